Context: an optimization exercise on an open-source flow, tuned for small area. The choices shown serve that exercise and are no tape-out recipe.
In this exercise RTL edits were held to simulation tests only and were not proved equivalent to the original.
Order is by start time. A run may have started before the one above it ended, and the first run may already hold edits.
Not every run is shown, and edits may drop behaviour that the tests do not exercise.
No driver is modelled on the clock port, so clocking that relies on it looks cheaper here than on a real chip.
Power and IR drop assume default switching activity.

<file path="design/flow/config.mk">
export PLATFORM = sky130hd
export DESIGN_NAME = ALU_P2
export DESIGN_NICKNAME = ALU_P2
export VERILOG_FILES = /design/flow/design.v
export SDC_FILE = /design/flow/constraint.sdc
export NUM_CORES = 4
export LEC_CHECK = 0
export CAP_MARGIN = 20
export CORE_MARGIN = 2
export CORE_UTILIZATION = 40
export SLEW_MARGIN = 20
</file>
<file path="design/flow/constraint.sdc">
create_clock -name core_clock -period 10.0 [get_ports {clock}]
set_input_delay 2.0000 -clock core_clock [delete_from_list [all_inputs] [get_ports {clock}]]
set_output_delay 2.0000 -clock core_clock [all_outputs]
set_load 0.01 [all_outputs]
</file>
<file path="design/flow/design.v">
module ALU_P2(RS1,RS2,OPC,ALU_OUT,ALU,Jump,clock);
input [31:0]RS1;
input [31:0]RS2;
input [5:0]OPC;
input clock;
output [31:0]ALU_OUT;
output [31:0]ALU;
output Jump;
reg [31:0]ALU_OUT;
reg [31:0]ALU;
reg Jump;
parameter NOP = 6'b0;
parameter ADD = 6'b1;
parameter SUB = 6'b10;
parameter STORE = 6'b11;
parameter LOAD= 6'b100;
parameter MOVE = 6'b101;
parameter SGE = 6'b110;
parameter SLE = 6'b111;
parameter SGT = 6'b1000;
parameter SLT = 6'b1001;
parameter SEQ = 6'b1010;
parameter SNE = 6'b1011;
parameter AND = 6'b1100;
parameter OR = 6'b1101;
parameter XOR= 6'b1110;
parameter NOT = 6'b1111;
parameter MOVEI = 6'b10000;
parameter SLI = 6'b10001;
parameter SRI = 6'b10010;
parameter ADDI = 6'b10011;
parameter SUBI = 6'b10100;
parameter JUMP = 6'b10101;
parameter BRA = 6'b10110;
parameter ADDF = 6'b10111;
parameter MULF = 6'b 11000; 
always @(*)
begin
case(OPC)
NOP : ALU_OUT = ALU;  
ADD : ALU_OUT = RS1 + RS2;
SUB : ALU_OUT =  RS1 - RS2;
STORE : ALU_OUT = RS1 + RS2;  
LOAD : ALU_OUT = RS1 + RS2;  
MOVE : ALU_OUT = RS1;
SGE : ALU_OUT = RS1>=RS2;
SLE : ALU_OUT = RS1<=RS2;
SGT : ALU_OUT = RS1>RS2;
SLT : ALU_OUT = RS1<RS2;
SEQ : ALU_OUT = RS1==RS2;
SNE : ALU_OUT = RS1!=RS2;
AND : ALU_OUT = RS1 & RS2;
OR : ALU_OUT =RS1||RS2;
XOR : ALU_OUT = RS1 ^ RS2;
NOT : ALU_OUT = ~RS1;
MOVEI : ALU_OUT = RS1;
SLI : ALU_OUT = RS1 <<RS2; 
SRI : ALU_OUT = RS1>>RS2; 
ADDI: ALU_OUT = RS1+RS2; 
SUBI : ALU_OUT = RS1-RS2;  
default : ALU_OUT = ALU;  
endcase
Jump = (OPC==JUMP);
end
always @(posedge clock)
begin
ALU<=ALU_OUT;
end
endmodule
</file>
<file path="design/flow/run.sh">
#!/bin/bash
# synth_recipe.tcl (not shown) runs the flow's synth.tcl, then flattens the netlist and writes it again
# the make line also repeats each setting of config.mk as NAME=value (left out here)
make -C /OpenROAD-flow-scripts/flow DESIGN_CONFIG=/design/flow/config.mk WORK_HOME=/design/flow/orfs CLKGATE_MAP_FILE= SYNTH_SCRIPT=/design/flow/synth_recipe.tcl finish
</file>
==> key figures, run 1 <==
Final layout
  – Reg with most FFs: ALU
  – Max reg flops: 32
  – Most common cell after layout, fill and taps aside: nor2_1
  – Final Non-Filler Cells: 1767
  – Final nets: 1617
  – P&R area growth vs syn: 17.3%
  – Commonest non-fill, non-tap cells in the layout: nor2_1, a21oi_1, clkdlybuf4s50_1
  – Layout cell share with drive strength beyond 1: 6.89%
  – Filler cell count: 2429
  – Biggest registers after layout: ALU (32)

Routing
  – Vias/cell: 6.78
  – Routed length per placed instance: 27.3 µm
  – Post-Route WL: 48200 µm
  – DR vias: 12000
  – Drt first pass iters: 6
  – Post-route DRC: 0
  – Final ANT Viol Nets: 0
  – DR iter-0 viols: 1617

Synth
  – Ys Warns: 1
  – Fraction of registers with async set/reset: 0%
  – Synth Net Count: 1562
  – Synthesized netlist cell count: 1425
  – Share of the synthesized area in the top cell type: 8.87%
  – Post-synthesis mux area share: 13.8%
  – Mapped cell area: 9310 µm²
  – Post-synth EDFFs: 0
  – Distinct cell type count after synthesis: 85
  – Main combinational cell family by area after synthesis: compound AO/OA/AOI/OAI gates
  – Compound-Gate Fraction of Synth Area: 36.2%
  – Number of synthesized register bits: 32
  – Synth area leaders: a21oi_1, ha_1, mux2i_1
  – Register area share after synthesis: 6.88%
  – Primary FF master, synth: dfxtp_1
  – Syn_area_per_cell: 6.53 µm²
  – Xor-xnor portion of the synthesized cell area: 1.22%
  – Synthesized-area fraction occupied by adder cells: 9.04%
  – Simple-Gate Fraction of Synth Area: 24.9%
  – Cell taking the most area after synthesis: a21oi_1

Floorplanning
  – Die area: 24500 µm²
  – DIE WIDTH: 157 µm
  – Initial core utilization: 41.0%
  – IO Pins: 136
  – Row cnt: 55
  – Die H: 157 µm
  – Core area: 22700 µm²

Timing
  – Slew margin rel.: 31.1%
  – Final slew viol count: 0
  – Worst Tran Pin Value: 1030 ps
  – Final min period: 8430 ps
  – Post-Route Skew: 0 ps
  – Fin. Hold Viols: 0
  – Max Clk Rate: 119 MHz
  – RSZ-0062 raised after global routing: no
  – Final Cycle Share: 84.3%
  – # setup viols final: 0
  – Total Neg Setup Slack: 0 ps

Placement
  – GP Congestion: 1.03
  – IO buf count: 135
  – Dpl cells: 1758
  – DP Wirelength: 37200 µm

Run
  – Max Cap Viol: 0

Clocking
  – Clk Latency, worst-skew pair: 310 ps
  – Hold-fix buffers at CTS: 0
  – Setup bufs post-CTS: 0
  – H-tree levels: 2
  – CTS max path bufs: 2
  – Post_cts resized: 0
  – Sink Count: 32
  – CTS Root Cell: clkbuf_16
  – Reg clk slew, reported paths: 60 ps
  – TritonCTS clock tree: yes
  – Total CTS buffers: 5

GRT
  – Total congestion overflow: 0
  – First-pass GRT wire length: 71500 µm
  – Initial antenna violation count: 2
  – Grt met3 use: 8.36%
  – Largest net degree at the start of global routing: 79
  – Global-route usage over all layers: 38.6%
  – Met2 GRT Util: 60.8%
  – Vias in the first global route: 11100
  – Met1 Use GR: 53.2%
  – GR peak layer: met2

Setup path
  – CP endpoint kind: output pin
  – Worst Path Arrival: 6430 ps
  – Max Fanout on Critical Path: 24
  – Worst endpoint required time: 8000 ps
  – CP startpoint kind: input port
  – Crit path kind: input port to output pin

Run status
  – Outcome: no timing/DRC/antenna violations

Hold path
  – Hold Crit Class: register to register

Power
  – Maximum VDD drop: 0.0552 mV
  – Lkg Pwr: 4.20 nW
  – Total power per unit cell area: 89.1 nW/µm²
power by group:
| group | leakage (nW) | internal, mW | total, mW | switching (mW) |
|---|---|---|---|---|
| Sequential | 0.270 | 0.151 | 0.163 | 0.0127 |
| Combinational | 3.85 | 0.254 | 0.617 | 0.363 |
| Clock | 0.0808 | 0.118 | 0.192 | 0.0739 |
| Total | 4.20 | 0.522 | 0.972 | 0.450 |
metrics by stage:
stage	power (mW)	cell area, µm²	util [%]	setup WS (ps)	hold WS [ps]
6_report	0.972	10900	48.1	1570	498
5_1_grt	1.02	10900	48.1	1380	536
4_1_cts	0.960	10900	48.1	1690	500
3_5_place_dp	0.767	10800	47.3	1700	492
3_3_place_gp	0.770	10800	47.3	1770	487
2_1_floorplan	0.513	9310	-	2600	559
final timing paths:
check                           depth (start not counted)  slack (ps)         endpoint             from
worst min register to register                          2         500  ALU[15]$_DFF_P_  ALU[15]$_DFF_P_
worst max-delay path                                   14        1570      ALU_OUT[29]           RS2[4]
worst max register to register                          3        9050  ALU[31]$_DFF_P_  ALU[31]$_DFF_P_
worst min-delay path                                    2         500  ALU[15]$_DFF_P_  ALU[15]$_DFF_P_
routing by layer:
layer / share of wire (%) / vias up
met1: 41 / 5666
met5: 0 / -
met4: 2.9 / 0
met3: 12 / 103
met2: 44 / 770
li1: - / 5437
synth_stat cells (all sizes together), types with 6 or more instances:
cell type,n
o21a,8
or3,9
nor2b,10
a221oi,16
mux2i,79
nand2b,23
a31oi,22
mux4,6
a211oi,37
nor3,48
o211ai,24
xnor2,11
o31a,7
nand3,35
dfxtp,32
mux2,32
a21o,11
o22a,11
buf,42
nor2,166
and3,13
nand4,14
o21bai,6
a2111oi,13
nand2,128
o221ai,15
a21oi,165
and2,7
o2111ai,6
nor4,24
o21ai,97
o2bb2ai,7
o31ai,14
ha,64
o22ai,19
clkbuf,75
inv,64
critical path, stage by stage:
cell and delay, ps:
clkdlybuf4s50_1 450, buf_4 290, inv_1 300, ha_1 490
nor3b_1 310, o21a_1 170, a21oi_1 70, a211oi_2 500
o21ai_0 290, a2111oi_1 540, o21a_1 170, nor3_1 40
o22ai_1 190, clkdlybuf4s50_1 570
cells by family (layout without fill, tap and decap cells):
family,after synthesis,count (layout)
AOI/OAI and AO/OA,518,518
xor gates and xnor gates,13,13
adders and majority gates,66,66
buffers and inverters,183,239
DFF,32,32
muxes,117,117
other,0,1
and+or+nand+nor,496,496
final cells by class:
class / count / area, µm² / share of cell area (%)
Inverter: 66 / 248 / 2.27
Sequential cell: 32 / 641 / 5.87
Multi-Input combinational cell: 1210 / 7950 / 72.8
Timing Repair Buffer: 165 / 1560 / 14.3
Antenna cell: 1 / 2.50 / 0.0229
Tap cell: 285 / 357 / 3.27
Clock inverter: 2 / 35.0 / 0.321
Clock buffer: 6 / 129 / 1.18
==> inputs of run 2 (changes only) <==
==> design/flow/design.v (replaced) <==
module ALU_P2(RS1,RS2,OPC,ALU_OUT,ALU,Jump,clock);
input [31:0]RS1;
input [31:0]RS2;
input [5:0]OPC;
input clock;
output [31:0]ALU_OUT;
output [31:0]ALU;
output Jump;
reg [31:0]ALU;
wire op_add  = (OPC==6'd1) | (OPC==6'd3) | (OPC==6'd4) | (OPC==6'd19);
wire op_sub  = (OPC==6'd2) | (OPC==6'd20);
wire op_cmp  = (OPC>=6'd6) & (OPC<=6'd11);
wire op_mov  = (OPC==6'd5) | (OPC==6'd16);
wire op_and  = (OPC==6'd12);
wire op_or   = (OPC==6'd13);
wire op_xor  = (OPC==6'd14);
wire op_not  = (OPC==6'd15);
wire op_shl  = (OPC==6'd17);
wire op_shr  = (OPC==6'd18);
wire op_hold = (OPC==6'd0) | (OPC>=6'd21);
wire sub = op_sub | op_cmp;
wire [31:0] b = RS2 ^ {32{sub}};
wire [31:0] p = RS1 ^ b;
wire [31:0] g = RS1 & b;
genvar i;
wire [32:0] c;
assign c[0] = sub;
generate for (i = 0; i < 8; i = i + 1) begin : grp
  wire [3:0] gp = p[4*i+3:4*i];
  wire [3:0] gg = g[4*i+3:4*i];
  wire G = gg[3] | (gp[3] & gg[2]) | (gp[3] & gp[2] & gg[1]) | (gp[3] & gp[2] & gp[1] & gg[0]);
  wire P = &gp;
  assign c[4*i+1] = gg[0] | (gp[0] & c[4*i]);
  assign c[4*i+2] = gg[1] | (gp[1] & c[4*i+1]);
  assign c[4*i+3] = gg[2] | (gp[2] & c[4*i+2]);
  assign c[4*i+4] = G | (P & c[4*i]);
end endgenerate
wire [31:0] sum = p ^ c[31:0];
wire geu = c[32];
wire eq  = &p;
reg cmp;
always @(*) begin
  case (OPC[2:0])
    3'd6: cmp = geu;           
    3'd7: cmp = ~geu | eq;     
    3'd0: cmp = geu & ~eq;     
    3'd1: cmp = ~geu;          
    3'd2: cmp = eq;            
    default: cmp = ~eq;        
  endcase
end
wire lor = (|RS1) | (|RS2);
wire big = |RS2[31:5];
wire [31:0] rrev;
generate for (i = 0; i < 32; i = i + 1) begin : rv
  assign rrev[i] = RS1[31-i];
end endgenerate
wire [31:0] s0 = op_shr ? rrev : RS1;
wire [31:0] s1 = RS2[0] ? {s0[30:0], 1'b0} : s0;
wire [31:0] s2 = RS2[1] ? {s1[29:0], 2'b0} : s1;
wire [31:0] s3 = RS2[2] ? {s2[27:0], 4'b0} : s2;
wire [31:0] s4 = RS2[3] ? {s3[23:0], 8'b0} : s3;
wire [31:0] s5 = RS2[4] ? {s4[15:0], 16'b0} : s4;
wire [31:0] shl = s5;
wire [31:0] shr;
generate for (i = 0; i < 32; i = i + 1) begin : ro
  assign shr[i] = s5[31-i];
end endgenerate
wire sel_l = op_shl & ~big;
wire sel_r = op_shr & ~big;
assign ALU_OUT = ({32{op_add | op_sub}} & sum)
               | ({32{op_and}} & g)
               | ({32{op_xor}} & p)
               | ({32{op_mov}} & RS1)
               | ({32{op_not}} & ~RS1)
               | ({32{sel_l}} & shl)
               | ({32{sel_r}} & shr)
               | ({32{op_hold}} & ALU)
               | {31'b0, (op_cmp & cmp) | (op_or & lor)};
assign Jump = (OPC==6'd21);
always @(posedge clock)
  ALU <= ALU_OUT;
endmodule
==> key figures, run 2 <==
GRT
  – First-pass GRT wire length: 43200 µm
  – Vias in the first global route: 6831
  – Largest net degree at the start of global routing: 41
  – Global-route usage over all layers: 35.1%
  – Initial antenna violation count: 0
  – Total congestion overflow: 0

Placement
  – IO buf count: 135
  – DP Wirelength: 22600 µm
  – Dpl cells: 1025
  – GP Congestion: 1.03
  – Pre-CTS WS: 283 ps

Synth
  – Number of synthesized register bits: 32
  – Mapped cell area: 6190 µm²
  – Register area share after synthesis: 10.3%
  – Distinct cell type count after synthesis: 61
  – Post-synth EDFFs: 0
  – Fraction of registers with async set/reset: 0%
  – Syn_area_per_cell: 8.48 µm²
  – Cell taking the most area after synthesis: mux4_2
  – Most numerous cell in the Yosys netlist: mux2i_1
  – Synth area leaders: mux4_2, mux2i_1, dfxtp_1
  – Synth Net Count: 856
  – Primary FF master, synth: dfxtp_1
  – Synthesized netlist cell count: 730
  – Post-synth top cells: mux2i_1, nand2_1, nor2_1
  – Ys Warns: 1
  – Share of the synthesized area in the top cell type: 12.0%

Final layout
  – P&R area growth vs syn: 27.9%
  – Layout cell share with drive strength beyond 1: 10.3%
  – Final cell utilization of the core: 52.3%
  – Biggest registers after layout: ALU (32)
  – Max reg flops: 32
  – Final nets: 970
  – Reg with most FFs: ALU
  – Most common cell after layout, fill and taps aside: clkdlybuf4s50_1
  – Commonest non-fill, non-tap cells in the layout: clkdlybuf4s50_1, mux2i_1, nand2_1
  – Final Non-Filler Cells: 1033

Routing
  – Vias/cell: 6.95
  – Drt first pass iters: 6
  – Post-Route WL: 29100 µm
  – Final ANT Viol Nets: 0
  – Post-route DRC: 0
  – DR iter-0 viols: 863
  – Routed length per placed instance: 28.2 µm
  – DR vias: 7176

Floorplanning
  – DIE WIDTH: 128 µm
  – Die area: 16500 µm²
  – Die H: 128 µm
  – IO Pins: 136
  – Core area: 15100 µm²
  – Initial core utilization: 40.9%
  – Row cnt: 45

Clocking
  – H-tree levels: 2
  – Total CTS buffers: 5
  – Sink Count: 32
  – Clk Latency, worst-skew pair: 300 ps
  – Setup bufs post-CTS: 0
  – CTS max path bufs: 2
  – CTS Root Cell: clkbuf_16
  – TritonCTS clock tree: yes
  – Reg clk slew, reported paths: 50 ps

Timing
  – Final min period: 9660 ps
  – # setup viols final: 0
  – Post-Route Skew: 0 ps
  – Final worst setup slack: 344 ps
  – Total Neg Setup Slack: 0 ps
  – Worst Tran Pin Value: 994 ps
  – Slew margin rel.: 33.5%
  – Fin. Hold Viols: 0
  – Max Clk Rate: 104 MHz
  – Final Cycle Share: 96.6%
  – Final slew viol count: 0
  – RSZ-0062 raised after global routing: no

Run status
  – Outcome: no timing/DRC/antenna violations

Setup path
  – Slowest cell on crit path: clkdlybuf4s50_1
  – CP max stage delay: 550 ps
  – Worst Path Buf+Inv: 5
  – Crit path kind: input port to output pin
  – Critical path's most frequent cell: fa_1
  – CP endpoint kind: output pin
  – Max Fanout on Critical Path: 10
  – CP top delay family: buffers and inverters
  – CP startpoint kind: input port
  – Worst endpoint required time: 8000 ps
  – Worst path cell trace: clkdlybuf4s50_1 -> buf_4 -> nor2_1 -> a21oi_4 -> buf_4 -> xnor2_1 -> ha_1 -> a21oi_1 -> o21ai_0 -> a21o_1 -> o21ai_0 -> nand3_1 -> a21oi_1 -> o21bai_1 -> a21o_1 -> fa_1 -> fa_1 -> inv_1 -> fa_1 -> nor2_1 -> or3_1 -> clkdlybuf4s50_1
  – Worst Path Arrival: 7660 ps

Power
  – Lkg Pwr: 3.07 nW
  – Maximum VDD drop: 0.0842 mV
  – Total power per unit cell area: 117 nW/µm²
  – Total power: 0.927 mW

Run
  – Max Cap Viol: 0

Hold path
  – Hold Crit Class: register to register
-- run 2: worst reg2reg max path, cell delays in order, from the launching register on --
cell      delay, ps
dfxtp_1         340
a222oi_1        380
o211ai_1        150
a221oi_1        320
o21a_1          180
o21ai_1          90
-- run 2: final timing paths --
check             slack [ps]             from  cells past startpoint         endpoint
hold reg to reg          550   ALU[5]$_DFF_P_                      2   ALU[5]$_DFF_P_
hold / removal           550   ALU[5]$_DFF_P_                      2   ALU[5]$_DFF_P_
setup reg to reg        8410  ALU[13]$_DFF_P_                      5  ALU[13]$_DFF_P_
setup / recovery         340           OPC[5]                     22      ALU_OUT[30]
-- run 2: logic make-up (layout without fill, tap and decap cells) --
family          count (synthesis)  after routing  share of synthesized area [%]
compound gates                221            221                           25.7
xor+xnor                       39             39                           5.52
fa+ha+maj                      55             55                           13.9
buf+inv                        82            196                           5.19
flops                          32             32                           10.3
mux                           103            103                           23.4
other cells                     0              1                              0
simple gates                  198            198                           16.0
-- run 2: per-stage QoR --
step	cell area, µm²	hold WS [ps]
3_5_place_dp	7770	546
2_1_floorplan	6190	622
5_1_grt	7920	596
6_report	7920	551
4_1_cts	7910	561
3_3_place_gp	7770	540
-- run 2: what timing repair did --
| action | 4_1_cts | 5_1_grt |
|---|---|---|
| resized for setup | 0 | 2 |
| hold buffers | 0 | 0 |
| endpoints found under the setup margin | 0 | 5 |
-- run 2: cell type report --
cell class,instances,area (µm²)
Antenna cell,1,2.50
Clock buffer,6,129
Clock inverter,1,5.00
Fill cell,1452,7230
Inverter,29,109
Multi-Input combinational cell,616,5270
Sequential cell,32,641
Tap cell,188,235
Timing Repair Buffer,160,1530
-- run 2: routing by layer --
metal / global-route usage (%) / vias to the layer above / part of all wire [%]
met5: 0 / - / 0
met4: 15.1 / 0 / 4.5
met3: 8.48 / 86 / 11
met2: 53.9 / 498 / 45
met1: 47.2 / 3492 / 40
li1: - / 3100 / -
-- run 2: power breakdown --
group | internal (mW) | switching [mW] | total (mW)
Combinational | 0.278 | 0.310 | 0.588
Clock | 0.0907 | 0.0667 | 0.157
Sequential | 0.158 | 0.0236 | 0.181
==> inputs of run 3 (changes only) <==
==> design/flow/design.v (replaced) <==
module ALU_P2(RS1,RS2,OPC,ALU_OUT,ALU,Jump,clock);
input [31:0]RS1;
input [31:0]RS2;
input [5:0]OPC;
input clock;
output [31:0]ALU_OUT;
output [31:0]ALU;
output Jump;
reg [31:0]ALU;
wire op_add  = (OPC==6'd1) | (OPC==6'd3) | (OPC==6'd4) | (OPC==6'd19);
wire op_sub  = (OPC==6'd2) | (OPC==6'd20);
wire op_cmp  = (OPC>=6'd6) & (OPC<=6'd11);
wire op_mov  = (OPC==6'd5) | (OPC==6'd16);
wire op_and  = (OPC==6'd12);
wire op_or   = (OPC==6'd13);
wire op_xor  = (OPC==6'd14);
wire op_not  = (OPC==6'd15);
wire op_shl  = (OPC==6'd17);
wire op_shr  = (OPC==6'd18);
wire op_hold = (OPC==6'd0) | (OPC>=6'd21);
wire sub = op_sub | op_cmp;
wire U = ~(sub | op_mov);
wire V = sub | op_not;
wire s_sum = op_add | op_sub;               
wire s_p   = op_xor | op_mov | op_not;      
wire s_g   = op_and;                        
wire s_h   = op_hold;                       
wire ns_p = ~s_p;
wire ns_g = ~s_g;
wire big = |RS2[31:5];
wire en  = (op_shl | op_shr) & ~big;
wire [31:0] bt;       
wire [31:0] pp;       
wire [31:0] gg;       
wire [32:0] c;        
wire [31:0] sum;
assign c[0] = sub;
genvar i;
m_mux2  ub0 (.x(bt[0]), .a0(V), .a1(U), .s(RS2[0]));
m_ha    uh0 (.s(pp[0]), .co(gg[0]), .a(RS1[0]), .b(bt[0]));
m_xor2  us0 (.y(sum[0]), .a(pp[0]), .b(c[0]));
m_mux2  ub1 (.x(bt[1]), .a0(V), .a1(U), .s(RS2[1]));
m_xnor2 up1 (.y(pp[1]), .a(RS1[1]), .b(bt[1]));
m_nand2 ug1 (.y(gg[1]), .a(RS1[1]), .b(bt[1]));
m_xor2  us1 (.y(sum[1]), .a(pp[1]), .b(c[1]));
m_mux2  ub2 (.x(bt[2]), .a0(V), .a1(U), .s(RS2[2]));
m_ha    uh2 (.s(pp[2]), .co(gg[2]), .a(RS1[2]), .b(bt[2]));
m_xor2  us2 (.y(sum[2]), .a(pp[2]), .b(c[2]));
m_mux2  ub3 (.x(bt[3]), .a0(V), .a1(U), .s(RS2[3]));
m_xnor2 up3 (.y(pp[3]), .a(RS1[3]), .b(bt[3]));
m_nand2 ug3 (.y(gg[3]), .a(RS1[3]), .b(bt[3]));
m_xor2  us3 (.y(sum[3]), .a(pp[3]), .b(c[3]));
m_mux2  ub4 (.x(bt[4]), .a0(V), .a1(U), .s(RS2[4]));
m_xnor2 up4 (.y(pp[4]), .a(RS1[4]), .b(bt[4]));
m_nand2 ug4 (.y(gg[4]), .a(RS1[4]), .b(bt[4]));
m_xor2  us4 (.y(sum[4]), .a(pp[4]), .b(c[4]));
m_mux2  ub5 (.x(bt[5]), .a0(V), .a1(U), .s(RS2[5]));
m_ha    uh5 (.s(pp[5]), .co(gg[5]), .a(RS1[5]), .b(bt[5]));
m_xor2  us5 (.y(sum[5]), .a(pp[5]), .b(c[5]));
m_mux2  ub6 (.x(bt[6]), .a0(V), .a1(U), .s(RS2[6]));
m_xnor2 up6 (.y(pp[6]), .a(RS1[6]), .b(bt[6]));
m_nand2 ug6 (.y(gg[6]), .a(RS1[6]), .b(bt[6]));
m_xor2  us6 (.y(sum[6]), .a(pp[6]), .b(c[6]));
m_mux2  ub7 (.x(bt[7]), .a0(V), .a1(U), .s(RS2[7]));
m_ha    uh7 (.s(pp[7]), .co(gg[7]), .a(RS1[7]), .b(bt[7]));
m_xor2  us7 (.y(sum[7]), .a(pp[7]), .b(c[7]));
m_mux2  ub8 (.x(bt[8]), .a0(V), .a1(U), .s(RS2[8]));
m_ha    uh8 (.s(pp[8]), .co(gg[8]), .a(RS1[8]), .b(bt[8]));
m_xor2  us8 (.y(sum[8]), .a(pp[8]), .b(c[8]));
m_mux2  ub9 (.x(bt[9]), .a0(V), .a1(U), .s(RS2[9]));
m_xnor2 up9 (.y(pp[9]), .a(RS1[9]), .b(bt[9]));
m_nand2 ug9 (.y(gg[9]), .a(RS1[9]), .b(bt[9]));
m_xor2  us9 (.y(sum[9]), .a(pp[9]), .b(c[9]));
m_mux2  ub10 (.x(bt[10]), .a0(V), .a1(U), .s(RS2[10]));
m_ha    uh10 (.s(pp[10]), .co(gg[10]), .a(RS1[10]), .b(bt[10]));
m_xor2  us10 (.y(sum[10]), .a(pp[10]), .b(c[10]));
m_mux2  ub11 (.x(bt[11]), .a0(V), .a1(U), .s(RS2[11]));
m_xnor2 up11 (.y(pp[11]), .a(RS1[11]), .b(bt[11]));
m_nand2 ug11 (.y(gg[11]), .a(RS1[11]), .b(bt[11]));
m_xor2  us11 (.y(sum[11]), .a(pp[11]), .b(c[11]));
m_mux2  ub12 (.x(bt[12]), .a0(V), .a1(U), .s(RS2[12]));
m_xnor2 up12 (.y(pp[12]), .a(RS1[12]), .b(bt[12]));
m_nand2 ug12 (.y(gg[12]), .a(RS1[12]), .b(bt[12]));
m_xor2  us12 (.y(sum[12]), .a(pp[12]), .b(c[12]));
m_mux2  ub13 (.x(bt[13]), .a0(V), .a1(U), .s(RS2[13]));
m_ha    uh13 (.s(pp[13]), .co(gg[13]), .a(RS1[13]), .b(bt[13]));
m_xor2  us13 (.y(sum[13]), .a(pp[13]), .b(c[13]));
m_mux2  ub14 (.x(bt[14]), .a0(V), .a1(U), .s(RS2[14]));
m_xnor2 up14 (.y(pp[14]), .a(RS1[14]), .b(bt[14]));
m_nand2 ug14 (.y(gg[14]), .a(RS1[14]), .b(bt[14]));
m_xor2  us14 (.y(sum[14]), .a(pp[14]), .b(c[14]));
m_mux2  ub15 (.x(bt[15]), .a0(V), .a1(U), .s(RS2[15]));
m_ha    uh15 (.s(pp[15]), .co(gg[15]), .a(RS1[15]), .b(bt[15]));
m_xor2  us15 (.y(sum[15]), .a(pp[15]), .b(c[15]));
m_mux2  ub16 (.x(bt[16]), .a0(V), .a1(U), .s(RS2[16]));
m_ha    uh16 (.s(pp[16]), .co(gg[16]), .a(RS1[16]), .b(bt[16]));
m_xor2  us16 (.y(sum[16]), .a(pp[16]), .b(c[16]));
m_mux2  ub17 (.x(bt[17]), .a0(V), .a1(U), .s(RS2[17]));
m_xnor2 up17 (.y(pp[17]), .a(RS1[17]), .b(bt[17]));
m_nand2 ug17 (.y(gg[17]), .a(RS1[17]), .b(bt[17]));
m_xor2  us17 (.y(sum[17]), .a(pp[17]), .b(c[17]));
m_mux2  ub18 (.x(bt[18]), .a0(V), .a1(U), .s(RS2[18]));
m_ha    uh18 (.s(pp[18]), .co(gg[18]), .a(RS1[18]), .b(bt[18]));
m_xor2  us18 (.y(sum[18]), .a(pp[18]), .b(c[18]));
m_mux2  ub19 (.x(bt[19]), .a0(V), .a1(U), .s(RS2[19]));
m_xnor2 up19 (.y(pp[19]), .a(RS1[19]), .b(bt[19]));
m_nand2 ug19 (.y(gg[19]), .a(RS1[19]), .b(bt[19]));
m_xor2  us19 (.y(sum[19]), .a(pp[19]), .b(c[19]));
m_mux2  ub20 (.x(bt[20]), .a0(V), .a1(U), .s(RS2[20]));
m_xnor2 up20 (.y(pp[20]), .a(RS1[20]), .b(bt[20]));
m_nand2 ug20 (.y(gg[20]), .a(RS1[20]), .b(bt[20]));
m_xor2  us20 (.y(sum[20]), .a(pp[20]), .b(c[20]));
m_mux2  ub21 (.x(bt[21]), .a0(V), .a1(U), .s(RS2[21]));
m_ha    uh21 (.s(pp[21]), .co(gg[21]), .a(RS1[21]), .b(bt[21]));
m_xor2  us21 (.y(sum[21]), .a(pp[21]), .b(c[21]));
m_mux2  ub22 (.x(bt[22]), .a0(V), .a1(U), .s(RS2[22]));
m_xnor2 up22 (.y(pp[22]), .a(RS1[22]), .b(bt[22]));
m_nand2 ug22 (.y(gg[22]), .a(RS1[22]), .b(bt[22]));
m_xor2  us22 (.y(sum[22]), .a(pp[22]), .b(c[22]));
m_mux2  ub23 (.x(bt[23]), .a0(V), .a1(U), .s(RS2[23]));
m_ha    uh23 (.s(pp[23]), .co(gg[23]), .a(RS1[23]), .b(bt[23]));
m_xor2  us23 (.y(sum[23]), .a(pp[23]), .b(c[23]));
m_mux2  ub24 (.x(bt[24]), .a0(V), .a1(U), .s(RS2[24]));
m_ha    uh24 (.s(pp[24]), .co(gg[24]), .a(RS1[24]), .b(bt[24]));
m_xor2  us24 (.y(sum[24]), .a(pp[24]), .b(c[24]));
m_mux2  ub25 (.x(bt[25]), .a0(V), .a1(U), .s(RS2[25]));
m_xnor2 up25 (.y(pp[25]), .a(RS1[25]), .b(bt[25]));
m_nand2 ug25 (.y(gg[25]), .a(RS1[25]), .b(bt[25]));
m_xor2  us25 (.y(sum[25]), .a(pp[25]), .b(c[25]));
m_mux2  ub26 (.x(bt[26]), .a0(V), .a1(U), .s(RS2[26]));
m_ha    uh26 (.s(pp[26]), .co(gg[26]), .a(RS1[26]), .b(bt[26]));
m_xor2  us26 (.y(sum[26]), .a(pp[26]), .b(c[26]));
m_mux2  ub27 (.x(bt[27]), .a0(V), .a1(U), .s(RS2[27]));
m_xnor2 up27 (.y(pp[27]), .a(RS1[27]), .b(bt[27]));
m_nand2 ug27 (.y(gg[27]), .a(RS1[27]), .b(bt[27]));
m_xor2  us27 (.y(sum[27]), .a(pp[27]), .b(c[27]));
m_mux2  ub28 (.x(bt[28]), .a0(V), .a1(U), .s(RS2[28]));
m_xnor2 up28 (.y(pp[28]), .a(RS1[28]), .b(bt[28]));
m_nand2 ug28 (.y(gg[28]), .a(RS1[28]), .b(bt[28]));
m_xor2  us28 (.y(sum[28]), .a(pp[28]), .b(c[28]));
m_mux2  ub29 (.x(bt[29]), .a0(V), .a1(U), .s(RS2[29]));
m_ha    uh29 (.s(pp[29]), .co(gg[29]), .a(RS1[29]), .b(bt[29]));
m_xor2  us29 (.y(sum[29]), .a(pp[29]), .b(c[29]));
m_mux2  ub30 (.x(bt[30]), .a0(V), .a1(U), .s(RS2[30]));
m_xnor2 up30 (.y(pp[30]), .a(RS1[30]), .b(bt[30]));
m_nand2 ug30 (.y(gg[30]), .a(RS1[30]), .b(bt[30]));
m_xor2  us30 (.y(sum[30]), .a(pp[30]), .b(c[30]));
m_mux2  ub31 (.x(bt[31]), .a0(V), .a1(U), .s(RS2[31]));
m_ha    uh31 (.s(pp[31]), .co(gg[31]), .a(RS1[31]), .b(bt[31]));
m_xor2  us31 (.y(sum[31]), .a(pp[31]), .b(c[31]));
m_a21oi uc0 (.y(c[1]), .a1(pp[0]), .a2(c[0]), .b1(gg[0]));
m_o21ai uc1 (.y(c[2]), .a1(pp[1]), .a2(c[1]), .b1(gg[1]));
m_a21oi uc2 (.y(c[3]), .a1(pp[2]), .a2(c[2]), .b1(gg[2]));
wire bg0, bp0;
m_bgp #(.K(4), .INV(4'b1010)) ul0 (.G(bg0), .P(bp0), .p(pp[3:0]), .g(gg[3:0]));
m_a21oi ucb0 (.y(c[4]), .a1(bp0), .a2(c[0]), .b1(bg0));
m_o21ai uc4 (.y(c[5]), .a1(pp[4]), .a2(c[4]), .b1(gg[4]));
m_a21oi uc5 (.y(c[6]), .a1(pp[5]), .a2(c[5]), .b1(gg[5]));
m_o21ai uc6 (.y(c[7]), .a1(pp[6]), .a2(c[6]), .b1(gg[6]));
wire bgn1, bpn1;
m_bgpn #(.K(4), .INV(4'b0101)) ul1 (.GN(bgn1), .PN(bpn1), .p(pp[7:4]), .g(gg[7:4]));
m_o21ai ucb1 (.y(c[8]), .a1(bpn1), .a2(c[4]), .b1(bgn1));
m_a21oi uc8 (.y(c[9]), .a1(pp[8]), .a2(c[8]), .b1(gg[8]));
m_o21ai uc9 (.y(c[10]), .a1(pp[9]), .a2(c[9]), .b1(gg[9]));
m_a21oi uc10 (.y(c[11]), .a1(pp[10]), .a2(c[10]), .b1(gg[10]));
wire bg2, bp2;
m_bgp #(.K(4), .INV(4'b1010)) ul2 (.G(bg2), .P(bp2), .p(pp[11:8]), .g(gg[11:8]));
m_a21oi ucb2 (.y(c[12]), .a1(bp2), .a2(c[8]), .b1(bg2));
m_o21ai uc12 (.y(c[13]), .a1(pp[12]), .a2(c[12]), .b1(gg[12]));
m_a21oi uc13 (.y(c[14]), .a1(pp[13]), .a2(c[13]), .b1(gg[13]));
m_o21ai uc14 (.y(c[15]), .a1(pp[14]), .a2(c[14]), .b1(gg[14]));
wire bgn3, bpn3;
m_bgpn #(.K(4), .INV(4'b0101)) ul3 (.GN(bgn3), .PN(bpn3), .p(pp[15:12]), .g(gg[15:12]));
m_o21ai ucb3 (.y(c[16]), .a1(bpn3), .a2(c[12]), .b1(bgn3));
m_a21oi uc16 (.y(c[17]), .a1(pp[16]), .a2(c[16]), .b1(gg[16]));
m_o21ai uc17 (.y(c[18]), .a1(pp[17]), .a2(c[17]), .b1(gg[17]));
m_a21oi uc18 (.y(c[19]), .a1(pp[18]), .a2(c[18]), .b1(gg[18]));
wire bg4, bp4;
m_bgp #(.K(4), .INV(4'b1010)) ul4 (.G(bg4), .P(bp4), .p(pp[19:16]), .g(gg[19:16]));
m_a21oi ucb4 (.y(c[20]), .a1(bp4), .a2(c[16]), .b1(bg4));
m_o21ai uc20 (.y(c[21]), .a1(pp[20]), .a2(c[20]), .b1(gg[20]));
m_a21oi uc21 (.y(c[22]), .a1(pp[21]), .a2(c[21]), .b1(gg[21]));
m_o21ai uc22 (.y(c[23]), .a1(pp[22]), .a2(c[22]), .b1(gg[22]));
wire bgn5, bpn5;
m_bgpn #(.K(4), .INV(4'b0101)) ul5 (.GN(bgn5), .PN(bpn5), .p(pp[23:20]), .g(gg[23:20]));
m_o21ai ucb5 (.y(c[24]), .a1(bpn5), .a2(c[20]), .b1(bgn5));
m_a21oi uc24 (.y(c[25]), .a1(pp[24]), .a2(c[24]), .b1(gg[24]));
m_o21ai uc25 (.y(c[26]), .a1(pp[25]), .a2(c[25]), .b1(gg[25]));
m_a21oi uc26 (.y(c[27]), .a1(pp[26]), .a2(c[26]), .b1(gg[26]));
wire bg6, bp6;
m_bgp #(.K(4), .INV(4'b1010)) ul6 (.G(bg6), .P(bp6), .p(pp[27:24]), .g(gg[27:24]));
m_a21oi ucb6 (.y(c[28]), .a1(bp6), .a2(c[24]), .b1(bg6));
m_o21ai uc28 (.y(c[29]), .a1(pp[28]), .a2(c[28]), .b1(gg[28]));
m_a21oi uc29 (.y(c[30]), .a1(pp[29]), .a2(c[29]), .b1(gg[29]));
m_o21ai uc30 (.y(c[31]), .a1(pp[30]), .a2(c[30]), .b1(gg[30]));
wire bgn7, bpn7;
m_bgpn #(.K(4), .INV(4'b0101)) ul7 (.GN(bgn7), .PN(bpn7), .p(pp[31:28]), .g(gg[31:28]));
m_o21ai ucb7 (.y(c[32]), .a1(bpn7), .a2(c[28]), .b1(bgn7));
wire geu = c[32];      
wire eq = (&{pp[0],pp[2],pp[5],pp[7],pp[8],pp[10],pp[13],pp[15],pp[16],pp[18],pp[21],pp[23],pp[24],pp[26],pp[29],pp[31]}) & ~(|{pp[1],pp[3],pp[4],pp[6],pp[9],pp[11],pp[12],pp[14],pp[17],pp[19],pp[20],pp[22],pp[25],pp[27],pp[28],pp[30]});
wire lor = (|RS1) | (|RS2);
reg cmp;
always @(*) begin
  case (OPC[2:0])
    3'd6: cmp = geu;           
    3'd7: cmp = ~geu | eq;     
    3'd0: cmp = geu & ~eq;     
    3'd1: cmp = ~geu;          
    3'd2: cmp = eq;            
    default: cmp = ~eq;        
  endcase
end
wire x0 = (op_cmp & cmp) | (op_or & lor);
wire [31:0] sd0 = RS1;
wire sN0 = en & ~RS2[4];
wire sL0 = en & RS2[4] & ~op_shr;
wire sR0 = en & RS2[4] & op_shr;
wire [31:0] sd1;
m_a22oi uk0_0 (.y(sd1[0]), .a1(sN0), .a2(sd0[0]), .b1(sR0), .b2(sd0[16]));
m_a22oi uk0_1 (.y(sd1[1]), .a1(sN0), .a2(sd0[1]), .b1(sR0), .b2(sd0[17]));
m_a22oi uk0_2 (.y(sd1[2]), .a1(sN0), .a2(sd0[2]), .b1(sR0), .b2(sd0[18]));
m_a22oi uk0_3 (.y(sd1[3]), .a1(sN0), .a2(sd0[3]), .b1(sR0), .b2(sd0[19]));
m_a22oi uk0_4 (.y(sd1[4]), .a1(sN0), .a2(sd0[4]), .b1(sR0), .b2(sd0[20]));
m_a22oi uk0_5 (.y(sd1[5]), .a1(sN0), .a2(sd0[5]), .b1(sR0), .b2(sd0[21]));
m_a22oi uk0_6 (.y(sd1[6]), .a1(sN0), .a2(sd0[6]), .b1(sR0), .b2(sd0[22]));
m_a22oi uk0_7 (.y(sd1[7]), .a1(sN0), .a2(sd0[7]), .b1(sR0), .b2(sd0[23]));
m_a22oi uk0_8 (.y(sd1[8]), .a1(sN0), .a2(sd0[8]), .b1(sR0), .b2(sd0[24]));
m_a22oi uk0_9 (.y(sd1[9]), .a1(sN0), .a2(sd0[9]), .b1(sR0), .b2(sd0[25]));
m_a22oi uk0_10 (.y(sd1[10]), .a1(sN0), .a2(sd0[10]), .b1(sR0), .b2(sd0[26]));
m_a22oi uk0_11 (.y(sd1[11]), .a1(sN0), .a2(sd0[11]), .b1(sR0), .b2(sd0[27]));
m_a22oi uk0_12 (.y(sd1[12]), .a1(sN0), .a2(sd0[12]), .b1(sR0), .b2(sd0[28]));
m_a22oi uk0_13 (.y(sd1[13]), .a1(sN0), .a2(sd0[13]), .b1(sR0), .b2(sd0[29]));
m_a22oi uk0_14 (.y(sd1[14]), .a1(sN0), .a2(sd0[14]), .b1(sR0), .b2(sd0[30]));
m_a22oi uk0_15 (.y(sd1[15]), .a1(sN0), .a2(sd0[15]), .b1(sR0), .b2(sd0[31]));
m_a22oi uk0_16 (.y(sd1[16]), .a1(sN0), .a2(sd0[16]), .b1(sL0), .b2(sd0[0]));
m_a22oi uk0_17 (.y(sd1[17]), .a1(sN0), .a2(sd0[17]), .b1(sL0), .b2(sd0[1]));
m_a22oi uk0_18 (.y(sd1[18]), .a1(sN0), .a2(sd0[18]), .b1(sL0), .b2(sd0[2]));
m_a22oi uk0_19 (.y(sd1[19]), .a1(sN0), .a2(sd0[19]), .b1(sL0), .b2(sd0[3]));
m_a22oi uk0_20 (.y(sd1[20]), .a1(sN0), .a2(sd0[20]), .b1(sL0), .b2(sd0[4]));
m_a22oi uk0_21 (.y(sd1[21]), .a1(sN0), .a2(sd0[21]), .b1(sL0), .b2(sd0[5]));
m_a22oi uk0_22 (.y(sd1[22]), .a1(sN0), .a2(sd0[22]), .b1(sL0), .b2(sd0[6]));
m_a22oi uk0_23 (.y(sd1[23]), .a1(sN0), .a2(sd0[23]), .b1(sL0), .b2(sd0[7]));
m_a22oi uk0_24 (.y(sd1[24]), .a1(sN0), .a2(sd0[24]), .b1(sL0), .b2(sd0[8]));
m_a22oi uk0_25 (.y(sd1[25]), .a1(sN0), .a2(sd0[25]), .b1(sL0), .b2(sd0[9]));
m_a22oi uk0_26 (.y(sd1[26]), .a1(sN0), .a2(sd0[26]), .b1(sL0), .b2(sd0[10]));
m_a22oi uk0_27 (.y(sd1[27]), .a1(sN0), .a2(sd0[27]), .b1(sL0), .b2(sd0[11]));
m_a22oi uk0_28 (.y(sd1[28]), .a1(sN0), .a2(sd0[28]), .b1(sL0), .b2(sd0[12]));
m_a22oi uk0_29 (.y(sd1[29]), .a1(sN0), .a2(sd0[29]), .b1(sL0), .b2(sd0[13]));
m_a22oi uk0_30 (.y(sd1[30]), .a1(sN0), .a2(sd0[30]), .b1(sL0), .b2(sd0[14]));
m_a22oi uk0_31 (.y(sd1[31]), .a1(sN0), .a2(sd0[31]), .b1(sL0), .b2(sd0[15]));
wire sN1 = ~RS2[0];
wire sL1 = RS2[0] & ~op_shr;
wire sR1 = RS2[0] & op_shr;
wire [31:0] sd2;
m_a221oi uk1_0 (.y(sd2[0]), .a1(sN1), .a2(sd1[0]), .b1(sR1), .b2(sd1[1]), .c1(sL1));
m_a222oi uk1_1 (.y(sd2[1]), .a1(sN1), .a2(sd1[1]), .b1(sL1), .b2(sd1[0]), .c1(sR1), .c2(sd1[2]));
m_a222oi uk1_2 (.y(sd2[2]), .a1(sN1), .a2(sd1[2]), .b1(sL1), .b2(sd1[1]), .c1(sR1), .c2(sd1[3]));
m_a222oi uk1_3 (.y(sd2[3]), .a1(sN1), .a2(sd1[3]), .b1(sL1), .b2(sd1[2]), .c1(sR1), .c2(sd1[4]));
m_a222oi uk1_4 (.y(sd2[4]), .a1(sN1), .a2(sd1[4]), .b1(sL1), .b2(sd1[3]), .c1(sR1), .c2(sd1[5]));
m_a222oi uk1_5 (.y(sd2[5]), .a1(sN1), .a2(sd1[5]), .b1(sL1), .b2(sd1[4]), .c1(sR1), .c2(sd1[6]));
m_a222oi uk1_6 (.y(sd2[6]), .a1(sN1), .a2(sd1[6]), .b1(sL1), .b2(sd1[5]), .c1(sR1), .c2(sd1[7]));
m_a222oi uk1_7 (.y(sd2[7]), .a1(sN1), .a2(sd1[7]), .b1(sL1), .b2(sd1[6]), .c1(sR1), .c2(sd1[8]));
m_a222oi uk1_8 (.y(sd2[8]), .a1(sN1), .a2(sd1[8]), .b1(sL1), .b2(sd1[7]), .c1(sR1), .c2(sd1[9]));
m_a222oi uk1_9 (.y(sd2[9]), .a1(sN1), .a2(sd1[9]), .b1(sL1), .b2(sd1[8]), .c1(sR1), .c2(sd1[10]));
m_a222oi uk1_10 (.y(sd2[10]), .a1(sN1), .a2(sd1[10]), .b1(sL1), .b2(sd1[9]), .c1(sR1), .c2(sd1[11]));
m_a222oi uk1_11 (.y(sd2[11]), .a1(sN1), .a2(sd1[11]), .b1(sL1), .b2(sd1[10]), .c1(sR1), .c2(sd1[12]));
m_a222oi uk1_12 (.y(sd2[12]), .a1(sN1), .a2(sd1[12]), .b1(sL1), .b2(sd1[11]), .c1(sR1), .c2(sd1[13]));
m_a222oi uk1_13 (.y(sd2[13]), .a1(sN1), .a2(sd1[13]), .b1(sL1), .b2(sd1[12]), .c1(sR1), .c2(sd1[14]));
m_a222oi uk1_14 (.y(sd2[14]), .a1(sN1), .a2(sd1[14]), .b1(sL1), .b2(sd1[13]), .c1(sR1), .c2(sd1[15]));
m_a222oi uk1_15 (.y(sd2[15]), .a1(sN1), .a2(sd1[15]), .b1(sL1), .b2(sd1[14]), .c1(sR1), .c2(sd1[16]));
m_a222oi uk1_16 (.y(sd2[16]), .a1(sN1), .a2(sd1[16]), .b1(sL1), .b2(sd1[15]), .c1(sR1), .c2(sd1[17]));
m_a222oi uk1_17 (.y(sd2[17]), .a1(sN1), .a2(sd1[17]), .b1(sL1), .b2(sd1[16]), .c1(sR1), .c2(sd1[18]));
m_a222oi uk1_18 (.y(sd2[18]), .a1(sN1), .a2(sd1[18]), .b1(sL1), .b2(sd1[17]), .c1(sR1), .c2(sd1[19]));
m_a222oi uk1_19 (.y(sd2[19]), .a1(sN1), .a2(sd1[19]), .b1(sL1), .b2(sd1[18]), .c1(sR1), .c2(sd1[20]));
m_a222oi uk1_20 (.y(sd2[20]), .a1(sN1), .a2(sd1[20]), .b1(sL1), .b2(sd1[19]), .c1(sR1), .c2(sd1[21]));
m_a222oi uk1_21 (.y(sd2[21]), .a1(sN1), .a2(sd1[21]), .b1(sL1), .b2(sd1[20]), .c1(sR1), .c2(sd1[22]));
m_a222oi uk1_22 (.y(sd2[22]), .a1(sN1), .a2(sd1[22]), .b1(sL1), .b2(sd1[21]), .c1(sR1), .c2(sd1[23]));
m_a222oi uk1_23 (.y(sd2[23]), .a1(sN1), .a2(sd1[23]), .b1(sL1), .b2(sd1[22]), .c1(sR1), .c2(sd1[24]));
m_a222oi uk1_24 (.y(sd2[24]), .a1(sN1), .a2(sd1[24]), .b1(sL1), .b2(sd1[23]), .c1(sR1), .c2(sd1[25]));
m_a222oi uk1_25 (.y(sd2[25]), .a1(sN1), .a2(sd1[25]), .b1(sL1), .b2(sd1[24]), .c1(sR1), .c2(sd1[26]));
m_a222oi uk1_26 (.y(sd2[26]), .a1(sN1), .a2(sd1[26]), .b1(sL1), .b2(sd1[25]), .c1(sR1), .c2(sd1[27]));
m_a222oi uk1_27 (.y(sd2[27]), .a1(sN1), .a2(sd1[27]), .b1(sL1), .b2(sd1[26]), .c1(sR1), .c2(sd1[28]));
m_a222oi uk1_28 (.y(sd2[28]), .a1(sN1), .a2(sd1[28]), .b1(sL1), .b2(sd1[27]), .c1(sR1), .c2(sd1[29]));
m_a222oi uk1_29 (.y(sd2[29]), .a1(sN1), .a2(sd1[29]), .b1(sL1), .b2(sd1[28]), .c1(sR1), .c2(sd1[30]));
m_a222oi uk1_30 (.y(sd2[30]), .a1(sN1), .a2(sd1[30]), .b1(sL1), .b2(sd1[29]), .c1(sR1), .c2(sd1[31]));
m_a221oi uk1_31 (.y(sd2[31]), .a1(sN1), .a2(sd1[31]), .b1(sL1), .b2(sd1[30]), .c1(sR1));
wire sN2 = ~RS2[3];
wire sL2 = RS2[3] & ~op_shr;
wire sR2 = RS2[3] & op_shr;
wire [31:0] sd3;
m_a22oi uk2_0 (.y(sd3[0]), .a1(sN2), .a2(sd2[0]), .b1(sR2), .b2(sd2[8]));
m_a22oi uk2_1 (.y(sd3[1]), .a1(sN2), .a2(sd2[1]), .b1(sR2), .b2(sd2[9]));
m_a22oi uk2_2 (.y(sd3[2]), .a1(sN2), .a2(sd2[2]), .b1(sR2), .b2(sd2[10]));
m_a22oi uk2_3 (.y(sd3[3]), .a1(sN2), .a2(sd2[3]), .b1(sR2), .b2(sd2[11]));
m_a22oi uk2_4 (.y(sd3[4]), .a1(sN2), .a2(sd2[4]), .b1(sR2), .b2(sd2[12]));
m_a22oi uk2_5 (.y(sd3[5]), .a1(sN2), .a2(sd2[5]), .b1(sR2), .b2(sd2[13]));
m_a22oi uk2_6 (.y(sd3[6]), .a1(sN2), .a2(sd2[6]), .b1(sR2), .b2(sd2[14]));
m_a22oi uk2_7 (.y(sd3[7]), .a1(sN2), .a2(sd2[7]), .b1(sR2), .b2(sd2[15]));
m_a222oi uk2_8 (.y(sd3[8]), .a1(sN2), .a2(sd2[8]), .b1(sL2), .b2(sd2[0]), .c1(sR2), .c2(sd2[16]));
m_a222oi uk2_9 (.y(sd3[9]), .a1(sN2), .a2(sd2[9]), .b1(sL2), .b2(sd2[1]), .c1(sR2), .c2(sd2[17]));
m_a222oi uk2_10 (.y(sd3[10]), .a1(sN2), .a2(sd2[10]), .b1(sL2), .b2(sd2[2]), .c1(sR2), .c2(sd2[18]));
m_a222oi uk2_11 (.y(sd3[11]), .a1(sN2), .a2(sd2[11]), .b1(sL2), .b2(sd2[3]), .c1(sR2), .c2(sd2[19]));
m_a222oi uk2_12 (.y(sd3[12]), .a1(sN2), .a2(sd2[12]), .b1(sL2), .b2(sd2[4]), .c1(sR2), .c2(sd2[20]));
m_a222oi uk2_13 (.y(sd3[13]), .a1(sN2), .a2(sd2[13]), .b1(sL2), .b2(sd2[5]), .c1(sR2), .c2(sd2[21]));
m_a222oi uk2_14 (.y(sd3[14]), .a1(sN2), .a2(sd2[14]), .b1(sL2), .b2(sd2[6]), .c1(sR2), .c2(sd2[22]));
m_a222oi uk2_15 (.y(sd3[15]), .a1(sN2), .a2(sd2[15]), .b1(sL2), .b2(sd2[7]), .c1(sR2), .c2(sd2[23]));
m_a222oi uk2_16 (.y(sd3[16]), .a1(sN2), .a2(sd2[16]), .b1(sL2), .b2(sd2[8]), .c1(sR2), .c2(sd2[24]));
m_a222oi uk2_17 (.y(sd3[17]), .a1(sN2), .a2(sd2[17]), .b1(sL2), .b2(sd2[9]), .c1(sR2), .c2(sd2[25]));
m_a222oi uk2_18 (.y(sd3[18]), .a1(sN2), .a2(sd2[18]), .b1(sL2), .b2(sd2[10]), .c1(sR2), .c2(sd2[26]));
m_a222oi uk2_19 (.y(sd3[19]), .a1(sN2), .a2(sd2[19]), .b1(sL2), .b2(sd2[11]), .c1(sR2), .c2(sd2[27]));
m_a222oi uk2_20 (.y(sd3[20]), .a1(sN2), .a2(sd2[20]), .b1(sL2), .b2(sd2[12]), .c1(sR2), .c2(sd2[28]));
m_a222oi uk2_21 (.y(sd3[21]), .a1(sN2), .a2(sd2[21]), .b1(sL2), .b2(sd2[13]), .c1(sR2), .c2(sd2[29]));
m_a222oi uk2_22 (.y(sd3[22]), .a1(sN2), .a2(sd2[22]), .b1(sL2), .b2(sd2[14]), .c1(sR2), .c2(sd2[30]));
m_a222oi uk2_23 (.y(sd3[23]), .a1(sN2), .a2(sd2[23]), .b1(sL2), .b2(sd2[15]), .c1(sR2), .c2(sd2[31]));
m_a22oi uk2_24 (.y(sd3[24]), .a1(sN2), .a2(sd2[24]), .b1(sL2), .b2(sd2[16]));
m_a22oi uk2_25 (.y(sd3[25]), .a1(sN2), .a2(sd2[25]), .b1(sL2), .b2(sd2[17]));
m_a22oi uk2_26 (.y(sd3[26]), .a1(sN2), .a2(sd2[26]), .b1(sL2), .b2(sd2[18]));
m_a22oi uk2_27 (.y(sd3[27]), .a1(sN2), .a2(sd2[27]), .b1(sL2), .b2(sd2[19]));
m_a22oi uk2_28 (.y(sd3[28]), .a1(sN2), .a2(sd2[28]), .b1(sL2), .b2(sd2[20]));
m_a22oi uk2_29 (.y(sd3[29]), .a1(sN2), .a2(sd2[29]), .b1(sL2), .b2(sd2[21]));
m_a22oi uk2_30 (.y(sd3[30]), .a1(sN2), .a2(sd2[30]), .b1(sL2), .b2(sd2[22]));
m_a22oi uk2_31 (.y(sd3[31]), .a1(sN2), .a2(sd2[31]), .b1(sL2), .b2(sd2[23]));
wire sN3 = ~RS2[1];
wire sL3 = RS2[1] & ~op_shr;
wire sR3 = RS2[1] & op_shr;
wire [31:0] sd4;
m_a221oi uk3_0 (.y(sd4[0]), .a1(sN3), .a2(sd3[0]), .b1(sR3), .b2(sd3[2]), .c1(sL3));
m_a221oi uk3_1 (.y(sd4[1]), .a1(sN3), .a2(sd3[1]), .b1(sR3), .b2(sd3[3]), .c1(sL3));
m_a222oi uk3_2 (.y(sd4[2]), .a1(sN3), .a2(sd3[2]), .b1(sL3), .b2(sd3[0]), .c1(sR3), .c2(sd3[4]));
m_a222oi uk3_3 (.y(sd4[3]), .a1(sN3), .a2(sd3[3]), .b1(sL3), .b2(sd3[1]), .c1(sR3), .c2(sd3[5]));
m_a222oi uk3_4 (.y(sd4[4]), .a1(sN3), .a2(sd3[4]), .b1(sL3), .b2(sd3[2]), .c1(sR3), .c2(sd3[6]));
m_a222oi uk3_5 (.y(sd4[5]), .a1(sN3), .a2(sd3[5]), .b1(sL3), .b2(sd3[3]), .c1(sR3), .c2(sd3[7]));
m_a222oi uk3_6 (.y(sd4[6]), .a1(sN3), .a2(sd3[6]), .b1(sL3), .b2(sd3[4]), .c1(sR3), .c2(sd3[8]));
m_a222oi uk3_7 (.y(sd4[7]), .a1(sN3), .a2(sd3[7]), .b1(sL3), .b2(sd3[5]), .c1(sR3), .c2(sd3[9]));
m_a222oi uk3_8 (.y(sd4[8]), .a1(sN3), .a2(sd3[8]), .b1(sL3), .b2(sd3[6]), .c1(sR3), .c2(sd3[10]));
m_a222oi uk3_9 (.y(sd4[9]), .a1(sN3), .a2(sd3[9]), .b1(sL3), .b2(sd3[7]), .c1(sR3), .c2(sd3[11]));
m_a222oi uk3_10 (.y(sd4[10]), .a1(sN3), .a2(sd3[10]), .b1(sL3), .b2(sd3[8]), .c1(sR3), .c2(sd3[12]));
m_a222oi uk3_11 (.y(sd4[11]), .a1(sN3), .a2(sd3[11]), .b1(sL3), .b2(sd3[9]), .c1(sR3), .c2(sd3[13]));
m_a222oi uk3_12 (.y(sd4[12]), .a1(sN3), .a2(sd3[12]), .b1(sL3), .b2(sd3[10]), .c1(sR3), .c2(sd3[14]));
m_a222oi uk3_13 (.y(sd4[13]), .a1(sN3), .a2(sd3[13]), .b1(sL3), .b2(sd3[11]), .c1(sR3), .c2(sd3[15]));
m_a222oi uk3_14 (.y(sd4[14]), .a1(sN3), .a2(sd3[14]), .b1(sL3), .b2(sd3[12]), .c1(sR3), .c2(sd3[16]));
m_a222oi uk3_15 (.y(sd4[15]), .a1(sN3), .a2(sd3[15]), .b1(sL3), .b2(sd3[13]), .c1(sR3), .c2(sd3[17]));
m_a222oi uk3_16 (.y(sd4[16]), .a1(sN3), .a2(sd3[16]), .b1(sL3), .b2(sd3[14]), .c1(sR3), .c2(sd3[18]));
m_a222oi uk3_17 (.y(sd4[17]), .a1(sN3), .a2(sd3[17]), .b1(sL3), .b2(sd3[15]), .c1(sR3), .c2(sd3[19]));
m_a222oi uk3_18 (.y(sd4[18]), .a1(sN3), .a2(sd3[18]), .b1(sL3), .b2(sd3[16]), .c1(sR3), .c2(sd3[20]));
m_a222oi uk3_19 (.y(sd4[19]), .a1(sN3), .a2(sd3[19]), .b1(sL3), .b2(sd3[17]), .c1(sR3), .c2(sd3[21]));
m_a222oi uk3_20 (.y(sd4[20]), .a1(sN3), .a2(sd3[20]), .b1(sL3), .b2(sd3[18]), .c1(sR3), .c2(sd3[22]));
m_a222oi uk3_21 (.y(sd4[21]), .a1(sN3), .a2(sd3[21]), .b1(sL3), .b2(sd3[19]), .c1(sR3), .c2(sd3[23]));
m_a222oi uk3_22 (.y(sd4[22]), .a1(sN3), .a2(sd3[22]), .b1(sL3), .b2(sd3[20]), .c1(sR3), .c2(sd3[24]));
m_a222oi uk3_23 (.y(sd4[23]), .a1(sN3), .a2(sd3[23]), .b1(sL3), .b2(sd3[21]), .c1(sR3), .c2(sd3[25]));
m_a222oi uk3_24 (.y(sd4[24]), .a1(sN3), .a2(sd3[24]), .b1(sL3), .b2(sd3[22]), .c1(sR3), .c2(sd3[26]));
m_a222oi uk3_25 (.y(sd4[25]), .a1(sN3), .a2(sd3[25]), .b1(sL3), .b2(sd3[23]), .c1(sR3), .c2(sd3[27]));
m_a222oi uk3_26 (.y(sd4[26]), .a1(sN3), .a2(sd3[26]), .b1(sL3), .b2(sd3[24]), .c1(sR3), .c2(sd3[28]));
m_a222oi uk3_27 (.y(sd4[27]), .a1(sN3), .a2(sd3[27]), .b1(sL3), .b2(sd3[25]), .c1(sR3), .c2(sd3[29]));
m_a222oi uk3_28 (.y(sd4[28]), .a1(sN3), .a2(sd3[28]), .b1(sL3), .b2(sd3[26]), .c1(sR3), .c2(sd3[30]));
m_a222oi uk3_29 (.y(sd4[29]), .a1(sN3), .a2(sd3[29]), .b1(sL3), .b2(sd3[27]), .c1(sR3), .c2(sd3[31]));
m_a221oi uk3_30 (.y(sd4[30]), .a1(sN3), .a2(sd3[30]), .b1(sL3), .b2(sd3[28]), .c1(sR3));
m_a221oi uk3_31 (.y(sd4[31]), .a1(sN3), .a2(sd3[31]), .b1(sL3), .b2(sd3[29]), .c1(sR3));
wire sN4 = ~RS2[2];
wire sL4 = RS2[2] & ~op_shr;
wire sR4 = RS2[2] & op_shr;
wire [31:0] sd5;
m_a22oi uk4_0 (.y(sd5[0]), .a1(sN4), .a2(sd4[0]), .b1(sR4), .b2(sd4[4]));
m_a22oi uk4_1 (.y(sd5[1]), .a1(sN4), .a2(sd4[1]), .b1(sR4), .b2(sd4[5]));
m_a22oi uk4_2 (.y(sd5[2]), .a1(sN4), .a2(sd4[2]), .b1(sR4), .b2(sd4[6]));
m_a22oi uk4_3 (.y(sd5[3]), .a1(sN4), .a2(sd4[3]), .b1(sR4), .b2(sd4[7]));
m_a222oi uk4_4 (.y(sd5[4]), .a1(sN4), .a2(sd4[4]), .b1(sL4), .b2(sd4[0]), .c1(sR4), .c2(sd4[8]));
m_a222oi uk4_5 (.y(sd5[5]), .a1(sN4), .a2(sd4[5]), .b1(sL4), .b2(sd4[1]), .c1(sR4), .c2(sd4[9]));
m_a222oi uk4_6 (.y(sd5[6]), .a1(sN4), .a2(sd4[6]), .b1(sL4), .b2(sd4[2]), .c1(sR4), .c2(sd4[10]));
m_a222oi uk4_7 (.y(sd5[7]), .a1(sN4), .a2(sd4[7]), .b1(sL4), .b2(sd4[3]), .c1(sR4), .c2(sd4[11]));
m_a222oi uk4_8 (.y(sd5[8]), .a1(sN4), .a2(sd4[8]), .b1(sL4), .b2(sd4[4]), .c1(sR4), .c2(sd4[12]));
m_a222oi uk4_9 (.y(sd5[9]), .a1(sN4), .a2(sd4[9]), .b1(sL4), .b2(sd4[5]), .c1(sR4), .c2(sd4[13]));
m_a222oi uk4_10 (.y(sd5[10]), .a1(sN4), .a2(sd4[10]), .b1(sL4), .b2(sd4[6]), .c1(sR4), .c2(sd4[14]));
m_a222oi uk4_11 (.y(sd5[11]), .a1(sN4), .a2(sd4[11]), .b1(sL4), .b2(sd4[7]), .c1(sR4), .c2(sd4[15]));
m_a222oi uk4_12 (.y(sd5[12]), .a1(sN4), .a2(sd4[12]), .b1(sL4), .b2(sd4[8]), .c1(sR4), .c2(sd4[16]));
m_a222oi uk4_13 (.y(sd5[13]), .a1(sN4), .a2(sd4[13]), .b1(sL4), .b2(sd4[9]), .c1(sR4), .c2(sd4[17]));
m_a222oi uk4_14 (.y(sd5[14]), .a1(sN4), .a2(sd4[14]), .b1(sL4), .b2(sd4[10]), .c1(sR4), .c2(sd4[18]));
m_a222oi uk4_15 (.y(sd5[15]), .a1(sN4), .a2(sd4[15]), .b1(sL4), .b2(sd4[11]), .c1(sR4), .c2(sd4[19]));
m_a222oi uk4_16 (.y(sd5[16]), .a1(sN4), .a2(sd4[16]), .b1(sL4), .b2(sd4[12]), .c1(sR4), .c2(sd4[20]));
m_a222oi uk4_17 (.y(sd5[17]), .a1(sN4), .a2(sd4[17]), .b1(sL4), .b2(sd4[13]), .c1(sR4), .c2(sd4[21]));
m_a222oi uk4_18 (.y(sd5[18]), .a1(sN4), .a2(sd4[18]), .b1(sL4), .b2(sd4[14]), .c1(sR4), .c2(sd4[22]));
m_a222oi uk4_19 (.y(sd5[19]), .a1(sN4), .a2(sd4[19]), .b1(sL4), .b2(sd4[15]), .c1(sR4), .c2(sd4[23]));
m_a222oi uk4_20 (.y(sd5[20]), .a1(sN4), .a2(sd4[20]), .b1(sL4), .b2(sd4[16]), .c1(sR4), .c2(sd4[24]));
m_a222oi uk4_21 (.y(sd5[21]), .a1(sN4), .a2(sd4[21]), .b1(sL4), .b2(sd4[17]), .c1(sR4), .c2(sd4[25]));
m_a222oi uk4_22 (.y(sd5[22]), .a1(sN4), .a2(sd4[22]), .b1(sL4), .b2(sd4[18]), .c1(sR4), .c2(sd4[26]));
m_a222oi uk4_23 (.y(sd5[23]), .a1(sN4), .a2(sd4[23]), .b1(sL4), .b2(sd4[19]), .c1(sR4), .c2(sd4[27]));
m_a222oi uk4_24 (.y(sd5[24]), .a1(sN4), .a2(sd4[24]), .b1(sL4), .b2(sd4[20]), .c1(sR4), .c2(sd4[28]));
m_a222oi uk4_25 (.y(sd5[25]), .a1(sN4), .a2(sd4[25]), .b1(sL4), .b2(sd4[21]), .c1(sR4), .c2(sd4[29]));
m_a222oi uk4_26 (.y(sd5[26]), .a1(sN4), .a2(sd4[26]), .b1(sL4), .b2(sd4[22]), .c1(sR4), .c2(sd4[30]));
m_a222oi uk4_27 (.y(sd5[27]), .a1(sN4), .a2(sd4[27]), .b1(sL4), .b2(sd4[23]), .c1(sR4), .c2(sd4[31]));
m_a22oi uk4_28 (.y(sd5[28]), .a1(sN4), .a2(sd4[28]), .b1(sL4), .b2(sd4[24]));
m_a22oi uk4_29 (.y(sd5[29]), .a1(sN4), .a2(sd4[29]), .b1(sL4), .b2(sd4[25]));
m_a22oi uk4_30 (.y(sd5[30]), .a1(sN4), .a2(sd4[30]), .b1(sL4), .b2(sd4[26]));
m_a22oi uk4_31 (.y(sd5[31]), .a1(sN4), .a2(sd4[31]), .b1(sL4), .b2(sd4[27]));
wire [31:0] shn = sd5;    
wire [31:0] res;
wire shx0 = shn[0] & ~x0;
wire t1_0, t2_0;
m_a222oi uo0 (.y(t1_0), .a1(s_sum), .a2(sum[0]), .b1(s_p), .b2(pp[0]), .c1(s_g), .c2(gg[0]));
m_nand2  uq0 (.y(t2_0), .a(s_h), .b(ALU[0]));
m_nand3  ur0 (.y(res[0]), .a(t1_0), .b(t2_0), .c(shx0));
wire t1_1, t2_1;
m_o22ai  uo1 (.y(t1_1), .a1(ns_p), .a2(pp[1]), .b1(ns_g), .b2(gg[1]));
m_a221oi uq1 (.y(t2_1), .a1(s_sum), .a2(sum[1]), .b1(s_h), .b2(ALU[1]), .c1(t1_1));
m_nand2  ur1 (.y(res[1]), .a(t2_1), .b(shn[1]));
wire t1_2, t2_2;
m_a222oi uo2 (.y(t1_2), .a1(s_sum), .a2(sum[2]), .b1(s_p), .b2(pp[2]), .c1(s_g), .c2(gg[2]));
m_nand2  uq2 (.y(t2_2), .a(s_h), .b(ALU[2]));
m_nand3  ur2 (.y(res[2]), .a(t1_2), .b(t2_2), .c(shn[2]));
wire t1_3, t2_3;
m_o22ai  uo3 (.y(t1_3), .a1(ns_p), .a2(pp[3]), .b1(ns_g), .b2(gg[3]));
m_a221oi uq3 (.y(t2_3), .a1(s_sum), .a2(sum[3]), .b1(s_h), .b2(ALU[3]), .c1(t1_3));
m_nand2  ur3 (.y(res[3]), .a(t2_3), .b(shn[3]));
wire t1_4, t2_4;
m_o22ai  uo4 (.y(t1_4), .a1(ns_p), .a2(pp[4]), .b1(ns_g), .b2(gg[4]));
m_a221oi uq4 (.y(t2_4), .a1(s_sum), .a2(sum[4]), .b1(s_h), .b2(ALU[4]), .c1(t1_4));
m_nand2  ur4 (.y(res[4]), .a(t2_4), .b(shn[4]));
wire t1_5, t2_5;
m_a222oi uo5 (.y(t1_5), .a1(s_sum), .a2(sum[5]), .b1(s_p), .b2(pp[5]), .c1(s_g), .c2(gg[5]));
m_nand2  uq5 (.y(t2_5), .a(s_h), .b(ALU[5]));
m_nand3  ur5 (.y(res[5]), .a(t1_5), .b(t2_5), .c(shn[5]));
wire t1_6, t2_6;
m_o22ai  uo6 (.y(t1_6), .a1(ns_p), .a2(pp[6]), .b1(ns_g), .b2(gg[6]));
m_a221oi uq6 (.y(t2_6), .a1(s_sum), .a2(sum[6]), .b1(s_h), .b2(ALU[6]), .c1(t1_6));
m_nand2  ur6 (.y(res[6]), .a(t2_6), .b(shn[6]));
wire t1_7, t2_7;
m_a222oi uo7 (.y(t1_7), .a1(s_sum), .a2(sum[7]), .b1(s_p), .b2(pp[7]), .c1(s_g), .c2(gg[7]));
m_nand2  uq7 (.y(t2_7), .a(s_h), .b(ALU[7]));
m_nand3  ur7 (.y(res[7]), .a(t1_7), .b(t2_7), .c(shn[7]));
wire t1_8, t2_8;
m_a222oi uo8 (.y(t1_8), .a1(s_sum), .a2(sum[8]), .b1(s_p), .b2(pp[8]), .c1(s_g), .c2(gg[8]));
m_nand2  uq8 (.y(t2_8), .a(s_h), .b(ALU[8]));
m_nand3  ur8 (.y(res[8]), .a(t1_8), .b(t2_8), .c(shn[8]));
wire t1_9, t2_9;
m_o22ai  uo9 (.y(t1_9), .a1(ns_p), .a2(pp[9]), .b1(ns_g), .b2(gg[9]));
m_a221oi uq9 (.y(t2_9), .a1(s_sum), .a2(sum[9]), .b1(s_h), .b2(ALU[9]), .c1(t1_9));
m_nand2  ur9 (.y(res[9]), .a(t2_9), .b(shn[9]));
wire t1_10, t2_10;
m_a222oi uo10 (.y(t1_10), .a1(s_sum), .a2(sum[10]), .b1(s_p), .b2(pp[10]), .c1(s_g), .c2(gg[10]));
m_nand2  uq10 (.y(t2_10), .a(s_h), .b(ALU[10]));
m_nand3  ur10 (.y(res[10]), .a(t1_10), .b(t2_10), .c(shn[10]));
wire t1_11, t2_11;
m_o22ai  uo11 (.y(t1_11), .a1(ns_p), .a2(pp[11]), .b1(ns_g), .b2(gg[11]));
m_a221oi uq11 (.y(t2_11), .a1(s_sum), .a2(sum[11]), .b1(s_h), .b2(ALU[11]), .c1(t1_11));
m_nand2  ur11 (.y(res[11]), .a(t2_11), .b(shn[11]));
wire t1_12, t2_12;
m_o22ai  uo12 (.y(t1_12), .a1(ns_p), .a2(pp[12]), .b1(ns_g), .b2(gg[12]));
m_a221oi uq12 (.y(t2_12), .a1(s_sum), .a2(sum[12]), .b1(s_h), .b2(ALU[12]), .c1(t1_12));
m_nand2  ur12 (.y(res[12]), .a(t2_12), .b(shn[12]));
wire t1_13, t2_13;
m_a222oi uo13 (.y(t1_13), .a1(s_sum), .a2(sum[13]), .b1(s_p), .b2(pp[13]), .c1(s_g), .c2(gg[13]));
m_nand2  uq13 (.y(t2_13), .a(s_h), .b(ALU[13]));
m_nand3  ur13 (.y(res[13]), .a(t1_13), .b(t2_13), .c(shn[13]));
wire t1_14, t2_14;
m_o22ai  uo14 (.y(t1_14), .a1(ns_p), .a2(pp[14]), .b1(ns_g), .b2(gg[14]));
m_a221oi uq14 (.y(t2_14), .a1(s_sum), .a2(sum[14]), .b1(s_h), .b2(ALU[14]), .c1(t1_14));
m_nand2  ur14 (.y(res[14]), .a(t2_14), .b(shn[14]));
wire t1_15, t2_15;
m_a222oi uo15 (.y(t1_15), .a1(s_sum), .a2(sum[15]), .b1(s_p), .b2(pp[15]), .c1(s_g), .c2(gg[15]));
m_nand2  uq15 (.y(t2_15), .a(s_h), .b(ALU[15]));
m_nand3  ur15 (.y(res[15]), .a(t1_15), .b(t2_15), .c(shn[15]));
wire t1_16, t2_16;
m_a222oi uo16 (.y(t1_16), .a1(s_sum), .a2(sum[16]), .b1(s_p), .b2(pp[16]), .c1(s_g), .c2(gg[16]));
m_nand2  uq16 (.y(t2_16), .a(s_h), .b(ALU[16]));
m_nand3  ur16 (.y(res[16]), .a(t1_16), .b(t2_16), .c(shn[16]));
wire t1_17, t2_17;
m_o22ai  uo17 (.y(t1_17), .a1(ns_p), .a2(pp[17]), .b1(ns_g), .b2(gg[17]));
m_a221oi uq17 (.y(t2_17), .a1(s_sum), .a2(sum[17]), .b1(s_h), .b2(ALU[17]), .c1(t1_17));
m_nand2  ur17 (.y(res[17]), .a(t2_17), .b(shn[17]));
wire t1_18, t2_18;
m_a222oi uo18 (.y(t1_18), .a1(s_sum), .a2(sum[18]), .b1(s_p), .b2(pp[18]), .c1(s_g), .c2(gg[18]));
m_nand2  uq18 (.y(t2_18), .a(s_h), .b(ALU[18]));
m_nand3  ur18 (.y(res[18]), .a(t1_18), .b(t2_18), .c(shn[18]));
wire t1_19, t2_19;
m_o22ai  uo19 (.y(t1_19), .a1(ns_p), .a2(pp[19]), .b1(ns_g), .b2(gg[19]));
m_a221oi uq19 (.y(t2_19), .a1(s_sum), .a2(sum[19]), .b1(s_h), .b2(ALU[19]), .c1(t1_19));
m_nand2  ur19 (.y(res[19]), .a(t2_19), .b(shn[19]));
wire t1_20, t2_20;
m_o22ai  uo20 (.y(t1_20), .a1(ns_p), .a2(pp[20]), .b1(ns_g), .b2(gg[20]));
m_a221oi uq20 (.y(t2_20), .a1(s_sum), .a2(sum[20]), .b1(s_h), .b2(ALU[20]), .c1(t1_20));
m_nand2  ur20 (.y(res[20]), .a(t2_20), .b(shn[20]));
wire t1_21, t2_21;
m_a222oi uo21 (.y(t1_21), .a1(s_sum), .a2(sum[21]), .b1(s_p), .b2(pp[21]), .c1(s_g), .c2(gg[21]));
m_nand2  uq21 (.y(t2_21), .a(s_h), .b(ALU[21]));
m_nand3  ur21 (.y(res[21]), .a(t1_21), .b(t2_21), .c(shn[21]));
wire t1_22, t2_22;
m_o22ai  uo22 (.y(t1_22), .a1(ns_p), .a2(pp[22]), .b1(ns_g), .b2(gg[22]));
m_a221oi uq22 (.y(t2_22), .a1(s_sum), .a2(sum[22]), .b1(s_h), .b2(ALU[22]), .c1(t1_22));
m_nand2  ur22 (.y(res[22]), .a(t2_22), .b(shn[22]));
wire t1_23, t2_23;
m_a222oi uo23 (.y(t1_23), .a1(s_sum), .a2(sum[23]), .b1(s_p), .b2(pp[23]), .c1(s_g), .c2(gg[23]));
m_nand2  uq23 (.y(t2_23), .a(s_h), .b(ALU[23]));
m_nand3  ur23 (.y(res[23]), .a(t1_23), .b(t2_23), .c(shn[23]));
wire t1_24, t2_24;
m_a222oi uo24 (.y(t1_24), .a1(s_sum), .a2(sum[24]), .b1(s_p), .b2(pp[24]), .c1(s_g), .c2(gg[24]));
m_nand2  uq24 (.y(t2_24), .a(s_h), .b(ALU[24]));
m_nand3  ur24 (.y(res[24]), .a(t1_24), .b(t2_24), .c(shn[24]));
wire t1_25, t2_25;
m_o22ai  uo25 (.y(t1_25), .a1(ns_p), .a2(pp[25]), .b1(ns_g), .b2(gg[25]));
m_a221oi uq25 (.y(t2_25), .a1(s_sum), .a2(sum[25]), .b1(s_h), .b2(ALU[25]), .c1(t1_25));
m_nand2  ur25 (.y(res[25]), .a(t2_25), .b(shn[25]));
wire t1_26, t2_26;
m_a222oi uo26 (.y(t1_26), .a1(s_sum), .a2(sum[26]), .b1(s_p), .b2(pp[26]), .c1(s_g), .c2(gg[26]));
m_nand2  uq26 (.y(t2_26), .a(s_h), .b(ALU[26]));
m_nand3  ur26 (.y(res[26]), .a(t1_26), .b(t2_26), .c(shn[26]));
wire t1_27, t2_27;
m_o22ai  uo27 (.y(t1_27), .a1(ns_p), .a2(pp[27]), .b1(ns_g), .b2(gg[27]));
m_a221oi uq27 (.y(t2_27), .a1(s_sum), .a2(sum[27]), .b1(s_h), .b2(ALU[27]), .c1(t1_27));
m_nand2  ur27 (.y(res[27]), .a(t2_27), .b(shn[27]));
wire t1_28, t2_28;
m_o22ai  uo28 (.y(t1_28), .a1(ns_p), .a2(pp[28]), .b1(ns_g), .b2(gg[28]));
m_a221oi uq28 (.y(t2_28), .a1(s_sum), .a2(sum[28]), .b1(s_h), .b2(ALU[28]), .c1(t1_28));
m_nand2  ur28 (.y(res[28]), .a(t2_28), .b(shn[28]));
wire t1_29, t2_29;
m_a222oi uo29 (.y(t1_29), .a1(s_sum), .a2(sum[29]), .b1(s_p), .b2(pp[29]), .c1(s_g), .c2(gg[29]));
m_nand2  uq29 (.y(t2_29), .a(s_h), .b(ALU[29]));
m_nand3  ur29 (.y(res[29]), .a(t1_29), .b(t2_29), .c(shn[29]));
wire t1_30, t2_30;
m_o22ai  uo30 (.y(t1_30), .a1(ns_p), .a2(pp[30]), .b1(ns_g), .b2(gg[30]));
m_a221oi uq30 (.y(t2_30), .a1(s_sum), .a2(sum[30]), .b1(s_h), .b2(ALU[30]), .c1(t1_30));
m_nand2  ur30 (.y(res[30]), .a(t2_30), .b(shn[30]));
wire t1_31, t2_31;
m_a222oi uo31 (.y(t1_31), .a1(s_sum), .a2(sum[31]), .b1(s_p), .b2(pp[31]), .c1(s_g), .c2(gg[31]));
m_nand2  uq31 (.y(t2_31), .a(s_h), .b(ALU[31]));
m_nand3  ur31 (.y(res[31]), .a(t1_31), .b(t2_31), .c(shn[31]));
assign ALU_OUT = res;
assign Jump = (OPC==6'd21);
always @(posedge clock)
  ALU <= ALU_OUT;
endmodule
module m_mux2 (output x, input a0, input a1, input s); assign x = s ? a1 : a0; endmodule
module m_ha (output s, output co, input a, input b); assign s = a ^ b; assign co = a & b; endmodule
module m_xor2 (output y, input a, input b); assign y = a ^ b; endmodule
module m_xnor2 (output y, input a, input b); assign y = ~(a ^ b); endmodule
module m_nand2 (output y, input a, input b); assign y = ~(a & b); endmodule
module m_nand3 (output y, input a, input b, input c); assign y = ~(a & b & c); endmodule
module m_a21oi (output y, input a1, input a2, input b1); assign y = ~((a1 & a2) | b1); endmodule
module m_o21ai (output y, input a1, input a2, input b1); assign y = ~((a1 | a2) & b1); endmodule
module m_a22oi (output y, input a1, input a2, input b1, input b2); assign y = ~((a1 & a2) | (b1 & b2)); endmodule
module m_o22ai (output y, input a1, input a2, input b1, input b2); assign y = ~((a1 | a2) & (b1 | b2)); endmodule
module m_a221oi (output y, input a1, input a2, input b1, input b2, input c1); assign y = ~((a1 & a2) | (b1 & b2) | c1); endmodule
module m_a21o (output x, input a1, input a2, input b1); assign x = (a1 & a2) | b1; endmodule
module m_bgp #(parameter K = 4, parameter [K-1:0] INV = 0) (output G, output P, input [K-1:0] p, input [K-1:0] g);
  wire [K-1:0] tp = p ^ INV, tg = g ^ INV;
  integer j; reg t;
  always @(*) begin t = tg[0]; for (j = 1; j < K; j = j + 1) t = tg[j] | (tp[j] & t); end
  assign G = t; assign P = &tp;
endmodule
module m_bgpn #(parameter K = 4, parameter [K-1:0] INV = 0) (output GN, output PN, input [K-1:0] p, input [K-1:0] g);
  wire [K-1:0] tp = p ^ INV, tg = g ^ INV;
  integer j; reg t;
  always @(*) begin t = tg[0]; for (j = 1; j < K; j = j + 1) t = tg[j] | (tp[j] & t); end
  assign GN = ~t; assign PN = ~&tp;
endmodule
module m_a222oi (output y, input a1, input a2, input b1, input b2, input c1, input c2); assign y = ~((a1 & a2) | (b1 & b2) | (c1 & c2)); endmodule
==> design/flow/flow/run.sh (new file) <==
#!/bin/bash
# Own layout flow: the standard flow (standard.sh) with two changes:
#  - the port buffers are buf_1, the smallest buffer, rather than the resizer's default choice;
#  - before floorplanning, every cell gets its smallest-area variant (area recovery); the
#    standard repair steps then resize wherever timing, slew or load need it.
# make's full output goes to standard_flow.log; ORFS's per-step logs stay under orfs/logs/.
set -euo pipefail
cd "$(dirname "$0")/.."
here=$(pwd)
bash standard.sh \
  "PRE_FLOORPLAN_TCL=$here/flow/downsize.tcl" \
  "BUFFER_PORTS_ARGS=-buffer_cell sky130_fd_sc_hd__buf_1" \
  finish > "$here/standard_flow.log" 2>&1
==> design/flow/flow/downsize.tcl (new file) <==
# Area recovery before floorplanning: give every cell with a smaller-area variant of the same
set_dont_use $::env(DONT_USE_CELLS)
# function that variant. Later repair steps (floorplan repair_timing, placement repair_design,
# post-CTS/post-route timing repair) upsize again wherever timing, slew or load needs it.
set n 0
foreach inst [get_cells *] {
  set lc [get_lib_cells -of_objects $inst]
  set name [get_name $lc]
  if {![regexp {^(sky130_fd_sc_hd__[a-z0-9]+)_[0-9]+$} $name -> base]} { continue }
  if {[regexp {df|dl|conb|tap|fill|decap|clk} $base]} { continue }
  set best $name
  set best_area [get_property $lc area]
  foreach cand [get_lib_cells ${base}_*] {
    set cn [get_name $cand]
    if {![regexp "^${base}_\[0-9\]+\$" $cn]} { continue }
    if {[get_property $cand dont_use]} { continue }
    set a [get_property $cand area]
    if {$a < $best_area - 1e-6} { set best $cn; set best_area $a }
  }
  if {$best ne $name} {
    replace_cell $inst $best
    incr n
  }
}
puts "downsize: replaced $n cells with smaller variants"
==> design/flow/standard.sh (new file) <==
#!/bin/bash
# synth_recipe.tcl (not shown) runs the flow's synth.tcl, then flattens the netlist and writes it again
# the make line also repeats each setting of config.mk as NAME=value (left out here)
make -C /OpenROAD-flow-scripts/flow DESIGN_CONFIG=/design/flow/config.mk WORK_HOME=/design/flow/orfs CLKGATE_MAP_FILE= SYNTH_SCRIPT=/design/flow/synth_recipe.tcl "${@:-finish}"
--- a/design/flow/config.mk
+++ b/design/flow/config.mk
@@ -10,2 +10,3 @@
 export CORE_UTILIZATION = 40
 export SLEW_MARGIN = 20
+export SYNTH_HIERARCHICAL = 1
removed: design/flow/run.sh
==> key figures, run 3 <==
Final layout
  – Multi-input gate area: 4100 µm²
  – Commonest non-fill, non-tap cells in the layout: buf_1, a222oi_1, a22oi_1
  – Most common cell after layout, fill and taps aside: buf_1
  – Max reg flops: 32
  – Final cell utilization of the core: 48.6%
  – Filler cell count: 1233
  – Reg with most FFs: ALU
  – Sequential Area: 641 µm²
  – Layout cell share with drive strength beyond 1: 4.23%
  – Diodes inserted: 0
  – Final nets: 842
  – Biggest registers after layout: ALU (32)

Floorplanning
  – Die area: 13000 µm²
  – DIE WIDTH: 114 µm
  – Row cnt: 40
  – IO Pins: 136
  – Die H: 114 µm
  – Initial core utilization: 40.8%
  – Core area: 11900 µm²

Setup path
  – CP endpoint kind: output pin
  – CP top delay family: compound AO/OA/AOI/OAI gates
  – Slowest cell on crit path: xnor2_1
  – Max Fanout on Critical Path: 11
  – Critical path's most frequent cell: o21ai_1
  – Crit path kind: input port to output pin
  – CP startpoint kind: input port
  – Worst Path Buf+Inv: 3
  – CP max stage delay: 420 ps
  – Worst Path Arrival: 7470 ps
  – Reg2Reg Setup Slack: 9110 ps
  – Worst endpoint required time: 8000 ps

Routing
  – Drt first pass iters: 13
  – DR vias: 6663
  – Final ANT Viol Nets: 0
  – Vias/cell: 7.38
  – Post-Route WL: 22900 µm
  – Post-route DRC: 0
  – DR iter-0 viols: 1347
  – Routed length per placed instance: 25.3 µm

Synth
  – Synthesized netlist cell count: 606
  – Ys Warns: 9
  – Synth Net Count: 693

Power
  – Total power per unit cell area: 124 nW/µm²
  – Switch share: 46.7%
  – Net Sw Power: 0.335 mW
  – Flop pwr share: 23.7%
  – Combinational Power Share: 53.8%
  – Maximum VDD drop: 0.0577 mV
  – Int Power: 0.382 mW
  – Lkg Pwr: 2.00 nW
  – Clock Power Share: 22.5%

Clocking
  – Setup bufs post-CTS: 0
  – Hold-fix buffers at CTS: 0
  – Sink Count: 32
  – Total CTS buffers: 5
  – Clk Latency, worst-skew pair: 300 ps
  – Reg clk slew, reported paths: 60 ps
  – H-tree levels: 2
  – CTS max path bufs: 2
  – TritonCTS clock tree: yes
  – CTS Root Cell: clkbuf_16

GRT
  – Global-route usage over all layers: 33.2%
  – Largest net degree at the start of global routing: 35
  – Vias in the first global route: 5841
  – Total congestion overflow: 0
  – Initial antenna violation count: 0
  – First-pass GRT wire length: 33300 µm

Timing
  – Final slew viol count: 0
  – Total Neg Setup Slack: 0 ps
  – RSZ-0062 raised after global routing: no
  – Final worst setup slack: 527 ps
  – Worst Tran Pin Value: 1090 ps
  – Fin. Hold Viols: 0
  – # setup viols final: 0
  – Final Cycle Share: 94.7%
  – Max Clk Rate: 106 MHz
  – Post-Route Skew: 0 ps
  – Final min period: 9470 ps
  – Slew margin rel.: 27.1%

Run
  – Max Cap Viol: 0

Hold path
  – Hold Crit Class: register to register

Placement
  – GP Congestion: 1.02
  – Pre-CTS WS: 298 ps
  – DP Wirelength: 17600 µm
  – IO buf count: 135

Run status
  – Outcome: no timing/DRC/antenna violations
-- run 3: area by class of cell --
class	count	share of cell area, %
clock buffers	5	2.16
clock inverters	3	0.324
inverters	32	2.07
multi-input cells	536	70.7
flip-flops and latches	32	11.1
well taps	147	3.18
repair buffers	148	10.5
-- run 3: final timing paths --
path	startpoint	endpoint	depth (start not counted)
worst max-delay path	OPC[1]	ALU_OUT[0]	25
worst min-delay path	ALU[31]$_DFF_P_	ALU[31]$_DFF_P_	2
worst max register to register	ALU[20]$_DFF_P_	ALU[20]$_DFF_P_	2
worst min register to register	ALU[31]$_DFF_P_	ALU[31]$_DFF_P_	2
-- run 3: worst register-to-register path, stage by stage, from the launching register on --
cell and delay [ps]:
dfxtp_1 320, a221oi_1 320, nand2_1 120
-- run 3: timing repair --
action                                  in CTS  in global routing
gates resized for setup                      0                  3
endpoints found under the setup margin       0                  4
endpoints found under the hold margin        0                  0
-- run 3: stage by stage --
step	std cells	hold WS, ps	total power, mW	instance area [µm²]
finish	903	484	0.717	5790
global route	903	493	0.756	5790
CTS	903	486	0.709	5780
global placement	895	458	0.543	5640
floorplan	606	583	0.414	4860
detailed placement	895	466	0.546	5640
-- run 3: power groups by stage --
stage	logic (mW)	clock network [mW]	registers [mW]
floorplan	0.231	0	0.183
detailed placement	0.374	0	0.172
global placement	0.373	0	0.171
CTS	0.376	0.164	0.170
global route	0.416	0.168	0.172
finish	0.385	0.161	0.170
-- run 3: metal layers --
metal / part of all wire (%) / GRT usage (%) / vias up
li1: - / - / 3025
met1: 43 / 47.0 / 3168
met2: 44 / 50.4 / 423
met3: 11 / 6.93 / 47
met4: 2.4 / 10.4 / 0
met5: 0 / 0 / -
==> inputs of run 4 (changes only) <==
==> design/flow/design.v (replaced) <==
module ALU_P2(RS1,RS2,OPC,ALU_OUT,ALU,Jump,clock);
input [31:0]RS1;
input [31:0]RS2;
input [5:0]OPC;
input clock;
output [31:0]ALU_OUT;
output [31:0]ALU;
output Jump;
reg [31:0]ALU;
wire op_add  = (OPC==6'd1) | (OPC==6'd3) | (OPC==6'd4) | (OPC==6'd19);
wire op_sub  = (OPC==6'd2) | (OPC==6'd20);
wire op_cmp  = (OPC>=6'd6) & (OPC<=6'd11);
wire op_mov  = (OPC==6'd5) | (OPC==6'd16);
wire op_and  = (OPC==6'd12);
wire op_or   = (OPC==6'd13);
wire op_xor  = (OPC==6'd14);
wire op_not  = (OPC==6'd15);
wire op_shl  = (OPC==6'd17);
wire op_shr  = (OPC==6'd18);
wire op_hold = (OPC==6'd0) | (OPC>=6'd21);
wire sub = op_sub | op_cmp;
wire U, V, nU, nV;
wire s_sum = op_add | op_sub;               
wire s_p   = op_xor | op_mov | op_not;      
wire s_g   = op_and;                        
wire s_h   = op_hold;                       
wire ns_p = ~s_p;
wire ns_g = ~s_g;
wire big = |RS2[31:5];
wire en  = (op_shl | op_shr) & ~big;
m_decu udu (.U(U), .NU(nU), .o(OPC[4:0]));
m_decv udv (.V(V), .NV(nV), .o(OPC[4:0]));
wire [31:0] bt;       
wire [31:0] pp;       
wire [31:0] gg;       
wire [32:0] c;        
wire [31:0] sum;
assign c[0] = V;
genvar i;
m_mux2i ub0 (.y(bt[0]), .a0(nV), .a1(nU), .s(RS2[0]));
m_ha    uh0 (.s(pp[0]), .co(gg[0]), .a(RS1[0]), .b(bt[0]));
m_xor2  us0 (.y(sum[0]), .a(pp[0]), .b(c[0]));
m_mux2i ub1 (.y(bt[1]), .a0(nV), .a1(nU), .s(RS2[1]));
m_xnor2 up1 (.y(pp[1]), .a(RS1[1]), .b(bt[1]));
m_nand2 ug1 (.y(gg[1]), .a(RS1[1]), .b(bt[1]));
m_xor2  us1 (.y(sum[1]), .a(pp[1]), .b(c[1]));
m_mux2i ub2 (.y(bt[2]), .a0(nV), .a1(nU), .s(RS2[2]));
m_ha    uh2 (.s(pp[2]), .co(gg[2]), .a(RS1[2]), .b(bt[2]));
m_xor2  us2 (.y(sum[2]), .a(pp[2]), .b(c[2]));
m_mux2i ub3 (.y(bt[3]), .a0(nV), .a1(nU), .s(RS2[3]));
m_xnor2 up3 (.y(pp[3]), .a(RS1[3]), .b(bt[3]));
m_nand2 ug3 (.y(gg[3]), .a(RS1[3]), .b(bt[3]));
m_xor2  us3 (.y(sum[3]), .a(pp[3]), .b(c[3]));
m_mux2i ub4 (.y(bt[4]), .a0(nV), .a1(nU), .s(RS2[4]));
m_ha    uh4 (.s(pp[4]), .co(gg[4]), .a(RS1[4]), .b(bt[4]));
m_xor2  us4 (.y(sum[4]), .a(pp[4]), .b(c[4]));
m_mux2i ub5 (.y(bt[5]), .a0(nV), .a1(nU), .s(RS2[5]));
m_xnor2 up5 (.y(pp[5]), .a(RS1[5]), .b(bt[5]));
m_nand2 ug5 (.y(gg[5]), .a(RS1[5]), .b(bt[5]));
m_xor2  us5 (.y(sum[5]), .a(pp[5]), .b(c[5]));
m_mux2i ub6 (.y(bt[6]), .a0(nV), .a1(nU), .s(RS2[6]));
m_ha    uh6 (.s(pp[6]), .co(gg[6]), .a(RS1[6]), .b(bt[6]));
m_xor2  us6 (.y(sum[6]), .a(pp[6]), .b(c[6]));
m_mux2i ub7 (.y(bt[7]), .a0(nV), .a1(nU), .s(RS2[7]));
m_xnor2 up7 (.y(pp[7]), .a(RS1[7]), .b(bt[7]));
m_nand2 ug7 (.y(gg[7]), .a(RS1[7]), .b(bt[7]));
m_xor2  us7 (.y(sum[7]), .a(pp[7]), .b(c[7]));
m_mux2i ub8 (.y(bt[8]), .a0(nV), .a1(nU), .s(RS2[8]));
m_xnor2 up8 (.y(pp[8]), .a(RS1[8]), .b(bt[8]));
m_nand2 ug8 (.y(gg[8]), .a(RS1[8]), .b(bt[8]));
m_xor2  us8 (.y(sum[8]), .a(pp[8]), .b(c[8]));
m_mux2i ub9 (.y(bt[9]), .a0(nV), .a1(nU), .s(RS2[9]));
m_ha    uh9 (.s(pp[9]), .co(gg[9]), .a(RS1[9]), .b(bt[9]));
m_xor2  us9 (.y(sum[9]), .a(pp[9]), .b(c[9]));
m_mux2i ub10 (.y(bt[10]), .a0(nV), .a1(nU), .s(RS2[10]));
m_xnor2 up10 (.y(pp[10]), .a(RS1[10]), .b(bt[10]));
m_nand2 ug10 (.y(gg[10]), .a(RS1[10]), .b(bt[10]));
m_xor2  us10 (.y(sum[10]), .a(pp[10]), .b(c[10]));
m_mux2i ub11 (.y(bt[11]), .a0(nV), .a1(nU), .s(RS2[11]));
m_ha    uh11 (.s(pp[11]), .co(gg[11]), .a(RS1[11]), .b(bt[11]));
m_xor2  us11 (.y(sum[11]), .a(pp[11]), .b(c[11]));
m_mux2i ub12 (.y(bt[12]), .a0(nV), .a1(nU), .s(RS2[12]));
m_ha    uh12 (.s(pp[12]), .co(gg[12]), .a(RS1[12]), .b(bt[12]));
m_xor2  us12 (.y(sum[12]), .a(pp[12]), .b(c[12]));
m_mux2i ub13 (.y(bt[13]), .a0(nV), .a1(nU), .s(RS2[13]));
m_xnor2 up13 (.y(pp[13]), .a(RS1[13]), .b(bt[13]));
m_nand2 ug13 (.y(gg[13]), .a(RS1[13]), .b(bt[13]));
m_xor2  us13 (.y(sum[13]), .a(pp[13]), .b(c[13]));
m_mux2i ub14 (.y(bt[14]), .a0(nV), .a1(nU), .s(RS2[14]));
m_ha    uh14 (.s(pp[14]), .co(gg[14]), .a(RS1[14]), .b(bt[14]));
m_xor2  us14 (.y(sum[14]), .a(pp[14]), .b(c[14]));
m_mux2i ub15 (.y(bt[15]), .a0(nV), .a1(nU), .s(RS2[15]));
m_xnor2 up15 (.y(pp[15]), .a(RS1[15]), .b(bt[15]));
m_nand2 ug15 (.y(gg[15]), .a(RS1[15]), .b(bt[15]));
m_xor2  us15 (.y(sum[15]), .a(pp[15]), .b(c[15]));
m_mux2i ub16 (.y(bt[16]), .a0(nV), .a1(nU), .s(RS2[16]));
m_xnor2 up16 (.y(pp[16]), .a(RS1[16]), .b(bt[16]));
m_nand2 ug16 (.y(gg[16]), .a(RS1[16]), .b(bt[16]));
m_xor2  us16 (.y(sum[16]), .a(pp[16]), .b(c[16]));
m_mux2i ub17 (.y(bt[17]), .a0(nV), .a1(nU), .s(RS2[17]));
m_ha    uh17 (.s(pp[17]), .co(gg[17]), .a(RS1[17]), .b(bt[17]));
m_xor2  us17 (.y(sum[17]), .a(pp[17]), .b(c[17]));
m_mux2i ub18 (.y(bt[18]), .a0(nV), .a1(nU), .s(RS2[18]));
m_xnor2 up18 (.y(pp[18]), .a(RS1[18]), .b(bt[18]));
m_nand2 ug18 (.y(gg[18]), .a(RS1[18]), .b(bt[18]));
m_xor2  us18 (.y(sum[18]), .a(pp[18]), .b(c[18]));
m_mux2i ub19 (.y(bt[19]), .a0(nV), .a1(nU), .s(RS2[19]));
m_ha    uh19 (.s(pp[19]), .co(gg[19]), .a(RS1[19]), .b(bt[19]));
m_xor2  us19 (.y(sum[19]), .a(pp[19]), .b(c[19]));
m_mux2i ub20 (.y(bt[20]), .a0(nV), .a1(nU), .s(RS2[20]));
m_ha    uh20 (.s(pp[20]), .co(gg[20]), .a(RS1[20]), .b(bt[20]));
m_xor2  us20 (.y(sum[20]), .a(pp[20]), .b(c[20]));
m_mux2i ub21 (.y(bt[21]), .a0(nV), .a1(nU), .s(RS2[21]));
m_xnor2 up21 (.y(pp[21]), .a(RS1[21]), .b(bt[21]));
m_nand2 ug21 (.y(gg[21]), .a(RS1[21]), .b(bt[21]));
m_xor2  us21 (.y(sum[21]), .a(pp[21]), .b(c[21]));
m_mux2i ub22 (.y(bt[22]), .a0(nV), .a1(nU), .s(RS2[22]));
m_ha    uh22 (.s(pp[22]), .co(gg[22]), .a(RS1[22]), .b(bt[22]));
m_xor2  us22 (.y(sum[22]), .a(pp[22]), .b(c[22]));
m_mux2i ub23 (.y(bt[23]), .a0(nV), .a1(nU), .s(RS2[23]));
m_xnor2 up23 (.y(pp[23]), .a(RS1[23]), .b(bt[23]));
m_nand2 ug23 (.y(gg[23]), .a(RS1[23]), .b(bt[23]));
m_xor2  us23 (.y(sum[23]), .a(pp[23]), .b(c[23]));
m_mux2i ub24 (.y(bt[24]), .a0(nV), .a1(nU), .s(RS2[24]));
m_xnor2 up24 (.y(pp[24]), .a(RS1[24]), .b(bt[24]));
m_nand2 ug24 (.y(gg[24]), .a(RS1[24]), .b(bt[24]));
m_xor2  us24 (.y(sum[24]), .a(pp[24]), .b(c[24]));
m_mux2i ub25 (.y(bt[25]), .a0(nV), .a1(nU), .s(RS2[25]));
m_ha    uh25 (.s(pp[25]), .co(gg[25]), .a(RS1[25]), .b(bt[25]));
m_xor2  us25 (.y(sum[25]), .a(pp[25]), .b(c[25]));
m_mux2i ub26 (.y(bt[26]), .a0(nV), .a1(nU), .s(RS2[26]));
m_xnor2 up26 (.y(pp[26]), .a(RS1[26]), .b(bt[26]));
m_nand2 ug26 (.y(gg[26]), .a(RS1[26]), .b(bt[26]));
m_xor2  us26 (.y(sum[26]), .a(pp[26]), .b(c[26]));
m_mux2i ub27 (.y(bt[27]), .a0(nV), .a1(nU), .s(RS2[27]));
m_ha    uh27 (.s(pp[27]), .co(gg[27]), .a(RS1[27]), .b(bt[27]));
m_xor2  us27 (.y(sum[27]), .a(pp[27]), .b(c[27]));
m_mux2i ub28 (.y(bt[28]), .a0(nV), .a1(nU), .s(RS2[28]));
m_ha    uh28 (.s(pp[28]), .co(gg[28]), .a(RS1[28]), .b(bt[28]));
m_xor2  us28 (.y(sum[28]), .a(pp[28]), .b(c[28]));
m_mux2i ub29 (.y(bt[29]), .a0(nV), .a1(nU), .s(RS2[29]));
m_xnor2 up29 (.y(pp[29]), .a(RS1[29]), .b(bt[29]));
m_nand2 ug29 (.y(gg[29]), .a(RS1[29]), .b(bt[29]));
m_xor2  us29 (.y(sum[29]), .a(pp[29]), .b(c[29]));
m_mux2i ub30 (.y(bt[30]), .a0(nV), .a1(nU), .s(RS2[30]));
m_ha    uh30 (.s(pp[30]), .co(gg[30]), .a(RS1[30]), .b(bt[30]));
m_xor2  us30 (.y(sum[30]), .a(pp[30]), .b(c[30]));
m_mux2i ub31 (.y(bt[31]), .a0(nV), .a1(nU), .s(RS2[31]));
m_xnor2 up31 (.y(pp[31]), .a(RS1[31]), .b(bt[31]));
m_nand2 ug31 (.y(gg[31]), .a(RS1[31]), .b(bt[31]));
m_xor2  us31 (.y(sum[31]), .a(pp[31]), .b(c[31]));
m_a21oi uc0 (.y(c[1]), .a1(pp[0]), .a2(c[0]), .b1(gg[0]));
m_o21ai uc1 (.y(c[2]), .a1(pp[1]), .a2(c[1]), .b1(gg[1]));
m_a21oi uc2 (.y(c[3]), .a1(pp[2]), .a2(c[2]), .b1(gg[2]));
m_o21ai uc3 (.y(c[4]), .a1(pp[3]), .a2(c[3]), .b1(gg[3]));
m_a21oi uc4 (.y(c[5]), .a1(pp[4]), .a2(c[4]), .b1(gg[4]));
m_o21ai uc5 (.y(c[6]), .a1(pp[5]), .a2(c[5]), .b1(gg[5]));
m_a21oi uc6 (.y(c[7]), .a1(pp[6]), .a2(c[6]), .b1(gg[6]));
wire bg1_0, bg1_1, bg1_2, bg1, bp1;
m_inv   ulg1_0 (.y(bg1_0), .a(gg[4]));
m_o21ai ulg1_1 (.y(bg1_1), .a1(pp[5]), .a2(bg1_0), .b1(gg[5]));
m_a21oi ulg1_2 (.y(bg1_2), .a1(pp[6]), .a2(bg1_1), .b1(gg[6]));
m_o21ai ulg1_3 (.y(bg1), .a1(pp[7]), .a2(bg1_2), .b1(gg[7]));
m_and4bb ulp1 (.x(bp1), .a_n(pp[5]), .b_n(pp[7]), .c(pp[4]), .d(pp[6]));
m_a21oi ucb1 (.y(c[8]), .a1(bp1), .a2(c[4]), .b1(bg1));
m_o21ai uc8 (.y(c[9]), .a1(pp[8]), .a2(c[8]), .b1(gg[8]));
m_a21oi uc9 (.y(c[10]), .a1(pp[9]), .a2(c[9]), .b1(gg[9]));
m_o21ai uc10 (.y(c[11]), .a1(pp[10]), .a2(c[10]), .b1(gg[10]));
wire bg2_0, bg2_1, bg2_2, bgn2, bpn2;
m_inv   ulg2_0 (.y(bg2_0), .a(gg[8]));
m_a21oi ulg2_1 (.y(bg2_1), .a1(pp[9]), .a2(bg2_0), .b1(gg[9]));
m_o21ai ulg2_2 (.y(bg2_2), .a1(pp[10]), .a2(bg2_1), .b1(gg[10]));
m_a21oi ulg2_3 (.y(bgn2), .a1(pp[11]), .a2(bg2_2), .b1(gg[11]));
m_nand4bb ulp2 (.y(bpn2), .a_n(pp[8]), .b_n(pp[10]), .c(pp[9]), .d(pp[11]));
m_o21ai ucb2 (.y(c[12]), .a1(bpn2), .a2(c[8]), .b1(bgn2));
m_a21oi uc12 (.y(c[13]), .a1(pp[12]), .a2(c[12]), .b1(gg[12]));
m_o21ai uc13 (.y(c[14]), .a1(pp[13]), .a2(c[13]), .b1(gg[13]));
m_a21oi uc14 (.y(c[15]), .a1(pp[14]), .a2(c[14]), .b1(gg[14]));
wire bg3_0, bg3_1, bg3_2, bg3, bp3;
m_inv   ulg3_0 (.y(bg3_0), .a(gg[12]));
m_o21ai ulg3_1 (.y(bg3_1), .a1(pp[13]), .a2(bg3_0), .b1(gg[13]));
m_a21oi ulg3_2 (.y(bg3_2), .a1(pp[14]), .a2(bg3_1), .b1(gg[14]));
m_o21ai ulg3_3 (.y(bg3), .a1(pp[15]), .a2(bg3_2), .b1(gg[15]));
m_and4bb ulp3 (.x(bp3), .a_n(pp[13]), .b_n(pp[15]), .c(pp[12]), .d(pp[14]));
m_a21oi ucb3 (.y(c[16]), .a1(bp3), .a2(c[12]), .b1(bg3));
m_o21ai uc16 (.y(c[17]), .a1(pp[16]), .a2(c[16]), .b1(gg[16]));
m_a21oi uc17 (.y(c[18]), .a1(pp[17]), .a2(c[17]), .b1(gg[17]));
m_o21ai uc18 (.y(c[19]), .a1(pp[18]), .a2(c[18]), .b1(gg[18]));
wire bg4_0, bg4_1, bg4_2, bgn4, bpn4;
m_inv   ulg4_0 (.y(bg4_0), .a(gg[16]));
m_a21oi ulg4_1 (.y(bg4_1), .a1(pp[17]), .a2(bg4_0), .b1(gg[17]));
m_o21ai ulg4_2 (.y(bg4_2), .a1(pp[18]), .a2(bg4_1), .b1(gg[18]));
m_a21oi ulg4_3 (.y(bgn4), .a1(pp[19]), .a2(bg4_2), .b1(gg[19]));
m_nand4bb ulp4 (.y(bpn4), .a_n(pp[16]), .b_n(pp[18]), .c(pp[17]), .d(pp[19]));
m_o21ai ucb4 (.y(c[20]), .a1(bpn4), .a2(c[16]), .b1(bgn4));
m_a21oi uc20 (.y(c[21]), .a1(pp[20]), .a2(c[20]), .b1(gg[20]));
m_o21ai uc21 (.y(c[22]), .a1(pp[21]), .a2(c[21]), .b1(gg[21]));
m_a21oi uc22 (.y(c[23]), .a1(pp[22]), .a2(c[22]), .b1(gg[22]));
wire bg5_0, bg5_1, bg5_2, bg5, bp5;
m_inv   ulg5_0 (.y(bg5_0), .a(gg[20]));
m_o21ai ulg5_1 (.y(bg5_1), .a1(pp[21]), .a2(bg5_0), .b1(gg[21]));
m_a21oi ulg5_2 (.y(bg5_2), .a1(pp[22]), .a2(bg5_1), .b1(gg[22]));
m_o21ai ulg5_3 (.y(bg5), .a1(pp[23]), .a2(bg5_2), .b1(gg[23]));
m_and4bb ulp5 (.x(bp5), .a_n(pp[21]), .b_n(pp[23]), .c(pp[20]), .d(pp[22]));
m_a21oi ucb5 (.y(c[24]), .a1(bp5), .a2(c[20]), .b1(bg5));
m_o21ai uc24 (.y(c[25]), .a1(pp[24]), .a2(c[24]), .b1(gg[24]));
m_a21oi uc25 (.y(c[26]), .a1(pp[25]), .a2(c[25]), .b1(gg[25]));
m_o21ai uc26 (.y(c[27]), .a1(pp[26]), .a2(c[26]), .b1(gg[26]));
wire bg6_0, bg6_1, bg6_2, bgn6, bpn6;
m_inv   ulg6_0 (.y(bg6_0), .a(gg[24]));
m_a21oi ulg6_1 (.y(bg6_1), .a1(pp[25]), .a2(bg6_0), .b1(gg[25]));
m_o21ai ulg6_2 (.y(bg6_2), .a1(pp[26]), .a2(bg6_1), .b1(gg[26]));
m_a21oi ulg6_3 (.y(bgn6), .a1(pp[27]), .a2(bg6_2), .b1(gg[27]));
m_nand4bb ulp6 (.y(bpn6), .a_n(pp[24]), .b_n(pp[26]), .c(pp[25]), .d(pp[27]));
m_o21ai ucb6 (.y(c[28]), .a1(bpn6), .a2(c[24]), .b1(bgn6));
m_a21oi uc28 (.y(c[29]), .a1(pp[28]), .a2(c[28]), .b1(gg[28]));
m_o21ai uc29 (.y(c[30]), .a1(pp[29]), .a2(c[29]), .b1(gg[29]));
m_a21oi uc30 (.y(c[31]), .a1(pp[30]), .a2(c[30]), .b1(gg[30]));
wire bg7_0, bg7_1, bg7_2, bg7, bp7;
m_inv   ulg7_0 (.y(bg7_0), .a(gg[28]));
m_o21ai ulg7_1 (.y(bg7_1), .a1(pp[29]), .a2(bg7_0), .b1(gg[29]));
m_a21oi ulg7_2 (.y(bg7_2), .a1(pp[30]), .a2(bg7_1), .b1(gg[30]));
m_o21ai ulg7_3 (.y(bg7), .a1(pp[31]), .a2(bg7_2), .b1(gg[31]));
m_and4bb ulp7 (.x(bp7), .a_n(pp[29]), .b_n(pp[31]), .c(pp[28]), .d(pp[30]));
m_a21oi ucb7 (.y(c[32]), .a1(bp7), .a2(c[28]), .b1(bg7));
wire geu = ~c[32];      
wire eq = (&{pp[0],pp[2],pp[4],pp[6],pp[9],pp[11],pp[12],pp[14],pp[17],pp[19],pp[20],pp[22],pp[25],pp[27],pp[28],pp[30]}) & ~(|{pp[1],pp[3],pp[5],pp[7],pp[8],pp[10],pp[13],pp[15],pp[16],pp[18],pp[21],pp[23],pp[24],pp[26],pp[29],pp[31]});
wire lor = (|RS1) | (|RS2[4:0]) | big;
reg cmp;
always @(*) begin
  case (OPC[2:0])
    3'd6: cmp = geu;           
    3'd7: cmp = ~geu | eq;     
    3'd0: cmp = geu & ~eq;     
    3'd1: cmp = ~geu;          
    3'd2: cmp = eq;            
    default: cmp = ~eq;        
  endcase
end
wire x0 = (op_cmp & cmp) | (op_or & lor);
wire [31:0] sd0 = RS1;
wire sN0 = en & ~RS2[4];
wire sL0 = en & RS2[4] & ~op_shr;
wire sR0 = en & RS2[4] & op_shr;
wire sH0 = s_h;
wire [31:0] sd1;
m_a222oi uk0_0 (.y(sd1[0]), .a1(sN0), .a2(sd0[0]), .b1(sH0), .b2(ALU[0]), .c1(sR0), .c2(sd0[16]));
m_a222oi uk0_1 (.y(sd1[1]), .a1(sN0), .a2(sd0[1]), .b1(sH0), .b2(ALU[1]), .c1(sR0), .c2(sd0[17]));
m_a222oi uk0_2 (.y(sd1[2]), .a1(sN0), .a2(sd0[2]), .b1(sH0), .b2(ALU[2]), .c1(sR0), .c2(sd0[18]));
m_a222oi uk0_3 (.y(sd1[3]), .a1(sN0), .a2(sd0[3]), .b1(sH0), .b2(ALU[3]), .c1(sR0), .c2(sd0[19]));
m_a222oi uk0_4 (.y(sd1[4]), .a1(sN0), .a2(sd0[4]), .b1(sH0), .b2(ALU[4]), .c1(sR0), .c2(sd0[20]));
m_a222oi uk0_5 (.y(sd1[5]), .a1(sN0), .a2(sd0[5]), .b1(sH0), .b2(ALU[5]), .c1(sR0), .c2(sd0[21]));
m_a222oi uk0_6 (.y(sd1[6]), .a1(sN0), .a2(sd0[6]), .b1(sH0), .b2(ALU[6]), .c1(sR0), .c2(sd0[22]));
m_a222oi uk0_7 (.y(sd1[7]), .a1(sN0), .a2(sd0[7]), .b1(sH0), .b2(ALU[7]), .c1(sR0), .c2(sd0[23]));
m_a222oi uk0_8 (.y(sd1[8]), .a1(sN0), .a2(sd0[8]), .b1(sH0), .b2(ALU[8]), .c1(sR0), .c2(sd0[24]));
m_a222oi uk0_9 (.y(sd1[9]), .a1(sN0), .a2(sd0[9]), .b1(sH0), .b2(ALU[9]), .c1(sR0), .c2(sd0[25]));
m_a222oi uk0_10 (.y(sd1[10]), .a1(sN0), .a2(sd0[10]), .b1(sH0), .b2(ALU[10]), .c1(sR0), .c2(sd0[26]));
m_a222oi uk0_11 (.y(sd1[11]), .a1(sN0), .a2(sd0[11]), .b1(sH0), .b2(ALU[11]), .c1(sR0), .c2(sd0[27]));
m_a222oi uk0_12 (.y(sd1[12]), .a1(sN0), .a2(sd0[12]), .b1(sH0), .b2(ALU[12]), .c1(sR0), .c2(sd0[28]));
m_a222oi uk0_13 (.y(sd1[13]), .a1(sN0), .a2(sd0[13]), .b1(sH0), .b2(ALU[13]), .c1(sR0), .c2(sd0[29]));
m_a222oi uk0_14 (.y(sd1[14]), .a1(sN0), .a2(sd0[14]), .b1(sH0), .b2(ALU[14]), .c1(sR0), .c2(sd0[30]));
m_a222oi uk0_15 (.y(sd1[15]), .a1(sN0), .a2(sd0[15]), .b1(sH0), .b2(ALU[15]), .c1(sR0), .c2(sd0[31]));
m_a222oi uk0_16 (.y(sd1[16]), .a1(sN0), .a2(sd0[16]), .b1(sH0), .b2(ALU[16]), .c1(sL0), .c2(sd0[0]));
m_a222oi uk0_17 (.y(sd1[17]), .a1(sN0), .a2(sd0[17]), .b1(sH0), .b2(ALU[17]), .c1(sL0), .c2(sd0[1]));
m_a222oi uk0_18 (.y(sd1[18]), .a1(sN0), .a2(sd0[18]), .b1(sH0), .b2(ALU[18]), .c1(sL0), .c2(sd0[2]));
m_a222oi uk0_19 (.y(sd1[19]), .a1(sN0), .a2(sd0[19]), .b1(sH0), .b2(ALU[19]), .c1(sL0), .c2(sd0[3]));
m_a222oi uk0_20 (.y(sd1[20]), .a1(sN0), .a2(sd0[20]), .b1(sH0), .b2(ALU[20]), .c1(sL0), .c2(sd0[4]));
m_a222oi uk0_21 (.y(sd1[21]), .a1(sN0), .a2(sd0[21]), .b1(sH0), .b2(ALU[21]), .c1(sL0), .c2(sd0[5]));
m_a222oi uk0_22 (.y(sd1[22]), .a1(sN0), .a2(sd0[22]), .b1(sH0), .b2(ALU[22]), .c1(sL0), .c2(sd0[6]));
m_a222oi uk0_23 (.y(sd1[23]), .a1(sN0), .a2(sd0[23]), .b1(sH0), .b2(ALU[23]), .c1(sL0), .c2(sd0[7]));
m_a222oi uk0_24 (.y(sd1[24]), .a1(sN0), .a2(sd0[24]), .b1(sH0), .b2(ALU[24]), .c1(sL0), .c2(sd0[8]));
m_a222oi uk0_25 (.y(sd1[25]), .a1(sN0), .a2(sd0[25]), .b1(sH0), .b2(ALU[25]), .c1(sL0), .c2(sd0[9]));
m_a222oi uk0_26 (.y(sd1[26]), .a1(sN0), .a2(sd0[26]), .b1(sH0), .b2(ALU[26]), .c1(sL0), .c2(sd0[10]));
m_a222oi uk0_27 (.y(sd1[27]), .a1(sN0), .a2(sd0[27]), .b1(sH0), .b2(ALU[27]), .c1(sL0), .c2(sd0[11]));
m_a222oi uk0_28 (.y(sd1[28]), .a1(sN0), .a2(sd0[28]), .b1(sH0), .b2(ALU[28]), .c1(sL0), .c2(sd0[12]));
m_a222oi uk0_29 (.y(sd1[29]), .a1(sN0), .a2(sd0[29]), .b1(sH0), .b2(ALU[29]), .c1(sL0), .c2(sd0[13]));
m_a222oi uk0_30 (.y(sd1[30]), .a1(sN0), .a2(sd0[30]), .b1(sH0), .b2(ALU[30]), .c1(sL0), .c2(sd0[14]));
m_a222oi uk0_31 (.y(sd1[31]), .a1(sN0), .a2(sd0[31]), .b1(sH0), .b2(ALU[31]), .c1(sL0), .c2(sd0[15]));
wire sN1 = ~RS2[0] | s_h;
wire sL1 = RS2[0] & ~op_shr & ~s_h;
wire sR1 = RS2[0] & op_shr & ~s_h;
wire [31:0] sd2;
m_a221oi uk1_0 (.y(sd2[0]), .a1(sN1), .a2(sd1[0]), .b1(sR1), .b2(sd1[1]), .c1(sL1));
m_a222oi uk1_1 (.y(sd2[1]), .a1(sN1), .a2(sd1[1]), .b1(sL1), .b2(sd1[0]), .c1(sR1), .c2(sd1[2]));
m_a222oi uk1_2 (.y(sd2[2]), .a1(sN1), .a2(sd1[2]), .b1(sL1), .b2(sd1[1]), .c1(sR1), .c2(sd1[3]));
m_a222oi uk1_3 (.y(sd2[3]), .a1(sN1), .a2(sd1[3]), .b1(sL1), .b2(sd1[2]), .c1(sR1), .c2(sd1[4]));
m_a222oi uk1_4 (.y(sd2[4]), .a1(sN1), .a2(sd1[4]), .b1(sL1), .b2(sd1[3]), .c1(sR1), .c2(sd1[5]));
m_a222oi uk1_5 (.y(sd2[5]), .a1(sN1), .a2(sd1[5]), .b1(sL1), .b2(sd1[4]), .c1(sR1), .c2(sd1[6]));
m_a222oi uk1_6 (.y(sd2[6]), .a1(sN1), .a2(sd1[6]), .b1(sL1), .b2(sd1[5]), .c1(sR1), .c2(sd1[7]));
m_a222oi uk1_7 (.y(sd2[7]), .a1(sN1), .a2(sd1[7]), .b1(sL1), .b2(sd1[6]), .c1(sR1), .c2(sd1[8]));
m_a222oi uk1_8 (.y(sd2[8]), .a1(sN1), .a2(sd1[8]), .b1(sL1), .b2(sd1[7]), .c1(sR1), .c2(sd1[9]));
m_a222oi uk1_9 (.y(sd2[9]), .a1(sN1), .a2(sd1[9]), .b1(sL1), .b2(sd1[8]), .c1(sR1), .c2(sd1[10]));
m_a222oi uk1_10 (.y(sd2[10]), .a1(sN1), .a2(sd1[10]), .b1(sL1), .b2(sd1[9]), .c1(sR1), .c2(sd1[11]));
m_a222oi uk1_11 (.y(sd2[11]), .a1(sN1), .a2(sd1[11]), .b1(sL1), .b2(sd1[10]), .c1(sR1), .c2(sd1[12]));
m_a222oi uk1_12 (.y(sd2[12]), .a1(sN1), .a2(sd1[12]), .b1(sL1), .b2(sd1[11]), .c1(sR1), .c2(sd1[13]));
m_a222oi uk1_13 (.y(sd2[13]), .a1(sN1), .a2(sd1[13]), .b1(sL1), .b2(sd1[12]), .c1(sR1), .c2(sd1[14]));
m_a222oi uk1_14 (.y(sd2[14]), .a1(sN1), .a2(sd1[14]), .b1(sL1), .b2(sd1[13]), .c1(sR1), .c2(sd1[15]));
m_a222oi uk1_15 (.y(sd2[15]), .a1(sN1), .a2(sd1[15]), .b1(sL1), .b2(sd1[14]), .c1(sR1), .c2(sd1[16]));
m_a222oi uk1_16 (.y(sd2[16]), .a1(sN1), .a2(sd1[16]), .b1(sL1), .b2(sd1[15]), .c1(sR1), .c2(sd1[17]));
m_a222oi uk1_17 (.y(sd2[17]), .a1(sN1), .a2(sd1[17]), .b1(sL1), .b2(sd1[16]), .c1(sR1), .c2(sd1[18]));
m_a222oi uk1_18 (.y(sd2[18]), .a1(sN1), .a2(sd1[18]), .b1(sL1), .b2(sd1[17]), .c1(sR1), .c2(sd1[19]));
m_a222oi uk1_19 (.y(sd2[19]), .a1(sN1), .a2(sd1[19]), .b1(sL1), .b2(sd1[18]), .c1(sR1), .c2(sd1[20]));
m_a222oi uk1_20 (.y(sd2[20]), .a1(sN1), .a2(sd1[20]), .b1(sL1), .b2(sd1[19]), .c1(sR1), .c2(sd1[21]));
m_a222oi uk1_21 (.y(sd2[21]), .a1(sN1), .a2(sd1[21]), .b1(sL1), .b2(sd1[20]), .c1(sR1), .c2(sd1[22]));
m_a222oi uk1_22 (.y(sd2[22]), .a1(sN1), .a2(sd1[22]), .b1(sL1), .b2(sd1[21]), .c1(sR1), .c2(sd1[23]));
m_a222oi uk1_23 (.y(sd2[23]), .a1(sN1), .a2(sd1[23]), .b1(sL1), .b2(sd1[22]), .c1(sR1), .c2(sd1[24]));
m_a222oi uk1_24 (.y(sd2[24]), .a1(sN1), .a2(sd1[24]), .b1(sL1), .b2(sd1[23]), .c1(sR1), .c2(sd1[25]));
m_a222oi uk1_25 (.y(sd2[25]), .a1(sN1), .a2(sd1[25]), .b1(sL1), .b2(sd1[24]), .c1(sR1), .c2(sd1[26]));
m_a222oi uk1_26 (.y(sd2[26]), .a1(sN1), .a2(sd1[26]), .b1(sL1), .b2(sd1[25]), .c1(sR1), .c2(sd1[27]));
m_a222oi uk1_27 (.y(sd2[27]), .a1(sN1), .a2(sd1[27]), .b1(sL1), .b2(sd1[26]), .c1(sR1), .c2(sd1[28]));
m_a222oi uk1_28 (.y(sd2[28]), .a1(sN1), .a2(sd1[28]), .b1(sL1), .b2(sd1[27]), .c1(sR1), .c2(sd1[29]));
m_a222oi uk1_29 (.y(sd2[29]), .a1(sN1), .a2(sd1[29]), .b1(sL1), .b2(sd1[28]), .c1(sR1), .c2(sd1[30]));
m_a222oi uk1_30 (.y(sd2[30]), .a1(sN1), .a2(sd1[30]), .b1(sL1), .b2(sd1[29]), .c1(sR1), .c2(sd1[31]));
m_a221oi uk1_31 (.y(sd2[31]), .a1(sN1), .a2(sd1[31]), .b1(sL1), .b2(sd1[30]), .c1(sR1));
wire sN2 = ~RS2[3] | s_h;
wire sL2 = RS2[3] & ~op_shr & ~s_h;
wire sR2 = RS2[3] & op_shr & ~s_h;
wire [31:0] sd3;
m_a22oi uk2_0 (.y(sd3[0]), .a1(sN2), .a2(sd2[0]), .b1(sR2), .b2(sd2[8]));
m_a22oi uk2_1 (.y(sd3[1]), .a1(sN2), .a2(sd2[1]), .b1(sR2), .b2(sd2[9]));
m_a22oi uk2_2 (.y(sd3[2]), .a1(sN2), .a2(sd2[2]), .b1(sR2), .b2(sd2[10]));
m_a22oi uk2_3 (.y(sd3[3]), .a1(sN2), .a2(sd2[3]), .b1(sR2), .b2(sd2[11]));
m_a22oi uk2_4 (.y(sd3[4]), .a1(sN2), .a2(sd2[4]), .b1(sR2), .b2(sd2[12]));
m_a22oi uk2_5 (.y(sd3[5]), .a1(sN2), .a2(sd2[5]), .b1(sR2), .b2(sd2[13]));
m_a22oi uk2_6 (.y(sd3[6]), .a1(sN2), .a2(sd2[6]), .b1(sR2), .b2(sd2[14]));
m_a22oi uk2_7 (.y(sd3[7]), .a1(sN2), .a2(sd2[7]), .b1(sR2), .b2(sd2[15]));
m_a222oi uk2_8 (.y(sd3[8]), .a1(sN2), .a2(sd2[8]), .b1(sL2), .b2(sd2[0]), .c1(sR2), .c2(sd2[16]));
m_a222oi uk2_9 (.y(sd3[9]), .a1(sN2), .a2(sd2[9]), .b1(sL2), .b2(sd2[1]), .c1(sR2), .c2(sd2[17]));
m_a222oi uk2_10 (.y(sd3[10]), .a1(sN2), .a2(sd2[10]), .b1(sL2), .b2(sd2[2]), .c1(sR2), .c2(sd2[18]));
m_a222oi uk2_11 (.y(sd3[11]), .a1(sN2), .a2(sd2[11]), .b1(sL2), .b2(sd2[3]), .c1(sR2), .c2(sd2[19]));
m_a222oi uk2_12 (.y(sd3[12]), .a1(sN2), .a2(sd2[12]), .b1(sL2), .b2(sd2[4]), .c1(sR2), .c2(sd2[20]));
m_a222oi uk2_13 (.y(sd3[13]), .a1(sN2), .a2(sd2[13]), .b1(sL2), .b2(sd2[5]), .c1(sR2), .c2(sd2[21]));
m_a222oi uk2_14 (.y(sd3[14]), .a1(sN2), .a2(sd2[14]), .b1(sL2), .b2(sd2[6]), .c1(sR2), .c2(sd2[22]));
m_a222oi uk2_15 (.y(sd3[15]), .a1(sN2), .a2(sd2[15]), .b1(sL2), .b2(sd2[7]), .c1(sR2), .c2(sd2[23]));
m_a222oi uk2_16 (.y(sd3[16]), .a1(sN2), .a2(sd2[16]), .b1(sL2), .b2(sd2[8]), .c1(sR2), .c2(sd2[24]));
m_a222oi uk2_17 (.y(sd3[17]), .a1(sN2), .a2(sd2[17]), .b1(sL2), .b2(sd2[9]), .c1(sR2), .c2(sd2[25]));
m_a222oi uk2_18 (.y(sd3[18]), .a1(sN2), .a2(sd2[18]), .b1(sL2), .b2(sd2[10]), .c1(sR2), .c2(sd2[26]));
m_a222oi uk2_19 (.y(sd3[19]), .a1(sN2), .a2(sd2[19]), .b1(sL2), .b2(sd2[11]), .c1(sR2), .c2(sd2[27]));
m_a222oi uk2_20 (.y(sd3[20]), .a1(sN2), .a2(sd2[20]), .b1(sL2), .b2(sd2[12]), .c1(sR2), .c2(sd2[28]));
m_a222oi uk2_21 (.y(sd3[21]), .a1(sN2), .a2(sd2[21]), .b1(sL2), .b2(sd2[13]), .c1(sR2), .c2(sd2[29]));
m_a222oi uk2_22 (.y(sd3[22]), .a1(sN2), .a2(sd2[22]), .b1(sL2), .b2(sd2[14]), .c1(sR2), .c2(sd2[30]));
m_a222oi uk2_23 (.y(sd3[23]), .a1(sN2), .a2(sd2[23]), .b1(sL2), .b2(sd2[15]), .c1(sR2), .c2(sd2[31]));
m_a22oi uk2_24 (.y(sd3[24]), .a1(sN2), .a2(sd2[24]), .b1(sL2), .b2(sd2[16]));
m_a22oi uk2_25 (.y(sd3[25]), .a1(sN2), .a2(sd2[25]), .b1(sL2), .b2(sd2[17]));
m_a22oi uk2_26 (.y(sd3[26]), .a1(sN2), .a2(sd2[26]), .b1(sL2), .b2(sd2[18]));
m_a22oi uk2_27 (.y(sd3[27]), .a1(sN2), .a2(sd2[27]), .b1(sL2), .b2(sd2[19]));
m_a22oi uk2_28 (.y(sd3[28]), .a1(sN2), .a2(sd2[28]), .b1(sL2), .b2(sd2[20]));
m_a22oi uk2_29 (.y(sd3[29]), .a1(sN2), .a2(sd2[29]), .b1(sL2), .b2(sd2[21]));
m_a22oi uk2_30 (.y(sd3[30]), .a1(sN2), .a2(sd2[30]), .b1(sL2), .b2(sd2[22]));
m_a22oi uk2_31 (.y(sd3[31]), .a1(sN2), .a2(sd2[31]), .b1(sL2), .b2(sd2[23]));
wire sN3 = ~RS2[1] | s_h;
wire sL3 = RS2[1] & ~op_shr & ~s_h;
wire sR3 = RS2[1] & op_shr & ~s_h;
wire [31:0] sd4;
m_a221oi uk3_0 (.y(sd4[0]), .a1(sN3), .a2(sd3[0]), .b1(sR3), .b2(sd3[2]), .c1(sL3));
m_a221oi uk3_1 (.y(sd4[1]), .a1(sN3), .a2(sd3[1]), .b1(sR3), .b2(sd3[3]), .c1(sL3));
m_a222oi uk3_2 (.y(sd4[2]), .a1(sN3), .a2(sd3[2]), .b1(sL3), .b2(sd3[0]), .c1(sR3), .c2(sd3[4]));
m_a222oi uk3_3 (.y(sd4[3]), .a1(sN3), .a2(sd3[3]), .b1(sL3), .b2(sd3[1]), .c1(sR3), .c2(sd3[5]));
m_a222oi uk3_4 (.y(sd4[4]), .a1(sN3), .a2(sd3[4]), .b1(sL3), .b2(sd3[2]), .c1(sR3), .c2(sd3[6]));
m_a222oi uk3_5 (.y(sd4[5]), .a1(sN3), .a2(sd3[5]), .b1(sL3), .b2(sd3[3]), .c1(sR3), .c2(sd3[7]));
m_a222oi uk3_6 (.y(sd4[6]), .a1(sN3), .a2(sd3[6]), .b1(sL3), .b2(sd3[4]), .c1(sR3), .c2(sd3[8]));
m_a222oi uk3_7 (.y(sd4[7]), .a1(sN3), .a2(sd3[7]), .b1(sL3), .b2(sd3[5]), .c1(sR3), .c2(sd3[9]));
m_a222oi uk3_8 (.y(sd4[8]), .a1(sN3), .a2(sd3[8]), .b1(sL3), .b2(sd3[6]), .c1(sR3), .c2(sd3[10]));
m_a222oi uk3_9 (.y(sd4[9]), .a1(sN3), .a2(sd3[9]), .b1(sL3), .b2(sd3[7]), .c1(sR3), .c2(sd3[11]));
m_a222oi uk3_10 (.y(sd4[10]), .a1(sN3), .a2(sd3[10]), .b1(sL3), .b2(sd3[8]), .c1(sR3), .c2(sd3[12]));
m_a222oi uk3_11 (.y(sd4[11]), .a1(sN3), .a2(sd3[11]), .b1(sL3), .b2(sd3[9]), .c1(sR3), .c2(sd3[13]));
m_a222oi uk3_12 (.y(sd4[12]), .a1(sN3), .a2(sd3[12]), .b1(sL3), .b2(sd3[10]), .c1(sR3), .c2(sd3[14]));
m_a222oi uk3_13 (.y(sd4[13]), .a1(sN3), .a2(sd3[13]), .b1(sL3), .b2(sd3[11]), .c1(sR3), .c2(sd3[15]));
m_a222oi uk3_14 (.y(sd4[14]), .a1(sN3), .a2(sd3[14]), .b1(sL3), .b2(sd3[12]), .c1(sR3), .c2(sd3[16]));
m_a222oi uk3_15 (.y(sd4[15]), .a1(sN3), .a2(sd3[15]), .b1(sL3), .b2(sd3[13]), .c1(sR3), .c2(sd3[17]));
m_a222oi uk3_16 (.y(sd4[16]), .a1(sN3), .a2(sd3[16]), .b1(sL3), .b2(sd3[14]), .c1(sR3), .c2(sd3[18]));
m_a222oi uk3_17 (.y(sd4[17]), .a1(sN3), .a2(sd3[17]), .b1(sL3), .b2(sd3[15]), .c1(sR3), .c2(sd3[19]));
m_a222oi uk3_18 (.y(sd4[18]), .a1(sN3), .a2(sd3[18]), .b1(sL3), .b2(sd3[16]), .c1(sR3), .c2(sd3[20]));
m_a222oi uk3_19 (.y(sd4[19]), .a1(sN3), .a2(sd3[19]), .b1(sL3), .b2(sd3[17]), .c1(sR3), .c2(sd3[21]));
m_a222oi uk3_20 (.y(sd4[20]), .a1(sN3), .a2(sd3[20]), .b1(sL3), .b2(sd3[18]), .c1(sR3), .c2(sd3[22]));
m_a222oi uk3_21 (.y(sd4[21]), .a1(sN3), .a2(sd3[21]), .b1(sL3), .b2(sd3[19]), .c1(sR3), .c2(sd3[23]));
m_a222oi uk3_22 (.y(sd4[22]), .a1(sN3), .a2(sd3[22]), .b1(sL3), .b2(sd3[20]), .c1(sR3), .c2(sd3[24]));
m_a222oi uk3_23 (.y(sd4[23]), .a1(sN3), .a2(sd3[23]), .b1(sL3), .b2(sd3[21]), .c1(sR3), .c2(sd3[25]));
m_a222oi uk3_24 (.y(sd4[24]), .a1(sN3), .a2(sd3[24]), .b1(sL3), .b2(sd3[22]), .c1(sR3), .c2(sd3[26]));
m_a222oi uk3_25 (.y(sd4[25]), .a1(sN3), .a2(sd3[25]), .b1(sL3), .b2(sd3[23]), .c1(sR3), .c2(sd3[27]));
m_a222oi uk3_26 (.y(sd4[26]), .a1(sN3), .a2(sd3[26]), .b1(sL3), .b2(sd3[24]), .c1(sR3), .c2(sd3[28]));
m_a222oi uk3_27 (.y(sd4[27]), .a1(sN3), .a2(sd3[27]), .b1(sL3), .b2(sd3[25]), .c1(sR3), .c2(sd3[29]));
m_a222oi uk3_28 (.y(sd4[28]), .a1(sN3), .a2(sd3[28]), .b1(sL3), .b2(sd3[26]), .c1(sR3), .c2(sd3[30]));
m_a222oi uk3_29 (.y(sd4[29]), .a1(sN3), .a2(sd3[29]), .b1(sL3), .b2(sd3[27]), .c1(sR3), .c2(sd3[31]));
m_a221oi uk3_30 (.y(sd4[30]), .a1(sN3), .a2(sd3[30]), .b1(sL3), .b2(sd3[28]), .c1(sR3));
m_a221oi uk3_31 (.y(sd4[31]), .a1(sN3), .a2(sd3[31]), .b1(sL3), .b2(sd3[29]), .c1(sR3));
wire sN4 = ~RS2[2] | s_h;
wire sL4 = RS2[2] & ~op_shr & ~s_h;
wire sR4 = RS2[2] & op_shr & ~s_h;
wire [31:0] sd5;
m_a22oi uk4_0 (.y(sd5[0]), .a1(sN4), .a2(sd4[0]), .b1(sR4), .b2(sd4[4]));
m_a22oi uk4_1 (.y(sd5[1]), .a1(sN4), .a2(sd4[1]), .b1(sR4), .b2(sd4[5]));
m_a22oi uk4_2 (.y(sd5[2]), .a1(sN4), .a2(sd4[2]), .b1(sR4), .b2(sd4[6]));
m_a22oi uk4_3 (.y(sd5[3]), .a1(sN4), .a2(sd4[3]), .b1(sR4), .b2(sd4[7]));
m_a222oi uk4_4 (.y(sd5[4]), .a1(sN4), .a2(sd4[4]), .b1(sL4), .b2(sd4[0]), .c1(sR4), .c2(sd4[8]));
m_a222oi uk4_5 (.y(sd5[5]), .a1(sN4), .a2(sd4[5]), .b1(sL4), .b2(sd4[1]), .c1(sR4), .c2(sd4[9]));
m_a222oi uk4_6 (.y(sd5[6]), .a1(sN4), .a2(sd4[6]), .b1(sL4), .b2(sd4[2]), .c1(sR4), .c2(sd4[10]));
m_a222oi uk4_7 (.y(sd5[7]), .a1(sN4), .a2(sd4[7]), .b1(sL4), .b2(sd4[3]), .c1(sR4), .c2(sd4[11]));
m_a222oi uk4_8 (.y(sd5[8]), .a1(sN4), .a2(sd4[8]), .b1(sL4), .b2(sd4[4]), .c1(sR4), .c2(sd4[12]));
m_a222oi uk4_9 (.y(sd5[9]), .a1(sN4), .a2(sd4[9]), .b1(sL4), .b2(sd4[5]), .c1(sR4), .c2(sd4[13]));
m_a222oi uk4_10 (.y(sd5[10]), .a1(sN4), .a2(sd4[10]), .b1(sL4), .b2(sd4[6]), .c1(sR4), .c2(sd4[14]));
m_a222oi uk4_11 (.y(sd5[11]), .a1(sN4), .a2(sd4[11]), .b1(sL4), .b2(sd4[7]), .c1(sR4), .c2(sd4[15]));
m_a222oi uk4_12 (.y(sd5[12]), .a1(sN4), .a2(sd4[12]), .b1(sL4), .b2(sd4[8]), .c1(sR4), .c2(sd4[16]));
m_a222oi uk4_13 (.y(sd5[13]), .a1(sN4), .a2(sd4[13]), .b1(sL4), .b2(sd4[9]), .c1(sR4), .c2(sd4[17]));
m_a222oi uk4_14 (.y(sd5[14]), .a1(sN4), .a2(sd4[14]), .b1(sL4), .b2(sd4[10]), .c1(sR4), .c2(sd4[18]));
m_a222oi uk4_15 (.y(sd5[15]), .a1(sN4), .a2(sd4[15]), .b1(sL4), .b2(sd4[11]), .c1(sR4), .c2(sd4[19]));
m_a222oi uk4_16 (.y(sd5[16]), .a1(sN4), .a2(sd4[16]), .b1(sL4), .b2(sd4[12]), .c1(sR4), .c2(sd4[20]));
m_a222oi uk4_17 (.y(sd5[17]), .a1(sN4), .a2(sd4[17]), .b1(sL4), .b2(sd4[13]), .c1(sR4), .c2(sd4[21]));
m_a222oi uk4_18 (.y(sd5[18]), .a1(sN4), .a2(sd4[18]), .b1(sL4), .b2(sd4[14]), .c1(sR4), .c2(sd4[22]));
m_a222oi uk4_19 (.y(sd5[19]), .a1(sN4), .a2(sd4[19]), .b1(sL4), .b2(sd4[15]), .c1(sR4), .c2(sd4[23]));
m_a222oi uk4_20 (.y(sd5[20]), .a1(sN4), .a2(sd4[20]), .b1(sL4), .b2(sd4[16]), .c1(sR4), .c2(sd4[24]));
m_a222oi uk4_21 (.y(sd5[21]), .a1(sN4), .a2(sd4[21]), .b1(sL4), .b2(sd4[17]), .c1(sR4), .c2(sd4[25]));
m_a222oi uk4_22 (.y(sd5[22]), .a1(sN4), .a2(sd4[22]), .b1(sL4), .b2(sd4[18]), .c1(sR4), .c2(sd4[26]));
m_a222oi uk4_23 (.y(sd5[23]), .a1(sN4), .a2(sd4[23]), .b1(sL4), .b2(sd4[19]), .c1(sR4), .c2(sd4[27]));
m_a222oi uk4_24 (.y(sd5[24]), .a1(sN4), .a2(sd4[24]), .b1(sL4), .b2(sd4[20]), .c1(sR4), .c2(sd4[28]));
m_a222oi uk4_25 (.y(sd5[25]), .a1(sN4), .a2(sd4[25]), .b1(sL4), .b2(sd4[21]), .c1(sR4), .c2(sd4[29]));
m_a222oi uk4_26 (.y(sd5[26]), .a1(sN4), .a2(sd4[26]), .b1(sL4), .b2(sd4[22]), .c1(sR4), .c2(sd4[30]));
m_a222oi uk4_27 (.y(sd5[27]), .a1(sN4), .a2(sd4[27]), .b1(sL4), .b2(sd4[23]), .c1(sR4), .c2(sd4[31]));
m_a22oi uk4_28 (.y(sd5[28]), .a1(sN4), .a2(sd4[28]), .b1(sL4), .b2(sd4[24]));
m_a22oi uk4_29 (.y(sd5[29]), .a1(sN4), .a2(sd4[29]), .b1(sL4), .b2(sd4[25]));
m_a22oi uk4_30 (.y(sd5[30]), .a1(sN4), .a2(sd4[30]), .b1(sL4), .b2(sd4[26]));
m_a22oi uk4_31 (.y(sd5[31]), .a1(sN4), .a2(sd4[31]), .b1(sL4), .b2(sd4[27]));
wire [31:0] shn = sd5;    
wire [31:0] res;
wire shx0 = shn[0] & ~x0;
wire t1_0, t2_0;
m_a222oi uo0 (.y(t1_0), .a1(s_sum), .a2(sum[0]), .b1(s_p), .b2(pp[0]), .c1(s_g), .c2(gg[0]));
m_nand2  ur0 (.y(res[0]), .a(t1_0), .b(shx0));
wire t1_1, t2_1;
m_o22ai  uo1 (.y(t1_1), .a1(ns_p), .a2(pp[1]), .b1(ns_g), .b2(gg[1]));
m_a21oi  uq1 (.y(t2_1), .a1(s_sum), .a2(sum[1]), .b1(t1_1));
m_nand2  ur1 (.y(res[1]), .a(t2_1), .b(shn[1]));
wire t1_2, t2_2;
m_a222oi uo2 (.y(t1_2), .a1(s_sum), .a2(sum[2]), .b1(s_p), .b2(pp[2]), .c1(s_g), .c2(gg[2]));
m_nand2  ur2 (.y(res[2]), .a(t1_2), .b(shn[2]));
wire t1_3, t2_3;
m_o22ai  uo3 (.y(t1_3), .a1(ns_p), .a2(pp[3]), .b1(ns_g), .b2(gg[3]));
m_a21oi  uq3 (.y(t2_3), .a1(s_sum), .a2(sum[3]), .b1(t1_3));
m_nand2  ur3 (.y(res[3]), .a(t2_3), .b(shn[3]));
wire t1_4, t2_4;
m_a222oi uo4 (.y(t1_4), .a1(s_sum), .a2(sum[4]), .b1(s_p), .b2(pp[4]), .c1(s_g), .c2(gg[4]));
m_nand2  ur4 (.y(res[4]), .a(t1_4), .b(shn[4]));
wire t1_5, t2_5;
m_o22ai  uo5 (.y(t1_5), .a1(ns_p), .a2(pp[5]), .b1(ns_g), .b2(gg[5]));
m_a21oi  uq5 (.y(t2_5), .a1(s_sum), .a2(sum[5]), .b1(t1_5));
m_nand2  ur5 (.y(res[5]), .a(t2_5), .b(shn[5]));
wire t1_6, t2_6;
m_a222oi uo6 (.y(t1_6), .a1(s_sum), .a2(sum[6]), .b1(s_p), .b2(pp[6]), .c1(s_g), .c2(gg[6]));
m_nand2  ur6 (.y(res[6]), .a(t1_6), .b(shn[6]));
wire t1_7, t2_7;
m_o22ai  uo7 (.y(t1_7), .a1(ns_p), .a2(pp[7]), .b1(ns_g), .b2(gg[7]));
m_a21oi  uq7 (.y(t2_7), .a1(s_sum), .a2(sum[7]), .b1(t1_7));
m_nand2  ur7 (.y(res[7]), .a(t2_7), .b(shn[7]));
wire t1_8, t2_8;
m_o22ai  uo8 (.y(t1_8), .a1(ns_p), .a2(pp[8]), .b1(ns_g), .b2(gg[8]));
m_a21oi  uq8 (.y(t2_8), .a1(s_sum), .a2(sum[8]), .b1(t1_8));
m_nand2  ur8 (.y(res[8]), .a(t2_8), .b(shn[8]));
wire t1_9, t2_9;
m_a222oi uo9 (.y(t1_9), .a1(s_sum), .a2(sum[9]), .b1(s_p), .b2(pp[9]), .c1(s_g), .c2(gg[9]));
m_nand2  ur9 (.y(res[9]), .a(t1_9), .b(shn[9]));
wire t1_10, t2_10;
m_o22ai  uo10 (.y(t1_10), .a1(ns_p), .a2(pp[10]), .b1(ns_g), .b2(gg[10]));
m_a21oi  uq10 (.y(t2_10), .a1(s_sum), .a2(sum[10]), .b1(t1_10));
m_nand2  ur10 (.y(res[10]), .a(t2_10), .b(shn[10]));
wire t1_11, t2_11;
m_a222oi uo11 (.y(t1_11), .a1(s_sum), .a2(sum[11]), .b1(s_p), .b2(pp[11]), .c1(s_g), .c2(gg[11]));
m_nand2  ur11 (.y(res[11]), .a(t1_11), .b(shn[11]));
wire t1_12, t2_12;
m_a222oi uo12 (.y(t1_12), .a1(s_sum), .a2(sum[12]), .b1(s_p), .b2(pp[12]), .c1(s_g), .c2(gg[12]));
m_nand2  ur12 (.y(res[12]), .a(t1_12), .b(shn[12]));
wire t1_13, t2_13;
m_o22ai  uo13 (.y(t1_13), .a1(ns_p), .a2(pp[13]), .b1(ns_g), .b2(gg[13]));
m_a21oi  uq13 (.y(t2_13), .a1(s_sum), .a2(sum[13]), .b1(t1_13));
m_nand2  ur13 (.y(res[13]), .a(t2_13), .b(shn[13]));
wire t1_14, t2_14;
m_a222oi uo14 (.y(t1_14), .a1(s_sum), .a2(sum[14]), .b1(s_p), .b2(pp[14]), .c1(s_g), .c2(gg[14]));
m_nand2  ur14 (.y(res[14]), .a(t1_14), .b(shn[14]));
wire t1_15, t2_15;
m_o22ai  uo15 (.y(t1_15), .a1(ns_p), .a2(pp[15]), .b1(ns_g), .b2(gg[15]));
m_a21oi  uq15 (.y(t2_15), .a1(s_sum), .a2(sum[15]), .b1(t1_15));
m_nand2  ur15 (.y(res[15]), .a(t2_15), .b(shn[15]));
wire t1_16, t2_16;
m_o22ai  uo16 (.y(t1_16), .a1(ns_p), .a2(pp[16]), .b1(ns_g), .b2(gg[16]));
m_a21oi  uq16 (.y(t2_16), .a1(s_sum), .a2(sum[16]), .b1(t1_16));
m_nand2  ur16 (.y(res[16]), .a(t2_16), .b(shn[16]));
wire t1_17, t2_17;
m_a222oi uo17 (.y(t1_17), .a1(s_sum), .a2(sum[17]), .b1(s_p), .b2(pp[17]), .c1(s_g), .c2(gg[17]));
m_nand2  ur17 (.y(res[17]), .a(t1_17), .b(shn[17]));
wire t1_18, t2_18;
m_o22ai  uo18 (.y(t1_18), .a1(ns_p), .a2(pp[18]), .b1(ns_g), .b2(gg[18]));
m_a21oi  uq18 (.y(t2_18), .a1(s_sum), .a2(sum[18]), .b1(t1_18));
m_nand2  ur18 (.y(res[18]), .a(t2_18), .b(shn[18]));
wire t1_19, t2_19;
m_a222oi uo19 (.y(t1_19), .a1(s_sum), .a2(sum[19]), .b1(s_p), .b2(pp[19]), .c1(s_g), .c2(gg[19]));
m_nand2  ur19 (.y(res[19]), .a(t1_19), .b(shn[19]));
wire t1_20, t2_20;
m_a222oi uo20 (.y(t1_20), .a1(s_sum), .a2(sum[20]), .b1(s_p), .b2(pp[20]), .c1(s_g), .c2(gg[20]));
m_nand2  ur20 (.y(res[20]), .a(t1_20), .b(shn[20]));
wire t1_21, t2_21;
m_o22ai  uo21 (.y(t1_21), .a1(ns_p), .a2(pp[21]), .b1(ns_g), .b2(gg[21]));
m_a21oi  uq21 (.y(t2_21), .a1(s_sum), .a2(sum[21]), .b1(t1_21));
m_nand2  ur21 (.y(res[21]), .a(t2_21), .b(shn[21]));
wire t1_22, t2_22;
m_a222oi uo22 (.y(t1_22), .a1(s_sum), .a2(sum[22]), .b1(s_p), .b2(pp[22]), .c1(s_g), .c2(gg[22]));
m_nand2  ur22 (.y(res[22]), .a(t1_22), .b(shn[22]));
wire t1_23, t2_23;
m_o22ai  uo23 (.y(t1_23), .a1(ns_p), .a2(pp[23]), .b1(ns_g), .b2(gg[23]));
m_a21oi  uq23 (.y(t2_23), .a1(s_sum), .a2(sum[23]), .b1(t1_23));
m_nand2  ur23 (.y(res[23]), .a(t2_23), .b(shn[23]));
wire t1_24, t2_24;
m_o22ai  uo24 (.y(t1_24), .a1(ns_p), .a2(pp[24]), .b1(ns_g), .b2(gg[24]));
m_a21oi  uq24 (.y(t2_24), .a1(s_sum), .a2(sum[24]), .b1(t1_24));
m_nand2  ur24 (.y(res[24]), .a(t2_24), .b(shn[24]));
wire t1_25, t2_25;
m_a222oi uo25 (.y(t1_25), .a1(s_sum), .a2(sum[25]), .b1(s_p), .b2(pp[25]), .c1(s_g), .c2(gg[25]));
m_nand2  ur25 (.y(res[25]), .a(t1_25), .b(shn[25]));
wire t1_26, t2_26;
m_o22ai  uo26 (.y(t1_26), .a1(ns_p), .a2(pp[26]), .b1(ns_g), .b2(gg[26]));
m_a21oi  uq26 (.y(t2_26), .a1(s_sum), .a2(sum[26]), .b1(t1_26));
m_nand2  ur26 (.y(res[26]), .a(t2_26), .b(shn[26]));
wire t1_27, t2_27;
m_a222oi uo27 (.y(t1_27), .a1(s_sum), .a2(sum[27]), .b1(s_p), .b2(pp[27]), .c1(s_g), .c2(gg[27]));
m_nand2  ur27 (.y(res[27]), .a(t1_27), .b(shn[27]));
wire t1_28, t2_28;
m_a222oi uo28 (.y(t1_28), .a1(s_sum), .a2(sum[28]), .b1(s_p), .b2(pp[28]), .c1(s_g), .c2(gg[28]));
m_nand2  ur28 (.y(res[28]), .a(t1_28), .b(shn[28]));
wire t1_29, t2_29;
m_o22ai  uo29 (.y(t1_29), .a1(ns_p), .a2(pp[29]), .b1(ns_g), .b2(gg[29]));
m_a21oi  uq29 (.y(t2_29), .a1(s_sum), .a2(sum[29]), .b1(t1_29));
m_nand2  ur29 (.y(res[29]), .a(t2_29), .b(shn[29]));
wire t1_30, t2_30;
m_a222oi uo30 (.y(t1_30), .a1(s_sum), .a2(sum[30]), .b1(s_p), .b2(pp[30]), .c1(s_g), .c2(gg[30]));
m_nand2  ur30 (.y(res[30]), .a(t1_30), .b(shn[30]));
wire t1_31, t2_31;
m_o22ai  uo31 (.y(t1_31), .a1(ns_p), .a2(pp[31]), .b1(ns_g), .b2(gg[31]));
m_a21oi  uq31 (.y(t2_31), .a1(s_sum), .a2(sum[31]), .b1(t1_31));
m_nand2  ur31 (.y(res[31]), .a(t2_31), .b(shn[31]));
assign ALU_OUT = res;
assign Jump = (OPC==6'd21);
always @(posedge clock)
  ALU <= ALU_OUT;
endmodule
module m_decu (output U, output NU, input [4:0] o);
  assign U = (~o[4] & ~o[3] & ~o[1] & ~o[0]) | (~o[3] & ~o[2] & o[0]) | (o[3] & o[2]);
  assign NU = ~U;
endmodule
module m_decv (output V, output NV, input [4:0] o);
  assign V = (~o[4] & ~o[2] & ~o[0]) | (o[4] & o[2]) | (~o[3] & o[2] & o[1]) | (o[3] & o[0]);
  assign NV = ~V;
endmodule
module m_inv (output y, input a); assign y = ~a; endmodule
module m_and4bb (output x, input a_n, input b_n, input c, input d); assign x = ~a_n & ~b_n & c & d; endmodule
module m_nand4bb (output y, input a_n, input b_n, input c, input d); assign y = ~(~a_n & ~b_n & c & d); endmodule
module m_mux2i (output y, input a0, input a1, input s); assign y = ~(s ? a1 : a0); endmodule
module m_mux2 (output x, input a0, input a1, input s); assign x = s ? a1 : a0; endmodule
module m_ha (output s, output co, input a, input b); assign s = a ^ b; assign co = a & b; endmodule
module m_xor2 (output y, input a, input b); assign y = a ^ b; endmodule
module m_xnor2 (output y, input a, input b); assign y = ~(a ^ b); endmodule
module m_nand2 (output y, input a, input b); assign y = ~(a & b); endmodule
module m_nand3 (output y, input a, input b, input c); assign y = ~(a & b & c); endmodule
module m_a21oi (output y, input a1, input a2, input b1); assign y = ~((a1 & a2) | b1); endmodule
module m_o21ai (output y, input a1, input a2, input b1); assign y = ~((a1 | a2) & b1); endmodule
module m_a22oi (output y, input a1, input a2, input b1, input b2); assign y = ~((a1 & a2) | (b1 & b2)); endmodule
module m_o22ai (output y, input a1, input a2, input b1, input b2); assign y = ~((a1 | a2) & (b1 | b2)); endmodule
module m_a221oi (output y, input a1, input a2, input b1, input b2, input c1); assign y = ~((a1 & a2) | (b1 & b2) | c1); endmodule
module m_a21o (output x, input a1, input a2, input b1); assign x = (a1 & a2) | b1; endmodule
module m_bgp #(parameter K = 4, parameter [K-1:0] INV = 0) (output G, output P, input [K-1:0] p, input [K-1:0] g);
  wire [K-1:0] tp = p ^ INV, tg = g ^ INV;
  integer j; reg t;
  always @(*) begin t = tg[0]; for (j = 1; j < K; j = j + 1) t = tg[j] | (tp[j] & t); end
  assign G = t; assign P = &tp;
endmodule
module m_bgpn #(parameter K = 4, parameter [K-1:0] INV = 0) (output GN, output PN, input [K-1:0] p, input [K-1:0] g);
  wire [K-1:0] tp = p ^ INV, tg = g ^ INV;
  integer j; reg t;
  always @(*) begin t = tg[0]; for (j = 1; j < K; j = j + 1) t = tg[j] | (tp[j] & t); end
  assign GN = ~t; assign PN = ~&tp;
endmodule
module m_a222oi (output y, input a1, input a2, input b1, input b2, input c1, input c2); assign y = ~((a1 & a2) | (b1 & b2) | (c1 & c2)); endmodule
--- a/design/flow/config.mk
+++ b/design/flow/config.mk
@@ -9,4 +9,6 @@
 export CORE_MARGIN = 2
 export CORE_UTILIZATION = 40
+export CTS_BUF_LIST = sky130_fd_sc_hd__clkbuf_4
+export PLACE_DENSITY = 0.45
 export SLEW_MARGIN = 20
 export SYNTH_HIERARCHICAL = 1
==> key figures, run 4 <==
Synth
  – Synthesized netlist cell count: 562
  – Ys Warns: 7
  – Synth Net Count: 649
  – Syn_area_per_cell: 8.25 µm²
  – Mapped cell area: 4640 µm²

Power
  – Lkg Pwr: 1.94 nW
  – Total power per unit cell area: 154 nW/µm²
  – Maximum VDD drop: 0.0973 mV

Final layout
  – Filler cell count: 1203
  – Max reg flops: 32
  – Reg with most FFs: ALU
  – Sequential Area: 641 µm²
  – Final cell utilization of the core: 49.0%
  – Diodes inserted: 0
  – P&R area growth vs syn: 20.2%
  – Commonest non-fill, non-tap cells in the layout: a222oi_1, buf_1, nand2_1
  – Multi-input gate area: 3980 µm²
  – Biggest registers after layout: ALU (32)
  – Final nets: 811
  – Final Non-Filler Cells: 867
  – Most common cell after layout, fill and taps aside: a222oi_1
  – Layout cell share with drive strength beyond 1: 5.39%

Placement
  – DP Wirelength: 18700 µm
  – Dpl cells: 860
  – GP Congestion: 1.04
  – IO buf count: 135

Setup path
  – Reg-to-Reg End: ALU[0]$_DFF_P_
  – Max Fanout on Critical Path: 13
  – CP top delay family: compound AO/OA/AOI/OAI gates
  – Crit path kind: input port to output pin
  – FF-to-FF path depth: 11
  – CP startpoint kind: input port
  – Worst endpoint required time: 8000 ps
  – CP max stage delay: 480 ps
  – RR Startpoint: ALU[15]$_DFF_P_
  – Worst Path Arrival: 7260 ps
  – CP startpoint: OPC[1]
  – Critical path's most frequent cell: a21oi_1
  – Worst Path Buf+Inv: 2
  – Worst path cell trace: buf_1 -> nor2b_1 -> o21ai_0 -> o311a_1 -> mux2i_1 -> ha_1 -> a21oi_1 -> o21ai_1 -> a21oi_1 -> o21ai_1 -> a21oi_1 -> o21ai_1 -> a21oi_1 -> o21ai_1 -> a21oi_1 -> o21ai_1 -> a21oi_1 -> a22o_1 -> nand2_1 -> a311oi_1 -> a32oi_1 -> nand2_1 -> buf_1
  – Reg2Reg Setup Slack: 6740 ps
  – CP endpoint kind: output pin
  – Slowest cell on crit path: o311a_1

Floorplanning
  – Row cnt: 39
  – Die area: 12500 µm²
  – Die H: 112 µm
  – Initial core utilization: 40.8%
  – IO Pins: 136
  – Core area: 11400 µm²
  – DIE WIDTH: 112 µm

Routing
  – Drt first pass iters: 13
  – Routed length per placed instance: 27.5 µm
  – DR vias: 6762
  – Post-Route WL: 23900 µm
  – DR iter-0 viols: 1745
  – Final ANT Viol Nets: 0
  – Post-route DRC: 0
  – Vias/cell: 7.80

Clocking
  – Total CTS buffers: 5
  – Clk Latency, worst-skew pair: 360 ps
  – Setup bufs post-CTS: 0
  – H-tree levels: 2
  – CTS Root Cell: clkbuf_4
  – Reg clk slew, reported paths: 110 ps
  – TritonCTS clock tree: yes
  – CTS max path bufs: 2
  – Sink Count: 32
  – Hold-fix buffers at CTS: 0
  – Post_cts resized: 0

GRT
  – Total congestion overflow: 0
  – First-pass GRT wire length: 35400 µm
  – Vias in the first global route: 5947
  – Global-route usage over all layers: 36.1%
  – Initial antenna violation count: 0
  – Largest net degree at the start of global routing: 35

Hold path
  – Worst Hold Path Cells: 6
  – Hold Crit Class: register to register
  – Hold Path Origin: ALU[1]$_DFF_P_
  – Hold endpoint: ALU[4]$_DFF_P_

Run status
  – Outcome: no timing/DRC/antenna violations

Timing
  – Fin. Hold Viols: 0
  – Worst Tran Pin Value: 818 ps
  – Final min period: 9260 ps
  – Slew margin rel.: 45.4%
  – Post-Route Skew: 16.4 ps
  – RSZ-0062 raised after global routing: no
  – Final slew viol count: 0
  – # setup viols final: 0
  – Max Clk Rate: 108 MHz
  – Total Neg Setup Slack: 0 ps
  – Hold slack: 1630 ps
  – Final Cycle Share: 92.6%

Run
  – Max Cap Viol: 0
==> run 4: metrics by stage <==
stage                     power, mW  cell area, µm²  setup slack [ps]
after floorplan               0.555            4640               801
after global placement        0.761            5530              1040
after detailed placement      0.763            5530               843
after CTS                     0.839            5580               808
after global routing          0.901            5580               254
final                         0.860            5580               744
==> run 4: routing by layer <==
layer | wire, µm | global-route usage, %
met2 | 11200 | 60.6
met3 | 2580 | 5.17
met5 | 0 | 0
met4 | 809 | 12.3
met1 | 9300 | 47.5
==> run 4: final cells by class <==
class | instances | share of cell area (%)
Inverter | 10 | 0.673
Multi-Input combinational cell | 515 | 71.4
Clock inverter | 2 | 0.135
Timing Repair Buffer | 160 | 12.5
Tap cell | 143 | 3.21
Sequential cell | 32 | 11.5
Clock buffer | 5 | 0.673
==> run 4: worst max-delay path by stage <==
stage	to	slack [ps]	cells past startpoint
5_1_grt	ALU_OUT[0]	250	23
2_1_floorplan	ALU_OUT[30]	800	19
3_5_place_dp	ALU_OUT[0]	840	22
3_3_place_gp	ALU_OUT[0]	1040	22
4_1_cts	ALU_OUT[0]	810	22
6_report	ALU_OUT[0]	740	23
==> run 4: worst register-to-register path: stages, from the launching register on <==
cell      delay [ps]
dfxtp_1          330
a222oi_1         640
a222oi_1         330
a22oi_1          340
a222oi_1         190
a22oi_1          410
nor4b_1          280
nand4_1          150
nor2_1           100
nand4_1          100
a32oi_1          200
nand2_1           80
==> run 4: where the power goes <==
group | total (mW) | internal (mW) | leakage, nW | switching, mW
registers | 0.191 | 0.164 | 0.270 | 0.0262
logic | 0.594 | 0.211 | 1.64 | 0.383
clock network | 0.0753 | 0.0245 | 0.0261 | 0.0508
total | 0.860 | 0.400 | 1.94 | 0.460
==> inputs of run 5 (changes only) <==
--- a/design/flow/design.v
+++ b/design/flow/design.v
@@ -217,26 +217,23 @@
 m_o21ai uc29 (.y(c[30]), .a1(pp[29]), .a2(c[29]), .b1(gg[29]));
 m_a21oi uc30 (.y(c[31]), .a1(pp[30]), .a2(c[30]), .b1(gg[30]));
-wire bg7_0, bg7_1, bg7_2, bg7, bp7;
-m_inv   ulg7_0 (.y(bg7_0), .a(gg[28]));
-m_o21ai ulg7_1 (.y(bg7_1), .a1(pp[29]), .a2(bg7_0), .b1(gg[29]));
-m_a21oi ulg7_2 (.y(bg7_2), .a1(pp[30]), .a2(bg7_1), .b1(gg[30]));
-m_o21ai ulg7_3 (.y(bg7), .a1(pp[31]), .a2(bg7_2), .b1(gg[31]));
-m_and4bb ulp7 (.x(bp7), .a_n(pp[29]), .b_n(pp[31]), .c(pp[28]), .d(pp[30]));
-m_a21oi ucb7 (.y(c[32]), .a1(bp7), .a2(c[28]), .b1(bg7));
-wire geu = ~c[32];      
+m_o21ai uc31 (.y(c[32]), .a1(pp[31]), .a2(c[31]), .b1(gg[31]));
+wire geu = c[32];      
 wire eq = (&{pp[0],pp[2],pp[4],pp[6],pp[9],pp[11],pp[12],pp[14],pp[17],pp[19],pp[20],pp[22],pp[25],pp[27],pp[28],pp[30]}) & ~(|{pp[1],pp[3],pp[5],pp[7],pp[8],pp[10],pp[13],pp[15],pp[16],pp[18],pp[21],pp[23],pp[24],pp[26],pp[29],pp[31]});
 wire lor = (|RS1) | (|RS2[4:0]) | big;
-reg cmp;
+reg cmpa, cmpb;
 always @(*) begin
   case (OPC[2:0])
-    3'd6: cmp = geu;           
-    3'd7: cmp = ~geu | eq;     
-    3'd0: cmp = geu & ~eq;     
-    3'd1: cmp = ~geu;          
-    3'd2: cmp = eq;            
-    default: cmp = ~eq;        
+    3'd6: begin cmpa = 1'b1; cmpb = 1'b0; end    
+    3'd7: begin cmpa = eq;   cmpb = 1'b1; end    
+    3'd0: begin cmpa = ~eq;  cmpb = 1'b0; end    
+    3'd1: begin cmpa = 1'b0; cmpb = 1'b1; end    
+    3'd2: begin cmpa = eq;   cmpb = eq;   end    
+    default: begin cmpa = ~eq; cmpb = ~eq; end   
   endcase
 end
-wire x0 = (op_cmp & cmp) | (op_or & lor);
+wire xa = (op_cmp & cmpa) | (op_or & lor);
+wire xb = (op_cmp & cmpb) | (op_or & lor);
+wire nx0;
+m_mux2i ux0 (.y(nx0), .a0(xb), .a1(xa), .s(c[32]));
 wire [31:0] sd0 = RS1;
 wire sN0 = en & ~RS2[4];
@@ -423,8 +420,7 @@
 wire [31:0] shn = sd5;    
 wire [31:0] res;
-wire shx0 = shn[0] & ~x0;
 wire t1_0, t2_0;
 m_a222oi uo0 (.y(t1_0), .a1(s_sum), .a2(sum[0]), .b1(s_p), .b2(pp[0]), .c1(s_g), .c2(gg[0]));
-m_nand2  ur0 (.y(res[0]), .a(t1_0), .b(shx0));
+m_nand3  ur0 (.y(res[0]), .a(t1_0), .b(shn[0]), .c(nx0));
 wire t1_1, t2_1;
 m_o22ai  uo1 (.y(t1_1), .a1(ns_p), .a2(pp[1]), .b1(ns_g), .b2(gg[1]));
==> design/flow/flow/run.sh (replaced) <==
#!/bin/bash
# Own layout flow: the standard flow (standard.sh) with these changes:
#  - the port buffers are buf_1, the smallest buffer, rather than the resizer's default choice;
#  - before floorplanning, every cell gets its smallest-area variant (area recovery); the
#    standard repair steps then resize wherever timing, slew or load need it;
#  - clock tree synthesis with clkbuf_4 buffers and without dummy loads.
# make's full output goes to standard_flow.log; ORFS's per-step logs stay under orfs/logs/.
set -euo pipefail
cd "$(dirname "$0")/.."
here=$(pwd)
bash standard.sh \
  "PRE_FLOORPLAN_TCL=$here/flow/downsize.tcl" \
  "BUFFER_PORTS_ARGS=-buffer_cell sky130_fd_sc_hd__buf_1" \
  "CTS_ARGS=-sink_clustering_enable -repair_clock_nets -buf_list sky130_fd_sc_hd__clkbuf_4 -dont_use_dummy_load" \
  finish > "$here/standard_flow.log" 2>&1
==> key figures, run 5 <==
Setup path
  – Worst Path Arrival: 7260 ps
  – CP startpoint kind: input port
  – Crit path kind: input port to output pin
  – Max Fanout on Critical Path: 32
  – Worst endpoint required time: 8000 ps
  – CP endpoint kind: output pin

GRT
  – Initial antenna violation count: 0
  – Largest net degree at the start of global routing: 35
  – Global-route usage over all layers: 37.7%
  – Vias in the first global route: 6031
  – First-pass GRT wire length: 36700 µm
  – Total congestion overflow: 0

Floorplanning
  – Die area: 12300 µm²
  – Row cnt: 39
  – DIE WIDTH: 111 µm
  – Initial core utilization: 40.6%
  – Die H: 111 µm
  – Core area: 11300 µm²
  – IO Pins: 136

Synth
  – Syn_area_per_cell: 8.26 µm²
  – Mapped cell area: 4590 µm²
  – Ys Warns: 7
  – Synthesized netlist cell count: 556
  – Synth Net Count: 643

Placement
  – DP Wirelength: 18500 µm
  – GP Congestion: 0.976
  – IO buf count: 135

Clocking
  – Hold-fix buffers at CTS: 0
  – Reg clk slew, reported paths: 100 ps
  – Sink Count: 32
  – Setup bufs post-CTS: 0
  – CTS Root Cell: clkbuf_4
  – Post_cts resized: 0
  – Clk Latency, worst-skew pair: 360 ps
  – Total CTS buffers: 5
  – CTS max path bufs: 2
  – TritonCTS clock tree: yes
  – H-tree levels: 2

Final layout
  – Diodes inserted: 0
  – P&R area growth vs syn: 18.9%
  – Final nets: 798
  – Biggest registers after layout: ALU (32)
  – Most common cell after layout, fill and taps aside: a222oi_1
  – Final cell utilization of the core: 48.2%
  – Max reg flops: 32
  – Layout cell share with drive strength beyond 1: 4.51%
  – Commonest non-fill, non-tap cells in the layout: a222oi_1, buf_1, nand2_1
  – Reg with most FFs: ALU

Routing
  – Drt first pass iters: 17
  – Final ANT Viol Nets: 0
  – Post-Route WL: 24500 µm
  – DR iter-0 viols: 2613
  – DR vias: 6808
  – Vias/cell: 7.99
  – Routed length per placed instance: 28.8 µm
  – Post-route DRC: 0

Timing
  – Fin. Hold Viols: 0
  – Total Neg Setup Slack: 0 ps
  – Final slew viol count: 0
  – Final min period: 9260 ps
  – Slew margin rel.: 22.5%
  – RSZ-0062 raised after global routing: no
  – Post-Route Skew: 28.0 ps
  – Final Cycle Share: 92.6%
  – # setup viols final: 0
  – Max Clk Rate: 108 MHz
  – Worst Tran Pin Value: 1160 ps

Hold path
  – Hold Crit Class: register to register

Run
  – Max Cap Viol: 0

Power
  – Total power per unit cell area: 155 nW/µm²
  – Lkg Pwr: 1.92 nW
  – Maximum VDD drop: 0.108 mV
  – Total power: 0.846 mW

Run status
  – Outcome: no timing/DRC/antenna violations
run 5: cell count changes in the layout (fill, tap and decap cells not counted), moves of 3 or more:
cell,change
nand3b_1,+3
nand3_1,+4
a211oi_1,+3
nor2_1,+6
buf_4,-8
nand2_2,+3
o21ai_0,-3
nand2_1,-4
run 5: stage by stage:
step	hold WS (ps)	area, µm²	worst slack (ps)	instances
floorplan	1390	4590	792	556
global placement	1520	5410	1090	847
global route	1730	5460	379	852
finish	1570	5460	741	852
CTS	1540	5450	960	852
detailed placement	1520	5410	989	847
run 5: path summary, 6_finish.rpt:
path / depth (start not counted) / end / from / slack, ps
worst max-delay path: 12 / ALU_OUT[18] / OPC[2] / 740
worst min-delay path: 6 / ALU[31]$_DFF_P_ / ALU[31]$_DFF_P_ / 1570
worst max register to register: 6 / ALU[18]$_DFF_P_ / ALU[21]$_DFF_P_ / 6800
worst min register to register: 6 / ALU[31]$_DFF_P_ / ALU[31]$_DFF_P_ / 1570
run 5: critical path, cell delays in order:
cell      delay [ps]
buf_1            310
o21a_1           240
o21a_1           170
a211oi_1         700
inv_1            720
a222oi_1         800
a222oi_1         330
a222oi_1         650
a222oi_1         260
a222oi_1         690
nand2_1          200
buf_1            180
run 5: area by class of cell:
type / count / area [µm²]
clock buffer: 5 / 37.5
sequential: 32 / 641
multi-input combinational: 510 / 3930
fill: 1215 / 5860
tap: 143 / 179
timing repair buffer: 152 / 634
inverter: 10 / 37.5
run 5: routing by layer:
layer	GRT usage (%)	part of all wire, %
met1	53.9	40
met2	54.7	40
met3	8.20	14
met4	15.4	6.1
met5	0	0
run 5: where the power goes:
group          total, mW  switching, mW  internal [mW]
clock network     0.0662         0.0428         0.0234
registers          0.195         0.0303          0.164
logic              0.586          0.380          0.205
total              0.846          0.453          0.393
==> inputs of run 6 (changes only) <==
--- a/design/flow/config.mk
+++ b/design/flow/config.mk
@@ -6,9 +6,9 @@
 export NUM_CORES = 4
 export LEC_CHECK = 0
-export CAP_MARGIN = 20
+export CAP_MARGIN = 10
 export CORE_MARGIN = 2
 export CORE_UTILIZATION = 40
 export CTS_BUF_LIST = sky130_fd_sc_hd__clkbuf_4
 export PLACE_DENSITY = 0.45
-export SLEW_MARGIN = 20
+export SLEW_MARGIN = 10
 export SYNTH_HIERARCHICAL = 1
==> key figures, run 6 <==
Final layout
  – Max reg flops: 32
  – Most common cell after layout, fill and taps aside: a222oi_1
  – Sequential Area: 641 µm²
  – Final nets: 798
  – Commonest non-fill, non-tap cells in the layout: a222oi_1, buf_1, nand2_1
  – Final Non-Filler Cells: 852
  – P&R area growth vs syn: 18.6%
  – Layout cell share with drive strength beyond 1: 3.95%
  – Biggest registers after layout: ALU (32)
  – Filler cell count: 1218
  – Multi-input gate area: 3920 µm²
  – Diodes inserted: 0
  – Reg with most FFs: ALU

GRT
  – Vias in the first global route: 6031
  – Largest net degree at the start of global routing: 35
  – First-pass GRT wire length: 36700 µm
  – Grt met3 use: 8.20%
  – Global-route usage over all layers: 37.7%
  – Met1 Use GR: 53.9%
  – GR peak layer: met2
  – Met2 GRT Util: 54.7%
  – Initial antenna violation count: 0
  – Total congestion overflow: 0

Clocking
  – H-tree levels: 2
  – CTS Root Cell: clkbuf_4
  – Clk Latency, worst-skew pair: 360 ps
  – CTS max path bufs: 2
  – Hold-fix buffers at CTS: 0
  – Sink Count: 32
  – Setup bufs post-CTS: 0
  – Post_cts resized: 0
  – TritonCTS clock tree: yes
  – Total CTS buffers: 5
  – Reg clk slew, reported paths: 80 ps

Run
  – Max Cap Viol: 0

Hold path
  – Hold Crit Class: register to register

Floorplanning
  – Initial core utilization: 40.6%
  – IO Pins: 136
  – Core area: 11300 µm²
  – Die area: 12300 µm²
  – Die H: 111 µm
  – DIE WIDTH: 111 µm
  – Row cnt: 39

Routing
  – Routed length per placed instance: 28.7 µm
  – Post-route DRC: 0
  – DR vias: 6801
  – Drt first pass iters: 20
  – Post-Route WL: 24400 µm
  – Vias/cell: 7.98
  – DR iter-0 viols: 2530
  – Final ANT Viol Nets: 0

Timing
  – Final min period: 9230 ps
  – Final slew viol count: 0
  – Slew margin rel.: 19.5%
  – Total Neg Setup Slack: 0 ps
  – Worst Tran Pin Value: 1200 ps
  – Fin. Hold Viols: 0
  – Post-Route Skew: 28.7 ps
  – RSZ-0062 raised after global routing: no
  – Final Cycle Share: 92.3%
  – Max Clk Rate: 108 MHz
  – # setup viols final: 0

Synth
  – Ys Warns: 7
  – Synth Net Count: 643
  – Synthesized netlist cell count: 556
  – Syn_area_per_cell: 8.26 µm²
  – Mapped cell area: 4590 µm²

Setup path
  – Crit path kind: input port to output pin
  – CP startpoint kind: input port
  – Worst endpoint required time: 8000 ps
  – Worst Path Arrival: 7230 ps
  – Max Fanout on Critical Path: 30
  – CP endpoint kind: output pin

Placement
  – GP Congestion: 0.976
  – IO buf count: 135
  – DP Wirelength: 18500 µm
  – Dpl cells: 847

Run status
  – Outcome: no timing/DRC/antenna violations

Power
  – Maximum VDD drop: 0.108 mV
  – Total power per unit cell area: 156 nW/µm²
  – Lkg Pwr: 1.92 nW
==> run 6: worst max-delay path, stage by stage <==
cell	delay [ps]
buf_1	480
nor2b_1	100
o21ai_0	210
o311a_1	250
buf_4	330
mux2i_1	170
xnor2_1	530
o21ai_1	240
a21oi_1	320
o21ai_1	190
a21oi_1	300
o21ai_1	190
a21oi_1	350
o21ai_1	170
a21oi_1	240
o21ai_1	120
xor2_1	180
a222oi_1	520
nand2_1	150
buf_1	150
==> run 6: per-stage QoR <==
stage	hold slack (ps)	area (µm²)	utilization (%)	power [mW]	worst slack [ps]
floorplan	1390	4590	-	0.552	792
global placement	1520	5410	47.8	0.756	1090
detailed placement	1520	5410	47.8	0.753	989
CTS	1540	5450	48.1	0.822	960
global route	1730	5450	48.1	0.891	377
finish	1590	5450	48.1	0.847	769
==> run 6: layout make-up <==
cell class	instances	area share (%)
sequential	32	11.8
multi-input combinational	510	71.9
clock buffer	5	0.689
inverter	10	0.689
timing repair buffer	152	11.6
tap	143	3.29
==> run 6: worst paths after layout <==
kind / from / slack (ps) / depth (start not counted) / endpoint
max reg2reg: ALU[12]$_DFF_P_ / 6860 / 6 / ALU[18]$_DFF_P_
min reg2reg: ALU[0]$_DFF_P_ / 1590 / 6 / ALU[3]$_DFF_P_
min: ALU[0]$_DFF_P_ / 1590 / 6 / ALU[3]$_DFF_P_
max: OPC[3] / 770 / 20 / ALU_OUT[27]
==> run 6: layer usage <==
| metal | share of wire, % | wire length [µm] |
|---|---|---|
| met1 | 40 | 9880 |
| met4 | 5.4 | 1330 |
| met2 | 41 | 9900 |
| met3 | 14 | 3330 |
| met5 | 0 | 0 |
==> run 6: power by group <==
part / internal [mW] / leakage [nW] / switching, mW / total (mW)
Combinational: 0.205 / 1.63 / 0.380 / 0.585
Sequential: 0.164 / 0.270 / 0.0310 / 0.195
Clock: 0.0234 / 0.0230 / 0.0435 / 0.0669
==> inputs of run 7 (changes only) <==
--- a/design/flow/flow/run.sh
+++ b/design/flow/flow/run.sh
@@ -4,4 +4,5 @@
 #  - before floorplanning, every cell gets its smallest-area variant (area recovery); the
 #    standard repair steps then resize wherever timing, slew or load need it;
+#  - placement, resizing, CTS and global-route repairs buffer with buf_1/buf_2 only;
 #  - clock tree synthesis with clkbuf_4 buffers and without dummy loads.
 # make's full output goes to standard_flow.log; ORFS's per-step logs stay under orfs/logs/.
@@ -9,7 +10,9 @@
 cd "$(dirname "$0")/.."
 here=$(pwd)
+sb=$here/flow/smallbuf.tcl
 bash standard.sh \
   "PRE_FLOORPLAN_TCL=$here/flow/downsize.tcl" \
   "BUFFER_PORTS_ARGS=-buffer_cell sky130_fd_sc_hd__buf_1" \
+  "PRE_GLOBAL_PLACE_TCL=$sb" "PRE_RESIZE_TCL=$sb" "PRE_CTS_TCL=$sb" "PRE_GLOBAL_ROUTE_TCL=$sb" \
   "CTS_ARGS=-sink_clustering_enable -repair_clock_nets -buf_list sky130_fd_sc_hd__clkbuf_4 -dont_use_dummy_load" \
   finish > "$here/standard_flow.log" 2>&1
==> design/flow/flow/smallbuf.tcl (new file) <==
set_dont_use [get_lib_cells {sky130_fd_sc_hd__buf_4 sky130_fd_sc_hd__buf_6 sky130_fd_sc_hd__buf_8 sky130_fd_sc_hd__buf_12 sky130_fd_sc_hd__buf_16 sky130_fd_sc_hd__bufbuf_8 sky130_fd_sc_hd__bufbuf_16}]
==> key figures, run 7 <==
Synth
  – Synthesized netlist cell count: 556
  – Syn_area_per_cell: 8.26 µm²
  – Ys Warns: 7
  – Mapped cell area: 4590 µm²
  – Synth Net Count: 643

Clocking
  – Hold-fix buffers at CTS: 0
  – Clk Latency, worst-skew pair: 360 ps
  – Reg clk slew, reported paths: 100 ps
  – Total CTS buffers: 5
  – Sink Count: 32
  – TritonCTS clock tree: yes
  – Setup bufs post-CTS: 0
  – Post_cts resized: 0

Timing
  – Max Clk Rate: 107 MHz
  – RSZ-0062 raised after global routing: no
  – Fin. Hold Viols: 0
  – Final worst setup slack: 689 ps
  – Worst Tran Pin Value: 1020 ps
  – Slew margin rel.: 31.9%
  – Final slew viol count: 0
  – Hold slack: 1610 ps
  – Post-Route Skew: 21.6 ps
  – Final Cycle Share: 93.1%
  – Final min period: 9310 ps
  – # setup viols final: 0
  – Total Neg Setup Slack: 0 ps

Setup path
  – CP startpoint kind: input port
  – CP top delay family: compound AO/OA/AOI/OAI gates
  – Crit path kind: input port to output pin
  – Worst endpoint required time: 8000 ps
  – Worst Path Buf+Inv: 2
  – Max Fanout on Critical Path: 15
  – Slowest cell on crit path: buf_1
  – CP max stage delay: 490 ps
  – Worst path cell trace: buf_1 -> nor2b_1 -> o21ai_0 -> o311a_1 -> mux2i_1 -> ha_1 -> a21oi_1 -> o21ai_1 -> a21oi_1 -> o21ai_1 -> a21oi_1 -> o21ai_1 -> a21oi_1 -> o21ai_1 -> a21oi_1 -> o21ai_1 -> a21oi_1 -> o21ai_1 -> a21oi_1 -> o21ai_1 -> mux2i_1 -> nand3_1 -> buf_1
  – Worst Path Arrival: 7310 ps
  – CP endpoint kind: output pin

Power
  – Total power: 0.847 mW
  – Combinational Power Share: 69.1%
  – Int Power: 0.393 mW
  – Net Sw Power: 0.454 mW
  – Maximum VDD drop: 0.0943 mV
  – Clock Power Share: 8.2%
  – Lkg Pwr: 1.91 nW
  – Total power per unit cell area: 156 nW/µm²
  – Switch share: 53.6%
  – Flop pwr share: 22.7%

Floorplanning
  – DIE WIDTH: 111 µm
  – Die H: 111 µm
  – Row cnt: 39
  – Initial core utilization: 40.6%
  – Die area: 12300 µm²
  – IO Pins: 136
  – Core area: 11300 µm²

Final layout
  – Sequential Area: 641 µm²
  – Final nets: 805
  – Reg with most FFs: ALU
  – Diodes inserted: 0
  – Final Non-Filler Cells: 859
  – Multi-input gate area: 3920 µm²
  – Max reg flops: 32
  – Commonest non-fill, non-tap cells in the layout: buf_1, a222oi_1, nand2_1
  – Biggest registers after layout: ALU (32)
  – Filler cell count: 1207
  – Most common cell after layout, fill and taps aside: buf_1
  – Layout cell share with drive strength beyond 1: 3.21%
  – P&R area growth vs syn: 18.2%

GRT
  – Largest net degree at the start of global routing: 33
  – Vias in the first global route: 5882
  – Initial antenna violation count: 0
  – Global-route usage over all layers: 35.9%
  – Total congestion overflow: 0
  – First-pass GRT wire length: 34800 µm

Routing
  – Vias/cell: 7.90
  – Met3 wire length: 3210 µm
  – Post-Route WL: 23700 µm
  – DR vias: 6789
  – Met2 Routed Length: 9780 µm
  – Routed length per placed instance: 27.6 µm
  – Final ANT Viol Nets: 0
  – DR iter-0 viols: 2189
  – Highest routed layer: met4
  – Post-route DRC: 0
  – Drt first pass iters: 17
  – Wire length on met1: 9720 µm

Hold path
  – Hold Crit Class: register to register

Placement
  – Pre-CTS WS: 858 ps
  – GP Congestion: 1.00
  – IO buf count: 135
  – Dpl cells: 854
  – DP Wirelength: 18300 µm

Run
  – Max Cap Viol: 0

Run status
  – Outcome: no timing/DRC/antenna violations
==> run 7: per-stage QoR <==
stage	area, µm²	util [%]
floorplan	4590	-
global placement	5390	47.6
detailed placement	5390	47.6
CTS	5420	47.9
global route	5420	47.9
finish	5420	47.9
==> run 7: tightest hold or removal path: cells and delay by family, from the launching register on <==
family	cells	cell delay (ps)
AOI/OAI and AO/OA	5	1130
DFF	1	360
and+or+nand+nor	1	100
==> run 7: routing by layer <==
| layer | up-vias | GRT usage (%) |
|---|---|---|
| met5 | - | 0 |
| met4 | 0 | 12.7 |
| met3 | 74 | 6.29 |
| met2 | 616 | 53.4 |
| met1 | 3185 | 52.0 |
| li1 | 2914 | - |
==> run 7: final cells by class <==
cell class	instances	share of cell area, %
multi-input combinational	510	72.2
sequential	32	11.8
timing repair buffer	159	11.3
tap	143	3.30
clock buffer	5	0.692
inverter	10	0.692
==> run 7: worst paths after layout <==
path                        start              end  slack (ps)  cells past startpoint
hold reg to reg    ALU[1]$_DFF_P_   ALU[2]$_DFF_P_        1610                      6
hold / removal     ALU[1]$_DFF_P_   ALU[2]$_DFF_P_        1610                      6
setup reg to reg  ALU[25]$_DFF_P_  ALU[12]$_DFF_P_        6740                      6
setup / recovery           OPC[3]       ALU_OUT[0]         690                     23
==> run 7: power groups by stage <==
stage / clock network (mW) / logic, mW / registers, mW
floorplan: 0 / 0.350 / 0.202
global placement: 0 / 0.559 / 0.193
detailed placement: 0 / 0.558 / 0.193
CTS: 0.0699 / 0.562 / 0.190
global route: 0.0761 / 0.618 / 0.194
finish: 0.0696 / 0.585 / 0.192
==> inputs of run 8 (changes only) <==
--- a/design/flow/config.mk
+++ b/design/flow/config.mk
@@ -10,5 +10,5 @@
 export CORE_UTILIZATION = 40
 export CTS_BUF_LIST = sky130_fd_sc_hd__clkbuf_4
-export PLACE_DENSITY = 0.45
+export PLACE_DENSITY = 0.6
 export SLEW_MARGIN = 10
 export SYNTH_HIERARCHICAL = 1
==> key figures, run 8 <==
Power
  – Combinational Power Share: 69.2%
  – Net Sw Power: 0.450 mW
  – Int Power: 0.392 mW
  – Total power per unit cell area: 156 nW/µm²
  – Switch share: 53.4%
  – Flop pwr share: 22.4%
  – Maximum VDD drop: 0.106 mV
  – Clock Power Share: 8.4%
  – Lkg Pwr: 1.90 nW

Final layout
  – Final Non-Filler Cells: 856
  – Sequential Area: 641 µm²
  – Multi-input gate area: 3920 µm²
  – Filler cell count: 1237
  – Max reg flops: 32
  – Biggest registers after layout: ALU (32)
  – Commonest non-fill, non-tap cells in the layout: a222oi_1, buf_1, nand2_1
  – Layout cell share with drive strength beyond 1: 2.95%
  – Reg with most FFs: ALU
  – Diodes inserted: 0
  – Final nets: 802
  – P&R area growth vs syn: 17.9%

Setup path
  – Reg-to-Reg End: ALU[19]$_DFF_P_
  – CP startpoint kind: input port
  – CP max stage delay: 490 ps
  – Worst Path Arrival: 7290 ps
  – Max Fanout on Critical Path: 15
  – Worst path cell trace: buf_1 -> nor2b_1 -> o21ai_0 -> o311a_1 -> mux2i_1 -> ha_1 -> a21oi_1 -> o21ai_1 -> a21oi_1 -> o21ai_1 -> a21oi_1 -> o21ai_1 -> a21oi_1 -> o21ai_1 -> a21oi_1 -> o21ai_1 -> a21oi_1 -> o21ai_1 -> a21oi_1 -> o21ai_1 -> mux2i_1 -> nand3_1 -> buf_1
  – CP startpoint: OPC[3]
  – CP endpoint kind: output pin
  – RR Startpoint: ALU[16]$_DFF_P_
  – Reg2Reg Setup Slack: 6710 ps
  – Slowest cell on crit path: buf_1
  – Worst endpoint required time: 8000 ps
  – Crit path kind: input port to output pin
  – FF-to-FF path depth: 6

GRT
  – Initial antenna violation count: 0
  – Total congestion overflow: 0
  – Global-route usage over all layers: 35.2%
  – Vias in the first global route: 5796
  – First-pass GRT wire length: 34500 µm
  – Largest net degree at the start of global routing: 35

Clocking
  – Reg clk slew, reported paths: 100 ps
  – Hold-fix buffers at CTS: 0
  – Sink Count: 32
  – TritonCTS clock tree: yes
  – Setup bufs post-CTS: 0
  – Post_cts resized: 0
  – Total CTS buffers: 5
  – Clk Latency, worst-skew pair: 360 ps

Timing
  – Slew margin rel.: 14.3%
  – Max Clk Rate: 108 MHz
  – Worst Tran Pin Value: 1280 ps
  – Final slew viol count: 0
  – Total Neg Setup Slack: 0 ps
  – Final Cycle Share: 92.9%
  – Post-Route Skew: 19.0 ps
  – # setup viols final: 0
  – Fin. Hold Viols: 0
  – Hold slack: 1620 ps
  – Final min period: 9290 ps
  – RSZ-0062 raised after global routing: no

Floorplanning
  – Die H: 111 µm
  – Initial core utilization: 40.6%
  – DIE WIDTH: 111 µm
  – Core area: 11300 µm²
  – Row cnt: 39
  – Die area: 12300 µm²
  – IO Pins: 136

Hold path
  – Worst Hold Path Cells: 6
  – Hold endpoint: ALU[29]$_DFF_P_
  – Hold Path Origin: ALU[31]$_DFF_P_
  – Hold Crit Class: register to register

Run
  – Max Cap Viol: 0

Routing
  – Drt first pass iters: 19
  – Post-Route WL: 23400 µm
  – Vias/cell: 7.93
  – DR iter-0 viols: 2111
  – Post-route DRC: 0
  – Final ANT Viol Nets: 0
  – DR vias: 6786
  – Routed length per placed instance: 27.3 µm

Synth
  – Ys Warns: 7
  – Synth Net Count: 643
  – Mapped cell area: 4590 µm²
  – Synthesized netlist cell count: 556
  – Syn_area_per_cell: 8.26 µm²

Placement
  – DP Wirelength: 17800 µm
  – GP Congestion: 1.02
  – IO buf count: 135
  – Dpl cells: 851

Run status
  – Outcome: no timing/DRC/antenna violations
-- run 8: final cells by class --
cell class                      count  share of cell area [%]
Timing Repair Buffer              156                    11.1
Clock buffer                        5                   0.694
Multi-Input combinational cell    510                    72.4
Sequential cell                    32                    11.8
Tap cell                          143                    3.31
Inverter                           10                   0.694
-- run 8: critical path, delay by kind of cell --
kind            cells  cell delay [ps]
simple gates        2              210
mux                 2              320
buf+inv             2              650
fa+ha+maj           1              350
compound gates     16             3720
-- run 8: worst max-delay path by stage --
stage                     slack, ps           to  depth (start not counted)
after detailed placement        880  ALU_OUT[27]                         22
final                           710   ALU_OUT[0]                         23
after global placement         1120  ALU_OUT[27]                         22
after floorplan                 790  ALU_OUT[31]                         20
after CTS                       840  ALU_OUT[27]                         22
after global routing            300   ALU_OUT[0]                         23
-- run 8: layer usage --
metal	global-route usage (%)	wire length [µm]	vias up
met1	50.7	9500	3162
li1	-	-	2916
met5	0	0	-
met3	7.38	3260	93
met2	52.2	9450	615
met4	11.3	1170	0
-- run 8: power by group through the flow --
stage / Sequential, mW / Combinational, mW / Clock (mW)
after CTS: 0.188 / 0.557 / 0.0704
after global placement: 0.191 / 0.551 / 0
after floorplan: 0.202 / 0.350 / 0
final: 0.189 / 0.583 / 0.0705
after detailed placement: 0.190 / 0.553 / 0
after global routing: 0.191 / 0.614 / 0.0769
-- run 8: metrics by stage --
stage,power (mW),utilization [%],instance area [µm²],worst slack [ps]
after detailed placement,0.743,47.5,5370,885
after CTS,0.816,47.8,5410,844
final,0.843,47.8,5410,707
after global routing,0.882,47.8,5410,304
after floorplan,0.552,-,4590,792
after global placement,0.742,47.5,5370,1120

[port drivers added, routing unchanged]
The results above use ideal ports. As a check the final layouts listed here were re-extracted and re-timed, cells and wires unchanged.
Step 1 assumes that a clkbuf_16 drives the clock port and a buf_2 every other input.
Step 2, shift: input delay + t, output delay - t, t = (earliest + latest rising clock arrival at the registers) / 2. This alone moves slack from input paths to output paths.
a / b / c = no drivers / after step 1 / after step 2; a / b = the first two.
| run | shift t [ns] | slack for setup (ns) | cell pins on the clock port's net |
|---|---|---|---|
| run 1 | 0.343 | 1.575 / 1.544 / 1.544 | 1 |
| run 2 | 0.340 | 0.344 / 0.321 / 0.321 | 1 |
| run 3 | 0.332 | 0.527 / 0.504 / 0.504 | 1 |
| run 4 | 0.381 | 0.744 / 0.723 / 0.723 | 1 |
| run 5 | 0.374 | 0.741 / 0.721 / 0.721 | 1 |
| run 6 | 0.380 | 0.769 / 0.743 / 0.743 | 1 |
| run 7 | 0.383 | 0.689 / 0.665 / 0.665 | 1 |
| run 8 | 0.380 | 0.707 / 0.679 / 0.679 | 1 |
After both steps setup and hold are still met in every run listed. The setup slack of run 1, which loses most, moves by -0.031 ns with the drivers and by -0.031 ns with both steps.
